Source: an optimization exercise on an open RTL-to-GDS flow (aim: small area, a short achievable clock period and few clock cycles per item). Production flows keep margins and buffers that such runs may drop. At most, simulation tests tie the RTL to the original design; equivalence was not proved. Runs are listed by start time; runs that overlapped did not see each other's results, and the first one shown may already differ from the original design. Some runs may be left out. An edit can pass the tests and still lose a function that they never use. For runs 2, 5 to 9 and 17, only the layout was checked, not whether the RTL still works.

## run.sh

```bash
#!/bin/bash
# synth_recipe.tcl (not shown) runs the flow's synth.tcl, then flattens the netlist and writes it again
# the make line also repeats each setting of config.mk as NAME=value (left out here)
make -C /OpenROAD-flow-scripts/flow DESIGN_CONFIG=/design/flow/config.mk WORK_HOME=/design/flow/orfs CLKGATE_MAP_FILE= SYNTH_SCRIPT=/design/flow/synth_recipe.tcl finish
```

## design.v

```verilog
`timescale 1 ns / 100 ps
module D_REG(iRSTn,
             iCLK,
             iEN,
             iCLR,
             iDATA,
             oDATA);
    parameter WL = 8;
    input	iRSTn;
    input	iCLK;
    input	iEN;
    input	iCLR;
    input	[WL-1:0] iDATA;
    output	[WL-1:0] oDATA;
    reg 	[WL-1:0] oDATA;
    always @(posedge iCLK or negedge iRSTn)
    begin
        if (~iRSTn)
        begin
            oDATA <= 0;
        end
        else if (iCLR)
        begin
            oDATA <= 0;
        end
            else if (iEN)
            begin
            oDATA	 <= iDATA;
            end
        else
        begin
            oDATA	 <= oDATA;
        end
    end
endmodule
`timescale 1 ns / 100 ps
module COUNTER_VER3	(iCLK,
                     iRSTn,
                     iEN,
                     iCLR,
                     oCNT);
parameter WL  = 8;
parameter IV  = 0;  
parameter LSB = 2;
parameter ECV = 13;  
input	       		iCLK;
input	       		iRSTn;
input	     		iCLR;
input	       		iEN;
output	[WL-1:0]	oCNT;
reg		[WL-1:0]	oCNT;
always @(negedge iRSTn or posedge iCLK)
begin
    if (~iRSTn)
    begin
        oCNT <= IV ;
    end
    else if (iCLR)
    begin
        oCNT <= IV ;
    end
        else if (iEN)
        begin
        if (oCNT[WL-1:LSB] == ECV)
        begin
            oCNT <= IV;
        end
        else
        begin
            oCNT <= oCNT+1;
        end
        end
    else
    begin
        oCNT <= oCNT;
    end
end
endmodule
`timescale 1 ns / 100 ps
module BF(iDATA1,
          iDATA2,
          oDATA_add,
          oDATA_sub);
    parameter IL = 16;
    parameter OL = IL+1;
    input	[IL-1:0] 	iDATA1;
    input	[IL-1:0] 	iDATA2;
    output	[OL-1:0] 	oDATA_add;
    output	[OL-1:0] 	oDATA_sub;
    assign oDATA_add = {iDATA1[IL-1],iDATA1} + {iDATA2[IL-1],iDATA2};
    assign oDATA_sub = {iDATA1[IL-1],iDATA1} - {iDATA2[IL-1],iDATA2};
endmodule
`timescale 1 ns / 100 ps
module CLIP(iDATA,
            oDATA);
    parameter IL = 10;  
    parameter OL = 8;  
    input  [IL-1:0] iDATA;  
    output [OL-1:0] oDATA;  
    wire   [OL-1:0] oDATA;
    assign oDATA = (iDATA[IL-1]) ?
    ((((&iDATA[IL-2:OL-1]) == 0)|((|iDATA[OL-2:0]) == 0)) ?
    ({iDATA[IL-1],{(OL-2){1'b0}},{1'b1}}) :
    ({iDATA[IL-1],iDATA[OL-2:0]})) :  
    ((|(iDATA[IL-2:OL-1])) ?
    ({iDATA[IL-1],{(OL-1){1'b1}}}) : ({iDATA[IL-1],iDATA[OL-2:0]}));
endmodule
`timescale 1 ns / 100 ps
module ROUND_2B(iDATA,
                oDATA);
    parameter IL = 10;
    parameter OL = 7;
    parameter RL = IL - OL;
    input [IL-1:0] iDATA;
    output [OL-1:0] oDATA;
    wire [1:0] sel = iDATA[RL-1:RL-2];
    assign oDATA = (iDATA[IL-1] == 0) ?
    (&iDATA[IL-2:RL-1]) ?
    (iDATA[IL-1:RL]) :
    (iDATA[IL-1:RL]+iDATA[RL-1]) :
    (sel == 2'b00 || sel == 2'b01) ?
    (iDATA[IL-1:RL]) :
    (sel == 2'b10) ?
    (iDATA[IL-1:RL]+|(iDATA[RL-2:0])) : (iDATA[IL-1:RL]+1'b1);
endmodule
`timescale 1 ns / 100 ps
module CPX_MULT(iCLK,
                iRSTn,
                iEN,
                iCLR,
                iDATA_re_1,
                iDATA_im_1,
                iDATA_re_2,
                iDATA_im_2,
                oDATA_re,
                oDATA_im);
    parameter IL1 = 9;
    parameter IL2 = 10;
    parameter OL  = IL1+IL2;
    input 				iCLK;
    input				iRSTn;
    input				iEN;
    input				iCLR;
    input	[IL1-1:0]	iDATA_re_1;
    input	[IL1-1:0]	iDATA_im_1;
    input	[IL2-1:0]	iDATA_re_2;
    input	[IL2-1:0]	iDATA_im_2;
    output	[OL-1:0]	oDATA_re, oDATA_im;
    wire	[OL-2:0]	comp_re_1, comp_im_1;
    wire	[OL-2:0]	comp_re_2, comp_im_2;
    wire	[OL-1:0]	oDATA_re_tmp;
    wire	[OL-1:0]	oDATA_im_tmp;
    wire	[OL-2:0]	D_ff_re1, D_ff_im1,D_ff_re2, D_ff_im2;
    wire	[OL-2:0] 	iDATA1_re_ext  = {{(IL2-1){iDATA_re_1[IL1-1]}}, iDATA_re_1};
    wire 	[OL-2:0] 	iDATA2_re_ext = {{(IL1-1){iDATA_re_2[IL2-1]}}, iDATA_re_2};
    wire	[OL-2:0] 	iDATA1_im_ext  = {{(IL2-1){iDATA_im_1[IL1-1]}}, iDATA_im_1};
    wire	[OL-2:0] 	iDATA2_im_ext  = {{(IL1-1){iDATA_im_2[IL2-1]}}, iDATA_im_2};
    assign	comp_re_1 = iDATA1_re_ext*iDATA2_re_ext;
    assign	comp_re_2 = iDATA1_im_ext*iDATA2_im_ext;
    assign	comp_im_1 = iDATA1_re_ext*iDATA2_im_ext;
    assign	comp_im_2 = iDATA2_re_ext*iDATA1_im_ext;
    assign	oDATA_re_tmp = {{comp_re_1[OL-2],comp_re_1}}-{{comp_re_2[OL-2],comp_re_2}};
    assign	oDATA_im_tmp = {{comp_im_1[OL-2],comp_im_1}}+{{comp_im_2[OL-2],comp_im_2}};
    D_REG#(
    .WL(OL)
    )D_FF_oDATA_RE(
    .iCLK(iCLK),
    .iRSTn(iRSTn),
    .iEN(iEN),
    .iCLR(iCLR),
    .iDATA(oDATA_re_tmp),
    .oDATA(oDATA_re)
    );
    D_REG#(
    .WL(OL)
    )D_FF_oDATA_IM(
    .iCLK(iCLK),
    .iRSTn(iRSTn),
    .iEN(iEN),
    .iCLR(iCLR),
    .iDATA(oDATA_im_tmp),
    .oDATA(oDATA_im)
    );
endmodule
`timescale 1 ns / 100 ps
module TW_ROM(twiddle_addr,
              oDATA_RE,
              oDATA_IM);
    parameter WL = 10;
    parameter WN = 3;
    parameter paraP0000 = 10'b0000000000;  
    parameter paraP3827 = 10'b0011000100;  
    parameter paraN3827 = 10'b1100111100;  
    parameter paraP7071 = 10'b0101101010;  
    parameter paraN7071 = 10'b1010010110;  
    parameter paraP9239 = 10'b0111011001;  
    parameter paraN9239 = 10'b1000100110;  
    parameter paraP1000 = 10'b0111111111;  
    parameter paraN1000 = 10'b1000000001;  
    input		[WN-1:0]		twiddle_addr;
    output		[WL-1:0] 		oDATA_RE;
    output  	[WL-1:0] 		oDATA_IM;
    reg			[WL-1:0]		oDATA_RE;
    reg			[WL-1:0]		oDATA_IM;
    always @(*)
    begin
        case(twiddle_addr)	 
            'd00:
            begin
                oDATA_RE = paraP1000;
                oDATA_IM = paraP0000;
            end
            'd01:
            begin
                oDATA_RE = paraP9239;
                oDATA_IM = paraN3827;
            end
            'd02:
            begin
                oDATA_RE = paraP7071;
                oDATA_IM = paraN7071;
            end
            'd03:
            begin
                oDATA_RE = paraP3827;
                oDATA_IM = paraN9239;
            end
            'd04:
            begin
                oDATA_RE = paraP0000;
                oDATA_IM = paraN1000;
            end
            'd05:
            begin
                oDATA_RE = paraN3827;
                oDATA_IM = paraN9239;
            end
            'd06:
            begin
                oDATA_RE = paraN7071;
                oDATA_IM = paraN7071;
            end
            'd07:
            begin
                oDATA_RE = paraN9239;
                oDATA_IM = paraN3827;
            end
            default:
            begin
                oDATA_RE = 10'b0100000000;
                oDATA_IM = 10'b0000000000;
            end
        endcase
    end
endmodule
`timescale 1 ns / 100 ps
module SINGLE_BF(iRSTn,
                 iCLK,
                 iCLR,
                 iEN,
                 STATE,
                 iDATA,
                 oEN,
                 oDATA);
    parameter	STATE0	 = 3'b000;
    parameter	STATE1	 = 3'b001;
    parameter	STATE2	 = 3'b010;
    parameter	STATE3	 = 3'b011;
    parameter	STATE4	 = 3'b100;
    parameter	CNT	 = 	16;
    parameter	IL 	 = 	16;
    parameter	OL 	 = 	16;
    parameter	TW	  = 	10;
    input 					iRSTn;
    input 					iCLK;
    input 					iCLR;
    input					iEN;
    input	[2:0]			STATE;
    input	[2*IL-1:0]		iDATA;
    output 					oEN;
    output	[2*OL-1:0]		oDATA;
    wire	[IL-1:0]		iDATA_RE = iDATA[2*IL-1:IL];
    wire	[IL-1:0]		iDATA_IM = iDATA[IL-1:0];
    wire	[IL-1:0]		iDATA_RE_D;
    wire	[IL-1:0]		iDATA_IM_D;
    wire	[IL	 :0]		oDATA_RE_HIGH;
    wire	[IL	 :0]		oDATA_RE_LOW;
    wire	[IL	 :0]		oDATA_IM_HIGH;
    wire	[IL	 :0]		oDATA_IM_LOW;
    wire	[OL-1:0]		oDATA_RE_HIGH_C;
    wire	[OL-1:0]		oDATA_IM_HIGH_C;
    wire	[2*OL-1:0]		oDATA_HIGH;
    wire					Cnt_EN;
    wire	[3:0]			oCNT;
    wire	[2:0]			TW_ADDR;
    wire	[TW-1:0]		Tw_RE;
    wire	[TW-1:0]		Tw_IM;
    wire	[IL+TW:0]		oDATA_RE_LOW_TW;
    wire	[IL+TW:0]		oDATA_IM_LOW_TW;
    wire	[OL+1:0]		oDATA_RE_LOW_R;
    wire	[OL+1:0]		oDATA_IM_LOW_R;
    wire	[OL-1:0]		oDATA_RE_LOW_C;
    wire	[OL-1:0]		oDATA_IM_LOW_C;
    wire	[2*OL-1:0]		oDATA_LOW;
    wire	[2*OL-1:0]		oDATA_TMP;
    wire                    iEN_1D;
    wire                    iEN_2D;
    D_REG#(
    .WL(IL)
    )D_REG_BF1_RE(
    .iRSTn(iRSTn),
    .iCLK(iCLK),
    .iEN(iEN||oEN),
    .iCLR(iCLR),
    .iDATA(iDATA_RE),
    .oDATA(iDATA_RE_D)
    );
    D_REG#(
    .WL(IL)
    )D_REG_BF2_IM(
    .iRSTn(iRSTn),
    .iCLK(iCLK),
    .iEN(iEN||oEN),
    .iCLR(iCLR),
    .iDATA(iDATA_IM),
    .oDATA(iDATA_IM_D)
    );
    BF#(
    .IL(IL),
    .OL(IL+1)
    )BF_RE(
    .iDATA1(iDATA_RE_D),		 
    .iDATA2(iDATA_RE),
    .oDATA_add(oDATA_RE_HIGH),		 
    .oDATA_sub(oDATA_RE_LOW)
    );
    BF#(
    .IL(IL),
    .OL(IL+1)
    )BF_IM(
    .iDATA1	(iDATA_IM_D),
    .iDATA2	(iDATA_IM),
    .oDATA_add(oDATA_IM_HIGH),
    .oDATA_sub(oDATA_IM_LOW)
    );
    CLIP#(
    .IL(IL+1),
    .OL(OL)
    )CLIP_HIGH_RE(
    .iDATA(oDATA_RE_HIGH),
    .oDATA(oDATA_RE_HIGH_C)
    );
    CLIP#(
    .IL(IL+1),
    .OL(OL)
    )CLIP_HIGH_IM(
    .iDATA(oDATA_IM_HIGH),
    .oDATA(oDATA_IM_HIGH_C)
    );
    assign	oDATA_HIGH = {oDATA_RE_HIGH_C,oDATA_IM_HIGH_C};
    D_REG#(
    .WL(1'b1)
    )U_D_REG_EN_DELAY(
    .iRSTn(iRSTn),
    .iCLK(iCLK),
    .iEN(1'b1),
    .iCLR(iCLR),
    .iDATA(iEN),
    .oDATA(Cnt_EN)
    );
    COUNTER_VER3#(
    .WL(4),
    .IV(0),
    .LSB(0),
    .ECV(CNT-1)
    )U_COUNTER_V3_WC(
    .iCLK(iCLK),
    .iRSTn(iRSTn),
    .iEN(Cnt_EN),
    .iCLR(iCLR),
    .oCNT(oCNT)
    );
    assign TW_ADDR = (STATE == STATE1) ? {oCNT[3:1]} :
    (STATE == STATE2) ? {oCNT[2:1],1'b0} :
    (STATE == STATE3) ? {oCNT[3],2'b00} :
    (STATE == STATE4) ? {3'b000} : 0;
    TW_ROM U_TW_ROM(		 
    .twiddle_addr(TW_ADDR),
    .oDATA_RE(Tw_RE),
    .oDATA_IM(Tw_IM)
    );
    CPX_MULT#(
    .IL1(IL+1),
    .IL2(10)
    )CPX_MULT_LOW(
    .iCLK(iCLK),
    .iRSTn(iRSTn),
    .iEN(iEN||oEN),
    .iCLR(iCLR),
    .iDATA_re_1(oDATA_RE_LOW),
    .iDATA_im_1(oDATA_IM_LOW),
    .iDATA_re_2(Tw_RE),
    .iDATA_im_2(Tw_IM),
    .oDATA_re(oDATA_RE_LOW_TW),
    .oDATA_im(oDATA_IM_LOW_TW)
    );
    ROUND_2B#(
    .IL(IL+11),
    .OL(IL+2)
    )ROUND_2B_LOW_RE(
    .iDATA(oDATA_RE_LOW_TW),
    .oDATA(oDATA_RE_LOW_R)
    );
    ROUND_2B#(
    .IL(IL+11),
    .OL(IL+2)
    )ROUND_2B_LOW_IM(
    .iDATA(oDATA_IM_LOW_TW),
    .oDATA(oDATA_IM_LOW_R)
    );
    CLIP#(
    .IL(IL+2),
    .OL(OL)
    )CLIP_LOW_RE(
    .iDATA(oDATA_RE_LOW_R),
    .oDATA(oDATA_RE_LOW_C)
    );
    CLIP#(
    .IL(IL+2),
    .OL(OL)
    )CLIP_LOW_IM(
    .iDATA(oDATA_IM_LOW_R),
    .oDATA(oDATA_IM_LOW_C)
    );
    assign oDATA_LOW = {oDATA_RE_LOW_C,oDATA_IM_LOW_C};
    assign	oDATA_TMP = (oCNT[0] == 1) ?
    (oDATA_HIGH) :
    (oCNT[0] == 0) ?
    (oDATA_LOW) : (16'b0);
    D_REG#(
    .WL(1)
    )D_REG_iEN_1D(
    .iRSTn(iRSTn),
    .iCLK(iCLK),
    .iEN(1'b1),
    .iCLR(iCLR),
    .iDATA(iEN),
    .oDATA(iEN_1D)
    );
    D_REG#(
    .WL(1)
    )D_REG_iEN_2D(
    .iRSTn(iRSTn),
    .iCLK(iCLK),
    .iEN(1'b1),
    .iCLR(iCLR),
    .iDATA(iEN_1D),
    .oDATA(iEN_2D)
    );
    D_REG#(
    .WL(1)
    )D_REG_iEN_3D(
    .iRSTn(iRSTn),
    .iCLK(iCLK),
    .iEN(1'b1),
    .iCLR(iCLR),
    .iDATA(iEN_2D),
    .oDATA(oEN)
    );
    D_REG#(
    .WL(2*IL)
    )D_REG_BF_OUT(
    .iRSTn(iRSTn),
    .iCLK(iCLK),
    .iEN(iEN||oEN),
    .iCLR(iCLR),
    .iDATA(oDATA_TMP),
    .oDATA(oDATA)
    );
endmodule
`timescale 1 ns / 100 ps
module MEM_R_CTRL(iRSTn,
                  iCLK,
                  iStart_INT,
                  iCLR,
                  oEN_RC,
                  oEN,
                  RADDR,
                  STATE);
    parameter	STATE0	 = 3'b000;
    parameter	STATE1	 = 3'b001;
    parameter	STATE2	 = 3'b010;
    parameter	STATE3	 = 3'b011;
    parameter	STATE4	 = 3'b100;
    parameter	STATE5	 = 3'b101;
    parameter	CNT		   = 20;
    input 				iRSTn;
    input 				iCLK;
    input 				iStart_INT;
    input 				iCLR;
    output 				oEN_RC;
    output 				oEN;
    output	[6:0]		RADDR;
    output	[2:0]		STATE;
    reg		[2:0]		current_state;
    wire	[2:0]		next_state;
    wire				Cnt_EN;
    wire	[4:0]		oCNT;
    wire				oEN_FINAL;
    always @(posedge iCLK or negedge iRSTn)
    begin
        if (~iRSTn)
        begin
            current_state <= STATE0;
        end
        else if (iCLR)
        begin
            current_state <= STATE0;
        end
        else
        begin
            current_state <= next_state;
        end
    end
    assign next_state = (current_state == STATE0) ? ((iStart_INT == 1) ? STATE1 : STATE0) :
    (current_state == STATE1) ? ((oCNT == CNT-1) ?	STATE2 : STATE1) :
    (current_state == STATE2) ? ((oCNT == CNT-1) ? STATE3 : STATE2) :
    (current_state == STATE3) ? ((oCNT == CNT-1) ? STATE4 : STATE3) :
    (current_state == STATE4) ? ((oCNT == CNT-1) ? STATE5 : STATE4) :
    (current_state == STATE5) ? ((oCNT == CNT-1) ? STATE0 : STATE5) : STATE0;
    assign Cnt_EN = (current_state == STATE0) ? 1'b0 : 1'b1 ;
    COUNTER_VER3#(
    .WL(5),
    .IV(0),
    .LSB(0),
    .ECV(CNT-1)
    )U_COUNTER_V3_WC(
    .iCLK(iCLK),
    .iRSTn(iRSTn),
    .iEN(Cnt_EN),
    .iCLR(iCLR),
    .oCNT(oCNT)
    );
    assign	oEN_RC = (current_state == STATE1) ? ((oCNT < 5'd16) ? {1'b1} : 0) :
    (current_state == STATE2) ? ((oCNT < 5'd16) ? {1'b1} : 0) :
    (current_state == STATE3) ? ((oCNT < 5'd16) ? {1'b1} : 0) :
    (current_state == STATE4) ? ((oCNT < 5'd16) ? {1'b1} : 0) :
    (current_state == STATE5) ? ((oCNT < 5'd16) ? {1'b1} : 0) : 0;
    assign	RADDR = (current_state == STATE1) ? {3'b000,{oCNT[0]},{oCNT[3]},{oCNT[2]},{oCNT[1]}} :
    (current_state == STATE2) ? {3'b001,{oCNT[3]},{oCNT[0]},{oCNT[2]},{oCNT[1]}} :
    (current_state == STATE3) ? {3'b010,{oCNT[2]},{oCNT[1]},{oCNT[0]},{oCNT[3]}} :
    (current_state == STATE4) ? {3'b011,{oCNT[3:0]}} :
    (current_state == STATE5) ? {3'b100,{oCNT[3:0]}} :	0;
    assign	oEN_FINAL = 	(current_state == STATE5)	? ((oCNT < 5'd16) ? 1'b1 : 0) : 0;
    assign	STATE = current_state;
    D_REG#(
    .WL(1)
    )D_REG_oEN(
    .iRSTn(iRSTn),
    .iCLK(iCLK),
    .iCLR(iCLR),
    .iEN(1'b1),
    .iDATA(oEN_FINAL),
    .oDATA(oEN)
    );
endmodule
`timescale 1 ns / 100 ps
module MEM_W_CTRL(iRSTn,
                  iCLK,
                  iStart_W,
                  iCLR,
                  oEN_WC,
                  WADDR);
    parameter	STATE0		 = 3'b000;
    parameter	STATE1		 = 3'b001;
    parameter	STATE2		 = 3'b010;
    parameter	STATE3		 = 3'b011;
    parameter	STATE4		 = 3'b100;
    parameter	CNT			   = 20;
    input 				iRSTn;
    input 				iCLK;
    input 				iStart_W;
    input 				iCLR;
    output 				oEN_WC;
    output	[6:0]		WADDR;
    reg		[2:0]		current_state;
    wire				Cnt_EN;
    wire	[2:0]		next_state;
    wire	[4:0]		oCNT;
    always @(posedge iCLK or negedge iRSTn)
    begin
        if (~iRSTn)
        begin
            current_state <= STATE0;
        end
        else if (iCLR)
        begin
            current_state <= STATE0;
        end
        else
        begin
            current_state <= next_state;
        end
    end
    assign next_state = (current_state == STATE0) ? ((iStart_W == 1) ? STATE1 : STATE0) :
    (current_state == STATE1) ? ((oCNT == CNT-1) ? STATE2 : STATE1) :
    (current_state == STATE2) ? ((oCNT == CNT-1) ? STATE3 : STATE2) :
    (current_state == STATE3) ? ((oCNT == CNT-1) ? STATE4 : STATE3) :
    (current_state == STATE4) ? ((oCNT == CNT-1) ? STATE0 : STATE4) : STATE0;
    assign Cnt_EN = (current_state == STATE0) ? 1'b0 : 1'b1;
    COUNTER_VER3#(
    .WL(5),
    .IV(0),
    .LSB(0),
    .ECV(CNT-1)
    )U_COUNTER_V3_WC(
    .iCLK(iCLK),
    .iRSTn(iRSTn),
    .iEN(Cnt_EN),
    .iCLR(iCLR),
    .oCNT(oCNT)
    );
    assign	oEN_WC = (current_state == STATE1) ? ((oCNT < 5'd16) ? {1'b1} : 0) :
    (current_state == STATE2) ? ((oCNT < 5'd16) ? {1'b1} : 0) :
    (current_state == STATE3) ? ((oCNT < 5'd16) ? {1'b1} : 0) :
    (current_state == STATE4) ? ((oCNT < 5'd16) ? {1'b1} : 0) : 0;
    assign	WADDR = (current_state == STATE1) ? {3'b001,{oCNT[0]},{oCNT[3]},{oCNT[2]},{oCNT[1]}} :
    (current_state == STATE2) ? {3'b010,{oCNT[3]},{oCNT[0]},{oCNT[2]},{oCNT[1]}} :
    (current_state == STATE3) ? {3'b011,{oCNT[2]},{oCNT[1]},{oCNT[0]},{oCNT[3]}} :
    (current_state == STATE4) ? {3'b100,{oCNT[3:0]}} : 0;
endmodule
`timescale 1 ns / 100 ps
module MEMORY(clka,
              ena,
              wea,
              addra,
              dina,
              clkb,
              enb,
              addrb,
              doutb);
    input           clka;
    input           ena;
    input           wea;
    input   [6:0]   addra;
    input   [31:0]  dina;
    input           clkb;
    input           enb;
    input   [6:0]   addrb;
    output  [31:0]  doutb;
    reg     [31:0]  doutb;
    reg     [31:0]  mem [0:79];
    always @(posedge clka)
    begin
        if (ena && wea)
            mem[addra] <= dina;
    end
    always @(posedge clkb)
    begin
        if (enb)
            doutb <= mem[addrb];
    end
endmodule
`timescale 1 ns / 100 ps
module FFT_Top(iRSTn,
               iCLK,
               iStart_INT,
               iCLR,
               iWR_EN,
               iWR_ADDR,
               iWR_DATA,
               oREADY,
               oEN,
               oDATA_re,
               oDATA_im);
    parameter WL = 16;
    input 					iRSTn;
    input 					iCLK;
    input 					iStart_INT;
    input 					iCLR;
    input 					iWR_EN;
    input	[3:0]			iWR_ADDR;
    input	[2*WL-1:0]		iWR_DATA;
    output 					oREADY;
    output 					oEN;
    output	[WL-1:0]		oDATA_re;
    output	[WL-1:0]		oDATA_im;
    wire					oEN_RC;
    wire	[6:0]			RADDR;
    wire	[2:0]			STATE;
    wire	[2*WL-1:0]		MEM_OUT;
    wire					oEN_FFT;
    wire	[2*WL-1:0]		oDATA_FFT;
    wire					iStart_W;
    wire					oEN_WC;
    wire	[6:0]			WADDR;
    wire                   iDATA_RE_1D;
    wire                   iDATA_RE_2D;
    wire					MEM_WE;
    wire	[6:0]			MEM_WADDR;
    wire	[2*WL-1:0]		MEM_WDATA;
    assign	oREADY    = (STATE == 3'b000);
    assign	MEM_WE    = oEN_WC | (iWR_EN & oREADY);
    assign	MEM_WADDR = oEN_WC ? WADDR : {3'b000, iWR_ADDR};
    assign	MEM_WDATA = oEN_WC ? oDATA_FFT : iWR_DATA;
    MEM_R_CTRL uMEM_R_CTRL(
    .iRSTn(iRSTn),
    .iCLK(iCLK),
    .iStart_INT(iStart_INT),
    .iCLR(iCLR),
    .oEN_RC(oEN_RC),
    .oEN(oEN),
    .RADDR(RADDR),
    .STATE(STATE)
    );
    SINGLE_BF U_SINGLE_BF(
    .iRSTn(iRSTn),
    .iCLK(iCLK),
    .iCLR(iCLR),
    .iEN(oEN_RC),
    .STATE(STATE),
    .iDATA(MEM_OUT),
    .oEN(oEN_FFT),
    .oDATA(oDATA_FFT)
    );
    MEMORY U_MEMORY(
    .clka(iCLK),
    .ena(MEM_WE),
    .wea(MEM_WE),
    .addra(MEM_WADDR),
    .dina(MEM_WDATA),
    .clkb(iCLK),
    .enb(oEN_RC),
    .addrb(RADDR),
    .doutb(MEM_OUT)
    );
    MEM_W_CTRL uMEM_W_CTRL(
    .iRSTn(iRSTn),
    .iCLK(iCLK),
    .iStart_W(iStart_W),
    .iCLR(iCLR),
    .oEN_WC(oEN_WC),
    .WADDR(WADDR)
    );
    assign		oDATA_re = MEM_OUT[2*WL-1:WL];
    assign		oDATA_im = MEM_OUT[WL-1:0];
    D_REG#(
    .WL(1)
    )D_REG_Write_Start_1D(
    .iRSTn(iRSTn),
    .iCLK(iCLK),
    .iEN(1'b1),
    .iCLR(iCLR),
    .iDATA(iStart_INT),
    .oDATA(iDATA_RE_1D)
    );
    D_REG#(
    .WL(1)
    )D_REG_Write_Start_2D(
    .iRSTn(iRSTn),
    .iCLK(iCLK),
    .iEN(1'b1),
    .iCLR(iCLR),
    .iDATA(iDATA_RE_1D),
    .oDATA(iDATA_RE_2D)
    );
    D_REG#(
    .WL(1)
    )D_REG_Write_Start_3D(
    .iRSTn(iRSTn),
    .iCLK(iCLK),
    .iEN(1'b1),
    .iCLR(iCLR),
    .iDATA(iDATA_RE_2D),
    .oDATA(iStart_W)
    );
endmodule
```

## constraint.sdc

```tcl
create_clock -name core_clock -period 10.0 [get_ports {iCLK}]
set_input_delay 2.0000 -clock core_clock [delete_from_list [all_inputs] [get_ports {iCLK}]]
set_output_delay 2.0000 -clock core_clock [all_outputs]
set_load 0.01 [all_outputs]
```

## config.mk

```make
export PLATFORM = sky130hd
export DESIGN_NAME = FFT_Top
export DESIGN_NICKNAME = FFT_Top
export VERILOG_FILES = /design/flow/design.v
export SDC_FILE = /design/flow/constraint.sdc
export NUM_CORES = 4
export LEC_CHECK = 0
export CAP_MARGIN = 20
export CORE_MARGIN = 2
export CORE_UTILIZATION = 40
export PLACE_DENSITY = 0.6
export SLEW_MARGIN = 20
```

==> notes.md, run 1 <==
status complete, no violations; EDFF count, synth 2592; Synth top area share 57.48%; setup violators final 0; Syn Area/Cell 15.17 um2; xor/xnor share of the synthesized area 1.656%; final WL 385100 um; met1 Track Usage GR 30.11%; GRT overflow 0; vias per inst 5.685; Resize count post-CTS 0; startpoint class of the critical path flop; Final Hold Fails 0; relative slew slack 22.36%; hold buffer count at cts 0; RSZ-0062 raised after global routing false; largest family of logic cells by synthesized area adder cells; Slew @ Worst Pin 1.148 ns; Mapped Cells 8923; Compound-Gate Fraction of Synth Area 4.974%; top cell family by delay on the critical path compound AO/OA/AOI/OAI gates; met3 Use GR 3.227%; Synth Register Bits 2737; Final Wtd Congestion 0.8864; post-CTS setup buffer count 0; Die ar. 343200 um2; Crit Path Class flop to flop; deepest clock path buffer count 4; Distinct cells, synth 98; clock-pin slew on the worst setup and hold paths 0.06 ns; Max Cap Violations 0; Layout area overhead 12.53%; slowest stage cell, crit path a21boi_2; Worst Hold Class flop to flop; Post-Synth Adder-Cell Area 11.77%; H-Tree Depth 5; Clock Latency Late Sink 0.90 ns; number of primary I/O pins 75; mux share of post-synthesis cell area 11.15%; clk sink count 2737; initial antenna violation count 16; hold slack 0.4800 ns; hpwl dp 241300 um; vias in the first global route 80770; top cells by area, synth edfxtp_1 57%, mux4_2 11%, fa_1 8.0%; Top cell by count, worst path inv_1; Worst Path Required 10.76 ns; Total GRT Usage 22.38%; Synth Cell Area 135400 um2; Synth Area in Simple Gates 6.502%; first-pass GRT wire length 559100 um; fin crit share 93.95%; fraction of layout cells with a size suffix above 1 16.20%; initial core utilization 40.20%; sequential share of the synthesized area 60.16%; clock skew 0.05813 ns; cell taking the most area after synthesis edfxtp_1; critical path arrival 10.15 ns; width of the die 585.8 um; fin util 45.23%; clock root buffer master clkbuf_16; Worst Path Max Fanout 29; Setup crit end kind flop; ys flop type edfxtp_1; Final Max Tran Viols 0; CP bufs+invs 6; Pre-antenna DRT Iters 7; max incr delay on CP 0.82 ns; Final #Nets 10090; Final min period 9.395 ns; Post-synth ARST share 5.298%; post-route ant nets 0; Peak Freq 106.4 MHz; Syn. warnings 11; wire per inst 27.79 um; via count 78780; CTS tree done; Post-route DRC 0; GR met2 Demand/Resource 37.20%; largest net degree at the start of global routing 129; GRT busiest layer met2; initial DRC count 8156; port bufs 74; TNS Setup 0 ns; Core Rows 213; Die Height 585.8 um; Core ar. 336900 um2; TritonCTS Buffers 291
[logic make-up (layout without fill, tap and decap cells)]
family | after synthesis | after routing
AOI/OAI and AO/OA | 983 | 983
xor gates and xnor gates | 256 | 256
adders and majority gates | 949 | 949
buffers and inverters | 1320 | 1727
DFF | 2737 | 2737
muxes | 711 | 711
other | 0 | 11
and+or+nand+nor | 1967 | 1967
[cells in the final DEF, fill, tap and decap left out, drive strengths merged, types with 47 or more instances in the layout]
master,n
nand2,914
a31oi,47
inv,891
xor2,80
nor2,435
o31ai,47
o21ai,149
a22oi,227
fa,542
xnor2,176
clkdlybuf4s50,72
ha,407
nand3,185
a21oi,187
clkinv,133
nor3,70
buf,258
mux4,634
dfrtp,145
clkbuf,343
edfxtp,2592
and3,50
nand2b,82
nor2b,57
[worst paths after layout]
check                                                           startpoint                                                to  slack (ns)  depth (start not counted)
max                                           uMEM_R_CTRL.current_state[0]  U_SINGLE_BF.CPX_MULT_LOW.D_FF_oDATA_IM.oDATA[25]        0.60                         33
min                        U_SINGLE_BF.CPX_MULT_LOW.D_FF_oDATA_RE.oDATA[1]   U_SINGLE_BF.CPX_MULT_LOW.D_FF_oDATA_RE.oDATA[1]        0.48                          2
max reg2reg                                   uMEM_R_CTRL.current_state[0]  U_SINGLE_BF.CPX_MULT_LOW.D_FF_oDATA_IM.oDATA[25]        0.60                         33
min reg2reg                U_SINGLE_BF.CPX_MULT_LOW.D_FF_oDATA_RE.oDATA[1]   U_SINGLE_BF.CPX_MULT_LOW.D_FF_oDATA_RE.oDATA[1]        0.48                          2
max in group asynchronous                                            iRSTn   U_SINGLE_BF.CPX_MULT_LOW.D_FF_oDATA_RE.oDATA[0]        7.07                          3
min in group asynchronous                                            iRSTn                 U_SINGLE_BF.D_REG_BF_OUT.oDATA[1]        1.08                          1
[worst reg2reg max path: cells and delay by family, from the launching register on]
family,cells,cell delay [ns]
compound gates,11,3.64
fa+ha+maj,7,2.95
simple gates,8,1.42
buf+inv,6,0.73
flops,1,0.34
xor+xnor,1,0.25
[layer usage]
layer,vias up,wire length (um)
li1,33410,-
met1,41790,154800
met2,3009,187400
met3,556,27570
met4,2,15350
met5,-,13
[cells in the mapped netlist (43+ instances only)]
master,count
edfxtp_1,2592
nand2_1,914
inv_1,874
mux4_2,634
fa_1,542
nor2_1,435
ha_1,407
clkbuf_1,314
a22oi_1,227
a21oi_1,187
nand3_1,183
xnor2_1,176
dfrtp_1,145
o21ai_0,144
buf_1,84
nand2b_1,82
xor2_1,80
nor3_1,69
nor2b_1,57
a31oi_1,47
and3_1,47
o31ai_1,47
a21o_1,43
[area by class of cell]
class / instances / area [um2]
antenna: 11 / 27.53
inverter: 878 / 3296
tap: 4515 / 5649
timing repair buffer: 330 / 2877
sequential: 2737 / 81460
fill: 29330 / 184500
clock inverter: 176 / 1632
multi-input combinational: 4866 / 49860
clock buffer: 343 / 7561
[sequential cells by signal (all words and copies together) (netlist names), 4 cells and up]
register / count
U_MEMORY.mem: 2560
U_MEMORY.doutb: 32
U_SINGLE_BF.D_REG_BF_OUT.oDATA: 32
U_SINGLE_BF.CPX_MULT_LOW.D_FF_oDATA_IM.oDATA: 27
U_SINGLE_BF.CPX_MULT_LOW.D_FF_oDATA_RE.oDATA: 27
U_SINGLE_BF.D_REG_BF1_RE.oDATA: 16
U_SINGLE_BF.D_REG_BF2_IM.oDATA: 16
uMEM_R_CTRL.U_COUNTER_V3_WC.oCNT: 5
uMEM_W_CTRL.U_COUNTER_V3_WC.oCNT: 5
U_SINGLE_BF.U_COUNTER_V3_WC.oCNT: 4
[per-stage QoR]
| stage | cell area, um2 | cells | setup slack [ns] |
|---|---|---|---|
| after CTS | 152200 | 13840 | 0.2557 |
| final | 152400 | 13860 | 0.6046 |
| after global placement | 142900 | 13320 | 0.4654 |
| after detailed placement | 143000 | 13330 | 0.3309 |
| after global routing | 152300 | 13850 | 0.01847 |
| after floorplan | 135400 | 8923 | 1.354 |
Testbench counts, summed over its fixed seeds: cycles 22,240, items 192.
Power of run 1 is left out: the tool's default activity adds up to more than one toggle a clock period on the data nets, which glitch-free logic cannot reach.
==> run 2, diff against run 1 <==
--- a/design.v
+++ b/design.v
@@ -675,103 +675,531 @@
                oDATA_im);
-    parameter WL = 16;
-    input 					iRSTn;
-    input 					iCLK;
-    input 					iStart_INT;
-    input 					iCLR;
-    input 					iWR_EN;
-    input	[3:0]			iWR_ADDR;
-    input	[2*WL-1:0]		iWR_DATA;
-    output 					oREADY;
-    output 					oEN;
-    output	[WL-1:0]		oDATA_re;
-    output	[WL-1:0]		oDATA_im;
-    wire					oEN_RC;
-    wire	[6:0]			RADDR;
-    wire	[2:0]			STATE;
-    wire	[2*WL-1:0]		MEM_OUT;
-    wire					oEN_FFT;
-    wire	[2*WL-1:0]		oDATA_FFT;
-    wire					iStart_W;
-    wire					oEN_WC;
-    wire	[6:0]			WADDR;
-    wire                   iDATA_RE_1D;
-    wire                   iDATA_RE_2D;
-    wire					MEM_WE;
-    wire	[6:0]			MEM_WADDR;
-    wire	[2*WL-1:0]		MEM_WDATA;
-    assign	oREADY    = (STATE == 3'b000);
-    assign	MEM_WE    = oEN_WC | (iWR_EN & oREADY);
-    assign	MEM_WADDR = oEN_WC ? WADDR : {3'b000, iWR_ADDR};
-    assign	MEM_WDATA = oEN_WC ? oDATA_FFT : iWR_DATA;
-    MEM_R_CTRL uMEM_R_CTRL(
-    .iRSTn(iRSTn),
-    .iCLK(iCLK),
-    .iStart_INT(iStart_INT),
-    .iCLR(iCLR),
-    .oEN_RC(oEN_RC),
-    .oEN(oEN),
-    .RADDR(RADDR),
-    .STATE(STATE)
-    );
-    SINGLE_BF U_SINGLE_BF(
-    .iRSTn(iRSTn),
-    .iCLK(iCLK),
-    .iCLR(iCLR),
-    .iEN(oEN_RC),
-    .STATE(STATE),
-    .iDATA(MEM_OUT),
-    .oEN(oEN_FFT),
-    .oDATA(oDATA_FFT)
-    );
-    MEMORY U_MEMORY(
-    .clka(iCLK),
-    .ena(MEM_WE),
-    .wea(MEM_WE),
-    .addra(MEM_WADDR),
-    .dina(MEM_WDATA),
-    .clkb(iCLK),
-    .enb(oEN_RC),
-    .addrb(RADDR),
-    .doutb(MEM_OUT)
-    );
-    MEM_W_CTRL uMEM_W_CTRL(
-    .iRSTn(iRSTn),
-    .iCLK(iCLK),
-    .iStart_W(iStart_W),
-    .iCLR(iCLR),
-    .oEN_WC(oEN_WC),
-    .WADDR(WADDR)
-    );
-    assign		oDATA_re = MEM_OUT[2*WL-1:WL];
-    assign		oDATA_im = MEM_OUT[WL-1:0];
-    D_REG#(
-    .WL(1)
-    )D_REG_Write_Start_1D(
-    .iRSTn(iRSTn),
-    .iCLK(iCLK),
-    .iEN(1'b1),
-    .iCLR(iCLR),
-    .iDATA(iStart_INT),
-    .oDATA(iDATA_RE_1D)
-    );
-    D_REG#(
-    .WL(1)
-    )D_REG_Write_Start_2D(
-    .iRSTn(iRSTn),
-    .iCLK(iCLK),
-    .iEN(1'b1),
-    .iCLR(iCLR),
-    .iDATA(iDATA_RE_1D),
-    .oDATA(iDATA_RE_2D)
-    );
-    D_REG#(
-    .WL(1)
-    )D_REG_Write_Start_3D(
-    .iRSTn(iRSTn),
-    .iCLK(iCLK),
-    .iEN(1'b1),
-    .iCLR(iCLR),
-    .iDATA(iDATA_RE_2D),
-    .oDATA(iStart_W)
-    );
+    input               iRSTn;
+    input               iCLK;
+    input               iStart_INT;
+    input               iCLR;
+    input               iWR_EN;
+    input   [3:0]       iWR_ADDR;
+    input   [31:0]      iWR_DATA;
+    output              oREADY;
+    output              oEN;
+    output  [15:0]      oDATA_re;
+    output  [15:0]      oDATA_im;
+    reg                 ir_we, ir_st;
+    reg     [3:0]       ir_a;
+    reg     [31:0]      ir_d;
+    always @(posedge iCLK or negedge iRSTn)
+    begin
+        if (~iRSTn) begin
+            ir_we <= 1'b0;
+            ir_st <= 1'b0;
+        end
+        else begin
+            ir_we <= iWR_EN;
+            ir_st <= iStart_INT & ~iCLR;
+        end
+    end
+    always @(posedge iCLK)
+    begin
+        ir_a <= iWR_ADDR;
+        ir_d <= iWR_DATA;
+    end
+    reg                 rdy;
+    always @(posedge iCLK or negedge iRSTn)
+    begin
+        if (~iRSTn) rdy <= 1'b0;
+        else        rdy <= 1'b1;
+    end
+    assign oREADY = rdy;
+    reg                 fresh;       
+    reg     [3:0]       nf;          
+    reg     [3:0]       fi;          
+    reg     [15:0]      asg;         
+    reg     [63:0]      wmap;        
+    reg     [63:0]      rmap;        
+    wire    [3:0]       wm_a  = wmap[ir_a*4 +: 4];
+    wire                rew   = asg[ir_a];
+    wire    [3:0]       rm_f  = fresh ? fi : rmap[fi*4 +: 4];
+    wire    [3:0]       wm0_n = (ir_we && ir_a == 4'd0) ? nf : wmap[3:0];
+    reg     [63:0]      wmap_n;
+    integer             q;
+    always @(*)
+    begin
+        wmap_n = wmap;
+        if (ir_we) wmap_n[ir_a*4 +: 4] = nf;
+    end
+    always @(posedge iCLK or negedge iRSTn)
+    begin
+        if (~iRSTn) begin
+            fresh <= 1'b1;
+            nf    <= 4'd0;
+            fi    <= 4'd1;
+            asg   <= 16'd0;
+        end
+        else if (iCLR) begin
+            fresh <= 1'b1;
+            nf    <= 4'd0;
+            fi    <= 4'd1;
+            asg   <= 16'd0;
+        end
+        else if (ir_st) begin
+            fresh <= 1'b0;
+            nf    <= wm0_n;
+            fi    <= 4'd1;
+            asg   <= 16'd0;
+        end
+        else if (ir_we) begin
+            asg[ir_a] <= 1'b1;
+            if (rew)
+                nf <= wm_a;
+            else begin
+                nf <= rm_f;
+                fi <= fi + 4'd1;
+            end
+        end
+    end
+    always @(posedge iCLK)
+    begin
+        wmap <= wmap_n;
+        if (ir_st) rmap <= wmap_n;
+    end
+    reg     [511:0]     mem;
+    genvar              g;
+    generate
+        for (g = 0; g < 16; g = g + 1) begin : G_MEM
+            always @(posedge iCLK)
+                if (ir_we && nf == g) mem[g*32 +: 32] <= ir_d;
+        end
+    endgenerate
+    reg                 rd_act;
+    reg     [3:0]       rd_t;
+    reg     [3:0]       rs;
+    always @(posedge iCLK or negedge iRSTn)
+    begin
+        if (~iRSTn) begin
+            rd_act <= 1'b0;
+            rd_t   <= 4'd0;
+        end
+        else if (iCLR) begin
+            rd_act <= 1'b0;
+            rd_t   <= 4'd0;
+        end
+        else if (ir_st) begin
+            rd_act <= 1'b1;
+            rd_t   <= 4'd0;
+        end
+        else if (rd_act) begin
+            rd_t   <= rd_t + 4'd1;
+            if (rd_t == 4'd15) rd_act <= 1'b0;
+        end
+    end
+    wire    [3:0]       rd_t1 = rd_t + 4'd1;
+    always @(posedge iCLK)
+        rs <= ir_st ? wm0_n : rmap[rd_t1*4 +: 4];
+    reg     [31:0]      fd;
+    reg                 fv;
+    reg     [3:0]       fidx;
+    always @(posedge iCLK)
+    begin
+        fd   <= mem[rs*32 +: 32];
+        fidx <= rd_t;
+    end
+    always @(posedge iCLK or negedge iRSTn)
+    begin
+        if (~iRSTn)     fv <= 1'b0;
+        else if (iCLR)  fv <= 1'b0;
+        else            fv <= rd_act;
+    end
+    wire    [31:0]      y1, y2, y3, y4;
+    wire                v1, v2, v3, v4;
+    wire    [3:0]       i1, i2, i3, i4;
+    SDF_S1 U_S1(.clk(iCLK), .rstn(iRSTn), .clr(iCLR), .x(fd), .xv(fv), .xi(fidx), .y(y1), .yv(v1), .yi(i1));
+    SDF_S2 U_S2(.clk(iCLK), .rstn(iRSTn), .clr(iCLR), .x(y1), .xv(v1), .xi(i1), .y(y2), .yv(v2), .yi(i2));
+    SDF_S3 U_S3(.clk(iCLK), .rstn(iRSTn), .clr(iCLR), .x(y2), .xv(v2), .xi(i2), .y(y3), .yv(v3), .yi(i3));
+    SDF_S4 U_S4(.clk(iCLK), .rstn(iRSTn), .clr(iCLR), .x(y3), .xv(v3), .xi(i3), .y(y4), .yv(v4), .yi(i4));
+    assign oEN      = v4;
+    assign oDATA_re = y4[31:16];
+    assign oDATA_im = y4[15:0];
+endmodule
+module TAGD(clk, rstn, clr, iv, ii, ov, oi);
+    parameter N = 1;
+    input               clk, rstn, clr;
+    input               iv;
+    input   [3:0]       ii;
+    output  [N-1:0]     ov;          
+    output  [4*N-1:0]   oi;
+    reg     [N-1:0]     v;
+    reg     [4*N-1:0]   t;
+    always @(posedge clk or negedge rstn)
+    begin
+        if (~rstn)      v <= {N{1'b0}};
+        else if (clr)   v <= {N{1'b0}};
+        else if (N > 1) v <= {v[N-2:0], iv};
+        else            v <= iv;
+    end
+    always @(posedge clk)
+    begin
+        if (N > 1) t <= {t[4*N-5:0], ii};
+        else       t <= ii;
+    end
+    assign ov = v;
+    assign oi = t;
+endmodule
+module SAT17(s, y);
+    input   [16:0]  s;
+    output  [15:0]  y;
+    assign y = (s[16] != s[15]) ? (s[16] ? 16'h8001 : 16'h7fff) :
+               (s[15:0] == 16'h8000) ? 16'h8001 : s[15:0];
+endmodule
+module SAT18(s, y);
+    input   [17:0]  s;
+    output  [15:0]  y;
+    wire            ov = s[17] ? ~(&s[16:15]) : (|s[16:15]);
+    assign y = ov ? (s[17] ? 16'h8001 : 16'h7fff) :
+               (s[15:0] == 16'h8000) ? 16'h8001 : s[15:0];
+endmodule
+module R511(d, r);
+    input   [16:0]  d;
+    output  [17:0]  r;
+    wire            c = d[8] & (d[16] | (|d[7:0]));
+    assign r = {d[16], d} + {{10{~d[16]}}, ~d[16:9]} + {17'd0, ~c};
+endmodule
+module BFTOP(a, b, y);
+    input   [31:0]  a, b;
+    output  [31:0]  y;
+    wire    [16:0]  sr = {a[31], a[31:16]} + {b[31], b[31:16]};
+    wire    [16:0]  si = {a[15], a[15:0]}  + {b[15], b[15:0]};
+    SAT17 U_R(.s(sr), .y(y[31:16]));
+    SAT17 U_I(.s(si), .y(y[15:0]));
+endmodule
+module BFSUB(a, b, rot, dr, di);
+    input   [31:0]  a, b;
+    input           rot;
+    output  [16:0]  dr, di;
+    wire    [15:0]  ar = a[31:16], ai = a[15:0], br = b[31:16], bi = b[15:0];
+    wire    [15:0]  p1 = rot ? ai : ar;
+    wire    [15:0]  q1 = rot ? bi : br;
+    wire    [15:0]  p2 = rot ? br : ai;
+    wire    [15:0]  q2 = rot ? ar : bi;
+    assign dr = {p1[15], p1} - {q1[15], q1};
+    assign di = {p2[15], p2} - {q2[15], q2};
+endmodule
+module CSA27(a, b, c, s, y);
+    input   [26:0]  a, b, c;
+    output  [26:0]  s, y;
+    wire    [26:0]  m = (a & b) | (a & c) | (b & c);
+    assign s = a ^ b ^ c;
+    assign y = {m[25:0], 1'b0};
+endmodule
+module SDF_S1(clk, rstn, clr, x, xv, xi, y, yv, yi);
+    input               clk, rstn, clr;
+    input   [31:0]      x;
+    input               xv;
+    input   [3:0]       xi;
+    output  [31:0]      y;
+    output              yv;
+    output  [3:0]       yi;
+    localparam D = 8;
+    wire    [8:0]       tv;
+    wire    [35:0]      ti;
+    TAGD #(.N(9)) U_TAG(.clk(clk), .rstn(rstn), .clr(clr), .iv(xv), .ii(xi), .ov(tv), .oi(ti));
+    wire                osel = ti[4*7+3];
+    assign yv = tv[8];
+    assign yi = ti[35:32];
+    reg     [255:0]     sr;          
+    wire    [31:0]      a = sr[255:224];
+    wire                bf = xv & xi[3];
+    wire    [31:0]      top;
+    BFTOP U_TOP(.a(a), .b(x), .y(top));
+    wire    [16:0]      dr, di;
+    BFSUB U_SUB(.a(a), .b(x), .rot(xi[2]), .dr(dr), .di(di));
+    reg     [16:0]      d1r, d1i;
+    reg     [1:0]       k1;
+    reg                 s1;
+    reg     [3:0]       bp;
+    always @(posedge clk)
+    begin
+        d1r <= dr;
+        d1i <= di;
+        k1  <= xi[1:0];
+        s1  <= xi[0] & (xi[2] | xi[1]);      
+        bp  <= {bp[2:0], bf};
+    end
+    wire    [17:0]      e1r = {d1r[16], d1r};
+    wire    [17:0]      e1i = {d1i[16], d1i};
+    wire    [17:0]      sx = e1r + e1i;
+    wire    [17:0]      sy = e1i - e1r;
+    reg     [17:0]      x2, y2;
+    reg     [1:0]       k2;
+    reg                 s2;
+    always @(posedge clk)
+    begin
+        x2 <= (k1 == 2'd2) ? sx : e1r;
+        y2 <= (k1 == 2'd2) ? sy : e1i;
+        k2 <= k1;
+        s2 <= s1;
+    end
+    wire    [26:0]      xe = {{9{x2[17]}}, x2};
+    wire    [26:0]      ye = {{9{y2[17]}}, y2};
+    wire    [26:0]      wr = (k2 == 2'd3) ? ye : (k2 == 2'd2) ? {xe[25:0], 1'b0} : xe;
+    wire    [26:0]      vr = k2[1] ? xe : ye;
+    wire    [26:0]      wi = (k2 == 2'd3) ? xe : (k2 == 2'd2) ? {ye[25:0], 1'b0} : ye;
+    wire    [26:0]      vi = k2[1] ? ye : xe;
+    wire                nw = (k2 == 2'd3);
+    wire                nv = (k2 == 2'd1);
+    wire    [26:0]      cr, ci, ar_, br_, ai_, bi_;
+    S1ROWS U_RR(.w(wr), .v(vr), .k(k2), .s(s2), .nw(1'b0), .nv(1'b0), .ps(ar_), .pc(br_));
+    S1ROWS U_RI(.w(wi), .v(vi), .k(k2), .s(s2), .nw(nw),   .nv(nv),   .ps(ai_), .pc(bi_));
+    reg     [26:0]      c3rs, c3rc, c3is, c3ic;
+    always @(posedge clk)
+    begin
+        c3rs <= ar_;
+        c3rc <= br_;
+        c3is <= ai_;
+        c3ic <= bi_;
+    end
+    wire    [26:0]      qr = c3rs + c3rc;
+    wire    [26:0]      qi = c3is + c3ic;
+    reg     [17:0]      q4r, q4i;
+    reg                 f4r, f4i;
+    always @(posedge clk)
+    begin
+        q4r <= qr[26:9];
+        q4i <= qi[26:9];
+        f4r <= (&qr[8:0]) & ~qr[26];
+        f4i <= (&qi[8:0]) & ~qi[26];
+    end
+    wire    [17:0]      rr = q4r + {17'd0, f4r};
+    wire    [17:0]      ri = q4i + {17'd0, f4i};
+    wire    [31:0]      bot;
+    SAT18 U_CR(.s(rr), .y(bot[31:16]));
+    SAT18 U_CI(.s(ri), .y(bot[15:0]));
+    always @(posedge clk)
+    begin
+        sr[31:0]    <= x;
+        sr[127:32]  <= sr[95:0];
+        sr[159:128] <= bp[3] ? bot : sr[127:96];
+        sr[255:160] <= sr[223:128];
+    end
+    reg     [31:0]      yr;
+    always @(posedge clk)
+        yr <= osel ? a : top;
+    assign y = yr;
+endmodule
+module S1ROWS(w, v, k, s, nw, nv, ps, pc);
+    input   [26:0]  w, v;
+    input   [1:0]   k;
+    input           s;               
+    input           nw, nv;          
+    output  [26:0]  ps, pc;
+    wire            k0 = (k == 2'd0);
+    wire            k2 = (k == 2'd2);
+    wire            eA = ~k2;
+    wire            eB = ~k0;
+    wire            gA = nw;
+    wire            gB = k[0] ^ nw;
+    wire            gC = 1'b1 ^ nw;
+    wire            gD = ~k[0] ^ nw;
+    wire            gE = nv;
+    wire            gF = k[0] ^ nv;
+    wire            gG = ~k[0] ^ nv;
+    wire    [26:0]  rA = eA ? ({w[17:0], 9'd0} ^ {27{gA}}) : 27'd0;
+    wire    [26:0]  rB = eB ? ({w[21:0], 5'd0} ^ {27{gB}}) : 27'd0;
+    wire    [26:0]  rC = eB ? ({w[23:0], 3'd0} ^ {27{gC}}) : 27'd0;
+    wire    [26:0]  rD = (s ? {w[25:0], 1'b0} : w) ^ {27{gD}};
+    wire    [26:0]  rE = eB ? ({v[18:0], 8'd0} ^ {27{gE}}) : 27'd0;
+    wire    [26:0]  rF = eB ? ({v[20:0], 6'd0} ^ {27{gF}}) : 27'd0;
+    wire    [26:0]  rG = eB ? ({v[24:0], 2'd0} ^ {27{gG}}) : 27'd0;
+    wire    [3:0]   nneg = {3'd0, eA & gA} + {3'd0, eB & gB} + {3'd0, eB & gC} + {3'd0, gD}
+                         + {3'd0, eB & gE} + {3'd0, eB & gF} + {3'd0, eB & gG};
+    wire    [26:0]  rK = 27'd255 + {23'd0, nneg};
+    wire    [26:0]  s1, c1, s2, c2, s3, c3, s4, c4, s5, c5, s6, c6;
+    CSA27 U1(.a(rA), .b(rB), .c(rC), .s(s1), .y(c1));
+    CSA27 U2(.a(rD), .b(rE), .c(rF), .s(s2), .y(c2));
+    CSA27 U3(.a(s1), .b(c1), .c(s2), .s(s3), .y(c3));
+    CSA27 U4(.a(c2), .b(rG), .c(rK), .s(s4), .y(c4));
+    CSA27 U5(.a(s3), .b(c3), .c(s4), .s(s5), .y(c5));
+    CSA27 U6(.a(s5), .b(c5), .c(c4), .s(s6), .y(c6));
+    assign ps = s6;
+    assign pc = c6;
+endmodule
+module SDF_S2(clk, rstn, clr, x, xv, xi, y, yv, yi);
+    input               clk, rstn, clr;
+    input   [31:0]      x;
+    input               xv;
+    input   [3:0]       xi;
+    output  [31:0]      y;
+    output              yv;
+    output  [3:0]       yi;
+    wire    [4:0]       tv;
+    wire    [19:0]      ti;
+    TAGD #(.N(5)) U_TAG(.clk(clk), .rstn(rstn), .clr(clr), .iv(xv), .ii(xi), .ov(tv), .oi(ti));
+    wire                osel = ti[4*3+2];
+    assign yv = tv[4];
+    assign yi = ti[19:16];
+    reg     [127:0]     sr;
+    wire    [31:0]      a = sr[127:96];
+    wire                bf = xv & xi[2];
+    wire    [31:0]      top;
+    BFTOP U_TOP(.a(a), .b(x), .y(top));
+    wire    [16:0]      dr, di;
+    BFSUB U_SUB(.a(a), .b(x), .rot(xi[1]), .dr(dr), .di(di));
+    reg     [16:0]      d1r, d1i;
+    reg                 w1;
+    reg     [2:0]       bp;
+    always @(posedge clk)
+    begin
+        d1r <= dr;
+        d1i <= di;
+        w1  <= xi[0];
+        bp  <= {bp[1:0], bf};
+    end
+    wire    [17:0]      e1r = {d1r[16], d1r};
+    wire    [17:0]      e1i = {d1i[16], d1i};
+    wire    [17:0]      sx = e1r + e1i;
+    wire    [17:0]      sy = e1i - e1r;
+    reg     [17:0]      x2, y2;
+    reg                 w2;
+    always @(posedge clk)
+    begin
+        x2 <= w1 ? sx : e1r;
+        y2 <= w1 ? sy : e1i;
+        w2 <= w1;
+    end
+    wire    [26:0]      pr_s, pr_c, pi_s, pi_c;
+    S2ROWS U_RR(.z(x2), .w(w2), .ps(pr_s), .pc(pr_c));
+    S2ROWS U_RI(.z(y2), .w(w2), .ps(pi_s), .pc(pi_c));
+    reg     [26:0]      c3rs, c3rc, c3is, c3ic;
+    always @(posedge clk)
+    begin
+        c3rs <= pr_s;
+        c3rc <= pr_c;
+        c3is <= pi_s;
+        c3ic <= pi_c;
+    end
+    wire    [26:0]      qr = c3rs + c3rc;
+    wire    [26:0]      qi = c3is + c3ic;
+    wire    [31:0]      bot;
+    SAT18 U_CR(.s(qr[26:9]), .y(bot[31:16]));
+    SAT18 U_CI(.s(qi[26:9]), .y(bot[15:0]));
+    always @(posedge clk)
+    begin
+        sr[31:0]   <= x;
+        sr[95:32]  <= sr[63:0];
+        sr[127:96] <= bp[2] ? bot : sr[95:64];
+    end
+    reg     [31:0]      yr;
+    always @(posedge clk)
+        yr <= osel ? a : top;
+    assign y = yr;
+endmodule
+module S2ROWS(z, w, ps, pc);
+    input   [17:0]  z;
+    input           w;
+    output  [26:0]  ps, pc;
+    wire    [26:0]  ze = {{9{z[17]}}, z};
+    wire    [26:0]  r1 = {ze[17:0], 9'd0};
+    wire    [26:0]  r2 = ~(w ? {ze[19:0], 7'd0} : ze);
+    wire    [26:0]  r3 = w ? ~{ze[21:0], 5'd0} : 27'd0;
+    wire    [26:0]  r4 = w ? {ze[23:0], 3'd0} : 27'd0;
+    wire    [26:0]  r5 = w ? {ze[25:0], 1'b0} : 27'd0;
+    wire    [26:0]  rk = w ? (27'd257 + {26'd0, ~z[17]}) : (27'd256 + {26'd0, ~z[17]});
+    wire    [26:0]  s1, c1, s2, c2, s3, c3, s4, c4;
+    CSA27 U1(.a(r1), .b(r2), .c(r3), .s(s1), .y(c1));
+    CSA27 U2(.a(r4), .b(r5), .c(rk), .s(s2), .y(c2));
+    CSA27 U3(.a(s1), .b(c1), .c(s2), .s(s3), .y(c3));
+    CSA27 U4(.a(s3), .b(c3), .c(c2), .s(s4), .y(c4));
+    assign ps = s4;
+    assign pc = c4;
+endmodule
+module SDF_S3(clk, rstn, clr, x, xv, xi, y, yv, yi);
+    input               clk, rstn, clr;
+    input   [31:0]      x;
+    input               xv;
+    input   [3:0]       xi;
+    output  [31:0]      y;
+    output              yv;
+    output  [3:0]       yi;
+    wire    [2:0]       tv;
+    wire    [11:0]      ti;
+    TAGD #(.N(3)) U_TAG(.clk(clk), .rstn(rstn), .clr(clr), .iv(xv), .ii(xi), .ov(tv), .oi(ti));
+    wire                osel = ti[4*1+1];
+    assign yv = tv[2];
+    assign yi = ti[11:8];
+    reg     [63:0]      sr;
+    wire    [31:0]      a = sr[63:32];
+    wire    [31:0]      top;
+    BFTOP U_TOP(.a(a), .b(x), .y(top));
+    wire    [16:0]      dr, di;
+    BFSUB U_SUB(.a(a), .b(x), .rot(xi[0]), .dr(dr), .di(di));
+    reg     [16:0]      d1r, d1i;
+    always @(posedge clk)
+    begin
+        d1r <= dr;
+        d1i <= di;
+    end
+    wire    [17:0]      mr, mi;
+    R511 U_MR(.d(d1r), .r(mr));
+    R511 U_MI(.d(d1i), .r(mi));
+    reg     [17:0]      m2r, m2i;
+    always @(posedge clk)
+    begin
+        m2r <= mr;
+        m2i <= mi;
+    end
+    wire    [31:0]      bot;
+    SAT18 U_CR(.s(m2r), .y(bot[31:16]));
+    SAT18 U_CI(.s(m2i), .y(bot[15:0]));
+    always @(posedge clk)
+        sr <= {sr[31:0], x};
+    reg     [31:0]      yr;
+    always @(posedge clk)
+        yr <= osel ? bot : top;
+    assign y = yr;
+endmodule
+module SDF_S4(clk, rstn, clr, x, xv, xi, y, yv, yi);
+    input               clk, rstn, clr;
+    input   [31:0]      x;
+    input               xv;
+    input   [3:0]       xi;
+    output  [31:0]      y;
+    output              yv;
+    output  [3:0]       yi;
+    wire    [2:0]       tv;
+    wire    [11:0]      ti;
+    TAGD #(.N(3)) U_TAG(.clk(clk), .rstn(rstn), .clr(clr), .iv(xv), .ii(xi), .ov(tv), .oi(ti));
+    wire                osel = ti[4*1+0];
+    assign yv = tv[2];
+    assign yi = ti[11:8];
+    reg     [31:0]      sr;
+    wire    [31:0]      a = sr;
+    wire    [31:0]      top;
+    BFTOP U_TOP(.a(a), .b(x), .y(top));
+    reg     [31:0]      t1;
+    wire    [16:0]      dr, di;
+    BFSUB U_SUB(.a(a), .b(x), .rot(1'b0), .dr(dr), .di(di));
+    reg     [16:0]      d1r, d1i;
+    always @(posedge clk)
+    begin
+        t1  <= top;
+        d1r <= dr;
+        d1i <= di;
+    end
+    wire    [17:0]      mr, mi;
+    R511 U_MR(.d(d1r), .r(mr));
+    R511 U_MI(.d(d1i), .r(mi));
+    reg     [17:0]      m2r, m2i;
+    always @(posedge clk)
+    begin
+        m2r <= mr;
+        m2i <= mi;
+    end
+    wire    [31:0]      bot;
+    SAT18 U_CR(.s(m2r), .y(bot[31:16]));
+    SAT18 U_CI(.s(m2i), .y(bot[15:0]));
+    always @(posedge clk)
+        sr <= x;
+    reg     [31:0]      yr;
+    always @(posedge clk)
+        yr <= osel ? bot : t1;
+    assign y = yr;
 endmodule
==> notes.md, run 2 <==
commonest cells in the netlist 1367 x dfxtp_1, 695 x inv_1, 635 x nor2_1 (was 2592 x edfxtp_1, 914 x nand2_1, 874 x inv_1); final WL 244200 um (was 385100 um); clock-pin slew on the worst setup and hold paths 0.06 ns (about the same); Die Height 498.7 um (was 585.8 um); Syn. warnings 8 (was 11); Post-route DRC 0 (unchanged); Synth top area share 27.96% (was 57.48%); EDFF count, synth 576 (was 2592); hold buffer count at cts 0 (unchanged); Core ar. 243200 um2 (was 336900 um2); startpoint class of the critical path flop (unchanged); Core Rows 181 (was 213); relative slew slack 27.70% (was 22.36%); number of primary I/O pins 75 (unchanged); Final Hold Fails 0 (unchanged); status complete, no violations (unchanged); Setup crit end kind flop (unchanged); post-CTS setup buffer count 0 (unchanged); RR Endpoint U_S1.c3is[26] (was U_SINGLE_BF.CPX_MULT_LOW.D_FF_oDATA_IM.oDATA[25]); wire per inst 20.25 um (was 27.79 um); clock skew 0.1095 ns (was 0.05813 ns); Synth Cell Area 97880 um2 (was 135400 um2); Clock Latency Late Sink 0.91 ns (was 0.90 ns); vias in the first global route 64510 (was 80770); Final Max Tran Viols 0 (unchanged); Final min period 5.686 ns (was 9.395 ns); width of the die 498.7 um (was 585.8 um); ys flop type dfxtp_1 (was edfxtp_1); TNS Setup 0 ns (unchanged); Mapped Cells 8621 (was 8923); top cells by area, synth dfxtp_1 28%, edfxtp_1 18%, ha_1 8.0% (was edfxtp_1 57%, mux4_2 11%, fa_1 8.0%); port bufs 74 (unchanged); Post-synth ARST share 2.704% (was 5.298%); WHS Path Cells 0 (was 2); Total GRT Usage 19.39% (was 22.38%); Final Wtd Congestion 0.9111 (was 0.8864); Biggest register mem (was U_MEMORY.mem); Worst Hold Class flop to flop (unchanged); largest net degree at the start of global routing 101 (was 129); Resize count post-CTS 0 (unchanged); RSZ-0062 raised after global routing false (unchanged); most common cell in the netlist dfxtp_1 (was edfxtp_1); most frequent cells in the layout 1351 x dfxtp_1, 693 x inv_1, 623 x nor2_1 (was 2592 x edfxtp_1, 913 x nand2_1, 874 x inv_1); cell taking the most area after synthesis dfxtp_1 (was edfxtp_1); Max Cap Violations 0 (unchanged); reg2reg start U_S1.U_TAG.t[5] (was uMEM_R_CTRL.current_state[0]); deepest clock path buffer count 3 (was 4); sequential share of the synthesized area 47.01% (was 60.16%); H-Tree Depth 4 (was 5); CTS tree done (unchanged); clock root buffer master clkbuf_16 (unchanged); Largest regs mem x512, U_S1.sr x256, U_S2.sr x128 (was U_MEMORY.mem x2560, U_MEMORY.doutb x32, U_SINGLE_BF.D_REG_BF_OUT.oDATA x32); number of flip-flops in the largest register 512 (was 2560); vias per inst 5.292 (was 5.685); critical path arrival 6.47 ns (was 10.15 ns); Synth Register Bits 1997 (was 2737); fraction of layout cells with a size suffix above 1 9.875% (was 16.20%); GRT overflow 0 (unchanged); post-route ant nets 0 (unchanged); Syn Area/Cell 11.35 um2 (was 15.17 um2); initial antenna violation count 16 (unchanged); TritonCTS Buffers 204 (was 291); Pre-antenna DRT Iters 6 (was 7); worst r2r path cells 15 (was 33); Final #Nets 9714 (was 10090); most common cell after layout, fill and taps aside dfxtp_1 (was edfxtp_1); hold endpoint U_S3.U_TAG.t[5] (was U_SINGLE_BF.CPX_MULT_LOW.D_FF_oDATA_RE.oDATA[1]); fillers 22270 (was 29330); HP Start U_S3.U_TAG.t[1] (was U_SINGLE_BF.CPX_MULT_LOW.D_FF_oDATA_RE.oDATA[1]); via count 63830 (was 78780); Peak Freq 175.9 MHz (was 106.4 MHz); Worst Path Required 10.79 ns (was 10.76 ns); Crit Path Class flop to flop (unchanged); setup violators final 0 (unchanged); initial DRC count 4892 (was 8156); fin crit share 56.86% (was 93.95%); hpwl dp 178600 um (was 241300 um); R2R Setup Slk 4.31 ns (was 0.60 ns); Slew @ Worst Pin 1.084 ns (was 1.148 ns); initial core utilization 40.24% (was 40.20%); Layout area overhead 11.98% (was 12.53%); Distinct cells, synth 86 (was 98); first-pass GRT wire length 377200 um (was 559100 um); Worst Path Max Fanout 66 (was 29); clk sink count 1997 (was 2737); Die ar. 248700 um2 (was 343200 um2)
==> run 2: cell count changes in the layout (fill, tap and decap cells not counted), sizes merged, moves of 197 or more <==
cell,previous run,this run
edfxtp,2592,576
nor2,435,635
dfxtp,0,1367
ha,407,623
o21ai,149,346
xnor2,176,408
nand2,914,427
mux4,634,207
a22oi,227,8
a21oi,187,443
buf,258,56
==> run 2: final cells by class <==
| class | instances | area (um2) | share of cell area (%) |
|---|---|---|---|
| antenna | 8 | 20.02 | 0.01826 |
| tap | 3202 | 4006 | 3.655 |
| multi-input combinational | 5639 | 48340 | 44.10 |
| inverter | 699 | 2624 | 2.394 |
| timing repair buffer | 130 | 1161 | 1.059 |
| clock inverter | 101 | 1509 | 1.377 |
| sequential | 1997 | 46050 | 42.01 |
| clock buffer | 285 | 5899 | 5.382 |
==> run 2: kinds of logic (layout without fill, tap and decap cells) <==
group | count (synthesis) | in the layout | share of synthesized area, %
flip-flops | 1997 | 1997 | 47.01
AND/OR/NAND/NOR | 1981 | 1981 | 9.769
other | 2 | 13 | 0.007673
buffers and inverters | 988 | 1215 | 3.793
adder cells (fa/ha/maj) | 1063 | 1063 | 16.34
multiplexers | 579 | 579 | 8.743
XOR/XNOR | 526 | 526 | 4.707
AO/OA/AOI/OAI | 1485 | 1485 | 9.629
==> run 2: how the worst max path moves through the flow <==
| stage | start | endpoint | slack (ns) |
|---|---|---|---|
| 2_1_floorplan | U_S1.k2[0] | U_S1.c3is[6] | 4.27 |
| 3_3_place_gp | U_S1.U_TAG.t[5] | U_S1.c3is[26] | 4.42 |
| 5_1_grt | U_S1.U_TAG.t[5] | U_S1.c3is[26] | 3.94 |
| 6_report | U_S1.U_TAG.t[5] | U_S1.c3is[26] | 4.31 |
| 3_5_place_dp | U_S1.U_TAG.t[5] | U_S1.c3is[26] | 4.34 |
| 4_1_cts | U_S1.U_TAG.t[5] | U_S1.c3is[26] | 4.31 |
==> run 2: through the flow <==
stage	utilization (%)	hold WS (ns)	setup WS (ns)	cells	cell area [um2]
2_1_floorplan	-	0.3096	4.275	8624	97890
4_1_cts	45.04	0.2396	4.312	12050	109600
3_3_place_gp	41.99	0.3096	4.421	11670	102100
3_5_place_dp	41.99	0.3120	4.343	11670	102100
5_1_grt	45.06	0.2445	3.945	12060	109600
6_report	45.07	0.2505	4.314	12060	109600
==> run 2: worst max-delay path, cell delays in order (launching register included) <==
cell	delay, ns
dfxtp_2	0.70
buf_4	0.47
ha_4	0.65
clkinv_1	0.14
buf_4	0.32
a21boi_0	0.35
xnor2_1	0.48
nand2b_1	0.32
fa_1	0.56
fa_1	0.49
inv_1	0.05
fa_1	0.38
xor2_1	0.18
xnor2_1	0.21
xnor2_1	0.16
xnor2_1	0.14
==> run 2: metal layers <==
| metal | track usage, % | routed length, um | vias to the layer above |
|---|---|---|---|
| li1 | - | - | 30400 |
| met1 | 25.03 | 105000 | 31450 |
| met2 | 33.84 | 121100 | 1588 |
| met3 | 2.555 | 11070 | 390 |
| met4 | 5.634 | 6933 | 2 |
| met5 | 0 | 13 | - |
Power of run 2 is not shown: the default activity estimate is doubtful for this run.
==> run 3, diff against run 2 <==
--- a/design.v
+++ b/design.v
@@ -686,2 +686,9 @@
     output  [15:0]      oDATA_im;
+    reg                 fresh;       
+    reg     [3:0]       nf;          
+    reg     [3:0]       fi;          
+    reg     [15:0]      asg;         
+    reg     [63:0]      wmap;        
+    reg     [63:0]      rmap;        
+    wire    [3:0]       ws;
     reg                 ir_we, ir_st;
@@ -700,6 +707,11 @@
     end
+    reg                 ir_rew;
+    reg     [3:0]       ir_wm;
+    wire                byp   = ir_we && (ir_a == iWR_ADDR);
     always @(posedge iCLK)
     begin
-        ir_a <= iWR_ADDR;
-        ir_d <= iWR_DATA;
+        ir_a   <= iWR_ADDR;
+        ir_d   <= iWR_DATA;
+        ir_rew <= ~iCLR & ~ir_st & (asg[iWR_ADDR] | byp);
+        ir_wm  <= byp ? ws : wmap[iWR_ADDR*4 +: 4];
     end
@@ -712,12 +724,7 @@
     assign oREADY = rdy;
-    reg                 fresh;       
-    reg     [3:0]       nf;          
-    reg     [3:0]       fi;          
-    reg     [15:0]      asg;         
-    reg     [63:0]      wmap;        
-    reg     [63:0]      rmap;        
-    wire    [3:0]       wm_a  = wmap[ir_a*4 +: 4];
-    wire                rew   = asg[ir_a];
+    wire    [3:0]       wm_a  = ir_wm;
+    wire                rew   = ir_rew;
     wire    [3:0]       rm_f  = fresh ? fi : rmap[fi*4 +: 4];
-    wire    [3:0]       wm0_n = (ir_we && ir_a == 4'd0) ? nf : wmap[3:0];
+    assign              ws    = rew ? wm_a : nf;    
+    wire    [3:0]       wm0_n = (ir_we && ir_a == 4'd0) ? ws : wmap[3:0];
     reg     [63:0]      wmap_n;
@@ -727,3 +734,3 @@
         wmap_n = wmap;
-        if (ir_we) wmap_n[ir_a*4 +: 4] = nf;
+        if (ir_we) wmap_n[ir_a*4 +: 4] = ws;
     end
@@ -751,5 +758,3 @@
             asg[ir_a] <= 1'b1;
-            if (rew)
-                nf <= wm_a;
-            else begin
+            if (~rew) begin
                 nf <= rm_f;
@@ -769,3 +774,3 @@
             always @(posedge iCLK)
-                if (ir_we && nf == g) mem[g*32 +: 32] <= ir_d;
+                if (ir_we && ws == g) mem[g*32 +: 32] <= ir_d;
         end
@@ -930,23 +935,39 @@
     wire    [17:0]      sy = e1i - e1r;
-    reg     [17:0]      x2, y2;
-    reg     [1:0]       k2;
-    reg                 s2;
+    wire    [17:0]      xx = (k1 == 2'd2) ? sx : e1r;
+    wire    [17:0]      yy = (k1 == 2'd2) ? sy : e1i;
+    reg     [18:0]      w2r, w2i;
+    reg     [17:0]      v2r, v2i;
+    reg                 eA2, eB2, gBr, gDr, gFr, gGr, gAi, gBi, gCi, gDi, gEi, gFi, gGi, s2;
+    reg     [8:0]       kr2, ki2;
+    wire                k1_0 = (k1 == 2'd0), k1_1 = (k1 == 2'd1), k1_2 = (k1 == 2'd2), k1_3 = (k1 == 2'd3);
     always @(posedge clk)
     begin
-        x2 <= (k1 == 2'd2) ? sx : e1r;
-        y2 <= (k1 == 2'd2) ? sy : e1i;
-        k2 <= k1;
-        s2 <= s1;
-    end
-    wire    [26:0]      xe = {{9{x2[17]}}, x2};
-    wire    [26:0]      ye = {{9{y2[17]}}, y2};
-    wire    [26:0]      wr = (k2 == 2'd3) ? ye : (k2 == 2'd2) ? {xe[25:0], 1'b0} : xe;
-    wire    [26:0]      vr = k2[1] ? xe : ye;
-    wire    [26:0]      wi = (k2 == 2'd3) ? xe : (k2 == 2'd2) ? {ye[25:0], 1'b0} : ye;
-    wire    [26:0]      vi = k2[1] ? ye : xe;
-    wire                nw = (k2 == 2'd3);
-    wire                nv = (k2 == 2'd1);
-    wire    [26:0]      cr, ci, ar_, br_, ai_, bi_;
-    S1ROWS U_RR(.w(wr), .v(vr), .k(k2), .s(s2), .nw(1'b0), .nv(1'b0), .ps(ar_), .pc(br_));
-    S1ROWS U_RI(.w(wi), .v(vi), .k(k2), .s(s2), .nw(nw),   .nv(nv),   .ps(ai_), .pc(bi_));
+        w2r <= k1_3 ? {yy[17], yy} : k1_2 ? {xx, 1'b0} : {xx[17], xx};
+        v2r <= k1[1] ? xx : yy;
+        w2i <= k1_3 ? {xx[17], xx} : k1_2 ? {yy, 1'b0} : {yy[17], yy};
+        v2i <= k1[1] ? yy : xx;
+        eA2 <= ~k1_2;
+        eB2 <= ~k1_0;
+        s2  <= s1;
+        gBr <= k1[0];
+        gDr <= ~k1[0];
+        gFr <= k1[0];
+        gGr <= ~k1[0];
+        gAi <= k1_3;
+        gBi <= k1[0] ^ k1_3;
+        gCi <= ~k1_3;
+        gDi <= ~k1[0] ^ k1_3;
+        gEi <= k1_1;
+        gFi <= k1[0] ^ k1_1;
+        gGi <= ~k1[0] ^ k1_1;
+        kr2 <= k1_0 ? 9'd256 : 9'd258;
+        ki2 <= k1_0 ? 9'd256 : k1_1 ? 9'd259 : 9'd258;
+    end
+    wire    [26:0]      ar_, br_, ai_, bi_;
+    S1ROWS U_RR(.w(w2r), .v(v2r), .s(s2), .eA(eA2), .eB(eB2),
+                .gA(1'b0), .gB(gBr), .gC(1'b1), .gD(gDr), .gE(1'b0), .gF(gFr), .gG(gGr),
+                .kc(kr2), .ps(ar_), .pc(br_));
+    S1ROWS U_RI(.w(w2i), .v(v2i), .s(s2), .eA(eA2), .eB(eB2),
+                .gA(gAi), .gB(gBi), .gC(gCi), .gD(gDi), .gE(gEi), .gF(gFi), .gG(gGi),
+                .kc(ki2), .ps(ai_), .pc(bi_));
     reg     [26:0]      c3rs, c3rc, c3is, c3ic;
@@ -987,29 +1008,20 @@
 endmodule
-module S1ROWS(w, v, k, s, nw, nv, ps, pc);
-    input   [26:0]  w, v;
-    input   [1:0]   k;
+module S1ROWS(w, v, s, eA, eB, gA, gB, gC, gD, gE, gF, gG, kc, ps, pc);
+    input   [18:0]  w;
+    input   [17:0]  v;
     input           s;               
-    input           nw, nv;          
+    input           eA, eB;          
+    input           gA, gB, gC, gD, gE, gF, gG;      
+    input   [8:0]   kc;              
     output  [26:0]  ps, pc;
-    wire            k0 = (k == 2'd0);
-    wire            k2 = (k == 2'd2);
-    wire            eA = ~k2;
-    wire            eB = ~k0;
-    wire            gA = nw;
-    wire            gB = k[0] ^ nw;
-    wire            gC = 1'b1 ^ nw;
-    wire            gD = ~k[0] ^ nw;
-    wire            gE = nv;
-    wire            gF = k[0] ^ nv;
-    wire            gG = ~k[0] ^ nv;
-    wire    [26:0]  rA = eA ? ({w[17:0], 9'd0} ^ {27{gA}}) : 27'd0;
-    wire    [26:0]  rB = eB ? ({w[21:0], 5'd0} ^ {27{gB}}) : 27'd0;
-    wire    [26:0]  rC = eB ? ({w[23:0], 3'd0} ^ {27{gC}}) : 27'd0;
-    wire    [26:0]  rD = (s ? {w[25:0], 1'b0} : w) ^ {27{gD}};
-    wire    [26:0]  rE = eB ? ({v[18:0], 8'd0} ^ {27{gE}}) : 27'd0;
-    wire    [26:0]  rF = eB ? ({v[20:0], 6'd0} ^ {27{gF}}) : 27'd0;
-    wire    [26:0]  rG = eB ? ({v[24:0], 2'd0} ^ {27{gG}}) : 27'd0;
-    wire    [3:0]   nneg = {3'd0, eA & gA} + {3'd0, eB & gB} + {3'd0, eB & gC} + {3'd0, gD}
-                         + {3'd0, eB & gE} + {3'd0, eB & gF} + {3'd0, eB & gG};
-    wire    [26:0]  rK = 27'd255 + {23'd0, nneg};
+    wire    [26:0]  we = {{8{w[18]}}, w};
+    wire    [26:0]  ve = {{9{v[17]}}, v};
+    wire    [26:0]  rA = eA ? ({we[17:0], 9'd0} ^ {27{gA}}) : 27'd0;
+    wire    [26:0]  rB = eB ? ({we[21:0], 5'd0} ^ {27{gB}}) : 27'd0;
+    wire    [26:0]  rC = eB ? ({we[23:0], 3'd0} ^ {27{gC}}) : 27'd0;
+    wire    [26:0]  rD = (s ? {we[25:0], 1'b0} : we) ^ {27{gD}};
+    wire    [26:0]  rE = eB ? ({ve[18:0], 8'd0} ^ {27{gE}}) : 27'd0;
+    wire    [26:0]  rF = eB ? ({ve[20:0], 6'd0} ^ {27{gF}}) : 27'd0;
+    wire    [26:0]  rG = eB ? ({ve[24:0], 2'd0} ^ {27{gG}}) : 27'd0;
+    wire    [26:0]  rK = {18'd0, kc};
     wire    [26:0]  s1, c1, s2, c2, s3, c3, s4, c4, s5, c5, s6, c6;
--- a/config.mk
+++ b/config.mk
@@ -7,2 +7,3 @@
 export LEC_CHECK = 0
+export ABC_CLOCK_PERIOD_IN_PS = 3000
 export CAP_MARGIN = 20
@@ -11,2 +12,3 @@
 export PLACE_DENSITY = 0.6
+export SETUP_SLACK_MARGIN = 5
 export SLEW_MARGIN = 20
==> notes.md, run 3 <==
Synth Register Bits 2050 (was 1997); RSZ-0062 raised after global routing false (unchanged); top cells by area, synth dfxtp_1 29%, edfxtp_1 18%, ha_1 8.0% (was dfxtp_1 28%, edfxtp_1 18%, ha_1 8.0%); Worst Path Max Fanout 68 (was 66); Final min period 4.392 ns (was 5.686 ns); TNS Setup 0 ns (unchanged); fin util 45.17% (was 45.07%); critical path arrival 5.07 ns (was 6.47 ns); most common cell after layout, fill and taps aside dfxtp_1 (unchanged); Post-Synth Adder-Cell Area 16.25% (was 16.34%); clock-pin slew on the worst setup and hold paths 0.06 ns (about the same); hold buffer count at cts 0 (unchanged); CTS tree done (unchanged); Crit Path Class flop to flop (unchanged); Largest regs mem x512, U_S1.sr x256, U_S2.sr x128 (unchanged); Total GRT Usage 18.89% (was 19.39%); clk sink count 2050 (was 1997); Layout area overhead 12.26% (was 11.98%); Synth Cell Area 97860 um2 (was 97880 um2); most common cell in the netlist dfxtp_1 (unchanged); wire per inst 19.79 um (was 20.25 um); number of flip-flops in the largest register 512 (unchanged); EDFF count, synth 576 (unchanged); H-Tree Depth 4 (unchanged); via count 62360 (was 63830); fin crit share 43.92% (was 56.86%); Final #Nets 9640 (was 9714); Resize count post-CTS 0 (unchanged); final WL 237500 um (was 244200 um); Pre-antenna DRT Iters 9 (was 6); status complete, no violations (unchanged); max incr delay on CP 0.96 ns (was 0.70 ns); Clock Latency Late Sink 0.90 ns (was 0.91 ns); Worst Path Required 10.68 ns (was 10.79 ns); clock skew 0.1033 ns (was 0.1095 ns); port bufs 74 (unchanged); Mapped Cells 8541 (was 8621); vias per inst 5.197 (was 5.292); hpwl dp 172400 um (was 178600 um); Core Rows 181 (unchanged); TritonCTS Buffers 211 (was 204); Slew @ Worst Pin 1.116 ns (was 1.084 ns); width of the die 498.6 um (was 498.7 um); mux share of post-synthesis cell area 8.007% (was 8.743%); Synth Area in Simple Gates 8.971% (was 9.769%); GRT overflow 0 (unchanged); CP cell instances mux2_2 -> ha_1 -> fa_1 -> nor2b_1 -> o21ai_0 -> a21boi_0 -> o21ai_0 -> a21boi_0 -> o21ai_0 -> a21boi_0 -> o31a_1 -> o211ai_1 -> a21oi_1 -> o22ai_1 (was buf_4 -> ha_4 -> clkinv_1 -> buf_4 -> a21boi_0 -> xnor2_1 -> nand2b_1 -> fa_1 -> fa_1 -> inv_1 -> fa_1 -> xor2_1 -> xnor2_1 -> xnor2_1 -> xnor2_1); Worst Hold Class flop to flop (unchanged); Synth top area share 29.05% (was 27.96%); relative slew slack 25.05% (was 27.70%); Final Hold Fails 0 (unchanged); fraction of layout cells with a size suffix above 1 9.917% (was 9.875%); initial DRC count 4408 (was 4892); Compound-Gate Fraction of Synth Area 9.313% (was 9.629%); Distinct cells, synth 97 (was 86); ys flop type dfxtp_1 (unchanged); deepest clock path buffer count 3 (unchanged); Post-synth ARST share 2.634% (was 2.704%); Die Height 498.6 um (was 498.7 um); Syn Area/Cell 11.46 um2 (was 11.35 um2); Post-route DRC 0 (unchanged); vias in the first global route 63540 (was 64510); Biggest register mem (unchanged); sequential share of the synthesized area 48.11% (was 47.01%); R2R Setup Slk 5.61 ns (was 4.31 ns); Setup crit end kind flop (unchanged); largest family of logic cells by synthesized area adder cells (unchanged); post-route ant nets 0 (unchanged); slowest stage cell, crit path dfxtp_4 (was dfxtp_2); most frequent cells in the layout 1401 x dfxtp_1, 715 x inv_1, 623 x ha_1 (was 1351 x dfxtp_1, 693 x inv_1, 623 x nor2_1); initial core utilization 40.24% (about the same); clock root buffer master clkbuf_16 (unchanged); Max Cap Violations 0 (unchanged); largest net degree at the start of global routing 93 (was 101); Peak Freq 227.7 MHz (was 175.9 MHz); commonest cells in the netlist 1420 x dfxtp_1, 716 x inv_1, 623 x ha_1 (was 1367 x dfxtp_1, 695 x inv_1, 635 x nor2_1); Die ar. 248600 um2 (was 248700 um2); startpoint class of the critical path flop (unchanged); first-pass GRT wire length 367200 um (was 377200 um); xor/xnor share of the synthesized area 5.476% (was 4.707%); number of primary I/O pins 75 (unchanged); Final Max Tran Viols 0 (unchanged); post-CTS setup buffer count 0 (unchanged); setup violators final 0 (unchanged); Syn. warnings 8 (unchanged); Final Wtd Congestion 0.8837 (was 0.9111); Core ar. 243200 um2 (unchanged); cell taking the most area after synthesis dfxtp_1 (unchanged); initial antenna violation count 3 (was 16)
## run 3: cell types whose count changed after synthesis, sizes merged, moves of 31 or more
cell    change
xor2      +177
nand2      +92
xnor2      -92
and2       +84
mux2i      -80
nand2b     -66
nor3       -54
dfxtp      +53
a21oi      +44
nor2       -41
or2        -40
or3        -36
o31ai      -31
## run 3: metal layers
layer | track usage (%) | wire length (um)
met1 | 24.10 | 103000
met2 | 32.52 | 116200
met3 | 2.490 | 9282
met4 | 7.166 | 8709
met5 | 0 | 241
## run 3: layout make-up
cell class / count / area [um2]
Clock buffer: 280 / 5946
Tap cell: 3202 / 4006
Sequential cell: 2050 / 47120
Clock inverter: 119 / 1735
Inverter: 720 / 2703
Multi-Input combinational cell: 5488 / 47150
Timing Repair Buffer: 136 / 1194
Fill cell: 22200 / 133400
Antenna cell: 4 / 10.01
## run 3: worst paths after layout
path                                        from              end  cells past startpoint
worst max-delay path            U_S1.U_TAG.t[33]     U_S2.d1r[16]                     14
worst min-delay path             U_S2.U_TAG.t[1]  U_S2.U_TAG.t[5]                      0
worst max register to register  U_S1.U_TAG.t[33]     U_S2.d1r[16]                     14
worst min register to register   U_S2.U_TAG.t[1]  U_S2.U_TAG.t[5]                      0
max in group asynchronous                  iRSTn            ir_st                      2
min in group asynchronous                  iRSTn          asg[11]                      2
## run 3: stage by stage
| stage | instances | hold WS (ns) | setup slack [ns] | area (um2) |
|---|---|---|---|---|
| after global routing | 12000 | 0.2737 | 5.177 | 109900 |
| after floorplan | 8541 | 0.3096 | 6.086 | 97860 |
| after detailed placement | 11600 | 0.3121 | 5.321 | 102200 |
| after CTS | 12000 | 0.2694 | 5.614 | 109800 |
| final | 12000 | 0.2777 | 5.608 | 109900 |
| after global placement | 11600 | 0.3098 | 4.997 | 102100 |
## run 3: critical path: cells and delay by family (launching register included)
kind                     cells  cell delay, ns
AO/OA/AOI/OAI               10            1.98
flip-flops                   1            0.96
adder cells (fa/ha/maj)      2            0.69
multiplexers                 1            0.42
AND/OR/NAND/NOR              1            0.12
## run 3: kinds of logic (layout without fill, tap and decap cells)
kind of cell,Yosys count,after routing
fa+ha+maj,1064,1064
simple gates,1862,1862
compound gates,1457,1457
other cells,1,5
flops,2050,2050
buf+inv,1003,1255
xor+xnor,611,611
mux,493,493
Testbench counts for the RTL of run 3, summed over its fixed seeds: cycles 3,368, items 192.
Power of run 3 is not shown: the default activity estimate is doubtful for this run.
==> run 4, diff against run 3 <==
==> flow/run.sh (new file) <==
#!/bin/bash
set -euo pipefail
bash standard.sh SETUP_SLACK_MARGIN=6.5 TNS_END_PERCENT=100 finish > orfs_make.log 2>&1
==> standard.sh (new file) <==
#!/bin/bash
# synth_recipe.tcl (not shown) runs the flow's synth.tcl, then flattens the netlist and writes it again
# the make line also repeats each setting of config.mk as NAME=value (left out here)
make -C /OpenROAD-flow-scripts/flow DESIGN_CONFIG=/design/flow/config.mk WORK_HOME=/design/flow/orfs CLKGATE_MAP_FILE= SYNTH_SCRIPT=/design/flow/synth_recipe.tcl "${@:-finish}"
--- a/config.mk
+++ b/config.mk
@@ -7,3 +7,2 @@
 export LEC_CHECK = 0
-export ABC_CLOCK_PERIOD_IN_PS = 3000
 export CAP_MARGIN = 20
@@ -12,3 +11,2 @@
 export PLACE_DENSITY = 0.6
-export SETUP_SLACK_MARGIN = 5
 export SLEW_MARGIN = 20
removed: run.sh
==> notes.md, run 4 <==
Layout area overhead 14.11% (was 12.26%); number of flip-flops in the largest register 512 (unchanged); CTS tree done (unchanged); Syn Area/Cell 11.46 um2 (unchanged); Setup crit end kind flop (unchanged); Die Height 498.6 um (unchanged); post-route insts no fill 12090 (was 12000); H-Tree Depth 4 (unchanged); RSZ-0062 raised after global routing true (was false); Clock Latency Late Sink 0.90 ns (about the same); Max Cap Violations 0 (unchanged); TNS Setup 0 ns (unchanged); final WL 241000 um (was 237500 um); Die ar. 248600 um2 (unchanged); Total GRT Usage 18.96% (was 18.89%); vias per inst 5.211 (was 5.197); most common cell in the netlist dfxtp_1 (unchanged); sequential share of the synthesized area 48.11% (unchanged); startpoint class of the critical path flop (unchanged); Worst Hold Class flop to flop (unchanged); fin util 45.91% (was 45.17%); most common cell after layout, fill and taps aside dfxtp_1 (unchanged); vias in the first global route 63540 (about the same); first-pass GRT wire length 368800 um (was 367200 um); deepest clock path buffer count 3 (unchanged); initial core utilization 40.24% (unchanged); number of primary I/O pins 75 (unchanged); ys flop type dfxtp_1 (unchanged); initial antenna violation count 7 (was 3); via count 62990 (was 62360); critical path arrival 4.23 ns (was 5.07 ns); setup violators final 0 (unchanged); Synth top area share 29.05% (unchanged); Crit Path Class flop to flop (unchanged); Synth Register Bits 2050 (unchanged); Mapped Cells 8541 (unchanged); Post-synth ARST share 2.634% (unchanged); most frequent cells in the layout 1368 x dfxtp_1, 713 x inv_1, 620 x ha_1 (was 1401 x dfxtp_1, 715 x inv_1, 623 x ha_1); relative slew slack 31.13% (was 25.05%); cell taking the most area after synthesis dfxtp_1 (unchanged); Final Wtd Congestion 0.9066 (was 0.8837); fin crit share 34.93% (was 43.92%); initial DRC count 4569 (was 4408); wire per inst 19.94 um (was 19.79 um); Core Rows 181 (unchanged); Syn. warnings 8 (unchanged); fraction of layout cells with a size suffix above 1 12.88% (was 9.917%); Largest regs mem x512, U_S1.sr x256, U_S2.sr x128 (unchanged); Final Hold Fails 0 (unchanged); clock-pin slew on the worst setup and hold paths 0.06 ns (about the same); Slew @ Worst Pin 1.033 ns (was 1.116 ns); Worst Path Required 10.74 ns (was 10.68 ns); Biggest register mem (unchanged); Final #Nets 9729 (was 9640); Core ar. 243200 um2 (unchanged); commonest cells in the netlist 1420 x dfxtp_1, 716 x inv_1, 623 x ha_1 (unchanged); Peak Freq 286.3 MHz (was 227.7 MHz); hold buffer count at cts 0 (unchanged); clock root buffer master clkbuf_16 (unchanged); Synth Cell Area 97860 um2 (unchanged); largest net degree at the start of global routing 97 (was 93); top cells by area, synth dfxtp_1 29%, edfxtp_1 18%, ha_1 8.0% (unchanged); Final Max Tran Viols 0 (unchanged); port bufs 74 (unchanged); GRT overflow 0 (unchanged); Distinct cells, synth 97 (unchanged); Final min period 3.493 ns (was 4.392 ns); Worst Path Max Fanout 2 (was 68); TritonCTS Buffers 212 (was 211); clk sink count 2050 (unchanged); Post-route DRC 0 (unchanged); width of the die 498.6 um (unchanged); status complete, no violations (unchanged); EDFF count, synth 576 (unchanged); Pre-antenna DRT Iters 5 (was 9); hpwl dp 169900 um (was 172400 um); post-route ant nets 0 (unchanged); Inst Count DP 11600 (about the same); clock skew 0.07851 ns (was 0.1033 ns)
==> run 4: area by class of cell <==
cell class	instances	area, um2
fill	22160	131600
multi-input combinational	5490	48300
sequential	2050	47180
clock buffer	293	5953
tap	3202	4006
inverter	720	2703
timing repair buffer	222	2011
clock inverter	107	1519
antenna	2	5.005
==> run 4: path summary, 6_finish.rpt <==
kind                                   start      endpoint  slack (ns)  cells past startpoint
worst min register to register   U_S2.sr[32]   U_S2.sr[64]        0.27                      0
worst max-delay path            U_S4.d1i[16]  U_S4.m2i[16]        6.51                     15
min in group asynchronous              iRSTn       asg[12]        1.25                      2
worst min-delay path             U_S2.sr[32]   U_S2.sr[64]        0.27                      0
worst max register to register  U_S4.d1i[16]  U_S4.m2i[16]        6.51                     15
max in group asynchronous              iRSTn         ir_st        8.22                      2
==> run 4: timing repair <==
item,4_1_cts,5_1_grt
setup buffers,33,48
gates resized for setup,180,264
gates cloned,1,2
setup endpoints to repair,315,274
pin swaps,20,121
==> run 4: cells by family after synthesis <==
kind of cell	synth area share, %
mux	8.007
flops	48.11
other cells	0.003832
compound gates	9.313
xor+xnor	5.476
buf+inv	3.874
fa+ha+maj	16.25
simple gates	8.971
==> run 4: per-stage QoR <==
| stage | setup WS, ns | hold WS [ns] | area (um2) |
|---|---|---|---|
| finish | 6.507 | 0.2715 | 111700 |
| global placement | 5.324 | 0.3097 | 102200 |
| CTS | 6.355 | 0.2560 | 110300 |
| floorplan | 6.508 | 0.3096 | 97940 |
| global route | 6.301 | 0.2707 | 111700 |
| detailed placement | 5.308 | 0.3121 | 102200 |
==> run 4: critical path: stages (launching register included) <==
cell      delay (ns)
dfxtp_4         0.35
nor4_4          0.32
a31oi_2         0.15
fa_2            0.43
fa_2            0.41
nor2b_2         0.13
o21ai_2         0.07
a21boi_2        0.18
o21ai_2         0.10
a21boi_2        0.18
o21ai_2         0.10
a21boi_2        0.18
o21ai_2         0.09
a211o_1         0.31
o211ai_1        0.26
a31oi_1         0.11
==> run 4: routing by layer <==
layer	up-vias	global-route usage (%)	routed length, um
li1	29950	-	-
met1	31100	24.52	104500
met2	1525	32.62	118000
met3	409	2.370	10120
met4	0	6.661	8245
met5	-	0	0
Power of run 4 is not shown: the default activity estimate is doubtful for this run.
==> run 5, diff against run 4 <==
--- a/design.v
+++ b/design.v
@@ -779,3 +779,2 @@
     reg     [3:0]       rd_t;
-    reg     [3:0]       rs;
     always @(posedge iCLK or negedge iRSTn)
@@ -800,4 +799,14 @@
     wire    [3:0]       rd_t1 = rd_t + 4'd1;
+    wire    [3:0]       rs_n  = ir_st ? wm0_n : rmap[rd_t1*4 +: 4];
+    reg     [15:0]      rsh;         
     always @(posedge iCLK)
-        rs <= ir_st ? wm0_n : rmap[rd_t1*4 +: 4];
+        rsh <= 16'd1 << rs_n;
+    reg     [31:0]      rdat;
+    integer             m;
+    always @(*)
+    begin
+        rdat = 32'd0;
+        for (m = 0; m < 16; m = m + 1)
+            rdat = rdat | (mem[m*32 +: 32] & {32{rsh[m]}});
+    end
     reg     [31:0]      fd;
@@ -807,3 +816,3 @@
     begin
-        fd   <= mem[rs*32 +: 32];
+        fd   <= rdat;
         fidx <= rd_t;
@@ -864,2 +873,64 @@
 endmodule
+module ADDKS(a, b, ci, s, co);
+    parameter N = 17;
+    input   [N-1:0] a, b;
+    input           ci;
+    output  [N-1:0] s;
+    output          co;
+    reg     [N:0]   G, P, Gn, Pn;
+    integer         l, i;
+    always @(*)
+    begin
+        G = {a & b, ci};
+        P = {a ^ b, 1'b0};
+        for (l = 1; l < N + 1; l = l * 2) begin
+            Gn = G;
+            Pn = P;
+            for (i = l; i < N + 1; i = i + 1) begin
+                Gn[i] = G[i] | (P[i] & G[i - l]);
+                Pn[i] = P[i] & P[i - l];
+            end
+            G = Gn;
+            P = Pn;
+        end
+    end
+    assign s  = (a ^ b) ^ G[N-1:0];
+    assign co = G[N];
+endmodule
+module ADDBK(a, b, ci, s, co);
+    parameter N = 17;
+    input   [N-1:0] a, b;
+    input           ci;
+    output  [N-1:0] s;
+    output          co;
+    function integer toppow;
+        input integer n;
+        integer t;
+        begin
+            t = 1;
+            while (t * 2 < n) t = t * 2;
+            toppow = t;
+        end
+    endfunction
+    localparam TOP = toppow(N + 1);
+    reg     [N:0]   G, P;
+    integer         l, i;
+    always @(*)
+    begin
+        G = {a & b, ci};
+        P = {a ^ b, 1'b0};
+        for (l = 1; l <= TOP; l = l * 2)
+            for (i = 2 * l - 1; i < N + 1; i = i + 2 * l) begin
+                G[i] = G[i] | (P[i] & G[i - l]);
+                P[i] = P[i] & P[i - l];
+            end
+        for (l = TOP / 2; l >= 1; l = l / 2)
+            for (i = 3 * l - 1; i < N + 1; i = i + 2 * l) begin
+                G[i] = G[i] | (P[i] & G[i - l]);
+                P[i] = P[i] & P[i - l];
+            end
+    end
+    assign s  = (a ^ b) ^ G[N-1:0];
+    assign co = G[N];
+endmodule
 module R511(d, r);
@@ -868,3 +939,4 @@
     wire            c = d[8] & (d[16] | (|d[7:0]));
-    assign r = {d[16], d} + {{10{~d[16]}}, ~d[16:9]} + {17'd0, ~c};
+    wire            co;
+    ADDKS #(.N(18)) U_A(.a({d[16], d}), .b({{10{~d[16]}}, ~d[16:9]}), .ci(~c), .s(r), .co(co));
 endmodule
@@ -873,4 +945,6 @@
     output  [31:0]  y;
-    wire    [16:0]  sr = {a[31], a[31:16]} + {b[31], b[31:16]};
-    wire    [16:0]  si = {a[15], a[15:0]}  + {b[15], b[15:0]};
+    wire    [16:0]  sr, si;
+    wire            cr, ci;
+    ADDKS #(.N(17)) U_AR(.a({a[31], a[31:16]}), .b({b[31], b[31:16]}), .ci(1'b0), .s(sr), .co(cr));
+    ADDKS #(.N(17)) U_AI(.a({a[15], a[15:0]}),  .b({b[15], b[15:0]}),  .ci(1'b0), .s(si), .co(ci));
     SAT17 U_R(.s(sr), .y(y[31:16]));
@@ -887,4 +961,5 @@
     wire    [15:0]  q2 = rot ? ar : bi;
-    assign dr = {p1[15], p1} - {q1[15], q1};
-    assign di = {p2[15], p2} - {q2[15], q2};
+    wire            cr, ci;
+    ADDKS #(.N(17)) U_AR(.a({p1[15], p1}), .b(~{q1[15], q1}), .ci(1'b1), .s(dr), .co(cr));
+    ADDKS #(.N(17)) U_AI(.a({p2[15], p2}), .b(~{q2[15], q2}), .ci(1'b1), .s(di), .co(ci));
 endmodule
@@ -933,4 +1008,6 @@
     wire    [17:0]      e1i = {d1i[16], d1i};
-    wire    [17:0]      sx = e1r + e1i;
-    wire    [17:0]      sy = e1i - e1r;
+    wire    [17:0]      sx, sy;
+    wire                cx, cy;
+    ADDKS #(.N(18)) U_PX(.a(e1r), .b(e1i),  .ci(1'b0), .s(sx), .co(cx));
+    ADDKS #(.N(18)) U_PY(.a(e1i), .b(~e1r), .ci(1'b1), .s(sy), .co(cy));
     wire    [17:0]      xx = (k1 == 2'd2) ? sx : e1r;
@@ -940,3 +1017,2 @@
     reg                 eA2, eB2, gBr, gDr, gFr, gGr, gAi, gBi, gCi, gDi, gEi, gFi, gGi, s2;
-    reg     [8:0]       kr2, ki2;
     wire                k1_0 = (k1 == 2'd0), k1_1 = (k1 == 2'd1), k1_2 = (k1 == 2'd2), k1_3 = (k1 == 2'd3);
@@ -962,12 +1038,13 @@
         gGi <= ~k1[0] ^ k1_1;
-        kr2 <= k1_0 ? 9'd256 : 9'd258;
-        ki2 <= k1_0 ? 9'd256 : k1_1 ? 9'd259 : 9'd258;
     end
+    reg     [1:0]       k2;
+    always @(posedge clk)
+        k2 <= k1;
     wire    [26:0]      ar_, br_, ai_, bi_;
-    S1ROWS U_RR(.w(w2r), .v(v2r), .s(s2), .eA(eA2), .eB(eB2),
+    S1ROWS #(.PI(0)) U_RR(.w(w2r), .v(v2r), .k(k2), .s(s2), .eA(eA2), .eB(eB2),
                 .gA(1'b0), .gB(gBr), .gC(1'b1), .gD(gDr), .gE(1'b0), .gF(gFr), .gG(gGr),
-                .kc(kr2), .ps(ar_), .pc(br_));
-    S1ROWS U_RI(.w(w2i), .v(v2i), .s(s2), .eA(eA2), .eB(eB2),
+                .ps(ar_), .pc(br_));
+    S1ROWS #(.PI(1)) U_RI(.w(w2i), .v(v2i), .k(k2), .s(s2), .eA(eA2), .eB(eB2),
                 .gA(gAi), .gB(gBi), .gC(gCi), .gD(gDi), .gE(gEi), .gF(gFi), .gG(gGi),
-                .kc(ki2), .ps(ai_), .pc(bi_));
+                .ps(ai_), .pc(bi_));
     reg     [26:0]      c3rs, c3rc, c3is, c3ic;
@@ -980,4 +1057,6 @@
     end
-    wire    [26:0]      qr = c3rs + c3rc;
-    wire    [26:0]      qi = c3is + c3ic;
+    wire    [26:0]      qr, qi;
+    wire                cqr, cqi;
+    ADDKS #(.N(27)) U_QR(.a(c3rs), .b(c3rc), .ci(1'b0), .s(qr), .co(cqr));
+    ADDKS #(.N(27)) U_QI(.a(c3is), .b(c3ic), .ci(1'b0), .s(qi), .co(cqi));
     reg     [17:0]      q4r, q4i;
@@ -991,4 +1070,6 @@
     end
-    wire    [17:0]      rr = q4r + {17'd0, f4r};
-    wire    [17:0]      ri = q4i + {17'd0, f4i};
+    wire    [17:0]      rr, ri;
+    wire                crr, cri;
+    ADDKS #(.N(18)) U_FR(.a(q4r), .b(18'd0), .ci(f4r), .s(rr), .co(crr));
+    ADDKS #(.N(18)) U_FI(.a(q4i), .b(18'd0), .ci(f4i), .s(ri), .co(cri));
     wire    [31:0]      bot;
@@ -1008,5 +1089,7 @@
 endmodule
-module S1ROWS(w, v, s, eA, eB, gA, gB, gC, gD, gE, gF, gG, kc, ps, pc);
+module S1ROWS(w, v, k, s, eA, eB, gA, gB, gC, gD, gE, gF, gG, ps, pc);
+    parameter PI = 0;
     input   [18:0]  w;
     input   [17:0]  v;
+    input   [1:0]   k;
     input           s;               
@@ -1014,14 +1097,42 @@
     input           gA, gB, gC, gD, gE, gF, gG;      
-    input   [8:0]   kc;              
     output  [26:0]  ps, pc;
-    wire    [26:0]  we = {{8{w[18]}}, w};
-    wire    [26:0]  ve = {{9{v[17]}}, v};
-    wire    [26:0]  rA = eA ? ({we[17:0], 9'd0} ^ {27{gA}}) : 27'd0;
-    wire    [26:0]  rB = eB ? ({we[21:0], 5'd0} ^ {27{gB}}) : 27'd0;
-    wire    [26:0]  rC = eB ? ({we[23:0], 3'd0} ^ {27{gC}}) : 27'd0;
-    wire    [26:0]  rD = (s ? {we[25:0], 1'b0} : we) ^ {27{gD}};
-    wire    [26:0]  rE = eB ? ({ve[18:0], 8'd0} ^ {27{gE}}) : 27'd0;
-    wire    [26:0]  rF = eB ? ({ve[20:0], 6'd0} ^ {27{gF}}) : 27'd0;
-    wire    [26:0]  rG = eB ? ({ve[24:0], 2'd0} ^ {27{gG}}) : 27'd0;
-    wire    [26:0]  rK = {18'd0, kc};
+    wire    [18:0]  tA = w ^ {19{gA}}, tB = w ^ {19{gB}}, tC = w ^ {19{gC}}, tD = w ^ {19{gD}};
+    wire    [17:0]  tE = v ^ {18{gE}}, tF = v ^ {18{gF}}, tG = v ^ {18{gG}};
+    wire    [18:0]  uA = eA ? {~tA[18], tA[17:0]} : 19'd0;
+    wire    [18:0]  uB = eB ? {~tB[18], tB[17:0]} : 19'd0;
+    wire    [18:0]  uC = eB ? {~tC[18], tC[17:0]} : 19'd0;
+    wire    [18:0]  uD = {~tD[18], tD[17:0]};
+    wire    [17:0]  uE = eB ? {~tE[17], tE[16:0]} : 18'd0;
+    wire    [17:0]  uF = eB ? {~tF[17], tF[16:0]} : 18'd0;
+    wire    [17:0]  uG = eB ? {~tG[17], tG[16:0]} : 18'd0;
+    wire    [26:0]  rA = {uA[17:0], 9'd0};
+    wire    [26:0]  rB = {3'd0, uB, 5'd0};
+    wire    [26:0]  rC = {5'd0, uC, 3'd0};
+    wire    [26:0]  rD = s ? {7'd0, uD, 1'b0} : {8'd0, uD};
+    wire    [26:0]  rE = {1'd0, uE, 8'd0};
+    wire    [26:0]  rF = {3'd0, uF, 6'd0};
+    wire    [26:0]  rG = {7'd0, uG, 2'd0};
+    reg     [26:0]  rK;
+    reg             fA, fB, fC, fD, fE, fF, fG, xA, xB, xE;
+    always @(*)
+    begin
+        xA = (k != 2'd2);
+        xB = (k != 2'd0);
+        fA = PI ? (k == 2'd3) : 1'b0;
+        fB = k[0] ^ (PI ? (k == 2'd3) : 1'b0);
+        fC = PI ? (k != 2'd3) : 1'b1;
+        fD = ~k[0] ^ (PI ? (k == 2'd3) : 1'b0);
+        fE = PI ? (k == 2'd1) : 1'b0;
+        fF = k[0] ^ (PI ? (k == 2'd1) : 1'b0);
+        fG = ~k[0] ^ (PI ? (k == 2'd1) : 1'b0);
+        rK = 27'd255;
+        if (xA) rK = rK + (fA ? 27'd512 : 27'd0);                          
+        if (xB) rK = rK + (fB ? 27'd32  : 27'd0) - 27'd8388608;            
+        if (xB) rK = rK + (fC ? 27'd8   : 27'd0) - 27'd2097152;            
+        if (s)  rK = rK + (fD ? 27'd2   : 27'd0) - 27'd524288;             
+        else    rK = rK + (fD ? 27'd1   : 27'd0) - 27'd262144;             
+        if (xB) rK = rK + (fE ? 27'd256 : 27'd0) - 27'd33554432;           
+        if (xB) rK = rK + (fF ? 27'd64  : 27'd0) - 27'd8388608;            
+        if (xB) rK = rK + (fG ? 27'd4   : 27'd0) - 27'd524288;             
+    end
     wire    [26:0]  s1, c1, s2, c2, s3, c3, s4, c4, s5, c5, s6, c6;
@@ -1069,4 +1180,6 @@
     wire    [17:0]      e1i = {d1i[16], d1i};
-    wire    [17:0]      sx = e1r + e1i;
-    wire    [17:0]      sy = e1i - e1r;
+    wire    [17:0]      sx, sy;
+    wire                cx, cy;
+    ADDKS #(.N(18)) U_PX(.a(e1r), .b(e1i),  .ci(1'b0), .s(sx), .co(cx));
+    ADDKS #(.N(18)) U_PY(.a(e1i), .b(~e1r), .ci(1'b1), .s(sy), .co(cy));
     reg     [17:0]      x2, y2;
@@ -1082,15 +1195,24 @@
     S2ROWS U_RI(.z(y2), .w(w2), .ps(pi_s), .pc(pi_c));
-    reg     [26:0]      c3rs, c3rc, c3is, c3ic;
-    always @(posedge clk)
-    begin
-        c3rs <= pr_s;
-        c3rc <= pr_c;
-        c3is <= pi_s;
-        c3ic <= pi_c;
-    end
-    wire    [26:0]      qr = c3rs + c3rc;
-    wire    [26:0]      qi = c3is + c3ic;
+    wire    [8:0]       lr, li;
+    wire                lcr, lci;
+    ADDKS #(.N(9)) U_LR(.a(pr_s[8:0]), .b(pr_c[8:0]), .ci(1'b0), .s(lr), .co(lcr));
+    ADDKS #(.N(9)) U_LI(.a(pi_s[8:0]), .b(pi_c[8:0]), .ci(1'b0), .s(li), .co(lci));
+    reg     [17:0]      c3rs, c3rc, c3is, c3ic;
+    reg                 c3rk, c3ik;
+    always @(posedge clk)
+    begin
+        c3rs <= pr_s[26:9];
+        c3rc <= pr_c[26:9];
+        c3is <= pi_s[26:9];
+        c3ic <= pi_c[26:9];
+        c3rk <= lcr;
+        c3ik <= lci;
+    end
+    wire    [17:0]      qr, qi;
+    wire                cqr, cqi;
+    ADDKS #(.N(18)) U_QR(.a(c3rs), .b(c3rc), .ci(c3rk), .s(qr), .co(cqr));
+    ADDKS #(.N(18)) U_QI(.a(c3is), .b(c3ic), .ci(c3ik), .s(qi), .co(cqi));
     wire    [31:0]      bot;
-    SAT18 U_CR(.s(qr[26:9]), .y(bot[31:16]));
-    SAT18 U_CI(.s(qi[26:9]), .y(bot[15:0]));
+    SAT18 U_CR(.s(qr), .y(bot[31:16]));
+    SAT18 U_CI(.s(qi), .y(bot[15:0]));
     always @(posedge clk)
@@ -1110,9 +1232,13 @@
     output  [26:0]  ps, pc;
-    wire    [26:0]  ze = {{9{z[17]}}, z};
-    wire    [26:0]  r1 = {ze[17:0], 9'd0};
-    wire    [26:0]  r2 = ~(w ? {ze[19:0], 7'd0} : ze);
-    wire    [26:0]  r3 = w ? ~{ze[21:0], 5'd0} : 27'd0;
-    wire    [26:0]  r4 = w ? {ze[23:0], 3'd0} : 27'd0;
-    wire    [26:0]  r5 = w ? {ze[25:0], 1'b0} : 27'd0;
-    wire    [26:0]  rk = w ? (27'd257 + {26'd0, ~z[17]}) : (27'd256 + {26'd0, ~z[17]});
+    wire    [17:0]  up = {~z[17], z[16:0]};      
+    wire    [17:0]  un = {z[17], ~z[16:0]};      
+    wire    [26:0]  r1 = {up, 9'd0};
+    wire    [26:0]  r2 = w ? {2'd0, un, 7'd0} : {9'd0, un};
+    wire    [26:0]  r3 = w ? {4'd0, un, 5'd0} : 27'd0;
+    wire    [26:0]  r4 = w ? {6'd0, up, 3'd0} : 27'd0;
+    wire    [26:0]  r5 = w ? {8'd0, up, 1'b0} : 27'd0;
+    wire    [26:0]  kw = 27'd255 - 27'd67108864 + 27'd128 - 27'd16777216
+                   + 27'd32 - 27'd4194304 - 27'd1048576 - 27'd262144;
+    wire    [26:0]  kn = 27'd255 - 27'd67108864 + 27'd1 - 27'd131072;
+    wire    [26:0]  rk = (w ? kw : kn) + {26'd0, ~z[17]};
     wire    [26:0]  s1, c1, s2, c2, s3, c3, s4, c4;
==> flow/run.sh (replaced) <==
#!/bin/bash
set -euo pipefail
bash standard.sh SETUP_SLACK_MARGIN=7 TNS_END_PERCENT=100 finish > orfs_make.log 2>&1
==> notes.md, run 5 <==
TritonCTS Buffers 210 (was 212); H-Tree Depth 4 (unchanged); Worst Hold Class flop to flop (unchanged); port bufs 74 (unchanged); initial core utilization 40.13% (was 40.24%); via count 67890 (was 62990); Syn Area/Cell 10.98 um2 (was 11.46 um2); Biggest register mem (unchanged); startpoint class of the critical path flop (unchanged); Distinct cells, synth 83 (was 97); clock-pin slew on the worst setup and hold paths 0.07 ns (was 0.06 ns); fraction of layout cells with a size suffix above 1 20.30% (was 12.88%); fin crit share 37.04% (was 34.93%); clock root buffer master clkbuf_16 (unchanged); hpwl dp 175700 um (was 169900 um); Crit Path Class flop to flop (unchanged); most frequent cells in the layout 1284 x dfxtp_1, 595 x inv_1, 577 x ha_1 (was 1368 x dfxtp_1, 713 x inv_1, 620 x ha_1); Worst Path Required 10.77 ns (was 10.74 ns); Core ar. 239900 um2 (was 243200 um2); Reg area 47020 um2 (was 47180 um2); cell taking the most area after synthesis dfxtp_1 (unchanged); sequential share of the synthesized area 48.58% (was 48.11%); first-pass GRT wire length 400800 um (was 368800 um); vias in the first global route 67590 (was 63540); Die ar. 244600 um2 (was 248600 um2); status complete, no violations (unchanged); Slew @ Worst Pin 1.211 ns (was 1.033 ns); final WL 267200 um (was 241000 um); Mapped Cells 8769 (was 8541); deepest clock path buffer count 3 (unchanged); Final Hold Fails 0 (unchanged); Worst Path Max Fanout 2 (unchanged); EDFF count, synth 576 (unchanged); GRT overflow 0 (unchanged); TNS Setup 0 ns (unchanged); Syn. warnings 14 (was 8); setup violators final 0 (unchanged); clk sink count 2034 (was 2050); number of primary I/O pins 75 (unchanged); vias per inst 5.376 (was 5.211); relative slew slack 18.40% (was 31.13%); Final Max Tran Viols 0 (unchanged); Synth top area share 29.20% (was 29.05%); critical path arrival 4.48 ns (was 4.23 ns); Setup crit end kind flop (unchanged); number of flip-flops in the largest register 512 (unchanged); Synth Cell Area 96250 um2 (was 97860 um2); Post-route DRC 0 (unchanged); post-route ant nets 0 (unchanged); Final Wtd Congestion 0.8863 (was 0.9066); fillers 21140 (was 22160); R2R Setup Slk 6.30 ns (was 6.51 ns); width of the die 494.5 um (was 498.6 um); Largest regs mem x512, U_S1.sr x256, U_S2.sr x128 (unchanged); Die Height 494.5 um (was 498.6 um); hold buffer count at cts 0 (unchanged); Total GRT Usage 21.16% (was 18.96%); commonest cells in the netlist 1404 x dfxtp_1, 661 x inv_1, 644 x ha_1 (was 1420 x dfxtp_1, 716 x inv_1, 623 x ha_1); Synth Register Bits 2034 (was 2050); Post-synth ARST share 2.655% (was 2.634%); Max Cap Violations 0 (unchanged); Layout area overhead 21.36% (was 14.11%); CTS tree done (unchanged); fin worst setup slack 6.296 ns (was 6.507 ns); wire per inst 21.16 um (was 19.94 um); ys flop type dfxtp_1 (unchanged); most common cell after layout, fill and taps aside dfxtp_1 (unchanged); Pre-antenna DRT Iters 7 (was 5); initial antenna violation count 13 (was 7); initial DRC count 4917 (was 4569); top cells by area, synth dfxtp_1 29%, edfxtp_1 18%, ha_1 8.4% (was dfxtp_1 29%, edfxtp_1 18%, ha_1 8.0%); Core Rows 180 (was 181); Final min period 3.704 ns (was 3.493 ns); Clock Latency Late Sink 0.93 ns (was 0.90 ns); Multi-input gate area 50160 um2 (was 48300 um2); most common cell in the netlist dfxtp_1 (unchanged); Peak Freq 270.0 MHz (was 286.3 MHz); pre-CTS setup slack 5.401 ns (was 5.308 ns); Inst Count DP 11810 (was 11600); largest net degree at the start of global routing 83 (was 97); post-route insts no fill 12630 (was 12090); Final #Nets 10260 (was 9729); RSZ-0062 raised after global routing true (unchanged); clock skew 0.1276 ns (was 0.07851 ns)
-- run 5: cell count changes after synthesis, moves of 26 or more --
cell      before  now
nand2b_1      64   90
mux4_2       220   58
clkbuf_1     217  262
fa_1         369  321
and2_1       125  175
nand4_1       22   57
maj3_1        72   17
nor2_1       592  561
a22o_1         8  137
a221oi_1      12  139
a21boi_0      55   14
o21a_1        42   77
inv_1        716  661
a21oi_1      483  567
-- run 5: stage by stage --
| step | hold slack (ns) | area [um2] | util (%) |
|---|---|---|---|
| floorplan | 0.3095 | 97190 | - |
| global placement | 0.3097 | 100900 | 42.07 |
| detailed placement | 0.3121 | 100900 | 42.07 |
| CTS | 0.2527 | 113100 | 47.17 |
| global route | 0.2671 | 116800 | 48.69 |
| finish | 0.2457 | 116800 | 48.70 |
-- run 5: area by class of cell --
type	count	area share (%)
sequential	2034	40.26
antenna	8	0.01714
tap	3185	3.412
clock inverter	107	1.203
clock buffer	290	5.162
multi-input combinational	5793	42.95
inverter	664	2.156
timing repair buffer	547	4.849
-- run 5: metal layers --
metal	part of all wire [%]	up-vias	global-route usage [%]
met5	0	-	0
met4	3.8	0	7.982
met3	5.5	510	3.028
met2	48	2038	35.21
met1	43	33590	27.83
li1	-	31760	-
-- run 5: logic make-up (layout without fill, tap and decap cells) --
logic type | Yosys count | after routing | share of synthesized area, %
flip-flops | 2034 | 2034 | 48.58
AND/OR/NAND/NOR | 2032 | 2037 | 10.17
AO/OA/AOI/OAI | 1792 | 1794 | 12.13
adder cells (fa/ha/maj) | 982 | 982 | 15.23
buffers and inverters | 960 | 1608 | 3.744
XOR/XNOR | 633 | 633 | 5.760
multiplexers | 334 | 334 | 4.385
other | 2 | 21 | 0.007803
-- run 5: final timing paths --
kind                                    from           end  depth (start not counted)
max in group asynchronous              iRSTn         ir_st                          2
worst max-delay path            U_S2.c3rs[0]  U_S2.sr[112]                         10
worst min-delay path             U_S1.sr[50]   U_S1.sr[82]                          0
worst min register to register   U_S1.sr[50]   U_S1.sr[82]                          0
min in group asynchronous              iRSTn        asg[5]                          2
worst max register to register  U_S2.c3rs[0]  U_S2.sr[112]                         10
-- run 5: what timing repair did --
action	in CTS	in global routing
buffers inserted	245	138
pin swaps	259	290
gates resized for setup	746	596
gates cloned	23	9
endpoints found under the setup margin	541	457
-- run 5: worst max-delay path: stages (launching register included) --
cell	delay [ns]
dfxtp_2	0.33
fa_2	0.40
a211o_1	0.29
o21ai_2	0.08
xnor2_1	0.10
or4_1	0.51
or4_1	0.40
or4_1	0.39
or4b_1	0.51
or4b_4	0.51
a41oi_2	0.14
Power of run 5 is not shown: the default activity estimate is doubtful for this run.
==> run 6, diff against run 5 <==
--- a/design.v
+++ b/design.v
@@ -717,9 +717,2 @@
     end
-    reg                 rdy;
-    always @(posedge iCLK or negedge iRSTn)
-    begin
-        if (~iRSTn) rdy <= 1'b0;
-        else        rdy <= 1'b1;
-    end
-    assign oREADY = rdy;
     wire    [3:0]       wm_a  = ir_wm;
@@ -798,2 +791,9 @@
     end
+    reg                 rdy;
+    always @(posedge iCLK or negedge iRSTn)
+    begin
+        if (~iRSTn) rdy <= 1'b1;
+        else        rdy <= ~(ir_st & rd_act & (rd_t != 4'd15));
+    end
+    assign oREADY = rdy;
     wire    [3:0]       rd_t1 = rd_t + 4'd1;
@@ -1267,2 +1267,3 @@
     wire    [31:0]      a = sr[63:32];
+    wire                bf = xv & xi[1];
     wire    [31:0]      top;
@@ -1272,2 +1273,3 @@
     reg     [16:0]      d1r, d1i;
+    reg                 b1;
     always @(posedge clk)
@@ -1276,2 +1278,3 @@
         d1i <= di;
+        b1  <= bf;
     end
@@ -1280,16 +1283,13 @@
     R511 U_MI(.d(d1i), .r(mi));
-    reg     [17:0]      m2r, m2i;
+    wire    [31:0]      bot;
+    SAT18 U_CR(.s(mr), .y(bot[31:16]));
+    SAT18 U_CI(.s(mi), .y(bot[15:0]));
     always @(posedge clk)
     begin
-        m2r <= mr;
-        m2i <= mi;
+        sr[31:0]  <= x;
+        sr[63:32] <= b1 ? bot : sr[31:0];
     end
-    wire    [31:0]      bot;
-    SAT18 U_CR(.s(m2r), .y(bot[31:16]));
-    SAT18 U_CI(.s(m2i), .y(bot[15:0]));
-    always @(posedge clk)
-        sr <= {sr[31:0], x};
     reg     [31:0]      yr;
     always @(posedge clk)
-        yr <= osel ? bot : top;
+        yr <= osel ? a : top;
     assign y = yr;
@@ -1304,8 +1304,8 @@
     output  [3:0]       yi;
-    wire    [2:0]       tv;
-    wire    [11:0]      ti;
-    TAGD #(.N(3)) U_TAG(.clk(clk), .rstn(rstn), .clr(clr), .iv(xv), .ii(xi), .ov(tv), .oi(ti));
-    wire                osel = ti[4*1+0];
-    assign yv = tv[2];
-    assign yi = ti[11:8];
+    wire    [1:0]       tv;
+    wire    [7:0]       ti;
+    TAGD #(.N(2)) U_TAG(.clk(clk), .rstn(rstn), .clr(clr), .iv(xv), .ii(xi), .ov(tv), .oi(ti));
+    wire                osel = ti[4*0+0];
+    assign yv = tv[1];
+    assign yi = ti[7:4];
     reg     [31:0]      sr;
@@ -1314,3 +1314,2 @@
     BFTOP U_TOP(.a(a), .b(x), .y(top));
-    reg     [31:0]      t1;
     wire    [16:0]      dr, di;
@@ -1320,3 +1319,2 @@
     begin
-        t1  <= top;
         d1r <= dr;
@@ -1327,11 +1325,5 @@
     R511 U_MI(.d(d1i), .r(mi));
-    reg     [17:0]      m2r, m2i;
-    always @(posedge clk)
-    begin
-        m2r <= mr;
-        m2i <= mi;
-    end
     wire    [31:0]      bot;
-    SAT18 U_CR(.s(m2r), .y(bot[31:16]));
-    SAT18 U_CI(.s(m2i), .y(bot[15:0]));
+    SAT18 U_CR(.s(mr), .y(bot[31:16]));
+    SAT18 U_CI(.s(mi), .y(bot[15:0]));
     always @(posedge clk)
@@ -1340,3 +1332,3 @@
     always @(posedge clk)
-        yr <= osel ? bot : t1;
+        yr <= osel ? bot : top;
     assign y = yr;
==> flow/run.sh (replaced) <==
#!/bin/bash
set -euo pipefail
bash standard.sh SETUP_SLACK_MARGIN=6.5 TNS_END_PERCENT=100 finish > orfs_make.log 2>&1
==> notes.md, run 6 <==
Die ar. 241900 um2 (was 244600 um2); Slew @ Worst Pin 1.044 ns (was 1.211 ns); Final Max Tran Viols 0 (unchanged); final WL 261600 um (was 267200 um); Synth Cell Area 95180 um2 (was 96250 um2); Post-synth ARST share 2.748% (was 2.655%); pre-CTS setup slack 5.618 ns (was 5.401 ns); Crit Path Class flop to flop (unchanged); Max Cap Violations 0 (unchanged); GRT overflow 0 (unchanged); Syn Area/Cell 10.89 um2 (was 10.98 um2); clock-pin slew on the worst setup and hold paths 0.06 ns (was 0.07 ns); Distinct cells, synth 106 (was 83); top cells by area, synth dfxtp_1 27%, edfxtp_1 18%, ha_1 8.5% (was dfxtp_1 29%, edfxtp_1 18%, ha_1 8.4%); Core ar. 237200 um2 (was 239900 um2); H-Tree Depth 4 (unchanged); Clock Latency Late Sink 0.88 ns (was 0.93 ns); fraction of layout cells with a size suffix above 1 11.09% (was 20.30%); Setup crit end kind flop (unchanged); vias in the first global route 65760 (was 67590); ys flop type dfxtp_1 (unchanged); Syn. warnings 15 (was 14); fin worst setup slack 6.400 ns (was 6.296 ns); Worst Hold Class flop to flop (unchanged); CTS tree done (unchanged); commonest cells in the netlist 1300 x dfxtp_1, 680 x inv_1, 644 x ha_1 (was 1404 x dfxtp_1, 661 x inv_1, 644 x ha_1); Synth Register Bits 1929 (was 2034); deepest clock path buffer count 3 (unchanged); relative slew slack 30.37% (was 18.40%); hpwl dp 182200 um (was 175700 um); number of primary I/O pins 75 (unchanged); largest net degree at the start of global routing 112 (was 83); port bufs 74 (unchanged); number of flip-flops in the largest register 512 (unchanged); cell taking the most area after synthesis dfxtp_1 (unchanged); clk sink count 1929 (was 2034); Worst Path Required 10.70 ns (was 10.77 ns); clock skew 0.09926 ns (was 0.1276 ns); DRT met1 WL 113600 um (was 115100 um); width of the die 491.8 um (was 494.5 um); Final Wtd Congestion 0.9084 (was 0.8863); Core Rows 179 (was 180); Layout area overhead 14.43% (was 21.36%); sequential share of the synthesized area 46.91% (was 48.58%); vias per inst 5.417 (was 5.376); startpoint class of the critical path flop (unchanged); Synth top area share 27.34% (was 29.20%); most common cell in the netlist dfxtp_1 (unchanged); Final min period 3.600 ns (was 3.704 ns); clock root buffer master clkbuf_16 (unchanged); post-route ant nets 0 (unchanged); met3 wire length 14190 um (was 14760 um); hold buffer count at cts 0 (unchanged); TritonCTS Buffers 203 (was 210); initial core utilization 40.13% (about the same); Mapped Cells 8741 (was 8769); fillers 21650 (was 21140); TNS Setup 0 ns (unchanged); fin util 45.92% (was 48.70%); Worst Path Max Fanout 5 (was 2); via count 66170 (was 67890); Post-route DRC 0 (unchanged); status complete, no violations (unchanged); top routing layer used met5 (was met4); most common cell after layout, fill and taps aside dfxtp_1 (unchanged); Final #Nets 9880 (was 10260); Largest regs mem x512, U_S1.sr x256, U_S2.sr x128 (unchanged); wire per inst 21.42 um (was 21.16 um); fin crit share 36.00% (was 37.04%); RSZ-0062 raised after global routing true (unchanged); Biggest register mem (unchanged); Die Height 491.8 um (was 494.5 um); Total GRT Usage 20.95% (was 21.16%); met2 WL 124400 um (was 127200 um); EDFF count, synth 576 (unchanged); most frequent cells in the layout 1250 x dfxtp_1, 672 x inv_1, 632 x ha_1 (was 1284 x dfxtp_1, 595 x inv_1, 577 x ha_1); Peak Freq 277.8 MHz (was 270.0 MHz); initial antenna violation count 12 (was 13); initial DRC count 4713 (was 4917); critical path arrival 4.30 ns (was 4.48 ns); Pre-antenna DRT Iters 5 (was 7); first-pass GRT wire length 394400 um (was 400800 um); Final Hold Fails 0 (unchanged); setup violators final 0 (unchanged)
run 6: changes by cell type in the layout (fill, tap and decap cells not counted), moves of 62 or more:
| cell | delta |
|---|---|
| buf_6 | -97 |
| o21ai_0 | +69 |
| a21oi_1 | -82 |
| fa_2 | -80 |
| fa_1 | +80 |
| inv_1 | +77 |
| o21a_1 | +62 |
| buf_4 | -199 |
| nand2_1 | -80 |
run 6: timing repair:
item	4_1_cts	5_1_grt
gates resized for setup	197	192
setup endpoints to repair	392	227
cloned	5	6
pin swaps	37	66
buffers inserted	37	35
run 6: cell families after synthesis:
| family | Yosys count | share of synthesized area (%) |
|---|---|---|
| AND/OR/NAND/NOR | 2062 | 10.69 |
| other | 2 | 0.007890 |
| XOR/XNOR | 592 | 5.447 |
| buffers and inverters | 990 | 3.937 |
| multiplexers | 313 | 4.180 |
| adder cells (fa/ha/maj) | 974 | 15.31 |
| flip-flops | 1929 | 46.91 |
| AO/OA/AOI/OAI | 1879 | 13.52 |
run 6: routing by layer:
layer  global-route usage [%]  up-vias
met2                    35.13     1942
met3                    2.685      434
met4                    7.407        6
met1                    27.74    32590
met5                        0        -
li1                         -    31210
run 6: final timing paths:
check,slack (ns),to,startpoint,cells past startpoint
worst max-delay path,6.40,U_S3.sr[32],U_S3.d1i[2],13
worst min-delay path,0.29,U_S1.sr[191],U_S1.sr[159],0
worst max register to register,6.40,U_S3.sr[32],U_S3.d1i[2],13
worst min register to register,0.29,U_S1.sr[191],U_S1.sr[159],0
max in group asynchronous,8.22,ir_st,iRSTn,2
min in group asynchronous,1.26,ir_st,iRSTn,2
run 6: cell type report:
| type | instances | area, um2 | share of cell area [%] |
|---|---|---|---|
| multi-input cells | 5835 | 48230 | 44.28 |
| repair inverters | 1 | 5.005 | 0.004595 |
| inverters | 680 | 2560 | 2.350 |
| well taps | 3167 | 3963 | 3.638 |
| clock inverters | 114 | 1504 | 1.381 |
| diodes | 2 | 5.005 | 0.004595 |
| repair buffers | 224 | 2216 | 2.034 |
| flip-flops and latches | 1929 | 44750 | 41.08 |
| clock buffers | 265 | 5685 | 5.220 |
run 6: stage by stage:
| stage | cell area [um2] | instances | hold WS [ns] |
|---|---|---|---|
| 2_1_floorplan | 95300 | 8751 | 0.3096 |
| 3_3_place_gp | 99450 | 11750 | 0.3097 |
| 3_5_place_dp | 99470 | 11750 | 0.3120 |
| 4_1_cts | 107700 | 12170 | 0.3008 |
| 5_1_grt | 108900 | 12220 | 0.3067 |
| 6_report | 108900 | 12220 | 0.2937 |
run 6: worst max-delay path: stages, from the launching register on:
cell	delay, ns
dfxtp_2	0.32
or4_4	0.55
o31ai_4	0.19
fa_2	0.28
a21oi_4	0.08
nor2_4	0.10
nor3_2	0.06
or4_4	0.44
a211o_4	0.37
a21boi_4	0.16
nor3_2	0.08
a211o_4	0.35
o41ai_2	0.37
o31ai_1	0.12
Power of run 6 is not shown: the default activity estimate is doubtful for this run.
==> run 7, diff against run 6 <==
--- a/config.mk
+++ b/config.mk
@@ -9,4 +9,4 @@
 export CORE_MARGIN = 2
-export CORE_UTILIZATION = 40
-export PLACE_DENSITY = 0.6
+export CORE_UTILIZATION = 60
+export PLACE_DENSITY = 0.72
 export SLEW_MARGIN = 20
==> notes.md, run 7 <==
Clock Latency Late Sink 0.88 ns (about the same); most common cell in the netlist dfxtp_1 (unchanged); cell taking the most area after synthesis dfxtp_1 (unchanged); vias per inst 6.015 (was 5.417); fin crit share 37.03% (was 36.00%); largest family of logic cells by synthesized area adder cells (unchanged); Pre-antenna DRT Iters 6 (was 5); Synth Register Bits 1929 (unchanged); TNS Setup 0 ns (unchanged); critical path arrival 4.43 ns (was 4.30 ns); Final min period 3.703 ns (was 3.600 ns); fraction of layout cells with a size suffix above 1 10.92% (was 11.09%); Syn Area/Cell 10.89 um2 (unchanged); xor/xnor share of the synthesized area 5.447% (unchanged); first-pass GRT wire length 379700 um (was 394400 um); Layout area overhead 12.75% (was 14.43%); GRT overflow 0 (unchanged); Final Hold Fails 0 (unchanged); Die ar. 161800 um2 (was 241900 um2); RSZ-0062 raised after global routing true (unchanged); number of primary I/O pins 75 (unchanged); Distinct cells, synth 106 (unchanged); commonest cells in the netlist 1300 x dfxtp_1, 680 x inv_1, 644 x ha_1 (unchanged); Syn. warnings 15 (unchanged); port bufs 74 (unchanged); Worst Path Max Fanout 6 (was 5); CTS tree done (unchanged); Post-synth ARST share 2.748% (unchanged); initial core utilization 60.24% (was 40.13%); mux share of post-synthesis cell area 4.180% (unchanged); Post-Synth Adder-Cell Area 15.31% (unchanged); width of the die 402.3 um (was 491.8 um); Largest regs mem x512, U_S1.sr x256, U_S2.sr x128 (unchanged); clock root buffer master clkbuf_16 (unchanged); initial antenna violation count 7 (was 12); Final Max Tran Viols 0 (unchanged); Post-route DRC 0 (unchanged); Die Height 402.3 um (was 491.8 um); most frequent cells in the layout 1256 x dfxtp_1, 673 x inv_1, 632 x ha_1 (was 1250 x dfxtp_1, 672 x inv_1, 632 x ha_1); via count 66800 (was 66170); most common cell after layout, fill and taps aside dfxtp_1 (unchanged); Max Cap Violations 0 (unchanged); Final Wtd Congestion 0.9410 (was 0.9084); Synth top area share 27.34% (unchanged); Crit Path Class flop to flop (unchanged); post-route ant nets 0 (unchanged); hpwl dp 173900 um (was 182200 um); Total GRT Usage 30.24% (was 20.95%); Compound-Gate Fraction of Synth Area 13.52% (unchanged); Biggest register mem (unchanged); Synth Area in Simple Gates 10.69% (unchanged); fin util 67.92% (was 45.92%); Setup crit end kind flop (unchanged); startpoint class of the critical path flop (unchanged); deepest clock path buffer count 3 (unchanged); Mapped Cells 8741 (unchanged); Core Rows 146 (was 179); H-Tree Depth 4 (unchanged); EDFF count, synth 576 (unchanged); Core ar. 158000 um2 (was 237200 um2); number of flip-flops in the largest register 512 (unchanged); final WL 250900 um (was 261600 um); ys flop type dfxtp_1 (unchanged); Synth Cell Area 95180 um2 (unchanged); largest net degree at the start of global routing 99 (was 112); vias in the first global route 65940 (was 65760); top cells by area, synth dfxtp_1 27%, edfxtp_1 18%, ha_1 8.5% (unchanged); clock skew 0.1216 ns (was 0.09926 ns); TritonCTS Buffers 191 (was 203); setup violators final 0 (unchanged); Final #Nets 9868 (was 9880); Worst Path Required 10.73 ns (was 10.70 ns); clk sink count 1929 (unchanged); wire per inst 22.59 um (was 21.42 um); initial DRC count 5693 (was 4713); Worst Hold Class flop to flop (unchanged); Slew @ Worst Pin 1.083 ns (was 1.044 ns); sequential share of the synthesized area 46.91% (unchanged); clock-pin slew on the worst setup and hold paths 0.06 ns (about the same); relative slew slack 27.39% (was 30.37%); status complete, no violations (unchanged); hold buffer count at cts 0 (unchanged); Peak Freq 270.1 MHz (was 277.8 MHz)
==> run 7: cell counts after synthesis <==
No cell type changed its count.
==> run 7: worst paths after layout <==
| check | slack (ns) | endpoint | cells after the start | from |
|---|---|---|---|---|
| min in group asynchronous | 1.27 | U_S2.U_TAG.v[0] | 2 | iRSTn |
| worst max-delay path | 6.30 | U_S3.sr[32] | 13 | U_S3.d1i[1] |
| max in group asynchronous | 8.19 | rd_t[0] | 2 | iRSTn |
| worst min register to register | 0.28 | U_S1.sr[114] | 0 | U_S1.sr[82] |
| worst max register to register | 6.30 | U_S3.sr[32] | 13 | U_S3.d1i[1] |
| worst min-delay path | 0.28 | U_S1.sr[114] | 0 | U_S1.sr[82] |
==> run 7: cell type report <==
cell class,count,area (um2)
Tap cell,2072,2592
Timing Repair inverter,1,5.005
Clock inverter,108,1451
Fill cell,11670,50700
Clock buffer,254,5465
Sequential cell,1929,44750
Multi-Input combinational cell,5836,48300
Timing Repair Buffer,223,2186
Inverter,680,2566
Antenna cell,2,5.005
==> run 7: kinds of logic after synthesis <==
group | Yosys count
and+or+nand+nor | 2062
DFF | 1929
AOI/OAI and AO/OA | 1879
buffers and inverters | 990
adders and majority gates | 974
xor gates and xnor gates | 592
muxes | 313
other | 2
==> run 7: critical path, stage by stage (launching register included) <==
cell and delay (ns):
dfxtp_2 0.32, or4_4 0.55, o31ai_4 0.21, fa_2 0.28, a21oi_4 0.09, nor2_4 0.11
nor3_2 0.07, or4_4 0.44, a211o_4 0.37, a21boi_4 0.19, or2_4 0.19, xnor2_1 0.07
or4_1 0.52, o31ai_2 0.21
==> run 7: per-stage QoR <==
step	std cells	hold WS [ns]	setup slack (ns)	cell area, um2
finish	11110	0.2803	6.297	107300
global route	11100	0.2856	6.171	107300
CTS	11060	0.2861	6.406	106000
detailed placement	10650	0.3120	5.605	98060
global placement	10650	0.3098	5.701	98050
floorplan	8751	0.3096	6.504	95300
==> run 7: what timing repair did <==
item                                    4_1_cts  5_1_grt
pin swaps                                    35       74
gates resized for setup                     176      204
hold endpoints to repair                      0        0
endpoints found under the setup margin      368      271
setup buffers                                37       42
gates cloned                                  4        4
==> run 7: per-layer routing <==
metal,global-route usage [%],wire [um]
met4,14.58,13230
met2,50.05,118900
met3,5.087,17310
met1,38.63,101400
met5,0,54
Power of run 7 is not shown: the default activity estimate is doubtful for this run.
==> run 8, diff against run 7 <==
--- a/config.mk
+++ b/config.mk
@@ -9,4 +9,5 @@
 export CORE_MARGIN = 2
-export CORE_UTILIZATION = 60
-export PLACE_DENSITY = 0.72
+export CORE_UTILIZATION = 40
+export CTS_BUF_LIST = sky130_fd_sc_hd__clkbuf_8
+export PLACE_DENSITY = 0.6
 export SLEW_MARGIN = 20
==> notes.md, run 8 <==
cell taking the most area after synthesis dfxtp_1 (unchanged); Final min period 3.646 ns (was 3.703 ns); fin crit share 36.46% (was 37.03%); H-Tree Depth 5 (was 4); Setup crit end kind output pin (was flop); top cells by area, synth dfxtp_1 27%, edfxtp_1 18%, ha_1 8.5% (unchanged); wire per inst 21.19 um (was 22.59 um); Final #Nets 10020 (was 9868); mux share of post-synthesis cell area 4.180% (unchanged); Synth Area in Simple Gates 10.69% (unchanged); GRT busiest layer met2 (unchanged); Largest regs mem x512, U_S1.sr x256, U_S2.sr x128 (unchanged); CP Launch Point rdy (was U_S3.d1i[1]); hold buffer count at cts 0 (unchanged); Compound-Gate Fraction of Synth Area 13.52% (unchanged); end point of the critical path oREADY (was U_S3.sr[32]); deepest clock path buffer count 4 (was 3); clock skew 0.1184 ns (was 0.1216 ns); reg2reg start U_S3.d1i[2] (was U_S3.d1i[1]); post-route ant nets 0 (unchanged); commonest cells in the netlist 1300 x dfxtp_1, 680 x inv_1, 644 x ha_1 (unchanged); clock-pin slew on the worst setup and hold paths 0.06 ns (about the same); Total GRT Usage 21.09% (was 30.24%); Die Height 491.8 um (was 402.3 um); Pre-antenna DRT Iters 6 (unchanged); port bufs 74 (unchanged); hpwl dp 182200 um (was 173900 um); Final Max Tran Viols 0 (unchanged); vias per inst 5.377 (was 6.015); largest net degree at the start of global routing 112 (was 99); hold slack 0.2717 ns (was 0.2803 ns); Crit Path Class flop to output pin (was flop to flop); most common cell in the netlist dfxtp_1 (unchanged); ys flop type dfxtp_1 (unchanged); RSZ-0062 raised after global routing true (unchanged); Die ar. 241900 um2 (was 161800 um2); status complete, no violations (unchanged); TNS Setup 0 ns (unchanged); fillers 21850 (was 11670); Synth top area share 27.34% (unchanged); Syn Area/Cell 10.89 um2 (unchanged); top cell family by delay on the critical path flip-flops (was simple AND/OR/NAND/NOR gates); Peak Freq 274.3 MHz (was 270.1 MHz); critical path arrival 1.65 ns (was 4.43 ns); sequential share of the synthesized area 46.91% (unchanged); Core Rows 179 (was 146); initial core utilization 40.13% (was 60.24%); Synth Cell Area 95180 um2 (unchanged); Worst Hold Class flop to flop (unchanged); GRT overflow 0 (unchanged); initial antenna violation count 15 (was 7); most common cell after layout, fill and taps aside dfxtp_1 (unchanged); relative slew slack 28.06% (was 27.39%); slowest stage cell, crit path dfstp_2 (was or4_4); Synth Register Bits 1929 (unchanged); CTS tree done (unchanged); Stages on worst setup path 1 (was 13); Worst Path Required 8.00 ns (was 10.73 ns); met3 Use GR 2.997% (was 5.087%); post-route cell area 108600 um2 (was 107300 um2); number of flip-flops in the largest register 512 (unchanged); worst r2r path cells 13 (unchanged); final WL 263400 um (was 250900 um); Post-route DRC 0 (unchanged); largest family of logic cells by synthesized area adder cells (unchanged); Max Cap Violations 0 (unchanged); Post-synth ARST share 2.748% (unchanged); Biggest register mem (unchanged); Syn. warnings 15 (unchanged); Post-Synth Adder-Cell Area 15.31% (unchanged); initial DRC count 4761 (was 5693); fraction of layout cells with a size suffix above 1 12.80% (was 10.92%); vias in the first global route 66830 (was 65940); clock root buffer master clkbuf_8 (was clkbuf_16); via count 66840 (was 66800); Slew @ Worst Pin 1.079 ns (was 1.083 ns); setup violators final 0 (unchanged); Clock Latency Late Sink 1.07 ns (was 0.88 ns); xor/xnor share of the synthesized area 5.447% (unchanged); Core ar. 237200 um2 (was 158000 um2); EDFF count, synth 576 (unchanged); CP bufs+invs 1 (was 0); TritonCTS Buffers 335 (was 191); Final Wtd Congestion 0.9084 (was 0.9410); GR met2 Demand/Resource 34.98% (was 50.05%); Layout area overhead 14.05% (was 12.75%); R2R Setup Slk 6.40 ns (was 6.30 ns); fin util 45.77% (was 67.92%); first-pass GRT wire length 397400 um (was 379700 um); met1 Track Usage GR 27.70% (was 38.63%); CP cell instances buf_6 (was or4_4 -> o31ai_4 -> fa_2 -> a21oi_4 -> nor2_4 -> nor3_2 -> or4_4 -> a211o_4 -> a21boi_4 -> or2_4 -> xnor2_1 -> or4_1 -> o31ai_2); max incr delay on CP 0.53 ns (was 0.55 ns); most frequent cells in the layout 1227 x dfxtp_1, 775 x inv_1, 636 x ha_1 (was 1256 x dfxtp_1, 673 x inv_1, 632 x ha_1); number of primary I/O pins 75 (unchanged); startpoint class of the critical path flop (unchanged); Mapped Cells 8741 (unchanged); Distinct cells, synth 106 (unchanged); placed cell areas 99470 um2 (was 98060 um2); Worst Path Max Fanout 1 (was 6); RR Endpoint U_S3.sr[32] (unchanged); Final Hold Fails 0 (unchanged); clk sink count 1929 (unchanged); width of the die 491.8 um (was 402.3 um)
==> run 8: changes by cell type in the layout (fill, tap and decap cells not counted), sizes merged, moves of 2 or more <==
cell	change
buf	+37
bufinv	+5
clkbuf	+132
clkinv	-8
clkinvlp	+3
diode	+2
dlygate4sd2	-33
inv	+92
==> run 8: what timing repair did <==
| action | in CTS | in global routing |
|---|---|---|
| pin swaps | 38 | 59 |
| endpoints found under the setup margin | 405 | 266 |
| gates resized for setup | 301 | 214 |
| cloned | 5 | 7 |
| buffers inserted | 40 | 40 |
==> run 8: metal layers <==
metal | part of all wire [%] | wire length (um)
met1 | 43 | 114600
met2 | 47 | 124300
met3 | 5.4 | 14190
met4 | 3.9 | 10320
met5 | 0.021 | 55
==> run 8: through the flow <==
step / worst slack (ns) / cells
global route: 6.221 / 12430
CTS: 6.250 / 12380
detailed placement: 5.618 / 11750
floorplan: 6.504 / 8751
finish: 6.354 / 12430
global placement: 5.663 / 11750
==> run 8: final cells by class <==
cell class	instances	area, um2	share of cell area (%)
Multi-Input combinational cell	5836	48260	44.46
Sequential cell	1929	44780	41.25
Clock buffer	382	5258	4.843
Tap cell	3167	3963	3.650
Inverter	680	2560	2.358
Timing Repair Buffer	232	2257	2.079
Clock inverter	200	1466	1.351
Antenna cell	4	10.01	0.009221
Timing Repair inverter	1	5.005	0.004610
==> run 8: cells by family after synthesis <==
| logic type | Yosys count |
|---|---|
| other | 2 |
| multiplexers | 313 |
| flip-flops | 1929 |
| buffers and inverters | 990 |
| adder cells (fa/ha/maj) | 974 |
| AO/OA/AOI/OAI | 1879 |
| XOR/XNOR | 592 |
| AND/OR/NAND/NOR | 2062 |
==> run 8: worst min path at each step <==
stage,startpoint,cells after the start,to,slack [ns]
floorplan,U_S1.U_TAG.t[6],0,U_S1.U_TAG.t[10],0.31
global placement,U_S1.sr[9],0,U_S1.sr[41],0.31
detailed placement,U_S1.bp[2],0,U_S1.bp[3],0.31
CTS,U_S1.sr[50],0,U_S1.sr[82],0.28
global route,U_S1.sr[50],0,U_S1.sr[82],0.28
finish,U_S1.sr[50],0,U_S1.sr[82],0.27
Power of run 8 is not shown: the default activity estimate is doubtful for this run.
==> run 9, diff against run 8 <==
--- a/config.mk
+++ b/config.mk
@@ -10,3 +10,4 @@
 export CORE_UTILIZATION = 40
-export CTS_BUF_LIST = sky130_fd_sc_hd__clkbuf_8
+export CTS_BUF_LIST = sky130_fd_sc_hd__clkbuf_4 sky130_fd_sc_hd__clkbuf_8 sky130_fd_sc_hd__clkbuf_16
+export CTS_CLUSTER_SIZE = 25
 export PLACE_DENSITY = 0.6
==> notes.md, run 9 <==
Crit Path Class flop to flop (was flop to output pin); mux share of post-synthesis cell area 4.180% (unchanged); status complete, no violations (unchanged); R2R Setup Slk 6.39 ns (was 6.40 ns); Synth Area in Simple Gates 10.69% (unchanged); Worst Path Max Fanout 5 (was 1); Final #Nets 9880 (was 10020); clock root buffer master clkbuf_16 (was clkbuf_8); Synth top area share 27.34% (unchanged); Setup crit end kind flop (was output pin); fin util 45.97% (was 45.77%); placed cell areas 99470 um2 (unchanged); GRT overflow 0 (unchanged); Biggest register mem (unchanged); RSZ-0062 raised after global routing true (unchanged); reg2reg start U_S3.d1i[2] (unchanged); Final Wtd Congestion 0.9084 (unchanged); RR Endpoint U_S3.sr[32] (unchanged); initial DRC count 4729 (was 4761); hold buffer count at cts 0 (unchanged); Pre-antenna DRT Iters 5 (was 6); TritonCTS Buffers 203 (was 335); setup violators final 0 (unchanged); hold slack 0.2934 ns (was 0.2717 ns); Die Height 491.8 um (unchanged); largest net degree at the start of global routing 112 (unchanged); Worst Path Required 10.69 ns (was 8.00 ns); Worst Hold Class flop to flop (unchanged); hpwl dp 182200 um (unchanged); Clock Latency Late Sink 0.88 ns (was 1.07 ns); largest family of logic cells by synthesized area adder cells (unchanged); final WL 261500 um (was 263400 um); Post-synth ARST share 2.748% (unchanged); Synth Register Bits 1929 (unchanged); critical path arrival 4.30 ns (was 1.65 ns); CTS tree done (unchanged); Synth Cell Area 95180 um2 (unchanged); post-route ant nets 0 (unchanged); clock skew 0.09606 ns (was 0.1184 ns); width of the die 491.8 um (unchanged); number of flip-flops in the largest register 512 (unchanged); clk sink count 1929 (unchanged); ys flop type dfxtp_1 (unchanged); Core ar. 237200 um2 (unchanged); H-Tree Depth 4 (was 5); Final min period 3.607 ns (was 3.646 ns); commonest cells in the netlist 1300 x dfxtp_1, 680 x inv_1, 644 x ha_1 (unchanged); Post-route DRC 0 (unchanged); slowest stage cell, crit path or4_4 (was dfstp_2); relative slew slack 30.15% (was 28.06%); xor/xnor share of the synthesized area 5.447% (unchanged); Final Hold Fails 0 (unchanged); top cells by area, synth dfxtp_1 27%, edfxtp_1 18%, ha_1 8.5% (unchanged); most frequent cells in the layout 1250 x dfxtp_1, 672 x inv_1, 632 x ha_1 (was 1227 x dfxtp_1, 775 x inv_1, 636 x ha_1); port bufs 74 (unchanged); Peak Freq 277.3 MHz (was 274.3 MHz); Post-Synth Adder-Cell Area 15.31% (unchanged); first-pass GRT wire length 394300 um (was 397400 um); fin crit share 36.07% (was 36.46%); Max Cap Violations 0 (unchanged); Slew @ Worst Pin 1.048 ns (was 1.079 ns); hold endpoint U_S1.sr[191] (was U_S1.sr[82]); TNS Setup 0 ns (unchanged); number of primary I/O pins 75 (unchanged); max incr delay on CP 0.55 ns (was 0.53 ns); HP Start U_S1.sr[159] (was U_S1.sr[50]); worst r2r path cells 13 (unchanged); post-route cell area 109000 um2 (was 108600 um2); most common cell in the netlist dfxtp_1 (unchanged); vias per inst 5.413 (was 5.377); EDFF count, synth 576 (unchanged); Syn. warnings 15 (unchanged); deepest clock path buffer count 3 (was 4); Layout area overhead 14.55% (was 14.05%); Compound-Gate Fraction of Synth Area 13.52% (unchanged); sequential share of the synthesized area 46.91% (unchanged); Core Rows 179 (unchanged); cell taking the most area after synthesis dfxtp_1 (unchanged); initial core utilization 40.13% (unchanged); Distinct cells, synth 106 (unchanged); initial antenna violation count 12 (was 15); most common cell after layout, fill and taps aside dfxtp_1 (unchanged); wire per inst 21.41 um (was 21.19 um); Mapped Cells 8741 (unchanged); CP cell instances or4_4 -> o31ai_4 -> fa_2 -> a21oi_4 -> nor2_4 -> nor3_2 -> or4_4 -> a211o_4 -> a21boi_4 -> nor3_2 -> a211o_4 -> o41ai_2 -> o31ai_1 (was buf_6); via count 66130 (was 66840); Die ar. 241900 um2 (unchanged); WHS Path Cells 0 (unchanged); Final Max Tran Viols 0 (unchanged); Largest regs mem x512, U_S1.sr x256, U_S2.sr x128 (unchanged); fraction of layout cells with a size suffix above 1 11.42% (was 12.80%); startpoint class of the critical path flop (unchanged); Total GRT Usage 20.95% (was 21.09%); clock-pin slew on the worst setup and hold paths 0.06 ns (about the same); Syn Area/Cell 10.89 um2 (unchanged); vias in the first global route 65750 (was 66830)
[run 9: cell counts after synthesis]
Identical to the previous run, type by type.
[run 9: kinds of logic after synthesis]
logic type                 after synthesis
and+or+nand+nor                       2062
DFF                                   1929
AOI/OAI and AO/OA                     1879
buffers and inverters                  990
adders and majority gates              974
xor gates and xnor gates               592
muxes                                  313
other                                    2
[run 9: worst max-delay path, delay by kind of cell (launching register included)]
family,cells,cell delay [ns]
compound gates,7,1.64
fa+ha+maj,1,0.28
flops,1,0.32
simple gates,5,1.23
[run 9: layout make-up]
class / instances / area [um2]
Timing Repair inverter: 1 / 5.005
Clock buffer: 265 / 5801
Timing Repair Buffer: 224 / 2216
Multi-Input combinational cell: 5835 / 48230
Inverter: 680 / 2560
Fill cell: 21630 / 128100
Antenna cell: 2 / 5.005
Tap cell: 3167 / 3963
Sequential cell: 1929 / 44750
Clock inverter: 114 / 1504
[run 9: how the worst max path moves through the flow]
stage                    start     endpoint  slack [ns]  cells after the start
2_1_floorplan      iWR_ADDR[0]       ir_rew        6.50                      5
3_3_place_gp   U_S2.U_TAG.t[4]    U_S2.c3rk        5.66                     11
3_5_place_dp       iWR_ADDR[1]     ir_wm[1]        5.62                      5
4_1_cts                    rdy       oREADY        6.39                      1
5_1_grt            U_S3.d1i[2]  U_S3.sr[32]        6.22                     13
6_report           U_S3.d1i[2]  U_S3.sr[32]        6.39                     13
[run 9: per-layer routing]
metal | vias up | global-route usage [%] | wire length (um)
met5 | - | 0 | 45
li1 | 31220 | - | -
met3 | 429 | 2.666 | 13250
met2 | 1831 | 35.16 | 124500
met1 | 32650 | 27.73 | 114400
met4 | 6 | 7.376 | 9334
[run 9: per-stage QoR]
step / setup WS (ns) / instances
after floorplan: 6.504 / 8751
after global placement: 5.663 / 11750
after detailed placement: 5.618 / 11750
after CTS: 6.395 / 12170
after global routing: 6.224 / 12220
final: 6.393 / 12220
[run 9: timing repair]
action                                  4_1_cts  5_1_grt
gates cloned                                  5        6
endpoints found under the setup margin      392      226
resized for setup                           197      192
pin swaps                                    37       66
setup buffers                                37       35
Power of run 9 is not shown: the default activity estimate is doubtful for this run.
==> run 10, diff against run 9 <==
--- a/design.v
+++ b/design.v
@@ -1267,3 +1267,2 @@
     wire    [31:0]      a = sr[63:32];
-    wire                bf = xv & xi[1];
     wire    [31:0]      top;
@@ -1273,3 +1272,2 @@
     reg     [16:0]      d1r, d1i;
-    reg                 b1;
     always @(posedge clk)
@@ -1278,3 +1276,2 @@
         d1i <= di;
-        b1  <= bf;
     end
@@ -1283,13 +1280,16 @@
     R511 U_MI(.d(d1i), .r(mi));
-    wire    [31:0]      bot;
-    SAT18 U_CR(.s(mr), .y(bot[31:16]));
-    SAT18 U_CI(.s(mi), .y(bot[15:0]));
+    reg     [17:0]      m2r, m2i;
     always @(posedge clk)
     begin
-        sr[31:0]  <= x;
-        sr[63:32] <= b1 ? bot : sr[31:0];
+        m2r <= mr;
+        m2i <= mi;
     end
+    wire    [31:0]      bot;
+    SAT18 U_CR(.s(m2r), .y(bot[31:16]));
+    SAT18 U_CI(.s(m2i), .y(bot[15:0]));
+    always @(posedge clk)
+        sr <= {sr[31:0], x};
     reg     [31:0]      yr;
     always @(posedge clk)
-        yr <= osel ? a : top;
+        yr <= osel ? bot : top;
     assign y = yr;
--- a/config.mk
+++ b/config.mk
@@ -10,4 +10,2 @@
 export CORE_UTILIZATION = 40
-export CTS_BUF_LIST = sky130_fd_sc_hd__clkbuf_4 sky130_fd_sc_hd__clkbuf_8 sky130_fd_sc_hd__clkbuf_16
-export CTS_CLUSTER_SIZE = 25
 export PLACE_DENSITY = 0.6
==> notes.md, run 10 <==
Synth top area share 28.12% (was 27.34%); Die ar. 241500 um2 (was 241900 um2); Largest regs mem x512, U_S1.sr x256, U_S2.sr x128 (unchanged); fin crit share 35.47% (was 36.07%); Syn Area/Cell 10.97 um2 (was 10.89 um2); pre-CTS setup slack 5.361 ns (was 5.618 ns); most frequent cells in the layout 1286 x dfxtp_1, 656 x inv_1, 632 x ha_1 (was 1250 x dfxtp_1, 672 x inv_1, 632 x ha_1); reg2reg start U_S3.sr[48] (was U_S3.d1i[2]); status complete, no violations (unchanged); Final #Nets 9810 (was 9880); initial core utilization 40.33% (was 40.13%); Multi-input gate area 47290 um2 (was 48230 um2); deepest clock path buffer count 3 (unchanged); startpoint class of the critical path flop (unchanged); Max Cap Violations 0 (unchanged); number of flip-flops in the largest register 512 (unchanged); Post-route DRC 0 (unchanged); Layout area overhead 14.06% (was 14.55%); Clock Latency Late Sink 0.85 ns (was 0.88 ns); Reg area 45450 um2 (was 44750 um2); CP cell instances ha_4 -> inv_2 -> fa_2 -> nor2b_2 -> o31a_1 -> o31a_1 -> o22ai_2 -> xnor2_1 -> or4_1 -> or4_1 -> o41a_1 -> buf_4 -> nor2_4 -> nor3_1 (was or4_4 -> o31ai_4 -> fa_2 -> a21oi_4 -> nor2_4 -> nor3_2 -> or4_4 -> a211o_4 -> a21boi_4 -> nor3_2 -> a211o_4 -> o41ai_2 -> o31ai_1); Final min period 3.547 ns (was 3.607 ns); clock root buffer master clkbuf_16 (unchanged); wire per inst 20.29 um (was 21.41 um); most common cell in the netlist dfxtp_1 (unchanged); first-pass GRT wire length 377800 um (was 394300 um); Final Hold Fails 0 (unchanged); GRT overflow 0 (unchanged); placed cell areas 99310 um2 (was 99470 um2); Die Height 491.4 um (was 491.8 um); Synth Register Bits 1964 (was 1929); vias in the first global route 65200 (was 65750); Final Max Tran Viols 0 (unchanged); HP Start U_S1.sr[189] (was U_S1.sr[159]); Peak Freq 281.9 MHz (was 277.3 MHz); Setup crit end kind flop (unchanged); top cell family by delay on the critical path simple AND/OR/NAND/NOR gates (was compound AO/OA/AOI/OAI gates); Slew @ Worst Pin 1.204 ns (was 1.048 ns); vias per inst 5.331 (was 5.413); hpwl dp 170200 um (was 182200 um); Syn. warnings 15 (unchanged); via count 64710 (was 66130); fin worst setup slack 6.453 ns (was 6.393 ns); Mapped Cells 8663 (was 8741); ys flop type dfxtp_1 (unchanged); top cells by area, synth dfxtp_1 28%, edfxtp_1 18%, ha_1 8.5% (was dfxtp_1 27%, edfxtp_1 18%, ha_1 8.5%); Worst Path Max Fanout 5 (unchanged); clock-pin slew on the worst setup and hold paths 0.06 ns (about the same); Pre-antenna DRT Iters 9 (was 5); largest net degree at the start of global routing 93 (was 112); CTS tree done (unchanged); Core Rows 178 (was 179); Post-synth ARST share 2.699% (was 2.748%); hold buffer count at cts 0 (unchanged); TritonCTS Buffers 201 (was 203); Crit Path Class flop to flop (unchanged); clk sink count 1964 (was 1929); Worst Hold Class flop to flop (unchanged); H-Tree Depth 4 (unchanged); Final Wtd Congestion 0.8977 (was 0.9084); initial antenna violation count 5 (was 12); Worst Path Required 10.72 ns (was 10.69 ns); Core ar. 235600 um2 (was 237200 um2); post-route cell area 108400 um2 (was 109000 um2); sequential share of the synthesized area 47.72% (was 46.91%); fin util 46.00% (was 45.97%); fillers 21600 (was 21630); RSZ-0062 raised after global routing true (unchanged); CP bufs+invs 2 (was 0); fraction of layout cells with a size suffix above 1 10.32% (was 11.42%); initial DRC count 4661 (was 4729); number of primary I/O pins 75 (unchanged); max incr delay on CP 0.50 ns (was 0.55 ns); cell taking the most area after synthesis dfxtp_1 (unchanged); Synth Cell Area 95030 um2 (was 95180 um2); Distinct cells, synth 91 (was 106); post-route ant nets 0 (unchanged); CP Launch Point U_S3.sr[48] (was U_S3.d1i[2]); most common cell after layout, fill and taps aside dfxtp_1 (unchanged); relative slew slack 19.49% (was 30.15%); critical path arrival 4.27 ns (was 4.30 ns); width of the die 491.4 um (was 491.8 um); slowest stage cell, crit path or4_1 (was or4_4); clock skew 0.09748 ns (was 0.09606 ns); TNS Setup 0 ns (unchanged); setup violators final 0 (unchanged); final WL 246300 um (was 261500 um); commonest cells in the netlist 1335 x dfxtp_1, 660 x inv_1, 644 x ha_1 (was 1300 x dfxtp_1, 680 x inv_1, 644 x ha_1); EDFF count, synth 576 (unchanged); Total GRT Usage 19.83% (was 20.95%); Biggest register mem (unchanged); port bufs 74 (unchanged)
-- run 10: cell count changes in the layout (fill, tap and decap cells not counted), moves of 17 or more --
cell	delta
and3_1	-20
o211ai_1	-18
clkbuf_4	-32
xnor2_1	+19
dfxtp_1	+36
o21a_1	-56
clkbuf_1	+36
a21oi_1	+53
nand2_1	+32
a21oi_2	-17
o21bai_1	+23
xor2_1	+18
-- run 10: timing repair --
item / in CTS / in global routing
buffers inserted: 26 / 45
pin swaps: 18 / 53
cloned: 3 / 8
setup endpoints to repair: 277 / 233
gates resized for setup: 158 / 177
-- run 10: cell type report --
cell class | instances | area share, %
clock buffers | 277 | 5.359
well taps | 3150 | 3.636
multi-input cells | 5756 | 43.63
inverters | 661 | 2.295
clock inverters | 99 | 1.114
diodes | 12 | 0.02770
repair buffers | 220 | 2.003
flip-flops and latches | 1964 | 41.93
-- run 10: worst reg2reg max path, stage by stage, from the launching register on --
cell and delay, ns:
dfxtp_4 0.36, ha_4 0.16, inv_2 0.05, fa_2 0.20, nor2b_2 0.05, o31a_1 0.33
o31a_1 0.29, o22ai_2 0.16, xnor2_1 0.10, or4_1 0.50, or4_1 0.42, o41a_1 0.38
buf_4 0.17, nor2_4 0.17, nor3_1 0.10
-- run 10: path summary, 6_finish.rpt --
kind	end	slack, ns	cells past startpoint
worst max-delay path	U_S3.yr[24]	6.45	14
max in group asynchronous	asg[0]	8.25	2
worst max register to register	U_S3.yr[24]	6.45	14
worst min-delay path	U_S1.sr[221]	0.30	0
min in group asynchronous	asg[8]	1.25	2
worst min register to register	U_S1.sr[221]	0.30	0
-- run 10: logic make-up after synthesis --
group                      share of synthesized area, %
AOI/OAI and AO/OA                                 12.79
buffers and inverters                             3.776
DFF                                               47.72
and+or+nand+nor                                   10.20
muxes                                             4.321
xor gates and xnor gates                          5.862
other                                          0.007903
adders and majority gates                         15.32
-- run 10: routing by layer --
layer	vias up	GRT usage [%]	part of all wire, %
met2	1748	33.43	48
met4	4	6.607	3.4
met5	-	0	0.097
met3	468	2.690	5.0
li1	30840	-	-
met1	31650	26.18	44
-- run 10: metrics by stage --
stage | hold slack (ns) | cells
final | 0.2997 | 12140
after global routing | 0.3019 | 12130
after CTS | 0.2932 | 12070
after detailed placement | 0.3121 | 11670
after global placement | 0.3096 | 11670
after floorplan | 0.3096 | 8673
Testbench counts for the RTL of run 10, summed over its fixed seeds: cycles 3,360, items 192.
Power of run 10 is not shown: the default activity estimate is doubtful for this run.
==> run 11, diff against run 10 <==
==> flow/run.sh (replaced) <==
#!/bin/bash
set -euo pipefail
bash standard.sh SETUP_SLACK_MARGIN=6.8 TNS_END_PERCENT=100 finish > orfs_make.log 2>&1
==> notes.md, run 11 <==
WHS Path Cells 0 (unchanged); number of primary I/O pins 75 (unchanged); slowest stage cell, crit path or4_1 (unchanged); Final #Nets 9998 (was 9810); sequential share of the synthesized area 47.72% (unchanged); pre-CTS setup slack 5.350 ns (was 5.361 ns); ys flop type dfxtp_1 (unchanged); deepest clock path buffer count 3 (unchanged); startpoint class of the critical path flop (unchanged); Biggest register mem (unchanged); first-pass GRT wire length 388600 um (was 377800 um); port bufs 74 (unchanged); Die Height 491.4 um (unchanged); Final min period 3.652 ns (was 3.547 ns); GRT overflow 0 (unchanged); vias per inst 5.356 (was 5.331); setup violators final 0 (unchanged); RSZ-0062 raised after global routing true (unchanged); Max Cap Violations 0 (unchanged); Core ar. 235600 um2 (unchanged); Final Hold Fails 0 (unchanged); H-Tree Depth 4 (unchanged); CP Launch Point U_S2.yr[16] (was U_S3.sr[48]); clock skew 0.09829 ns (was 0.09748 ns); Total GRT Usage 20.44% (was 19.83%); initial DRC count 4345 (was 4661); Pre-antenna DRT Iters 6 (was 9); Multi-input gate area 49660 um2 (was 47290 um2); Crit Path Class flop to flop (unchanged); Worst Hold Class flop to flop (unchanged); EDFF count, synth 576 (unchanged); TNS Setup 0 ns (unchanged); Reg area 45570 um2 (was 45450 um2); TritonCTS Buffers 204 (was 201); max incr delay on CP 0.51 ns (was 0.50 ns); hold slack 0.2748 ns (was 0.2997 ns); Slew @ Worst Pin 1.133 ns (was 1.204 ns); Worst Path Required 10.70 ns (was 10.72 ns); Distinct cells, synth 91 (unchanged); top cell family by delay on the critical path simple AND/OR/NAND/NOR gates (unchanged); commonest cells in the netlist 1335 x dfxtp_1, 660 x inv_1, 644 x ha_1 (unchanged); via count 66010 (was 64710); Layout area overhead 19.07% (was 14.06%); final WL 256500 um (was 246300 um); top cells by area, synth dfxtp_1 28%, edfxtp_1 18%, ha_1 8.5% (unchanged); critical path arrival 4.35 ns (was 4.27 ns); number of flip-flops in the largest register 512 (unchanged); fin crit share 36.52% (was 35.47%); most common cell after layout, fill and taps aside dfxtp_1 (unchanged); hpwl dp 171700 um (was 170200 um); CP bufs+invs 1 (was 2); Synth Cell Area 95030 um2 (unchanged); CTS tree done (unchanged); most frequent cells in the layout 1222 x dfxtp_1, 629 x inv_1, 592 x ha_1 (was 1286 x dfxtp_1, 656 x inv_1, 632 x ha_1); Core Rows 178 (unchanged); Post-route DRC 0 (unchanged); Largest regs mem x512, U_S1.sr x256, U_S2.sr x128 (unchanged); Clock Latency Late Sink 0.86 ns (was 0.85 ns); Synth top area share 28.12% (unchanged); Peak Freq 273.9 MHz (was 281.9 MHz); R2R Setup Slk 6.35 ns (was 6.45 ns); Worst Path Max Fanout 5 (unchanged); clock-pin slew on the worst setup and hold paths 0.06 ns (about the same); width of the die 491.4 um (unchanged); relative slew slack 24.34% (was 19.49%); status complete, no violations (unchanged); Syn. warnings 15 (unchanged); initial core utilization 40.33% (unchanged); vias in the first global route 66460 (was 65200); Post-synth ARST share 2.699% (unchanged); fraction of layout cells with a size suffix above 1 17.28% (was 10.32%); reg2reg start U_S2.yr[16] (was U_S3.sr[48]); fillers 21120 (was 21600); post-route ant nets 0 (unchanged); worst r2r path cells 13 (was 14); Mapped Cells 8663 (unchanged); Die ar. 241500 um2 (unchanged); RR Endpoint U_S3.yr[28] (was U_S3.yr[24]); fin util 48.02% (was 46.00%); CP cell instances ha_4 -> inv_2 -> fa_2 -> nor2b_2 -> o31a_1 -> o31a_1 -> o22ai_2 -> xnor2_2 -> or4_1 -> or4_1 -> o41a_1 -> nor2_4 -> nor3_4 (was ha_4 -> inv_2 -> fa_2 -> nor2b_2 -> o31a_1 -> o31a_1 -> o22ai_2 -> xnor2_1 -> or4_1 -> or4_1 -> o41a_1 -> buf_4 -> nor2_4 -> nor3_1); fin worst setup slack 6.348 ns (was 6.453 ns); Final Wtd Congestion 0.8920 (was 0.8977); wire per inst 20.81 um (was 20.29 um); HP Start U_S2.sr[26] (was U_S1.sr[189]); Final Max Tran Viols 0 (unchanged); hold endpoint U_S2.sr[58] (was U_S1.sr[221]); most common cell in the netlist dfxtp_1 (unchanged); cell taking the most area after synthesis dfxtp_1 (unchanged); clock root buffer master clkbuf_16 (unchanged); Synth Register Bits 1964 (unchanged); Setup crit end kind flop (unchanged); Syn Area/Cell 10.97 um2 (unchanged); clk sink count 1964 (unchanged); initial antenna violation count 8 (was 5); largest net degree at the start of global routing 67 (was 93)
==> run 11: cell counts after synthesis <==
Identical to the previous run, type by type.
==> run 11: layer usage <==
layer / routed length [um] / up-vias / global-route usage [%]
li1: - / 31180 / -
met5: 50 / - / 0
met2: 124400 / 1715 / 34.57
met3: 12370 / 423 / 2.701
met4: 7669 / 8 / 6.400
met1: 112000 / 32680 / 27.08
==> run 11: worst max-delay path by stage <==
| stage | cells past startpoint | slack (ns) | endpoint |
|---|---|---|---|
| after global routing | 12 | 6.26 | U_S3.yr[24] |
| final | 13 | 6.35 | U_S3.yr[28] |
| after floorplan | 4 | 6.57 | ir_wm[0] |
| after global placement | 5 | 5.37 | ir_wm[3] |
| after detailed placement | 5 | 5.35 | ir_wm[0] |
| after CTS | 13 | 6.36 | U_S3.yr[16] |
==> run 11: through the flow <==
stage	cell area [um2]	cells
floorplan	95410	8673
global placement	99340	11660
detailed placement	99350	11660
CTS	109800	12190
global route	113100	12320
finish	113200	12320
==> run 11: cell families after synthesis <==
kind of cell | synth area share, %
and+or+nand+nor | 10.20
muxes | 4.321
other | 0.007903
AOI/OAI and AO/OA | 12.79
DFF | 47.72
xor gates and xnor gates | 5.862
adders and majority gates | 15.32
buffers and inverters | 3.776
==> run 11: final cells by class <==
type	count	share of cell area, %
multi-input cells	5762	43.88
flip-flops and latches	1964	40.27
clock buffers	286	5.303
repair buffers	398	3.574
well taps	3150	3.483
inverters	661	2.211
clock inverters	95	1.249
diodes	7	0.01548
repair inverters	1	0.006634
==> run 11: worst reg2reg max path: stages (launching register included) <==
cell and delay (ns):
dfxtp_4 0.38, ha_4 0.18, inv_2 0.05, fa_2 0.21, nor2b_2 0.05, o31a_1 0.31
o31a_1 0.33, o22ai_2 0.16, xnor2_2 0.09, or4_1 0.51, or4_1 0.42, o41a_1 0.43
nor2_4 0.30, nor3_4 0.07
==> run 11: what timing repair did <==
item / CTS / global route
gates resized for setup: 516 / 538
cloned: 15 / 13
hold buffers: 0 / 0
pin swaps: 150 / 283
endpoints found under the hold margin: 0 / 0
setup buffers: 128 / 116
endpoints found under the setup margin: 672 / 324
Power of run 11 is not shown: the default activity estimate is doubtful for this run.
==> run 12, diff against run 11 <==
==> flow/run.sh (replaced) <==
#!/bin/bash
set -euo pipefail
bash standard.sh SETUP_SLACK_MARGIN=6.2 TNS_END_PERCENT=100 finish > orfs_make.log 2>&1
==> notes.md, run 12 <==
status complete, no violations (unchanged); Synth Register Bits 1964 (unchanged); TritonCTS Buffers 201 (was 204); Syn Area/Cell 10.97 um2 (unchanged); Peak Freq 263.8 MHz (was 273.9 MHz); Layout area overhead 12.76% (was 19.07%); post-route cell area 107200 um2 (was 113200 um2); number of flip-flops in the largest register 512 (unchanged); most frequent cells in the layout 1311 x dfxtp_1, 658 x inv_1, 638 x ha_1 (was 1222 x dfxtp_1, 629 x inv_1, 592 x ha_1); hpwl dp 172100 um (was 171700 um); Synth Cell Area 95030 um2 (unchanged); initial antenna violation count 4 (was 8); port bufs 74 (unchanged); startpoint class of the critical path flop (unchanged); most common cell after layout, fill and taps aside dfxtp_1 (unchanged); Final Max Tran Viols 0 (unchanged); vias in the first global route 64610 (was 66460); Die Height 491.4 um (unchanged); Worst Path Required 10.73 ns (was 10.70 ns); width of the die 491.4 um (unchanged); vias per inst 5.320 (was 5.356); fraction of layout cells with a size suffix above 1 8.161% (was 17.28%); CTS tree done (unchanged); H-Tree Depth 4 (unchanged); Worst Path Max Fanout 5 (unchanged); Mapped Cells 8663 (unchanged); clock skew 0.1047 ns (was 0.09829 ns); Max Cap Violations 0 (unchanged); EDFF count, synth 576 (unchanged); Setup crit end kind flop (unchanged); TNS Setup 0 ns (unchanged); slowest stage cell, crit path or4_1 (unchanged); Post-synth ARST share 2.699% (unchanged); initial core utilization 40.33% (unchanged); Top cell by count, worst path o31a_1; hold buffer count at cts 0 (unchanged); setup violators final 0 (unchanged); Crit Path Class flop to flop (unchanged); Worst Hold Class flop to flop (unchanged); sequential share of the synthesized area 47.72% (unchanged); Biggest register mem (unchanged); max incr delay on CP 0.49 ns (was 0.51 ns); Core ar. 235600 um2 (unchanged); relative slew slack 21.44% (was 24.34%); cell taking the most area after synthesis dfxtp_1 (unchanged); number of primary I/O pins 75 (unchanged); CP cell instances ha_4 -> inv_2 -> fa_2 -> nor2b_2 -> o31a_1 -> o31a_1 -> o22ai_2 -> xnor2_2 -> or4_1 -> or4_4 -> o41a_1 -> buf_4 -> nor2_4 -> nor3_1 (was ha_4 -> inv_2 -> fa_2 -> nor2b_2 -> o31a_1 -> o31a_1 -> o22ai_2 -> xnor2_2 -> or4_1 -> or4_1 -> o41a_1 -> nor2_4 -> nor3_4); Syn. warnings 15 (unchanged); ys flop type dfxtp_1 (unchanged); Pre-antenna DRT Iters 6 (unchanged); Core Rows 178 (unchanged); Die ar. 241500 um2 (unchanged); Distinct cells, synth 91 (unchanged); clock root buffer master clkbuf_16 (unchanged); via count 64240 (was 66010); Slew @ Worst Pin 1.174 ns (was 1.133 ns); clock-pin slew on the worst setup and hold paths 0.06 ns (about the same); top cells by area, synth dfxtp_1 28%, edfxtp_1 18%, ha_1 8.5% (unchanged); Final Wtd Congestion 0.8930 (was 0.8920); GRT overflow 0 (unchanged); Largest regs mem x512, U_S1.sr x256, U_S2.sr x128 (unchanged); clk sink count 1964 (unchanged); critical path arrival 4.52 ns (was 4.35 ns); placed cell areas 99320 um2 (was 99350 um2); Total GRT Usage 19.81% (was 20.44%); first-pass GRT wire length 376100 um (was 388600 um); Clock Latency Late Sink 0.86 ns (about the same); most common cell in the netlist dfxtp_1 (unchanged); post-route ant nets 0 (unchanged); wire per inst 20.24 um (was 20.81 um); commonest cells in the netlist 1335 x dfxtp_1, 660 x inv_1, 644 x ha_1 (unchanged); deepest clock path buffer count 3 (unchanged); fin crit share 37.90% (was 36.52%); final WL 244500 um (was 256500 um); Final min period 3.790 ns (was 3.652 ns); Final #Nets 9749 (was 9998); Final Hold Fails 0 (unchanged); largest net degree at the start of global routing 93 (was 67); Synth top area share 28.12% (unchanged); Post-route DRC 0 (unchanged); RSZ-0062 raised after global routing true (unchanged); initial DRC count 4653 (was 4345)
run 12: cell types whose count changed in the layout (fill, tap and decap cells not counted), sizes merged, moves of 2 or more:
cell	change
clkinv	+13
diode	-2
inv	-6
bufbuf	-2
buf	-264
clkinvlp	-7
clkbuf	-11
bufinv	+4
clkdlybuf4s50	+35
run 12: logic make-up after synthesis:
group	count (synthesis)	synth area share, %
AO/OA/AOI/OAI	1814	12.79
flip-flops	1964	47.72
adder cells (fa/ha/maj)	972	15.32
other	2	0.007903
multiplexers	324	4.321
buffers and inverters	955	3.776
AND/OR/NAND/NOR	1996	10.20
XOR/XNOR	636	5.862
run 12: what timing repair did:
item	in CTS	in global routing
cloned	0	3
setup endpoints to repair	98	143
setup buffers	3	15
resized for setup	17	75
pin swaps	1	18
run 12: cell type report:
cell class / count / area, um2
timing repair buffer: 160 / 1554
inverter: 661 / 2481
sequential: 1964 / 45410
fill: 21730 / 128500
clock inverter: 100 / 1478
tap: 3150 / 3941
antenna: 5 / 12.51
multi-input combinational: 5755 / 46600
clock buffer: 281 / 5674
run 12: final timing paths:
path | from | endpoint | slack (ns) | cells past startpoint
hold / removal | U_S2.sr[53] | U_S2.sr[85] | 0.25 | 0
setup reg to reg | U_S2.yr[16] | U_S3.yr[21] | 6.21 | 14
setup / recovery | U_S2.yr[16] | U_S3.yr[21] | 6.21 | 14
min in group asynchronous | iRSTn | ir_st | 1.26 | 2
max in group asynchronous | iRSTn | ir_st | 8.26 | 2
hold reg to reg | U_S2.sr[53] | U_S2.sr[85] | 0.25 | 0
run 12: worst max-delay path: cells and delay by family (launching register included):
family | cells | cell delay (ns)
compound gates | 4 | 1.33
simple gates | 5 | 1.24
fa+ha+maj | 2 | 0.39
flops | 1 | 0.36
buf+inv | 2 | 0.23
xor+xnor | 1 | 0.11
run 12: metrics by stage:
| stage | setup slack (ns) | std cells | util [%] | hold WS [ns] |
|---|---|---|---|---|
| detailed placement | 5.528 | 11670 | 42.15 | 0.3120 |
| floorplan | 6.282 | 8673 | - | 0.3096 |
| global placement | 5.634 | 11670 | 42.14 | 0.3097 |
| CTS | 6.200 | 12050 | 45.24 | 0.2603 |
| global route | 6.089 | 12070 | 45.47 | 0.2604 |
| finish | 6.210 | 12080 | 45.48 | 0.2507 |
run 12: layer usage:
metal	GRT usage [%]	vias to the layer above	share of wire, %
met4	6.299	0	3.0
met5	0	-	0
li1	-	30700	-
met2	33.41	1628	48
met1	26.28	31500	44
met3	2.626	413	4.7
Power of run 12 is not shown: the default activity estimate is doubtful for this run.
==> run 13, diff against run 12 <==
==> flow/run.sh (replaced) <==
#!/bin/bash
set -euo pipefail
bash standard.sh SETUP_SLACK_MARGIN=6.5 TNS_END_PERCENT=100 finish > orfs_make.log 2>&1
--- a/config.mk
+++ b/config.mk
@@ -10,2 +10,4 @@
 export CORE_UTILIZATION = 40
+export CTS_CLUSTER_DIAMETER = 180
+export CTS_CLUSTER_SIZE = 28
 export PLACE_DENSITY = 0.6
==> notes.md, run 13 <==
status complete, no violations (unchanged); port bufs 74 (unchanged); Post-route DRC 0 (unchanged); critical path arrival 4.22 ns (was 4.52 ns); top cells by area, synth dfxtp_1 28%, edfxtp_1 18%, ha_1 8.5% (unchanged); clock skew 0.07784 ns (was 0.1047 ns); Syn. warnings 15 (unchanged); initial DRC count 4573 (was 4653); CTS tree done (unchanged); GRT overflow 0 (unchanged); most common cell after layout, fill and taps aside dfxtp_1 (unchanged); Final Hold Fails 0 (unchanged); EDFF count, synth 576 (unchanged); TNS Setup 0 ns (unchanged); initial antenna violation count 6 (was 4); Synth top area share 28.12% (unchanged); clk sink count 1964 (unchanged); Final min period 3.554 ns (was 3.790 ns); Worst Hold Class flop to flop (unchanged); Layout area overhead 9.095% (was 12.76%); fin crit share 35.54% (was 37.90%); fraction of layout cells with a size suffix above 1 7.917% (was 8.161%); RSZ-0062 raised after global routing true (unchanged); Syn Area/Cell 10.97 um2 (unchanged); largest net degree at the start of global routing 93 (unchanged); Post-synth ARST share 2.699% (unchanged); cell taking the most area after synthesis dfxtp_1 (unchanged); Worst Path Max Fanout 5 (unchanged); Mapped Cells 8663 (unchanged); vias per inst 5.336 (was 5.320); final WL 242500 um (was 244500 um); startpoint class of the critical path flop (unchanged); vias in the first global route 63680 (was 64610); Die ar. 241500 um2 (unchanged); ys flop type dfxtp_1 (unchanged); hold buffer count at cts 0 (unchanged); commonest cells in the netlist 1335 x dfxtp_1, 660 x inv_1, 644 x ha_1 (unchanged); clock root buffer master clkbuf_16 (unchanged); Die Height 491.4 um (unchanged); width of the die 491.4 um (unchanged); number of flip-flops in the largest register 512 (unchanged); Worst Path Required 10.67 ns (was 10.73 ns); Slew @ Worst Pin 1.151 ns (was 1.174 ns); Core ar. 235600 um2 (unchanged); Biggest register mem (unchanged); R2R Setup Slk 6.45 ns (was 6.21 ns); relative slew slack 23.18% (was 21.44%); post-route ant nets 0 (unchanged); Distinct cells, synth 91 (unchanged); Inst Count DP 11670 (unchanged); post-route insts no fill 11880 (was 12080); hpwl dp 170200 um (was 172100 um); Total GRT Usage 19.50% (was 19.81%); most frequent cells in the layout 1276 x dfxtp_1, 656 x inv_1, 632 x ha_1 (was 1311 x dfxtp_1, 658 x inv_1, 638 x ha_1); H-Tree Depth 3 (was 4); Final Max Tran Viols 0 (unchanged); clock-pin slew on the worst setup and hold paths 0.11 ns (was 0.06 ns); Final Wtd Congestion 0.8977 (was 0.8930); Final #Nets 9692 (was 9749); number of primary I/O pins 75 (unchanged); initial core utilization 40.33% (unchanged); Crit Path Class flop to flop (unchanged); setup violators final 0 (unchanged); via count 63410 (was 64240); Max Cap Violations 0 (unchanged); worst r2r path cells 14 (unchanged); deepest clock path buffer count 3 (unchanged); wire per inst 20.41 um (was 20.24 um); WHS Path Cells 0 (unchanged); TritonCTS Buffers 80 (was 201); most common cell in the netlist dfxtp_1 (unchanged); Largest regs mem x512, U_S1.sr x256, U_S2.sr x128 (unchanged); Synth Cell Area 95030 um2 (unchanged); Pre-antenna DRT Iters 5 (was 6); Core Rows 178 (unchanged); sequential share of the synthesized area 47.72% (unchanged); Setup crit end kind flop (unchanged); Clock Latency Late Sink 0.79 ns (was 0.86 ns); Peak Freq 281.4 MHz (was 263.8 MHz); first-pass GRT wire length 371700 um (was 376100 um); Synth Register Bits 1964 (unchanged)
[run 13: cell types whose count changed in the layout (fill, tap and decap cells not counted), moves of 12 or more]
cell | before | now
dfxtp_2 | 14 | 40
clkinv_2 | 29 | 0
clkbuf_8 | 28 | 0
bufinv_16 | 25 | 0
a211oi_2 | 4 | 16
dfxtp_1 | 1311 | 1276
a211oi_1 | 53 | 41
clkbuf_16 | 206 | 83
clkbuf_1 | 49 | 36
clkdlybuf4s50_1 | 71 | 38
buf_4 | 71 | 119
o21ai_0 | 328 | 315
dlygate4sd2_1 | 2 | 32
[run 13: final cells by class]
class,count,area (um2)
Sequential cell,1964,45470
Inverter,661,2487
Timing Repair Buffer,222,2125
Fill cell,22030,132000
Multi-Input combinational cell,5757,47300
Clock buffer,116,2137
Clock inverter,8,195.2
Antenna cell,5,12.51
Tap cell,3150,3941
[run 13: final timing paths]
check                            start          end
max                        U_S3.sr[48]  U_S3.yr[24]
min in group asynchronous        iRSTn        ir_st
min                        U_S2.sr[59]  U_S2.sr[91]
max in group asynchronous        iRSTn        nf[2]
min reg2reg                U_S2.sr[59]  U_S2.sr[91]
max reg2reg                U_S3.sr[48]  U_S3.yr[24]
[run 13: cells by family after synthesis]
logic type	count (synthesis)	share of synthesized area, %
AO/OA/AOI/OAI	1814	12.79
XOR/XNOR	636	5.862
adder cells (fa/ha/maj)	972	15.32
buffers and inverters	955	3.776
flip-flops	1964	47.72
multiplexers	324	4.321
other	2	0.007903
AND/OR/NAND/NOR	1996	10.20
[run 13: through the flow]
step                setup slack [ns]  utilization, %  hold WS [ns]  cell area (um2)
CTS                            6.407           43.47        0.2954           102400
finish                         6.446           44.00        0.3090           103700
floorplan                      6.506               -        0.3096            95140
detailed placement             5.361           42.15        0.3121            99310
global placement               5.278           42.14        0.3096            99290
global route                   6.329           43.99        0.3084           103700
[run 13: layer usage]
layer / track usage [%] / vias to the layer above / part of all wire [%] / routed length [um]
met5: 0 / - / 0.0058 / 14
met4: 5.763 / 2 / 3.2 / 7711
met3: 2.157 / 347 / 4.3 / 10530
met2: 33.18 / 1475 / 48 / 116600
met1: 26.06 / 31150 / 44 / 107700
li1: - / 30440 / - / -
[run 13: timing repair]
action / CTS / global route
pin swaps: 16 / 52
endpoints found under the setup margin: 273 / 227
setup buffers: 29 / 46
gates cloned: 3 / 7
resized for setup: 154 / 180
[run 13: worst max-delay path, stage by stage (launching register included)]
cell and delay [ns]:
dfxtp_4 0.37, ha_4 0.16, inv_2 0.05, fa_2 0.21, nor2b_2 0.05, o31a_1 0.31
o31a_1 0.29, o22ai_2 0.16, xnor2_1 0.10, or4_1 0.50, or4_1 0.42, o41a_1 0.38
buf_4 0.16, nor2_4 0.18, nor3_1 0.10
Power of run 13 is not shown: the default activity estimate is doubtful for this run.
==> run 14, diff against run 13 <==
--- a/config.mk
+++ b/config.mk
@@ -10,4 +10,4 @@
 export CORE_UTILIZATION = 40
-export CTS_CLUSTER_DIAMETER = 180
-export CTS_CLUSTER_SIZE = 28
+export CTS_CLUSTER_DIAMETER = 160
+export CTS_CLUSTER_SIZE = 24
 export PLACE_DENSITY = 0.6
==> notes.md, run 14 <==
Multi-input gate area 47310 um2 (was 47300 um2); final WL 242900 um (was 242500 um); Final min period 3.533 ns (was 3.554 ns); EDFF count, synth 576 (unchanged); clk sink count 1964 (unchanged); width of the die 491.4 um (unchanged); reg2reg start U_S2.yr[17] (was U_S3.sr[48]); critical path arrival 4.17 ns (was 4.22 ns); CTS tree done (unchanged); GRT overflow 0 (unchanged); Post-route DRC 0 (unchanged); Worst Hold Class flop to flop (unchanged); Pre-antenna DRT Iters 5 (unchanged); Final Wtd Congestion 0.8977 (unchanged); number of primary I/O pins 75 (unchanged); max incr delay on CP 0.50 ns (about the same); Clock Latency Late Sink 0.78 ns (was 0.79 ns); worst r2r path cells 13 (was 14); cell taking the most area after synthesis dfxtp_1 (unchanged); post-route ant nets 0 (unchanged); RR Endpoint U_S3.yr[20] (was U_S3.yr[24]); Core Rows 178 (unchanged); CP cell instances inv_1 -> fa_2 -> nor2b_2 -> o31a_1 -> o31a_1 -> o22ai_2 -> xnor2_1 -> or4_1 -> or4_1 -> o41a_1 -> buf_6 -> nor2_4 -> nor3_1 (was ha_4 -> inv_2 -> fa_2 -> nor2b_2 -> o31a_1 -> o31a_1 -> o22ai_2 -> xnor2_1 -> or4_1 -> or4_1 -> o41a_1 -> buf_4 -> nor2_4 -> nor3_1); port bufs 74 (unchanged); status complete, no violations (unchanged); TritonCTS Buffers 92 (was 80); Die ar. 241500 um2 (unchanged); WHS Path Cells 0 (unchanged); ys flop type dfxtp_1 (unchanged); initial core utilization 40.33% (unchanged); setup violators final 0 (unchanged); Reg area 45470 um2 (about the same); Total GRT Usage 19.53% (was 19.50%); Post-synth ARST share 2.699% (unchanged); first-pass GRT wire length 372600 um (was 371700 um); via count 63490 (was 63410); pre-CTS setup slack 5.361 ns (unchanged); number of flip-flops in the largest register 512 (unchanged); fillers 21940 (was 22030); RSZ-0062 raised after global routing true (unchanged); Final #Nets 9698 (was 9692); Core ar. 235600 um2 (unchanged); Largest regs mem x512, U_S1.sr x256, U_S2.sr x128 (unchanged); commonest cells in the netlist 1335 x dfxtp_1, 660 x inv_1, 644 x ha_1 (unchanged); fin crit share 35.33% (was 35.54%); Max Cap Violations 0 (unchanged); HP Start U_S2.sr[63] (was U_S2.sr[59]); TNS Setup 0 ns (unchanged); vias per inst 5.339 (was 5.336); Distinct cells, synth 91 (unchanged); hold buffer count at cts 0 (unchanged); Synth top area share 28.12% (unchanged); Synth Register Bits 1964 (unchanged); post-route cell area 104000 um2 (was 103700 um2); hpwl dp 170200 um (unchanged); sequential share of the synthesized area 47.72% (unchanged); clock root buffer master clkbuf_16 (unchanged); CP Launch Point U_S2.yr[17] (was U_S3.sr[48]); initial antenna violation count 6 (unchanged); Syn. warnings 15 (unchanged); Worst Path Required 10.64 ns (was 10.67 ns); Final Max Tran Viols 0 (unchanged); H-Tree Depth 3 (unchanged); placed cell areas 99310 um2 (unchanged); most common cell in the netlist dfxtp_1 (unchanged); R2R Setup Slk 6.47 ns (was 6.45 ns); Worst Path Max Fanout 5 (unchanged); hold slack 0.2963 ns (was 0.3090 ns); vias in the first global route 63890 (was 63680); Synth Cell Area 95030 um2 (unchanged); Crit Path Class flop to flop (unchanged); Setup crit end kind flop (unchanged); top cells by area, synth dfxtp_1 28%, edfxtp_1 18%, ha_1 8.5% (unchanged); deepest clock path buffer count 3 (unchanged); wire per inst 20.42 um (was 20.41 um); Peak Freq 283.1 MHz (was 281.4 MHz); top cell family by delay on the critical path simple AND/OR/NAND/NOR gates (unchanged); CP bufs+invs 2 (unchanged); hold endpoint U_S2.sr[95] (was U_S2.sr[91]); clock skew 0.07166 ns (was 0.07784 ns); Syn Area/Cell 10.97 um2 (unchanged); relative slew slack 23.24% (was 23.18%); fin worst setup slack 6.467 ns (was 6.446 ns); initial DRC count 4620 (was 4573); Layout area overhead 9.457% (was 9.095%); fraction of layout cells with a size suffix above 1 7.975% (was 7.917%); Mapped Cells 8663 (unchanged); largest net degree at the start of global routing 93 (unchanged); Biggest register mem (unchanged); startpoint class of the critical path flop (unchanged); Die Height 491.4 um (unchanged); Slew @ Worst Pin 1.150 ns (was 1.151 ns); clock-pin slew on the worst setup and hold paths 0.10 ns (was 0.11 ns); most common cell after layout, fill and taps aside dfxtp_1 (unchanged); slowest stage cell, crit path or4_1 (unchanged); most frequent cells in the layout 1278 x dfxtp_1, 655 x inv_1, 631 x ha_1 (was 1276 x dfxtp_1, 656 x inv_1, 632 x ha_1); Final Hold Fails 0 (unchanged)
run 14: cell counts after synthesis:
Identical to the previous run, type by type.
run 14: timing repair:
action                                  in CTS  in global routing
gates resized for setup                    156                176
endpoints found under the setup margin     274                232
gates cloned                                 3                  7
buffers inserted                            34                 35
pin swaps                                   17                 52
run 14: layout make-up:
cell class / count / share of cell area (%)
multi-input combinational: 5756 / 45.48
clock inverter: 8 / 0.2009
antenna: 3 / 0.007217
clock buffer: 134 / 2.385
tap: 3150 / 3.789
inverter: 661 / 2.391
timing repair buffer: 217 / 2.035
sequential: 1964 / 43.71
run 14: stage by stage:
step                      instances  utilization [%]
final                         11890            44.14
after global routing          11890            44.14
after CTS                     11850            43.64
after detailed placement      11670            42.15
after global placement        11670            42.14
after floorplan                8673                -
run 14: metal layers:
layer	GRT usage, %	part of all wire, %	routed length, um	up-vias
li1	-	-	-	30440
met1	26.11	44	108000	31210
met2	33.17	48	116200	1480
met3	2.112	4.3	10460	363
met4	6.022	3.4	8300	2
met5	0	0.0045	11	-
run 14: worst max path at each step:
stage                         to  cells past startpoint
floorplan           U_S2.d1i[16]                     15
global placement        ir_wm[3]                      5
detailed placement      ir_wm[1]                      5
CTS                  U_S3.yr[16]                     13
global route         U_S3.yr[20]                     14
finish               U_S3.yr[20]                     13
run 14: cell families after synthesis:
family / after synthesis / synth area share [%]
AO/OA/AOI/OAI: 1814 / 12.79
adder cells (fa/ha/maj): 972 / 15.32
AND/OR/NAND/NOR: 1996 / 10.20
multiplexers: 324 / 4.321
flip-flops: 1964 / 47.72
buffers and inverters: 955 / 3.776
XOR/XNOR: 636 / 5.862
other: 2 / 0.007903
Power of run 14 is not shown: the default activity estimate is doubtful for this run.
==> run 15, diff against run 14 <==
--- a/config.mk
+++ b/config.mk
@@ -10,4 +10,4 @@
 export CORE_UTILIZATION = 40
-export CTS_CLUSTER_DIAMETER = 160
-export CTS_CLUSTER_SIZE = 24
+export CTS_CLUSTER_DIAMETER = 140
+export CTS_CLUSTER_SIZE = 20
 export PLACE_DENSITY = 0.6
==> notes.md, run 15 <==
status complete, no violations (unchanged); hold buffer count at cts 0 (unchanged); initial antenna violation count 5 (was 6); Distinct cells, synth 91 (unchanged); setup violators final 0 (unchanged); Final Wtd Congestion 0.8977 (unchanged); critical path arrival 4.15 ns (was 4.17 ns); vias in the first global route 64020 (was 63890); worst r2r path cells 13 (unchanged); most common cell after layout, fill and taps aside dfxtp_1 (unchanged); CP cell instances inv_1 -> fa_2 -> nor2b_2 -> o31a_1 -> o31a_1 -> o22ai_2 -> xnor2_1 -> or4_1 -> or4_1 -> o41a_1 -> buf_6 -> nor2_4 -> nor3_1 (unchanged); Final #Nets 9712 (was 9698); Largest regs mem x512, U_S1.sr x256, U_S2.sr x128 (unchanged); Mapped Cells 8663 (unchanged); number of flip-flops in the largest register 512 (unchanged); Peak Freq 285.1 MHz (was 283.1 MHz); TNS Setup 0 ns (unchanged); Max Cap Violations 0 (unchanged); Setup crit end kind flop (unchanged); fin crit share 35.08% (was 35.33%); Post-route DRC 0 (unchanged); Syn Area/Cell 10.97 um2 (unchanged); CTS tree done (unchanged); placed cell areas 99310 um2 (unchanged); clk sink count 1964 (unchanged); Syn. warnings 15 (unchanged); CP Launch Point U_S2.yr[17] (unchanged); Synth Register Bits 1964 (unchanged); vias per inst 5.341 (was 5.339); Final Max Tran Viols 0 (unchanged); hold endpoint U_S3.sr[46] (was U_S2.sr[95]); Die Height 491.4 um (unchanged); Pre-antenna DRT Iters 6 (was 5); Slew @ Worst Pin 1.147 ns (was 1.150 ns); width of the die 491.4 um (unchanged); RR Endpoint U_S3.yr[21] (was U_S3.yr[20]); max incr delay on CP 0.50 ns (about the same); largest net degree at the start of global routing 93 (unchanged); Core ar. 235600 um2 (unchanged); fraction of layout cells with a size suffix above 1 7.966% (was 7.975%); H-Tree Depth 3 (unchanged); Worst Path Required 10.64 ns (about the same); startpoint class of the critical path flop (unchanged); GRT overflow 0 (unchanged); top cell family by delay on the critical path simple AND/OR/NAND/NOR gates (unchanged); Post-synth ARST share 2.699% (unchanged); relative slew slack 23.27% (was 23.24%); Biggest register mem (unchanged); final WL 243300 um (was 242900 um); top cells by area, synth dfxtp_1 28%, edfxtp_1 18%, ha_1 8.5% (unchanged); clock-pin slew on the worst setup and hold paths 0.09 ns (was 0.10 ns); Reg area 45460 um2 (was 45470 um2); most frequent cells in the layout 1282 x dfxtp_1, 655 x inv_1, 632 x ha_1 (was 1278 x dfxtp_1, 655 x inv_1, 631 x ha_1); Die ar. 241500 um2 (unchanged); RSZ-0062 raised after global routing true (unchanged); deepest clock path buffer count 3 (unchanged); clock root buffer master clkbuf_16 (unchanged); ys flop type dfxtp_1 (unchanged); TritonCTS Buffers 109 (was 92); wire per inst 20.42 um (about the same); initial core utilization 40.33% (unchanged); slowest stage cell, crit path or4_1 (unchanged); post-route cell area 104400 um2 (was 104000 um2); Synth top area share 28.12% (unchanged); CP bufs+invs 2 (unchanged); R2R Setup Slk 6.49 ns (was 6.47 ns); EDFF count, synth 576 (unchanged); Synth Cell Area 95030 um2 (unchanged); port bufs 74 (unchanged); most common cell in the netlist dfxtp_1 (unchanged); number of primary I/O pins 75 (unchanged); Final Hold Fails 0 (unchanged); reg2reg start U_S2.yr[17] (unchanged); Multi-input gate area 47250 um2 (was 47310 um2); hpwl dp 170200 um (unchanged); Core Rows 178 (unchanged); Total GRT Usage 19.56% (was 19.53%); initial DRC count 4452 (was 4620); cell taking the most area after synthesis dfxtp_1 (unchanged); Clock Latency Late Sink 0.81 ns (was 0.78 ns); first-pass GRT wire length 373000 um (was 372600 um); Layout area overhead 9.817% (was 9.457%); fillers 21950 (was 21940); sequential share of the synthesized area 47.72% (unchanged); WHS Path Cells 0 (unchanged); Worst Path Max Fanout 5 (unchanged); Final min period 3.508 ns (was 3.533 ns); via count 63650 (was 63490); post-route ant nets 0 (unchanged); commonest cells in the netlist 1335 x dfxtp_1, 660 x inv_1, 644 x ha_1 (unchanged); Worst Hold Class flop to flop (unchanged); HP Start U_S3.sr[14] (was U_S2.sr[63]); clock skew 0.1161 ns (was 0.07166 ns); Crit Path Class flop to flop (unchanged)
==> run 15: cell types whose count changed in the layout (fill, tap and decap cells not counted), sizes merged <==
cell	change
diode	+2
clkdlybuf4s15	-1
clkbuf	+23
buf	-1
clkinv	+1
dlygate4sd2	-1
inv	+1
==> run 15: area by class of cell <==
| cell class | instances | area share [%] |
|---|---|---|
| Clock inverter | 10 | 0.2242 |
| Clock buffer | 157 | 2.786 |
| Inverter | 661 | 2.383 |
| Sequential cell | 1964 | 43.56 |
| Multi-Input combinational cell | 5756 | 45.28 |
| Antenna cell | 5 | 0.01199 |
| Timing Repair Buffer | 214 | 1.978 |
| Tap cell | 3150 | 3.777 |
==> run 15: how the worst max path moves through the flow <==
stage / to / slack (ns) / cells after the start
after detailed placement: ir_wm[1] / 5.36 / 5
final: U_S3.yr[21] / 6.49 / 13
after CTS: U_S4.yr[26] / 6.45 / 14
after global placement: ir_wm[3] / 5.28 / 5
after global routing: U_S4.yr[2] / 6.36 / 15
after floorplan: U_S2.d1i[16] / 6.51 / 15
==> run 15: worst register-to-register path: cells and delay by family (launching register included) <==
kind                       cells  cell delay [ns]
xor gates and xnor gates       1             0.15
AOI/OAI and AO/OA              4             0.85
adders and majority gates      1             0.41
and+or+nand+nor                5             1.34
buffers and inverters          2             0.23
DFF                            1             0.41
==> run 15: repair_timing <==
item                                    in CTS  in global routing
endpoints found under the setup margin     273                234
gates cloned                                 3                  6
buffers inserted                            23                 44
pin swaps                                    7                 50
gates resized for setup                    144                175
==> run 15: per-stage QoR <==
| step | setup slack [ns] | cells | hold slack (ns) | utilization (%) |
|---|---|---|---|---|
| after floorplan | 6.506 | 8673 | 0.3096 | - |
| after global placement | 5.278 | 11670 | 0.3096 | 42.14 |
| final | 6.492 | 11920 | 0.2860 | 44.29 |
| after CTS | 6.446 | 11860 | 0.2775 | 43.77 |
| after global routing | 6.355 | 11910 | 0.2845 | 44.29 |
| after detailed placement | 5.361 | 11670 | 0.3121 | 42.15 |
==> run 15: logic make-up after synthesis <==
family / after synthesis / synth area share (%)
multiplexers: 324 / 4.321
flip-flops: 1964 / 47.72
AND/OR/NAND/NOR: 1996 / 10.20
AO/OA/AOI/OAI: 1814 / 12.79
buffers and inverters: 955 / 3.776
XOR/XNOR: 636 / 5.862
other: 2 / 0.007903
adder cells (fa/ha/maj): 972 / 15.32
==> run 15: per-layer routing <==
| layer | track usage [%] | vias to the layer above | wire length, um |
|---|---|---|---|
| met5 | 0 | - | 11 |
| met4 | 5.895 | 2 | 7958 |
| met3 | 2.358 | 389 | 11670 |
| met2 | 33.08 | 1598 | 116200 |
| met1 | 26.16 | 31160 | 107400 |
| li1 | - | 30500 | - |
Power of run 15 is not shown: the default activity estimate is doubtful for this run.
==> run 16, diff against run 15 <==
--- a/config.mk
+++ b/config.mk
@@ -9,6 +9,6 @@
 export CORE_MARGIN = 2
-export CORE_UTILIZATION = 40
+export CORE_UTILIZATION = 50
 export CTS_CLUSTER_DIAMETER = 140
 export CTS_CLUSTER_SIZE = 20
-export PLACE_DENSITY = 0.6
+export PLACE_DENSITY = 0.7
 export SLEW_MARGIN = 20
==> notes.md, run 16 <==
startpoint class of the critical path flop (unchanged); clock root buffer master clkbuf_16 (unchanged); TritonCTS Buffers 108 (was 109); top cells by area, synth dfxtp_1 28%, edfxtp_1 18%, ha_1 8.5% (unchanged); most common cell after layout, fill and taps aside dfxtp_1 (unchanged); largest net degree at the start of global routing 93 (unchanged); Final Max Tran Viols 0 (unchanged); Peak Freq 278.3 MHz (was 285.1 MHz); hpwl dp 170900 um (was 170200 um); Worst Path Required 10.64 ns (about the same); CP Launch Point U_S2.yr[17] (unchanged); Clock Latency Late Sink 0.85 ns (was 0.81 ns); Multi-input gate area 47390 um2 (was 47250 um2); critical path arrival 4.24 ns (was 4.15 ns); Final Hold Fails 0 (unchanged); Biggest register mem (unchanged); Syn Area/Cell 10.97 um2 (unchanged); Setup crit end kind flop (unchanged); cell taking the most area after synthesis dfxtp_1 (unchanged); vias in the first global route 64160 (was 64020); Mapped Cells 8663 (unchanged); GRT overflow 0 (unchanged); most frequent cells in the layout 1288 x dfxtp_1, 656 x inv_1, 633 x ha_1 (was 1282 x dfxtp_1, 655 x inv_1, 632 x ha_1); worst r2r path cells 14 (was 13); Core Rows 160 (was 178); clock-pin slew on the worst setup and hold paths 0.08 ns (was 0.09 ns); Largest regs mem x512, U_S1.sr x256, U_S2.sr x128 (unchanged); RSZ-0062 raised after global routing true (unchanged); first-pass GRT wire length 372900 um (was 373000 um); GR met2 Demand/Resource 43.38% (was 33.08%); initial core utilization 50.13% (was 40.33%); Pre-antenna DRT Iters 6 (unchanged); status complete, no violations (unchanged); end point of the critical path U_S3.yr[28] (was U_S3.yr[21]); fillers 16070 (was 21950); Post-synth ARST share 2.699% (unchanged); fraction of layout cells with a size suffix above 1 8.223% (was 7.966%); sequential share of the synthesized area 47.72% (unchanged); width of the die 440.0 um (was 491.4 um); R2R Setup Slk 6.41 ns (was 6.49 ns); reg2reg start U_S2.yr[17] (unchanged); final WL 244800 um (was 243300 um); H-Tree Depth 3 (unchanged); Distinct cells, synth 91 (unchanged); setup violators final 0 (unchanged); Final Wtd Congestion 0.9618 (was 0.8977); met1 Track Usage GR 31.97% (was 26.16%); RR Endpoint U_S3.yr[28] (was U_S3.yr[21]); number of primary I/O pins 75 (unchanged); clk sink count 1964 (unchanged); relative slew slack 23.47% (was 23.27%); Slew @ Worst Pin 1.140 ns (was 1.147 ns); met3 Use GR 3.209% (was 2.358%); commonest cells in the netlist 1335 x dfxtp_1, 660 x inv_1, 644 x ha_1 (unchanged); EDFF count, synth 576 (unchanged); number of flip-flops in the largest register 512 (unchanged); hold buffer count at cts 0 (unchanged); Layout area overhead 9.261% (was 9.817%); Die Height 440.0 um (was 491.4 um); Final min period 3.593 ns (was 3.508 ns); via count 64980 (was 63650); Synth Register Bits 1964 (unchanged); Worst Hold Class flop to flop (unchanged); Synth top area share 28.12% (unchanged); CTS tree done (unchanged); vias per inst 5.757 (was 5.341); ys flop type dfxtp_1 (unchanged); initial antenna violation count 13 (was 5); GRT busiest layer met2 (unchanged); Worst Path Max Fanout 5 (unchanged); Reg area 45450 um2 (was 45460 um2); Final #Nets 9723 (was 9712); Die ar. 193600 um2 (was 241500 um2); Post-route DRC 0 (unchanged); Max Cap Violations 0 (unchanged); deepest clock path buffer count 3 (unchanged); clock skew 0.09450 ns (was 0.1161 ns); Total GRT Usage 24.79% (was 19.56%); fin crit share 35.93% (was 35.08%); Syn. warnings 15 (unchanged); wire per inst 21.69 um (was 20.42 um); Crit Path Class flop to flop (unchanged); Synth Cell Area 95030 um2 (unchanged); initial DRC count 5117 (was 4452); Core ar. 189600 um2 (was 235600 um2); post-route ant nets 0 (unchanged); TNS Setup 0 ns (unchanged); most common cell in the netlist dfxtp_1 (unchanged); port bufs 74 (unchanged)
run 16: how the worst min path moves through the flow:
stage                           startpoint               end  slack, ns  cells past startpoint
after floorplan            U_S1.U_TAG.t[6]  U_S1.U_TAG.t[10]       0.31                      0
after global placement          U_S2.bp[0]        U_S2.bp[1]       0.31                      0
after detailed placement  U_S1.U_TAG.t[17]  U_S1.U_TAG.t[21]       0.31                      0
after CTS                     U_S1.sr[176]      U_S1.sr[208]       0.26                      0
after global routing          U_S1.sr[176]      U_S1.sr[208]       0.26                      0
final                         U_S1.sr[176]      U_S1.sr[208]       0.26                      0
run 16: area by class of cell:
cell class | count | area share [%]
inverters | 661 | 2.394
well taps | 2511 | 3.026
flip-flops and latches | 1964 | 43.78
multi-input cells | 5756 | 45.64
diodes | 8 | 0.01928
clock buffers | 152 | 2.762
clock inverters | 9 | 0.2217
repair buffers | 226 | 2.157
run 16: layer usage:
metal  share of wire [%]  vias up
met1                  42    31950
met3                 5.8      440
li1                    -    30490
met2                  49     2101
met4                 3.0        4
met5               0.087        -
run 16: stage by stage:
| step | instances | hold slack (ns) | cell area [um2] | util, % | setup slack, ns |
|---|---|---|---|---|---|
| after global placement | 11030 | 0.3096 | 98470 | 51.94 | 5.587 |
| final | 11290 | 0.2623 | 103800 | 54.77 | 6.407 |
| after detailed placement | 11030 | 0.3121 | 98470 | 51.94 | 5.588 |
| after floorplan | 8673 | 0.3096 | 95140 | - | 6.506 |
| after CTS | 11230 | 0.2643 | 102600 | 54.10 | 6.253 |
| after global routing | 11280 | 0.2635 | 103800 | 54.76 | 6.306 |
run 16: repair_timing:
| action | 4_1_cts | 5_1_grt |
|---|---|---|
| gates resized for setup | 159 | 169 |
| pin swaps | 27 | 61 |
| endpoints found under the hold margin | 0 | 0 |
| buffers inserted | 41 | 41 |
| gates cloned | 4 | 5 |
| endpoints found under the setup margin | 340 | 216 |
run 16: kinds of logic after synthesis:
family,count (synthesis),share of synthesized area (%)
and+or+nand+nor,1996,10.20
DFF,1964,47.72
AOI/OAI and AO/OA,1814,12.79
adders and majority gates,972,15.32
buffers and inverters,955,3.776
xor gates and xnor gates,636,5.862
muxes,324,4.321
other,2,0.007903
run 16: worst max-delay path, stage by stage (launching register included):
cell	delay (ns)
dfxtp_2	0.43
inv_1	0.10
fa_2	0.41
nor2b_2	0.16
o31a_1	0.16
o31a_1	0.19
o22ai_2	0.12
xnor2_2	0.16
or4_1	0.50
or4_1	0.40
o41a_1	0.38
buf_6	0.15
nor2_4	0.12
buf_12	0.15
nor3_4	0.05
Power of run 16 is not shown: the default activity estimate is doubtful for this run.
==> run 17, diff against run 16 <==
--- a/design.v
+++ b/design.v
@@ -991,3 +991,3 @@
     wire    [31:0]      top;
-    BFTOP U_TOP(.a(a), .b(x), .y(top));
+    BFTOP U_TOP(.a(a), .b(x & {32{~osel}}), .y(top));
     wire    [16:0]      dr, di;
@@ -1086,3 +1086,3 @@
     always @(posedge clk)
-        yr <= osel ? a : top;
+        yr <= top;
     assign y = yr;
@@ -1165,3 +1165,3 @@
     wire    [31:0]      top;
-    BFTOP U_TOP(.a(a), .b(x), .y(top));
+    BFTOP U_TOP(.a(a), .b(x & {32{~osel}}), .y(top));
     wire    [16:0]      dr, di;
@@ -1225,3 +1225,3 @@
     always @(posedge clk)
-        yr <= osel ? a : top;
+        yr <= top;
     assign y = yr;
--- a/config.mk
+++ b/config.mk
@@ -9,6 +9,6 @@
 export CORE_MARGIN = 2
-export CORE_UTILIZATION = 50
+export CORE_UTILIZATION = 40
 export CTS_CLUSTER_DIAMETER = 140
 export CTS_CLUSTER_SIZE = 20
-export PLACE_DENSITY = 0.7
+export PLACE_DENSITY = 0.6
 export SLEW_MARGIN = 20
==> notes.md, run 17 <==
Post-route DRC 0 (unchanged); Core Rows 178 (was 160); Compound-Gate Fraction of Synth Area 11.98% (was 12.79%); Synth Area in Simple Gates 10.12% (was 10.20%); Worst Hold Class flop to flop (unchanged); most common cell after layout, fill and taps aside dfxtp_1 (unchanged); Synth Register Bits 1964 (unchanged); most common cell in the netlist dfxtp_1 (unchanged); TritonCTS Buffers 109 (was 108); WHS Path Cells 0 (unchanged); clock skew 0.1033 ns (was 0.09450 ns); first-pass GRT wire length 369300 um (was 372900 um); fillers 21610 (was 16070); Clock Latency Late Sink 0.83 ns (was 0.85 ns); commonest cells in the netlist 1335 x dfxtp_1, 656 x inv_1, 644 x ha_1 (was 1335 x dfxtp_1, 660 x inv_1, 644 x ha_1); ys flop type dfxtp_1 (unchanged); Distinct cells, synth 91 (unchanged); Synth top area share 28.30% (was 28.12%); xor/xnor share of the synthesized area 5.805% (was 5.862%); H-Tree Depth 3 (unchanged); fraction of layout cells with a size suffix above 1 9.561% (was 8.223%); startpoint class of the critical path flop (unchanged); fin crit share 35.85% (was 35.93%); initial antenna violation count 13 (unchanged); Setup crit end kind flop (unchanged); Biggest register mem (unchanged); Final min period 3.585 ns (was 3.593 ns); Worst Path Max Fanout 2 (was 5); vias per inst 5.303 (was 5.757); wire per inst 20.30 um (was 21.69 um); Peak Freq 278.9 MHz (was 278.3 MHz); worst r2r path cells 11 (was 14); clk sink count 1964 (unchanged); largest family of logic cells by synthesized area adder cells (unchanged); CP bufs+invs 0 (was 3); Multi-input gate area 47320 um2 (was 47390 um2); initial core utilization 40.20% (was 50.13%); Final Wtd Congestion 0.8939 (was 0.9618); clock root buffer master clkbuf_16 (unchanged); setup violators final 0 (unchanged); Core ar. 235000 um2 (was 189600 um2); Synth Cell Area 94440 um2 (was 95030 um2); Final Max Tran Viols 0 (unchanged); RSZ-0062 raised after global routing true (unchanged); Reg area 45440 um2 (was 45450 um2); top cells by area, synth dfxtp_1 28%, edfxtp_1 18%, ha_1 8.5% (unchanged); hpwl dp 165800 um (was 170900 um); relative slew slack 29.34% (was 23.47%); cell taking the most area after synthesis dfxtp_1 (unchanged); Pre-antenna DRT Iters 6 (unchanged); Post-synth ARST share 2.699% (unchanged); sequential share of the synthesized area 48.02% (was 47.72%); slowest stage cell, crit path or4_4 (was or4_1); width of the die 489.9 um (was 440.0 um); top cell family by delay on the critical path simple AND/OR/NAND/NOR gates (unchanged); Syn Area/Cell 10.99 um2 (was 10.97 um2); Max Cap Violations 0 (unchanged); largest net degree at the start of global routing 93 (unchanged); initial DRC count 4490 (was 5117); most frequent cells in the layout 1287 x dfxtp_1, 651 x inv_1, 633 x ha_1 (was 1288 x dfxtp_1, 656 x inv_1, 633 x ha_1); hold buffer count at cts 0 (unchanged); Stages on worst setup path 11 (was 14); deepest clock path buffer count 3 (unchanged); final WL 242000 um (was 244800 um); Final #Nets 9714 (was 9723); Die ar. 240000 um2 (was 193600 um2); Slew @ Worst Pin 1.058 ns (was 1.140 ns); port bufs 74 (unchanged); CTS tree done (unchanged); Syn. warnings 15 (unchanged); Total GRT Usage 19.42% (was 24.79%); Die Height 489.9 um (was 440.0 um); Crit Path Class flop to flop (unchanged); TNS Setup 0 ns (unchanged); Layout area overhead 11.19% (was 9.261%); status complete, no violations (unchanged); hold slack 0.2966 ns (was 0.2623 ns); Worst Path Required 10.69 ns (was 10.64 ns); Mapped Cells 8597 (was 8663); post-route ant nets 0 (unchanged); clock-pin slew on the worst setup and hold paths 0.08 ns (about the same); Final Hold Fails 0 (unchanged); Top cell by count, worst path or4_4; GRT overflow 0 (unchanged); Largest regs mem x512, U_S1.sr x256, U_S2.sr x128 (unchanged); CP cell instances fa_2 -> a21oi_4 -> o21ai_2 -> xor2_2 -> or4_4 -> or4_4 -> or4_4 -> or4_4 -> o311ai_2 -> o21a_1 -> o22a_1 (was inv_1 -> fa_2 -> nor2b_2 -> o31a_1 -> o31a_1 -> o22ai_2 -> xnor2_2 -> or4_1 -> or4_1 -> o41a_1 -> buf_6 -> nor2_4 -> buf_12 -> nor3_4); number of primary I/O pins 75 (unchanged); Post-Synth Adder-Cell Area 15.81% (was 15.32%); vias in the first global route 62990 (was 64160); EDFF count, synth 576 (unchanged); critical path arrival 4.27 ns (was 4.24 ns); via count 63210 (was 64980); max incr delay on CP 0.53 ns (was 0.50 ns); number of flip-flops in the largest register 512 (unchanged); mux share of post-synthesis cell area 4.465% (was 4.321%)
[run 17: cell types whose count changed in the layout (fill, tap and decap cells not counted), sizes merged, moves of 28 or more]
cell   change
a21oi     +89
buf       +43
maj3      +38
nor2b     +38
o21ai     -28
xnor2     +31
xor2      -37
[run 17: through the flow]
step           utilization (%)  area (um2)  setup slack, ns  cells
5_1_grt                  44.69      105000            6.274  11920
2_1_floorplan                -       94560            6.503   8607
3_3_place_gp             42.02       98730            5.481  11600
6_report                 44.69      105000            6.415  11920
4_1_cts                  43.82      103000            6.407  11820
3_5_place_dp             42.03       98770            5.481  11610
[run 17: final timing paths]
path / start / endpoint / slack (ns)
max: U_S2.c3ic[0] / U_S2.sr[96] / 6.41
min: U_S2.sr[42] / U_S2.sr[74] / 0.30
max reg2reg: U_S2.c3ic[0] / U_S2.sr[96] / 6.41
min reg2reg: U_S2.sr[42] / U_S2.sr[74] / 0.30
max in group asynchronous: iRSTn / ir_st / 8.20
min in group asynchronous: iRSTn / asg[12] / 1.29
[run 17: timing repair]
action | in CTS | in global routing
pin swaps | 29 | 144
setup endpoints to repair | 391 | 280
gates cloned | 5 | 12
buffers inserted | 44 | 81
resized for setup | 160 | 264
[run 17: area by class of cell]
type,instances,share of cell area [%]
inverters,658,2.356
well taps,3150,3.753
diodes,5,0.01192
repair inverters,1,0.004766
multi-input cells,5702,45.06
clock buffers,156,2.766
clock inverters,12,0.2347
repair buffers,272,2.539
flip-flops and latches,1964,43.27
[run 17: cells by family after synthesis]
group,Yosys count
simple gates,1982
flops,1964
compound gates,1730
fa+ha+maj,1010
buf+inv,949
xor+xnor,626
mux,334
other cells,2
[run 17: routing by layer]
layer | track usage, % | routed length (um)
met1 | 26.26 | 107300
met2 | 33.41 | 117600
met3 | 2.015 | 11300
met4 | 4.392 | 5705
met5 | 0 | 34
Power of run 17 is not shown: the default activity estimate is doubtful for this run.
==> run 18, diff against run 17 <==
--- a/design.v
+++ b/design.v
@@ -991,3 +991,3 @@
     wire    [31:0]      top;
-    BFTOP U_TOP(.a(a), .b(x & {32{~osel}}), .y(top));
+    BFTOP U_TOP(.a(a), .b(x), .y(top));
     wire    [16:0]      dr, di;
@@ -1086,3 +1086,3 @@
     always @(posedge clk)
-        yr <= top;
+        yr <= osel ? a : top;
     assign y = yr;
@@ -1165,3 +1165,3 @@
     wire    [31:0]      top;
-    BFTOP U_TOP(.a(a), .b(x & {32{~osel}}), .y(top));
+    BFTOP U_TOP(.a(a), .b(x), .y(top));
     wire    [16:0]      dr, di;
@@ -1225,3 +1225,3 @@
     always @(posedge clk)
-        yr <= top;
+        yr <= osel ? a : top;
     assign y = yr;
==> flow/run.sh (replaced) <==
#!/bin/bash
set -euo pipefail
bash standard.sh SETUP_SLACK_MARGIN=6.6 TNS_END_PERCENT=100 finish > orfs_make.log 2>&1
==> notes.md, run 18 <==
RSZ-0062 raised after global routing true (unchanged); top cells by area, synth dfxtp_1 28%, edfxtp_1 18%, ha_1 8.5% (unchanged); deepest clock path buffer count 3 (unchanged); Layout area overhead 10.72% (was 11.19%); port bufs 74 (unchanged); Synth top area share 28.12% (was 28.30%); Setup crit end kind flop (unchanged); met3 Use GR 2.101% (was 2.015%); GRT busiest layer met2 (unchanged); via count 64240 (was 63210); final WL 247900 um (was 242000 um); Worst Path Max Fanout 5 (was 2); status complete, no violations (unchanged); clock skew 0.08515 ns (was 0.1033 ns); initial DRC count 4360 (was 4490); Crit Path Class flop to flop (unchanged); post-route ant nets 0 (unchanged); hpwl dp 170800 um (was 165800 um); Final Max Tran Viols 0 (unchanged); fillers 21930 (was 21610); EDFF count, synth 576 (unchanged); most common cell in the netlist dfxtp_1 (unchanged); width of the die 491.4 um (was 489.9 um); Clock Latency Late Sink 0.81 ns (was 0.83 ns); wire per inst 20.74 um (was 20.30 um); Synth Cell Area 95030 um2 (was 94440 um2); Worst Hold Class flop to flop (unchanged); Largest regs mem x512, U_S1.sr x256, U_S2.sr x128 (unchanged); number of primary I/O pins 75 (unchanged); Distinct cells, synth 91 (unchanged); Final Hold Fails 0 (unchanged); sequential share of the synthesized area 47.72% (was 48.02%); Pre-antenna DRT Iters 6 (unchanged); commonest cells in the netlist 1335 x dfxtp_1, 660 x inv_1, 644 x ha_1 (was 1335 x dfxtp_1, 656 x inv_1, 644 x ha_1); most frequent cells in the layout 1262 x dfxtp_1, 651 x inv_1, 628 x ha_1 (was 1287 x dfxtp_1, 651 x inv_1, 633 x ha_1); Final #Nets 9751 (was 9714); most common cell after layout, fill and taps aside dfxtp_1 (unchanged); Post-synth ARST share 2.699% (unchanged); Core ar. 235600 um2 (was 235000 um2); Synth Register Bits 1964 (unchanged); vias per inst 5.373 (was 5.303); Post-route DRC 0 (unchanged); TNS Setup 0 ns (unchanged); fraction of layout cells with a size suffix above 1 9.782% (was 9.561%); Die Height 491.4 um (was 489.9 um); initial antenna violation count 6 (was 13); Final Wtd Congestion 0.8988 (was 0.8939); critical path arrival 4.24 ns (was 4.27 ns); Peak Freq 279.9 MHz (was 278.9 MHz); Max Cap Violations 0 (unchanged); hold slack 0.2724 ns (was 0.2966 ns); GRT overflow 0 (unchanged); Mapped Cells 8663 (was 8597); hold buffer count at cts 0 (unchanged); cell taking the most area after synthesis dfxtp_1 (unchanged); Biggest register mem (unchanged); vias in the first global route 63770 (was 62990); Final min period 3.573 ns (was 3.585 ns); Worst Path Required 10.67 ns (was 10.69 ns); post-route insts no fill 11960 (was 11920); first-pass GRT wire length 376800 um (was 369300 um); placed cell areas 99280 um2 (was 98770 um2); startpoint class of the critical path flop (unchanged); Core Rows 178 (unchanged); clk sink count 1964 (unchanged); clock root buffer master clkbuf_16 (unchanged); Syn Area/Cell 10.97 um2 (was 10.99 um2); met1 Track Usage GR 26.53% (was 26.26%); largest net degree at the start of global routing 64 (was 93); H-Tree Depth 3 (unchanged); Inst Count DP 11670 (was 11610); Die ar. 241500 um2 (was 240000 um2); Syn. warnings 15 (unchanged); post-route cell area 105200 um2 (was 105000 um2); GR met2 Demand/Resource 33.95% (was 33.41%); Slew @ Worst Pin 1.086 ns (was 1.058 ns); TritonCTS Buffers 109 (unchanged); ys flop type dfxtp_1 (unchanged); CTS tree done (unchanged); clock-pin slew on the worst setup and hold paths 0.09 ns (was 0.08 ns); fin crit share 35.73% (was 35.85%); number of flip-flops in the largest register 512 (unchanged); setup violators final 0 (unchanged); relative slew slack 27.11% (was 29.34%); initial core utilization 40.33% (was 40.20%); Total GRT Usage 19.83% (was 19.42%)
run 18: changes by cell type in the layout (fill, tap and decap cells not counted), moves of 19 or more:
| cell | change |
|---|---|
| a21oi_1 | -85 |
| nor2b_1 | -37 |
| xor2_1 | +35 |
| dlygate4sd2_1 | -32 |
| buf_2 | +26 |
| dfxtp_1 | -25 |
| nand2_1 | +25 |
| xnor2_1 | -25 |
| maj3_1 | -24 |
| nor2_1 | -24 |
| dfxtp_2 | +21 |
| o22a_1 | +19 |
run 18: final timing paths:
kind / from / slack (ns) / cells after the start / end
max in group asynchronous: iRSTn / 8.21 / 2 / U_S1.U_TAG.v[8]
max: U_S2.yr[16] / 6.43 / 13 / U_S3.yr[25]
max reg2reg: U_S2.yr[16] / 6.43 / 13 / U_S3.yr[25]
min reg2reg: U_S1.sr[220] / 0.27 / 0 / U_S1.sr[252]
min in group asynchronous: iRSTn / 1.28 / 2 / ir_st
min: U_S1.sr[220] / 0.27 / 0 / U_S1.sr[252]
run 18: metrics by stage:
stage / setup slack (ns) / util, %
6_report: 6.427 / 44.65
5_1_grt: 6.298 / 44.65
4_1_cts: 6.376 / 43.97
3_5_place_dp: 5.422 / 42.14
3_3_place_gp: 5.407 / 42.13
2_1_floorplan: 6.532 / -
run 18: cell families (layout without fill, tap and decap cells):
| logic type | count (synthesis) | count (layout) | share of synthesized area (%) |
|---|---|---|---|
| compound gates | 1814 | 1818 | 12.79 |
| xor+xnor | 636 | 636 | 5.862 |
| fa+ha+maj | 972 | 972 | 15.32 |
| buf+inv | 955 | 1079 | 3.776 |
| flops | 1964 | 1964 | 47.72 |
| mux | 324 | 324 | 4.321 |
| other cells | 2 | 16 | 0.007903 |
| simple gates | 1996 | 1997 | 10.20 |
run 18: what timing repair did:
item,CTS,global route
gates resized for setup,305,226
setup buffers,36,69
pin swaps,28,85
cloned,7,7
setup endpoints to repair,593,301
run 18: final cells by class:
cell class	instances	area (um2)	area share, %
Tap cell	3150	3941	3.746
Timing Repair inverter	1	5.005	0.004757
Multi-Input combinational cell	5759	47770	45.41
Clock buffer	159	2937	2.791
Clock inverter	9	220.2	0.2093
Antenna cell	4	10.01	0.009513
Sequential cell	1964	45480	43.23
Timing Repair Buffer	249	2355	2.238
Inverter	661	2491	2.368
run 18: critical path, stage by stage (launching register included):
cell,delay [ns]
dfxtp_2,0.36
ha_4,0.15
inv_2,0.04
fa_2,0.39
buf_4,0.15
buf_4,0.12
xnor2_1,0.19
nor4b_1,0.28
nand2_1,0.08
or4_1,0.48
or4_1,0.40
o41a_1,0.43
nor2_4,0.30
nor3_2,0.08
run 18: layer usage:
layer  part of all wire [%]  vias up  routed length (um)
li1                       -    30570                   -
met1                     44    31670              109900
met2                     48     1657              119300
met3                    4.6      344               11340
met4                    3.0        0                7435
met5                      0        -                   0
Testbench counts for the RTL of run 18, summed over its fixed seeds: cycles 3,360, items 192.
Power of run 18 is not shown: the default activity estimate is doubtful for this run.
==> run 19, diff against run 18 <==
==> flow/run.sh (replaced) <==
#!/bin/bash
set -euo pipefail
bash standard.sh SETUP_SLACK_MARGIN=6.4 TNS_END_PERCENT=100 finish > orfs_make.log 2>&1
==> notes.md, run 19 <==
post-route ant nets 0 (unchanged); critical path arrival 4.36 ns (was 4.24 ns); RSZ-0062 raised after global routing true (unchanged); TritonCTS Buffers 109 (unchanged); sequential share of the synthesized area 47.72% (unchanged); fin util 44.12% (was 44.65%); Layout area overhead 9.393% (was 10.72%); Peak Freq 270.1 MHz (was 279.9 MHz); clock-pin slew on the worst setup and hold paths 0.08 ns (was 0.09 ns); reg2reg start U_S2.yr[16] (unchanged); Crit Path Class flop to flop (unchanged); Clock Latency Late Sink 0.80 ns (was 0.81 ns); Pre-antenna DRT Iters 7 (was 6); most common cell after layout, fill and taps aside dfxtp_1 (unchanged); clock root buffer master clkbuf_16 (unchanged); Die ar. 241500 um2 (unchanged); ys flop type dfxtp_1 (unchanged); most frequent cells in the layout 1304 x dfxtp_1, 657 x inv_1, 635 x ha_1 (was 1262 x dfxtp_1, 651 x inv_1, 628 x ha_1); fraction of layout cells with a size suffix above 1 7.185% (was 9.782%); initial DRC count 4576 (was 4360); fin crit share 37.02% (was 35.73%); Post-synth ARST share 2.699% (unchanged); Synth Register Bits 1964 (unchanged); R2R Setup Slk 6.30 ns (was 6.43 ns); RR Endpoint U_S3.yr[26] (was U_S3.yr[25]); GRT overflow 0 (unchanged); Core Rows 178 (unchanged); TNS Setup 0 ns (unchanged); top cells by area, synth dfxtp_1 28%, edfxtp_1 18%, ha_1 8.5% (unchanged); number of flip-flops in the largest register 512 (unchanged); clk sink count 1964 (unchanged); Die Height 491.4 um (unchanged); startpoint class of the critical path flop (unchanged); initial core utilization 40.33% (unchanged); Post-route DRC 0 (unchanged); Synth Cell Area 95030 um2 (unchanged); port bufs 74 (unchanged); Biggest register mem (unchanged); width of the die 491.4 um (unchanged); Max Cap Violations 0 (unchanged); relative slew slack 28.05% (was 27.11%); vias in the first global route 63360 (was 63770); Syn Area/Cell 10.97 um2 (unchanged); CTS tree done (unchanged); hold endpoint U_S1.sr[173] (was U_S1.sr[252]); most common cell in the netlist dfxtp_1 (unchanged); status complete, no violations (unchanged); EDFF count, synth 576 (unchanged); first-pass GRT wire length 373200 um (was 376800 um); number of primary I/O pins 75 (unchanged); Final Hold Fails 0 (unchanged); WHS Path Cells 0 (unchanged); hpwl dp 170800 um (about the same); Synth top area share 28.12% (unchanged); vias per inst 5.350 (was 5.373); Mapped Cells 8663 (unchanged); Largest regs mem x512, U_S1.sr x256, U_S2.sr x128 (unchanged); final WL 244400 um (was 247900 um); deepest clock path buffer count 3 (unchanged); Final #Nets 9705 (was 9751); Slew @ Worst Pin 1.071 ns (was 1.086 ns); Worst Path Max Fanout 5 (unchanged); Worst Path Required 10.65 ns (was 10.67 ns); Worst Hold Class flop to flop (unchanged); Setup crit end kind flop (unchanged); post-route cell area 104000 um2 (was 105200 um2); largest net degree at the start of global routing 93 (was 64); placed cell areas 99290 um2 (was 99280 um2); Final min period 3.702 ns (was 3.573 ns); via count 63700 (was 64240); HP Start U_S1.sr[141] (was U_S1.sr[220]); initial antenna violation count 9 (was 6); worst r2r path cells 15 (was 13); Total GRT Usage 19.68% (was 19.83%); cell taking the most area after synthesis dfxtp_1 (unchanged); Final Wtd Congestion 0.9168 (was 0.8988); Final Max Tran Viols 0 (unchanged); Core ar. 235600 um2 (unchanged); Syn. warnings 15 (unchanged); commonest cells in the netlist 1335 x dfxtp_1, 660 x inv_1, 644 x ha_1 (unchanged); setup violators final 0 (unchanged); Distinct cells, synth 91 (unchanged); clock skew 0.07186 ns (was 0.08515 ns); wire per inst 20.53 um (was 20.74 um); H-Tree Depth 3 (unchanged)
==> run 19: cell counts after synthesis <==
No cell type changed its count.
==> run 19: cells by family after synthesis <==
logic type,Yosys count,synth area share [%]
simple gates,1996,10.20
flops,1964,47.72
compound gates,1814,12.79
fa+ha+maj,972,15.32
buf+inv,955,3.776
xor+xnor,636,5.862
mux,324,4.321
other cells,2,0.007903
==> run 19: repair_timing <==
item / CTS / global route
cloned: 3 / 3
resized for setup: 109 / 123
setup endpoints to repair: 273 / 206
pin swaps: 5 / 30
hold buffers: 0 / 0
hold endpoints to repair: 0 / 0
setup buffers: 16 / 48
==> run 19: worst max path at each step <==
stage / from / endpoint / slack (ns) / depth (start not counted)
final: U_S2.yr[16] / U_S3.yr[26] / 6.30 / 15
after global routing: U_S2.yr[16] / U_S3.yr[26] / 6.20 / 15
after CTS: U_S2.U_TAG.t[4] / U_S2.c3rk / 6.11 / 19
after detailed placement: iWR_ADDR[1] / ir_wm[2] / 5.26 / 5
after global placement: iWR_ADDR[1] / ir_wm[3] / 5.27 / 5
after floorplan: U_S1.s2 / U_S1.c3is[8] / 6.41 / 9
==> run 19: critical path, stage by stage, from the launching register on <==
cell and delay [ns]:
dfxtp_4 0.38, ha_4 0.17, inv_2 0.05, fa_2 0.21, nor2b_2 0.05, o31a_1 0.31, o31a_1 0.29, o22ai_2 0.18
xnor2_2 0.10, or4_1 0.51, or4_1 0.41, o41a_1 0.36, buf_6 0.15, nor2_4 0.18, buf_4 0.16, nor3_4 0.04
==> run 19: layout make-up <==
| type | count | area (um2) |
|---|---|---|
| Antenna cell | 2 | 5.005 |
| Clock buffer | 155 | 2900 |
| Clock inverter | 11 | 217.7 |
| Fill cell | 21880 | 131700 |
| Inverter | 661 | 2489 |
| Multi-Input combinational cell | 5756 | 46980 |
| Sequential cell | 1964 | 45420 |
| Tap cell | 3150 | 3941 |
| Timing Repair Buffer | 206 | 1998 |
| Timing Repair inverter | 1 | 5.005 |
==> run 19: layer usage <==
metal  wire (um)  up-vias  GRT usage (%)  part of all wire (%)
li1            -    30490              -                     -
met1      108800    31290          26.54                    45
met2      117200     1580          33.32                    48
met3       11320      339          2.027                   4.6
met4        7023        2          5.842                   2.9
met5           7        -              0                0.0029
==> run 19: stage by stage <==
step / instances / setup WS [ns] / hold WS, ns
finish: 11910 / 6.298 / 0.2922
global route: 11910 / 6.197 / 0.2978
CTS: 11850 / 6.113 / 0.2833
detailed placement: 11670 / 5.259 / 0.3118
global placement: 11670 / 5.270 / 0.3095
floorplan: 8673 / 6.411 / 0.3096
Power of run 19 is not shown: the default activity estimate is doubtful for this run.

-- what the ideal ports hide --
The flow's constraints put no driver on any port. The routed layouts listed below were extracted and timed again, unchanged, in two steps. Step 1, drivers: a clkbuf_16 drives iCLK and a buf_2 each remaining input, both assumed. Step 2 adds t to the input delays and takes it off the output delays; t is the mean of the earliest and latest rising clock arrival at the registers after step 1. Input paths then give back, and output paths get back, about the clock's delay inside the block. Three values: ideal ports, drivers, drivers and shift; two values: the first two.
run | t (ns) | setup WS [ns] | worst register clock-pin slew, ns
run 1 | 0.968 | 0.605 / 0.605 / 0.605 | 0.08 / 0.08
run 2 | 0.946 | 4.314 / 4.314 / 4.314 | 0.07 / 0.07
run 3 | 0.939 | 5.608 / 5.608 / 5.393 | 0.07 / 0.07
run 4 | 0.949 | 6.507 / 6.498 / 5.780 | 0.07 / 0.07
run 5 | 0.966 | 6.296 / 6.296 / 6.166 | 0.07 / 0.07
run 6 | 0.935 | 6.400 / 6.367 / 5.852 | 0.07 / 0.07
run 7 | 0.906 | 6.297 / 6.297 / 5.864 | 0.07 / 0.07
run 8 | 1.103 | 6.354 / 6.266 / 5.663 | 0.07 / 0.07
run 9 | 0.936 | 6.393 / 6.374 / 5.837 | 0.07 / 0.07
run 10 | 0.895 | 6.453 / 6.422 / 5.761 | 0.07 / 0.07
run 11 | 0.923 | 6.348 / 6.348 / 5.946 | 0.07 / 0.07
run 12 | 0.911 | 6.210 / 6.188 / 5.554 | 0.08 / 0.08
run 13 | 0.834 | 6.446 / 6.446 / 5.842 | 0.12 / 0.12
run 14 | 0.844 | 6.467 / 6.467 / 5.839 | 0.11 / 0.11
run 15 | 0.844 | 6.492 / 6.468 / 5.785 | 0.10 / 0.10
run 16 | 0.873 | 6.407 / 6.407 / 5.759 | 0.10 / 0.10
run 17 | 0.869 | 6.415 / 6.415 / 5.843 | 0.10 / 0.10
run 18 | 0.860 | 6.427 / 6.380 / 5.839 | 0.09 / 0.09
run 19 | 0.859 | 6.298 / 6.298 / 5.710 | 0.10 / 0.10
After both steps setup and hold are still met in every run listed. For run 4, which loses most, drivers alone change the setup slack by -0.009 ns; drivers and shift together by -0.727 ns.
